From an optimization exercise on the open Yosys and OpenROAD flow, aimed at small area; shortcuts taken in it are not production practice.
Where RTL was checked, it was by simulation tests only, not by an equivalence proof against the original.
The runs stand in the order in which they began. Some may have run side by side, so a run need not build on the results above it, and the first need not be the original design.
Not every run is shown, and edits may drop behaviour that the tests do not exercise.
Function not checked in run 5: the RTL went through the layout flow alone.

==> design/flow/design.v <==
`timescale 1ns / 1ps
module stopwatch(input CLOCK, input rst, input tick, input SW1, SW0, SW2, SW3, SW4, input [3:0] layer, input [31:0] x, y, output reg [15:0] oled_data); 
    parameter [6:0] a = 62;  
    parameter [6:0] b = 24;
    parameter [6:0] c = 48;
    parameter [6:0] d = 30;
    wire stopwatch, one, two, three, four, five, six, seven, eight, nine, zero, 
        zero1, one1, two1, three1, four1, five1, six1, 
        zero2, one2, two2, three2, four2, five2, 
        vert, vert2, colon1;
    reg [300:0] state;
    reg [31:0] COUNT;
    wire [15:0] timer [300:0];
    assign vert2 = (y >=7 && y <=13);
    assign stopwatch = (x == b && (y==8 || y==9||y==12)) || (x == b+1 && (y==7 || y==10||y==13)) || (x == b+2 && (y==7 || y==10||y==13)) || (x == b+3 && (y==7 || y==10||y==13)) || (x == b+4 && (y==8 || y==11||y==12))
                    || (x==b+6 && y==7) || (x==b+7 && y==7) || (x==b+8 && vert2) || (x==b+9 && y==7) || (x==b+10 && y==7)
                    || (x==b+12 && (y>= 8 && y<= 12)) || (x == b+13 && (y==7||y==13)) || (x == b+14 && (y==7||y==13)) || (x == b+15 && (y==7||y==13)) || (x==b+16 && (y>= 8 && y<= 12))
                    || (x==b+18 && vert2) || (x == b+19 && (y==7||y==10)) || (x == b+20 && (y==7||y==10)) || (x == b+21 && (y==7||y==10)) || (x == b+22 && (y==8||y==9))
                    || (x==b+24 && (y >=7 && y <=12)) || (x==b+25 && y==13) || (x == b+26 && (y==11||y==12)) || (x==b+27 && y==13)  || (x==b+28 && (y >=7 && y <=12))
                    || (x==b+30 && (y >=9 && y <=12)) || (x == b+31 && (y==8||y==11)) || (x == b+32 && (y==7||y==11)) || (x == b+33 && (y==8||y==11)) || (x==b+34 && (y >=9 && y <=12))
                    || (x==b+36 && y==7) || (x==b+37 && y==7) || (x==b+38 && vert2) || (x==b+39 && y==7) || (x==b+40 && y==7)
                    || (x==b+42 && (y >=8 && y <=12)) || (x == b+43 && (y==7||y==13)) || (x == b+44 && (y==7||y==13)) || (x == b+45 && (y==7||y==13)) || (x == b+46 && (y==8||y==12))
                    || (x==b+48 && vert2) || (x==b+49 && y==10) || (x==b+50 && y==10) || (x==b+51 && y==10) || (x==b+52 && vert2)
                    || ((x >=23 && x<=77) && y ==15);
    assign vert = (y >= 24 && y <= 37);
    assign colon1 = ((x==43 || x == 44) && (y==27 || y==28 || y==33 || y==34));
    assign zero = ((x == a || x == a+1) && (y >= 26 && y <= 35)) || ((x >= a+2 && x <= a+7) && (y == 24 || y == 25 || y == 36 || y == 37)) || ((x == a+8 || x == a+9) && (y >= 26 && y <= 35));
    assign one = ((x >= a && x <= a+3) && (y == 27 || y == 26 || y == 37 || y == 36)) || ((x == a+4 || x == a+5) && vert) || ((x >= a+6 && x <= a+9) && (y == 36 || y==37));
    assign two = ((x == a || x==a+1) && (y == 27 || y == 26 || (y >= 34 && y <= 37))) || ((x == a+2 || x==a+3) && (y == 24 || y == 25 || y == 32 || y == 33 || y == 36 || y == 37)) || ((x == a+4 || x==a+5) && (y == 24 || y == 25 || y == 30 || y == 31 || y == 36 || y == 37)) || ((x == a+6 || x==a+7) && (y == 24 || y == 25 || y == 28 || y == 29 || y == 36 || y == 37)) || ((x == a+8 || x==a+9) && (y == 26 || y == 27 || y == 36 || y == 37));
    assign three = ((x == a || x == a+1) && (y == 26 || y == 27 || y == 34 || y == 35)) || ((x == a+2 || x == a+3) && (y == 24 || y == 25 || y == 36 || y == 37)) || ((x == a+4 || x == a+5) && (y == 24 || y == 25 || y == 36 || y == 37 || y == 30 || y == 31)) || ((x == a+6 || x == a+7) && (y == 24 || y == 25 || y == 36 || y == 37 || y == 30 || y == 31)) || ((x == a+8 || x == a+9) && (y == 26 || y == 27 || y == 28 || y == 29 || y == 35 || y == 32 || y == 33 || y == 34));
    assign four = ((x==a || x ==a+1) && (y>=24 && y<=33)) || ((x>=a+2 && x <= a+5) && (y==32 || y==33)) || ((x==a+6 || x ==a+7) && (y>=26 && y<=37)) || ((x==a+8 || x ==a+9) && (y==33 || y==32));
    assign five = ((x==a || x ==a+1) && ((y>=24 && y<=31) || y == 36 || y ==37)) || ((x>=a+2 && x <=a+7) && (y==24 || y==25 || y==30 || y==31 || y==36 ||y==37)) || ((x==a+8 || x ==a+9) && (y==24 || y==25 || y==32 || y==33 || y==34 ||y==35));
    assign six = ((x==a || x ==a+1) && (y>=26 && y<=35)) || ((x>=a+2 && x <=a+7) && (y==24 || y==25 || y==30 || y==31 || y==36 ||y==37)) || ((x==a+8 || x ==a+9) && (y==24 || y==25 || y==32 || y==33 || y==34 ||y==35));
    assign seven = ((x>=a && x <=a+3) && (y==24 || y==25)) || ((x==a+4 || x ==a+5) && ((y>= 30 && y<=37) || y==24 || y==25)) || ((x==a+6 || x ==a+7) && (y== 28 || y==29 || y==24 || y==25)) || ((x==a+8 || x ==a+9) && (y== 26 || y==27 || y==24 || y==25));
    assign eight = ((x==a || x ==a+1) && ((y>=26 && y<=29) || (y>=32 && y<=35))) || ((x==a+8 || x ==a+9) && ((y>=26 && y<=29) || (y>=32 && y<=35))) || ((x>=a+2 && x <=a+7) && (y==24 || y==25 || y==30 || y==31 || y==36 || y==37));
    assign nine = ((x==a || x ==a+1) && (y>=26 && y<=29)) || ((x==a+8 || x ==a+9) && ((y>=26 && y<=29) || (y>=32 && y<=35))) || ((x>=a+2 && x <=a+7) && (y==24 || y==25 || y==30 || y==31 || y==36 || y==37));
    assign zero1 = ((x == c || x == c+1) && (y >= 26 && y <= 35)) || ((x >= c+2 && x <= c+7) && (y == 24 || y == 25 || y == 36 || y == 37)) || ((x == c+8 || x == c+9) && (y >= 26 && y <= 35));
    assign one1 = ((x >= c && x <= c+3) && (y == 27 || y == 26 || y == 37 || y == 36)) || ((x == c+4 || x == c+5) && vert) || ((x >= c+6 && x <= c+9) && (y == 36 || y==37));
    assign two1 = ((x == c || x==c+1) && (y == 27 || y == 26 || (y >= 34 && y <= 37))) || ((x == c+2 || x==c+3) && (y == 24 || y == 25 || y == 32 || y == 33 || y == 36 || y == 37)) || ((x == c+4 || x==c+5) && (y == 24 || y == 25 || y == 30 || y == 31 || y == 36 || y == 37)) || ((x == c+6 || x==c+7) && (y == 24 || y == 25 || y == 28 || y == 29 || y == 36 || y == 37)) || ((x == c+8 || x==c+9) && (y == 26 || y == 27 || y == 36 || y == 37));
    assign three1 = ((x == c || x == c+1) && (y == 26 || y == 27 || y == 34 || y == 35)) || ((x == c+2 || x == c+3) && (y == 24 || y == 25 || y == 36 || y == 37)) || ((x == c+4 || x == c+5) && (y == 24 || y == 25 || y == 36 || y == 37 || y == 30 || y == 31)) || ((x == c+6 || x == c+7) && (y == 24 || y == 25 || y == 36 || y == 37 || y == 30 || y == 31)) || ((x == c+8 || x == c+9) && (y == 26 || y == 27 || y == 28 || y == 29 || y == 35 || y == 32 || y == 33 || y == 34));
    assign four1 = ((x==c || x ==c+1) && (y>=24 && y<=33)) || ((x>=c+2 && x <= c+5) && (y==32 || y==33)) || ((x==c+6 || x ==c+7) && (y>=26 && y<=37)) || ((x==c+8 || x ==c+9) && (y==33 || y==32));
    assign five1 = ((x==c || x ==c+1) && ((y>=24 && y<=31) || y == 36 || y ==37)) || ((x>=c+2 && x <=c+7) && (y==24 || y==25 || y==30 || y==31 || y==36 ||y==37)) || ((x==c+8 || x ==c+9) && (y==24 || y==25 || y==32 || y==33 || y==34 ||y==35));
    assign six1 = ((x==c || x ==c+1) && (y>=26 && y<=35)) || ((x>=c+2 && x <=c+7) && (y==24 || y==25 || y==30 || y==31 || y==36 ||y==37)) || ((x==c+8 || x ==c+9) && (y==24 || y==25 || y==32 || y==33 || y==34 ||y==35));
    assign zero2 = ((x == d || x == d+1) && (y >= 26 && y <= 35)) || ((x >= d+2 && x <= d+7) && (y == 24 || y == 25 || y == 36 || y == 37)) || ((x == d+8 || x == d+9) && (y >= 26 && y <= 35));
    assign one2 = ((x >= d && x <= d+3) && (y == 27 || y == 26 || y == 37 || y == 36)) || ((x == d+4 || x == d+5) && vert) || ((x >= d+6 && x <= d+9) && (y == 36 || y==37));
    assign two2 = ((x == d || x==d+1) && (y == 27 || y == 26 || (y >= 34 && y <= 37))) || ((x == d+2 || x==d+3) && (y == 24 || y == 25 || y == 32 || y == 33 || y == 36 || y == 37)) || ((x == d+4 || x==d+5) && (y == 24 || y == 25 || y == 30 || y == 31 || y == 36 || y == 37)) || ((x == d+6 || x==d+7) && (y == 24 || y == 25 || y == 28 || y == 29 || y == 36 || y == 37)) || ((x == d+8 || x==d+9) && (y == 26 || y == 27 || y == 36 || y == 37));
    assign three2 = ((x == d || x == d+1) && (y == 26 || y == 27 || y == 34 || y == 35)) || ((x == d+2 || x == d+3) && (y == 24 || y == 25 || y == 36 || y == 37)) || ((x == d+4 || x == d+5) && (y == 24 || y == 25 || y == 36 || y == 37 || y == 30 || y == 31)) || ((x == d+6 || x == d+7) && (y == 24 || y == 25 || y == 36 || y == 37 || y == 30 || y == 31)) || ((x == d+8 || x == d+9) && (y == 26 || y == 27 || y == 28 || y == 29 || y == 35 || y == 32 || y == 33 || y == 34));
    assign four2 = ((x==d || x ==d+1) && (y>=24 && y<=33)) || ((x>=d+2 && x <= d+5) && (y==32 || y==33)) || ((x==d+6 || x ==d+7) && (y>=26 && y<=37)) || ((x==d+8 || x ==d+9) && (y==33 || y==32));
    assign five2 = ((x==d || x ==d+1) && ((y>=24 && y<=31) || y == 36 || y ==37)) || ((x>=d+2 && x <=d+7) && (y==24 || y==25 || y==30 || y==31 || y==36 ||y==37)) || ((x==d+8 || x ==d+9) && (y==24 || y==25 || y==32 || y==33 || y==34 ||y==35));
    assign timer[0] = zero || colon1 || zero1 || zero2 || stopwatch;
    assign timer[1] = one || colon1 || zero1 || zero2 || stopwatch;
    assign timer[2] = two || colon1 || zero1 || zero2 || stopwatch;
    assign timer[3] = three || colon1 || zero1 || zero2 || stopwatch;
    assign timer[4] = four || colon1 || zero1 || zero2 || stopwatch;
    assign timer[5] = five || colon1 || zero1 || zero2 || stopwatch;
    assign timer[6] = six || colon1 || zero1 || zero2 || stopwatch;
    assign timer[7] = seven || colon1 || zero1 || zero2 || stopwatch;
    assign timer[8] = eight || colon1 || zero1 || zero2 || stopwatch;
    assign timer[9] = nine || colon1 || zero1 || zero2 || stopwatch;
    assign timer[10] = zero || colon1 || one1 || zero2 || stopwatch;
    assign timer[11] = one || colon1 || one1 || zero2 || stopwatch;
    assign timer[12] = two || colon1 || one1 || zero2 || stopwatch;
    assign timer[13] = three || colon1 || one1 || zero2 || stopwatch;
    assign timer[14] = four || colon1 || one1 || zero2 || stopwatch;
    assign timer[15] = five || colon1 || one1 || zero2 || stopwatch;
    assign timer[16] = six || colon1 || one1 || zero2 || stopwatch;
    assign timer[17] = seven || colon1 || one1 || zero2 || stopwatch;
    assign timer[18] = eight || colon1 || one1 || zero2 || stopwatch;
    assign timer[19] = nine || colon1 || one1 || zero2 || stopwatch;
    assign timer[20] = zero || colon1 || two1 || zero2 || stopwatch;
    assign timer[21] = one || colon1 || two1 || zero2 || stopwatch;
    assign timer[22] = two || colon1 || two1 || zero2 || stopwatch;
    assign timer[23] = three || colon1 || two1 || zero2 || stopwatch;
    assign timer[24] = four || colon1 || two1 || zero2 || stopwatch;
    assign timer[25] = five || colon1 || two1 || zero2 || stopwatch;
    assign timer[26] = six || colon1 || two1 || zero2 || stopwatch;
    assign timer[27] = seven || colon1 || two1 || zero2 || stopwatch;
    assign timer[28] = eight || colon1 || two1 || zero2 || stopwatch;
    assign timer[29] = nine || colon1 || two1 || zero2 || stopwatch;
    assign timer[30] = zero || colon1 || three1 || zero2 || stopwatch;
    assign timer[31] = one || colon1 || three1 || zero2 || stopwatch;
    assign timer[32] = two || colon1 || three1 || zero2 || stopwatch;
    assign timer[33] = three || colon1 || three1 || zero2 || stopwatch;
    assign timer[34] = four || colon1 || three1 || zero2 || stopwatch;
    assign timer[35] = five || colon1 || three1 || zero2 || stopwatch;
    assign timer[36] = six || colon1 || three1 || zero2 || stopwatch;
    assign timer[37] = seven || colon1 || three1 || zero2 || stopwatch;
    assign timer[38] = eight || colon1 || three1 || zero2 || stopwatch;
    assign timer[39] = nine || colon1 || three1 || zero2 || stopwatch;
    assign timer[40] = zero || colon1 || four1 || zero2 || stopwatch;
    assign timer[41] = one || colon1 || four1 || zero2 || stopwatch;
    assign timer[42] = two || colon1 || four1 || zero2 || stopwatch;
    assign timer[43] = three || colon1 || four1 || zero2 || stopwatch;
    assign timer[44] = four || colon1 || four1 || zero2 || stopwatch;
    assign timer[45] = five || colon1 || four1 || zero2 || stopwatch;
    assign timer[46] = six || colon1 || four1 || zero2 || stopwatch;
    assign timer[47] = seven || colon1 || four1 || zero2 || stopwatch;
    assign timer[48] = eight || colon1 || four1 || zero2 || stopwatch;
    assign timer[49] = nine || colon1 || four1 || zero2 || stopwatch;
    assign timer[50] = zero || colon1 || five1 || zero2 || stopwatch;
    assign timer[51] = one || colon1 || five1 || zero2 || stopwatch;
    assign timer[52] = two || colon1 || five1 || zero2 || stopwatch;
    assign timer[53] = three || colon1 || five1 || zero2 || stopwatch;
    assign timer[54] = four || colon1 || five1 || zero2 || stopwatch; 
    assign timer[55] = five || colon1 || five1 || zero2 || stopwatch;
    assign timer[56] = six || colon1 || five1 || zero2 || stopwatch;
    assign timer[57] = seven || colon1 || five1 || zero2 || stopwatch;
    assign timer[58] = eight || colon1 || five1 || zero2 || stopwatch;
    assign timer[59] = nine || colon1 || five1 || zero2 || stopwatch;
    assign timer[60] = zero || colon1 || zero1 || one2 || stopwatch;
    assign timer[61] = one || colon1 || zero1 || one2 || stopwatch;
    assign timer[62] = two || colon1 || zero1 || one2 || stopwatch;
    assign timer[63] = three || colon1 || zero1 || one2 || stopwatch;
    assign timer[64] = four || colon1 || zero1 || one2 || stopwatch;
    assign timer[65] = five || colon1 || zero1 || one2 || stopwatch;
    assign timer[66] = six || colon1 || zero1 || one2 || stopwatch;
    assign timer[67] = seven || colon1 || zero1 || one2 || stopwatch;
    assign timer[68] = eight || colon1 || zero1 || one2 || stopwatch;
    assign timer[69] = nine || colon1 || zero1 || one2 || stopwatch;
    assign timer[70] = zero || colon1 || one1 || one2 || stopwatch;
    assign timer[71] = one || colon1 || one1 || one2 || stopwatch;
    assign timer[72] = two || colon1 || one1 || one2 || stopwatch;
    assign timer[73] = three || colon1 || one1 || one2 || stopwatch;
    assign timer[74] = four || colon1 || one1 || one2 || stopwatch;
    assign timer[75] = five || colon1 || one1 || one2 || stopwatch;
    assign timer[76] = six || colon1 || one1 || one2 || stopwatch;
    assign timer[77] = seven || colon1 || one1 || one2 || stopwatch;
    assign timer[78] = eight || colon1 || one1 || one2 || stopwatch;
    assign timer[79] = nine || colon1 || one1 || one2 || stopwatch;
    assign timer[80] = zero || colon1 || two1 || one2 || stopwatch;
    assign timer[81] = one || colon1 || two1 || one2 || stopwatch;
    assign timer[82] = two || colon1 || two1 || one2 || stopwatch;
    assign timer[83] = three || colon1 || two1 || one2 || stopwatch;
    assign timer[84] = four || colon1 || two1 || one2 || stopwatch;
    assign timer[85] = five || colon1 || two1 || one2 || stopwatch;
    assign timer[86] = six || colon1 || two1 || one2 || stopwatch;
    assign timer[87] = seven || colon1 || two1 || one2 || stopwatch;
    assign timer[88] = eight || colon1 || two1 || one2 || stopwatch;
    assign timer[89] = nine || colon1 || two1 || one2 || stopwatch;
    assign timer[90] = zero || colon1 || three1 || one2 || stopwatch;
    assign timer[91] = one || colon1 || three1 || one2 || stopwatch;
    assign timer[92] = two || colon1 || three1 || one2 || stopwatch;
    assign timer[93] = three || colon1 || three1 || one2 || stopwatch;
    assign timer[94] = four || colon1 || three1 || one2 || stopwatch;
    assign timer[95] = five || colon1 || three1 || one2 || stopwatch;
    assign timer[96] = six || colon1 || three1 || one2 || stopwatch;
    assign timer[97] = seven || colon1 || three1 || one2 || stopwatch;
    assign timer[98] = eight || colon1 || three1 || one2 || stopwatch;
    assign timer[99] = nine || colon1 || three1 || one2|| stopwatch;
    assign timer[100] = zero || colon1 || four1 || one2|| stopwatch;
    assign timer[101] = one || colon1 || four1 || one2|| stopwatch;
    assign timer[102] = two || colon1 || four1 || one2|| stopwatch;
    assign timer[103] = three || colon1 || four1 || one2|| stopwatch;
    assign timer[104] = four || colon1 || four1 || one2|| stopwatch;
    assign timer[105] = five || colon1 || four1 || one2|| stopwatch;
    assign timer[106] = six || colon1 || four1 || one2|| stopwatch;
    assign timer[107] = seven || colon1 || four1 || one2|| stopwatch;
    assign timer[108] = eight || colon1 || four1 || one2|| stopwatch;
    assign timer[109] = nine || colon1 || four1 || one2|| stopwatch;
    assign timer[110] = zero || colon1 || five1 || one2|| stopwatch;
    assign timer[111] = one || colon1 || five1 || one2|| stopwatch;
    assign timer[112] = two || colon1 || five1 || one2|| stopwatch;
    assign timer[113] = three || colon1 || five1 || one2|| stopwatch;
    assign timer[114] = four || colon1 || five1 || one2|| stopwatch;
    assign timer[115] = five || colon1 || five1 || one2|| stopwatch;
    assign timer[116] = six || colon1 || five1 || one2|| stopwatch;
    assign timer[117] = seven || colon1 || five1 || one2|| stopwatch;
    assign timer[118] = eight || colon1 || five1 || one2|| stopwatch;
    assign timer[119] = nine || colon1 || five1 || one2|| stopwatch;
    assign timer[120] = zero || colon1 || zero1 || two2 || stopwatch;
    assign timer[121] = one || colon1 || zero1 || two2|| stopwatch;
    assign timer[122] = two || colon1 || zero1 || two2|| stopwatch;
    assign timer[123] = three || colon1 || zero1 || two2|| stopwatch;
    assign timer[124] = four || colon1 || zero1 || two2|| stopwatch;
    assign timer[125] = five || colon1 || zero1 || two2|| stopwatch;
    assign timer[126] = six || colon1 || zero1 || two2|| stopwatch;
    assign timer[127] = seven || colon1 || zero1 || two2|| stopwatch;
    assign timer[128] = eight || colon1 || zero1 || two2|| stopwatch;
    assign timer[129] = nine || colon1 || zero1 || two2|| stopwatch;
    assign timer[130] = zero || colon1 || one1 || two2|| stopwatch;
    assign timer[131] = one || colon1 || one1 || two2|| stopwatch;
    assign timer[132] = two || colon1 || one1 || two2|| stopwatch;
    assign timer[133] = three || colon1 || one1 || two2|| stopwatch;
    assign timer[134] = four || colon1 || one1 || two2|| stopwatch;
    assign timer[135] = five || colon1 || one1 || two2|| stopwatch;
    assign timer[136] = six || colon1 || one1 || two2|| stopwatch;
    assign timer[137] = seven || colon1 || one1 || two2|| stopwatch;
    assign timer[138] = eight || colon1 || one1 || two2|| stopwatch;
    assign timer[139] = nine || colon1 || one1 || two2|| stopwatch;
    assign timer[140] = zero || colon1 || two1 || two2|| stopwatch;
    assign timer[141] = one || colon1 || two1 || two2|| stopwatch;
    assign timer[142] = two || colon1 || two1 || two2|| stopwatch;
    assign timer[143] = three || colon1 || two1 || two2|| stopwatch;
    assign timer[144] = four || colon1 || two1 || two2|| stopwatch;
    assign timer[145] = five || colon1 || two1 || two2|| stopwatch;
    assign timer[146] = six || colon1 || two1 || two2|| stopwatch;
    assign timer[147] = seven || colon1 || two1 || two2|| stopwatch;
    assign timer[148] = eight || colon1 || two1 || two2|| stopwatch;
    assign timer[149] = nine || colon1 || two1 || two2|| stopwatch;
    assign timer[150] = zero || colon1 || three1 || two2|| stopwatch;
    assign timer[151] = one || colon1 || three1 || two2|| stopwatch;
    assign timer[152] = two || colon1 || three1 || two2|| stopwatch;
    assign timer[153] = three || colon1 || three1 || two2|| stopwatch;
    assign timer[154] = four || colon1 || three1 || two2|| stopwatch;
    assign timer[155] = five || colon1 || three1 || two2|| stopwatch;
    assign timer[156] = six || colon1 || three1 || two2|| stopwatch;
    assign timer[157] = seven || colon1 || three1 || two2|| stopwatch;
    assign timer[158] = eight || colon1 || three1 || two2|| stopwatch;
    assign timer[159] = nine || colon1 || three1 || two2|| stopwatch;
    assign timer[160] = zero || colon1 || four1 || two2|| stopwatch;
    assign timer[161] = one || colon1 || four1 || two2|| stopwatch;
    assign timer[162] = two || colon1 || four1 || two2|| stopwatch;
    assign timer[163] = three || colon1 || four1 || two2|| stopwatch;
    assign timer[164] = four || colon1 || four1 || two2|| stopwatch;
    assign timer[165] = five || colon1 || four1 || two2|| stopwatch;
    assign timer[166] = six || colon1 || four1 || two2|| stopwatch;
    assign timer[167] = seven || colon1 || four1 || two2|| stopwatch;
    assign timer[168] = eight || colon1 || four1 || two2|| stopwatch;
    assign timer[169] = nine || colon1 || four1 || two2|| stopwatch;
    assign timer[170] = zero || colon1 || five1 || two2|| stopwatch;
    assign timer[171] = one || colon1 || five1 || two2|| stopwatch;
    assign timer[172] = two || colon1 || five1 || two2|| stopwatch;
    assign timer[173] = three || colon1 || five1 || two2|| stopwatch;
    assign timer[174] = four || colon1 || five1 || two2|| stopwatch;
    assign timer[175] = five || colon1 || five1 || two2|| stopwatch;
    assign timer[176] = six || colon1 || five1 || two2|| stopwatch;
    assign timer[177] = seven || colon1 || five1 || two2|| stopwatch;
    assign timer[178] = eight || colon1 || five1 || two2|| stopwatch;
    assign timer[179] = nine || colon1 || five1 || two2|| stopwatch;
    assign timer[180] = zero || colon1 || zero1 || three2|| stopwatch;
    assign timer[181] = one || colon1 || zero1 || three2|| stopwatch;
    assign timer[182] = two || colon1 || zero1 || three2|| stopwatch;
    assign timer[183] = three || colon1 || zero1 || three2|| stopwatch;
    assign timer[184] = four || colon1 || zero1 || three2|| stopwatch;
    assign timer[185] = five || colon1 ||zero1 || three2|| stopwatch;
    assign timer[186] = six || colon1 ||zero1 || three2|| stopwatch;
    assign timer[187] = seven || colon1 || zero1 || three2|| stopwatch;
    assign timer[188] = eight || colon1 || zero1 || three2|| stopwatch;
    assign timer[189] = nine || colon1 || zero1 || three2|| stopwatch;
    assign timer[190] = zero || colon1 || one1 || three2|| stopwatch;
    assign timer[191] = one || colon1 || one1 || three2|| stopwatch;
    assign timer[192] = two || colon1 || one1 || three2|| stopwatch;
    assign timer[193] = three || colon1 || one1 || three2|| stopwatch;
    assign timer[194] = four || colon1 || one1 || three2|| stopwatch;
    assign timer[195] = five || colon1 ||one1 || three2|| stopwatch;
    assign timer[196] = six || colon1 ||one1 || three2|| stopwatch;
    assign timer[197] = seven || colon1 || one1 || three2|| stopwatch;
    assign timer[198] = eight || colon1 || one1 || three2|| stopwatch;
    assign timer[199] = nine || colon1 || one1 || three2|| stopwatch;    
    assign timer[200] = zero || colon1 || two1 || three2|| stopwatch;
    assign timer[201] = one || colon1 || two1 || three2|| stopwatch;
    assign timer[202] = two || colon1 || two1 || three2|| stopwatch;
    assign timer[203] = three || colon1 || two1 || three2|| stopwatch;
    assign timer[204] = four || colon1 || two1 || three2|| stopwatch;
    assign timer[205] = five || colon1 ||two1 || three2|| stopwatch;
    assign timer[206] = six || colon1 ||two1 || three2|| stopwatch;
    assign timer[207] = seven || colon1 || two1 || three2|| stopwatch;
    assign timer[208] = eight || colon1 || two1 || three2|| stopwatch;
    assign timer[209] = nine || colon1 || two1 || three2|| stopwatch;    
    assign timer[210] = zero || colon1 || three1 || three2|| stopwatch;
    assign timer[211] = one || colon1 || three1 || three2|| stopwatch;
    assign timer[212] = two || colon1 || three1 || three2|| stopwatch;
    assign timer[213] = three || colon1 || three1 || three2|| stopwatch;
    assign timer[214] = four || colon1 || three1 || three2|| stopwatch;
    assign timer[215] = five || colon1 || three1 || three2|| stopwatch;
    assign timer[216] = six || colon1 ||three1 || three2|| stopwatch;
    assign timer[217] = seven || colon1 || three1 || three2|| stopwatch;
    assign timer[218] = eight || colon1 || three1 || three2|| stopwatch;
    assign timer[219] = nine || colon1 || three1 || three2|| stopwatch;    
    assign timer[220] = zero || colon1 || four1 || three2|| stopwatch;
    assign timer[221] = one || colon1 || four1 || three2|| stopwatch;
    assign timer[222] = two || colon1 || four1 || three2|| stopwatch;
    assign timer[223] = three || colon1 || four1 || three2|| stopwatch;
    assign timer[224] = four || colon1 || four1 || three2|| stopwatch;
    assign timer[225] = five || colon1 || four1 || three2|| stopwatch;
    assign timer[226] = six || colon1 || four1 || three2|| stopwatch;
    assign timer[227] = seven || colon1 || four1 || three2|| stopwatch;
    assign timer[228] = eight || colon1 || four1 || three2|| stopwatch;
    assign timer[229] = nine || colon1 || four1 || three2|| stopwatch;
    assign timer[230] = zero || colon1 || five1 || three2|| stopwatch;
    assign timer[231] = one || colon1 || five1 || three2|| stopwatch;
    assign timer[232] = two || colon1 || five1 || three2|| stopwatch;
    assign timer[233] = three || colon1 || five1 || three2|| stopwatch;
    assign timer[234] = four || colon1 || five1 || three2|| stopwatch;
    assign timer[235] = five || colon1 || five1 || three2|| stopwatch;
    assign timer[236] = six || colon1 || five1 || three2|| stopwatch;
    assign timer[237] = seven || colon1 || five1 || three2|| stopwatch;
    assign timer[238] = eight || colon1 || five1 || three2|| stopwatch;
    assign timer[239] = nine || colon1 || five1 || three2|| stopwatch;
    assign timer[240] = zero || colon1 || zero1 || four2|| stopwatch;
    assign timer[241] = one || colon1 || zero1 || four2|| stopwatch;
    assign timer[242] = two || colon1 || zero1 || four2|| stopwatch;
    assign timer[243] = three || colon1 || zero1 || four2|| stopwatch;
    assign timer[244] = four || colon1 || zero1 || four2|| stopwatch;
    assign timer[245] = five || colon1 ||zero1 || four2|| stopwatch;
    assign timer[246] = six || colon1 ||zero1 || four2|| stopwatch;
    assign timer[247] = seven || colon1 || zero1 || four2|| stopwatch;
    assign timer[248] = eight || colon1 || zero1 || four2|| stopwatch;
    assign timer[249] = nine || colon1 || zero1 ||four2|| stopwatch;
    assign timer[250] = zero || colon1 || one1 || four2|| stopwatch;
    assign timer[251] = one || colon1 || one1 || four2|| stopwatch;
    assign timer[252] = two || colon1 || one1 || four2|| stopwatch;
    assign timer[253] = three || colon1 || one1 || four2|| stopwatch;
    assign timer[254] = four || colon1 || one1 || four2|| stopwatch;
    assign timer[255] = five || colon1 ||one1 || four2|| stopwatch;
    assign timer[256] = six || colon1 ||one1 || four2|| stopwatch;
    assign timer[257] = seven || colon1 || one1 || four2|| stopwatch;
    assign timer[258] = eight || colon1 || one1 ||four2|| stopwatch;
    assign timer[259] = nine || colon1 || one1 || four2|| stopwatch;    
    assign timer[260] = zero || colon1 || two1 || four2|| stopwatch;
    assign timer[261] = one || colon1 || two1 || four2|| stopwatch;
    assign timer[262] = two || colon1 || two1 || four2|| stopwatch;
    assign timer[263] = three || colon1 || two1 || four2|| stopwatch;
    assign timer[264] = four || colon1 || two1 || four2|| stopwatch;
    assign timer[265] = five || colon1 ||two1 || four2|| stopwatch;
    assign timer[266] = six || colon1 ||two1 || four2|| stopwatch;
    assign timer[267] = seven || colon1 || two1 || four2|| stopwatch;
    assign timer[268] = eight || colon1 || two1 || four2|| stopwatch;
    assign timer[269] = nine || colon1 || two1 || four2 || stopwatch;    
    assign timer[270] = zero || colon1 || three1 || four2|| stopwatch;
    assign timer[271] = one || colon1 || three1 || four2|| stopwatch;
    assign timer[272] = two || colon1 || three1 || four2|| stopwatch;
    assign timer[273] = three || colon1 || three1 || four2|| stopwatch;
    assign timer[274] = four || colon1 || three1 || four2|| stopwatch;
    assign timer[275] = five || colon1 || three1 || four2|| stopwatch;
    assign timer[276] = six || colon1 ||three1 || four2|| stopwatch;
    assign timer[277] = seven || colon1 || three1 || four2|| stopwatch;
    assign timer[278] = eight || colon1 || three1 || four2|| stopwatch;
    assign timer[279] = nine || colon1 || three1 || four2|| stopwatch;    
    assign timer[280] = zero || colon1 || four1 || four2|| stopwatch;
    assign timer[281] = one || colon1 || four1 || four2|| stopwatch;
    assign timer[282] = two || colon1 || four1 || four2|| stopwatch;
    assign timer[283] = three || colon1 || four1 || four2|| stopwatch;
    assign timer[284] = four || colon1 || four1 || four2|| stopwatch;
    assign timer[285] = five || colon1 || four1 || four2|| stopwatch;
    assign timer[286] = six || colon1 || four1 || four2|| stopwatch;
    assign timer[287] = seven || colon1 || four1 || four2|| stopwatch;
    assign timer[288] = eight || colon1 || four1 || four2|| stopwatch;
    assign timer[289] = nine || colon1 || four1 || four2|| stopwatch;
    assign timer[290] = zero || colon1 || five1 || four2|| stopwatch;
    assign timer[291] = one || colon1 || five1 || four2|| stopwatch;
    assign timer[292] = two || colon1 || five1 || four2|| stopwatch;
    assign timer[293] = three || colon1 || five1 || four2|| stopwatch;
    assign timer[294] = four || colon1 || five1 || four2|| stopwatch;
    assign timer[295] = five || colon1 || five1 || four2|| stopwatch;
    assign timer[296] = six || colon1 || five1 || four2|| stopwatch;
    assign timer[297] = seven || colon1 || five1 || four2|| stopwatch;
    assign timer[298] = eight || colon1 || five1 || four2|| stopwatch;
    assign timer[299] = nine || colon1 || five1 || four2|| stopwatch;
    assign timer[300] = zero || colon1 || zero1 || five2|| stopwatch;
    always @ (posedge CLOCK) begin
        if (rst) begin
            state <= 0;
            COUNT <= 0;
        end
        else if (!tick) begin
            state <= state;
            COUNT <= COUNT;
        end
        else if (SW1 && layer == 5) begin
            state <= 0;
            COUNT <= 0;
        end
        else if (SW0 && layer == 5) begin
            COUNT <= COUNT + 1;
            if (COUNT == 50 && state < 240) begin
                state <= state + 1;
                COUNT <= 0;
            end
            else state <= state;
        end
        else COUNT <= COUNT;
    end
    always @ (posedge CLOCK) begin  
        if (rst) oled_data <= 0;
        else if (SW2 && layer == 5) oled_data <= timer[state] ? 16'b1111100000000000 : 16'b1111111111100000;
        else if (SW3 && layer ==5) oled_data <= timer[state] ? 16'b0000000000011111 : 16'b0000011111100000;
        else if (SW4 && layer ==5) oled_data <= timer[state] ? 16'b0 : 16'b1111100000011111;
        else oled_data <= timer[state] ? 16'b1111111111111111 : 0;
    end
endmodule
==> design/flow/run.sh <==
#!/bin/bash
# synth_recipe.tcl (not shown) runs the flow's synth.tcl, then flattens the netlist and writes it again
# the make line also repeats each setting of config.mk as NAME=value (left out here)
make -C /OpenROAD-flow-scripts/flow DESIGN_CONFIG=/design/flow/config.mk WORK_HOME=/design/flow/orfs CLKGATE_MAP_FILE= SYNTH_SCRIPT=/design/flow/synth_recipe.tcl finish
==> design/flow/config.mk <==
export PLATFORM = sky130hd
export DESIGN_NAME = stopwatch
export DESIGN_NICKNAME = stopwatch
export VERILOG_FILES = /design/flow/design.v
export SDC_FILE = /design/flow/constraint.sdc
export NUM_CORES = 4
export LEC_CHECK = 0
export CAP_MARGIN = 20
export CORE_MARGIN = 2
export CORE_UTILIZATION = 40
export SLEW_MARGIN = 20
==> design/flow/constraint.sdc <==
create_clock -name core_clock -period 10.0 [get_ports {CLOCK}]
set_input_delay 2.0000 -clock core_clock [delete_from_list [all_inputs] [get_ports {CLOCK}]]
set_output_delay 2.0000 -clock core_clock [all_outputs]
set_load 0.01 [all_outputs]
==> results of run 1 <==
==> registers in the layout (all words and copies together) (netlist names) <==
name	cells
COUNT	32
state	301
oled_data	3
==> worst paths after layout <==
check | end | slack [ps] | startpoint
setup reg to reg | oled_data[14] | 2940 | state[2]
hold reg to reg | state[292] | 470 | state[292]
hold / removal | state[292] | 470 | state[292]
setup / recovery | oled_data[14] | 2760 | y[3]
==> routing by layer <==
metal / GRT usage, % / vias up / wire length, um
met5: 0 / - / 29
met4: 25.0 / 4 / 8910
met3: 13.8 / 498 / 15900
met2: 58.4 / 2024 / 48400
met1: 50.9 / 13000 / 45900
li1: - / 11600 / -
==> final cells by class <==
| class | instances | area share (%) |
|---|---|---|
| Multi-Input combinational cell | 2463 | 57.3 |
| Inverter | 43 | 0.653 |
| Clock inverter | 14 | 0.872 |
| Timing Repair Buffer | 181 | 6.37 |
| Sequential cell | 336 | 26.8 |
| Antenna cell | 1 | 0.00996 |
| Clock buffer | 54 | 4.26 |
| Tap cell | 748 | 3.73 |
==> critical path: cells and delay by family <==
family	cells	cell delay (ps)
adder cells (fa/ha/maj)	1	380
AND/OR/NAND/NOR	7	2150
AO/OA/AOI/OAI	7	1710
buffers and inverters	2	1440
==> cell families after synthesis <==
family	synth area share (%)
xor+xnor	1.54
flops	30.3
fa+ha+maj	0.450
mux	0.135
compound gates	22.6
simple gates	39.7
buf+inv	5.31
==> per-stage QoR <==
step / utilization (%) / cell area [sq um] / hold slack (ps) / setup slack, ps
2_1_floorplan: - / 22200 / 432 / 4810
3_3_place_gp: 43.3 / 23800 / 446 / 2430
3_5_place_dp: 43.3 / 23800 / 458 / 2390
4_1_cts: 45.6 / 25100 / 466 / 2990
5_1_grt: 45.7 / 25100 / 494 / 2650
6_report: 45.7 / 25100 / 470 / 2760
==> cells in the mapped netlist, types with 15 or more instances <==
master / number / share of area, %
nor2_1: 574 / 9.7
dfxtp_1: 336 / 30
nand2_1: 223 / 3.8
nor4_1: 164 / 4.6
a21oi_1: 145 / 3.3
nand3_1: 140 / 3.2
a31oi_1: 128 / 3.6
nand4_1: 115 / 3.2
nor3_1: 104 / 2.3
clkbuf_1: 102 / 1.7
and3_1: 86 / 2.4
and2_1: 69 / 1.9
o21ai_0: 67 / 1.5
o22ai_1: 52 / 1.5
a41oi_1: 49 / 1.9
buf_2: 47 / 1.1
inv_1: 40 / 0.68
and4_1: 33 / 1.3
buf_4: 28 / 0.95
a221oi_1: 26 / 1.0
nand2b_1: 22 / 0.62
o21a_1: 22 / 0.74
xor2_1: 22 / 0.87
a211oi_1: 21 / 0.71
a32oi_1: 21 / 0.83
o2111ai_1: 20 / 0.79
xnor2_1: 17 / 0.67
nand4b_1: 16 / 0.63
nor2b_1: 15 / 0.42
==> flow_summary.toml, run 1 <==
[job]
cap_violations = 0

[synth]
synth_async_sr_flop_share_pct = 0
syn_area_per_cell_sq_um = 7.30
synth-warning-count = 1
seq_area_frac_synth_pct = 30.3
ys_types = 114
synth_nets = 3128
ys_seq_elements = 336
synth-edff-count = 0
synth.cell_area_sq_mm = 0.0222
synth_flop_cell = "dfxtp_1"
netlist_instances = 3044

[place]
dp_hpwl_mm = 89.3
gp_congestion = 1.11
placed_cells = 3771
portBuffers = 91

[sta]
period_share_pct = 72.4
worstMarginPinSlew_ps = 1330
maxSlewViolCount = 0
max_freq_ghz = 0.138
setup_tns_ps = 0
post-route-min-period_ps = 7240
max_slew_margin_pct = 10.7
setup_violations = 0
final_hold_viol_count = 0
fin_skew_ps = 52.3
rsz0062_at_grt = "no"

[cells_and_area]
fin_nets = 3147
drive_above_1_share_pct = 7.64
multi_input_area_sq_mm = 0.0144
final_common_cell = "nor2_1"
synthToLayoutAreaGrowth_pct = 13.0
final_cells = 3840
seq_area_sq_mm = 0.00673
fillers = 5595
final_cell_mix = "nor2_1, dfxtp_1, nand2_1"

[drt]
drt_iter0_drc = 4491
num_vias = 27200
ant_nets = 0
drc_errors = 0
vias_per_cell = 7.07
dr.pass1.iters = 7
routedWlPerCell_um = 31.1
totalWireLength_mm = 119

[die]
fp-row-count = 86
start_util_pct = 40.4
core_area_sq_mm = 0.0550
die_h_um = 240
die-area_sq_mm = 0.0575
die_x_um = 240
io_pins = 92

[worst_setup_path]
end_kind = "flip-flop"
crit_required_ps = 10450
crit_chain = "clkdlybuf4s50_1 -> or3b_1 -> or3_4 -> a32oi_1 -> o211ai_1 -> buf_4 -> nor3_1 -> nor4b_1 -> a31oi_1 -> a21oi_1 -> nand4_1 -> nor4_2 -> a21oi_1 -> ha_1 -> a21oi_1 -> a21oi_1 -> nor2_1"
crit_fanout = 28
crit_slowest_cell = "clkdlybuf4s50_1"
crit_path_start_kind = "input port"
worst-endpoint-arrival_ps = 7700
r2r.worst_path.cells = 17
crit_path_max_incr_delay_ps = 1090
worst-setup-path-type = "input port to flip-flop"
crit_top_cell = "a21oi_1"

[status]
outcome = "complete, no violations"

[global_route]
grt_max_degree = 199
gr-total-overflow = 0
grt_pass1_vias = 25100
antenna_found_initial = 4
grtUsageTotal_pct = 40.3
grt_first_pass_wirelength_mm = 171

[clock_network]
cts_sinks = 336
cts_hold_buffers = 0
clk_latency_ps = 610
post_cts_buffers = 0
cts_max_path_buffers = 3
cts_root_buf = "clkbuf_16"
cts_tree = "done"
cts-buffers-inserted = 38
clk_pin_slew_worst_paths_ps = 60
h-tree-depth = 2
post_cts_resized = 0

[min_path]
hold_depth = 2
min_path_type = "flip-flop to flip-flop"
Power of run 1 is not shown: the default activity estimate is doubtful for this run.
==> run 2: changes to the inputs <==
==> design/flow/design.v (replaced) <==
module stopwatch(input CLOCK, input rst, input tick, input SW1, SW0, SW2, SW3, SW4, input [3:0] layer, input [31:0] x, y, output [15:0] oled_data);
    reg [5:0] cnt;
    reg [3:0] u;
    reg [2:0] t;
    reg [2:0] m;
    reg r, g_, b;
    wire l5 = layer == 4'd5;
    wire act = tick & l5;
    wire top = cnt[5] & cnt[4] & cnt[1];
    always @(posedge CLOCK) begin
        if (rst | (act & SW1)) begin
            cnt <= 0; u <= 0; t <= 0; m <= 0;
        end else if (act & SW0) begin
            cnt <= top ? 6'd0 : cnt + 6'd1;
            if (top & ~m[2]) begin
                if (u[3] & u[0]) begin
                    u <= 0;
                    if (t[2] & t[0]) begin t <= 0; m <= m + 3'd1; end
                    else t <= t + 3'd1;
                end else u <= u + 4'd1;
            end
        end
    end
    wire [5:0] X = x[6:1];
    wire [4:0] Y = y[5:1];
    wire inrow = Y >= 5'd12 && Y <= 5'd18;
    wire ru = X >= 6'd31 && X <= 6'd35;
    wire rt = X >= 6'd24 && X <= 6'd28;
    wire rm = X >= 6'd15 && X <= 6'd19;
    wire [3:0] d = ru ? u : rt ? {1'b0, t} : {1'b0, m};
    wire [2:0] c = X[2:0] + {2'b00, ~rt};
    reg g;
    always @* begin
        case ({d, c, Y[2:0]})
            10'd5,
            10'd6,
            10'd7,
            10'd0,
            10'd1,
            10'd12,
            10'd10,
            10'd20,
            10'd18,
            10'd28,
            10'd26,
            10'd37,
            10'd38,
            10'd39,
            10'd32,
            10'd33,
            10'd69,
            10'd66,
            10'd77,
            10'd74,
            10'd84,
            10'd85,
            10'd86,
            10'd87,
            10'd80,
            10'd81,
            10'd82,
            10'd90,
            10'd98,
            10'd133,
            10'd129,
            10'd130,
            10'd140,
            10'd136,
            10'd138,
            10'd148,
            10'd151,
            10'd146,
            10'd156,
            10'd158,
            10'd154,
            10'd165,
            10'd162,
            10'd197,
            10'd193,
            10'd204,
            10'd202,
            10'd212,
            10'd215,
            10'd210,
            10'd220,
            10'd223,
            10'd218,
            10'd229,
            10'd230,
            10'd224,
            10'd225,
            10'd260,
            10'd261,
            10'd262,
            10'd263,
            10'd256,
            10'd264,
            10'd272,
            10'd285,
            10'd286,
            10'd287,
            10'd280,
            10'd281,
            10'd282,
            10'd288,
            10'd324,
            10'd325,
            10'd326,
            10'd327,
            10'd322,
            10'd332,
            10'd335,
            10'd330,
            10'd340,
            10'd343,
            10'd338,
            10'd348,
            10'd351,
            10'd346,
            10'd356,
            10'd352,
            10'd353,
            10'd389,
            10'd390,
            10'd391,
            10'd384,
            10'd385,
            10'd396,
            10'd399,
            10'd394,
            10'd404,
            10'd407,
            10'd402,
            10'd412,
            10'd415,
            10'd410,
            10'd420,
            10'd416,
            10'd417,
            10'd452,
            10'd460,
            10'd468,
            10'd471,
            10'd464,
            10'd465,
            10'd466,
            10'd476,
            10'd478,
            10'd484,
            10'd485,
            10'd517,
            10'd518,
            10'd512,
            10'd513,
            10'd524,
            10'd527,
            10'd522,
            10'd532,
            10'd535,
            10'd530,
            10'd540,
            10'd543,
            10'd538,
            10'd549,
            10'd550,
            10'd544,
            10'd545,
            10'd581,
            10'd582,
            10'd588,
            10'd591,
            10'd586,
            10'd596,
            10'd599,
            10'd594,
            10'd604,
            10'd607,
            10'd602,
            10'd613,
            10'd614,
            10'd608,
            10'd609,
            10'd1023: g = 1'b1;
            default: g = 1'b0;
        endcase
    end
    wire dig = inrow & (ru | rt | rm) & g;
    reg [52:0] trow;
    always @* begin
        case (y[5:0])
            6'd7: trow = 53'b10001001110011111000100010001001111001110011111001110;
            6'd8: trow = 53'b10001010001000100001010010001010001010001000100010001;
            6'd9: trow = 53'b10001000001000100010001010001010001010001000100000001;
            6'd10: trow = 53'b11111000001000100010001010001001111010001000100001110;
            6'd11: trow = 53'b10001000001000100011111010101000001010001000100010000;
            6'd12: trow = 53'b10001010001000100010001010101000001010001000100010001;
            6'd13: trow = 53'b10001001110000100000000001010000001001110000100001110;
            default: trow = 53'd0;
        endcase
    end
    wire [6:0] tx = x[6:0] - 7'd24;
    wire ttl = (x[6:0] >= 7'd24 && x[6:0] <= 7'd76 && trow[tx[5:0]]) || (y[5:0] == 6'd15 && x[6:0] >= 7'd23 && x[6:0] <= 7'd77);
    wire col = (x[6:0] == 7'd43 || x[6:0] == 7'd44) && (y[5:0] == 6'd27 || y[5:0] == 6'd28 || y[5:0] == 6'd33 || y[5:0] == 6'd34);
    wire lit = ttl | col | dig;
    wire s2 = SW2 & l5;
    wire s3 = ~SW2 & SW3 & l5;
    wire s4 = ~SW2 & ~SW3 & SW4 & l5;
    wire sd = ~(s2 | s3 | s4);
    always @(posedge CLOCK) begin
        if (rst) begin r <= 0; g_ <= 0; b <= 0; end
        else begin
            r <= lit ? (s2 | sd) : (s2 | s4);
            g_ <= lit ? sd : (s2 | s3);
            b <= lit ? (s3 | sd) : s4;
        end
    end
    assign oled_data = {{5{r}}, {6{g_}}, {5{b}}};
endmodule
==> flow_summary.toml, run 2 <==
[die]
core_area_sq_mm = 0.00718
die-area_sq_mm = 0.00803
die_x_um = 89.6
io_pins = 92
start_util_pct = 40.9
fp-row-count = 31
die_h_um = 89.6

[synth]
ys_top_cells_by_count = "nor2_1, nand2_1, clkbuf_1, a21oi_1, nand3_1"
synth_async_sr_flop_share_pct = 0
synth_nets = 505
synth-warning-count = 1
syn_area_per_cell_sq_um = 7.01
ys_types = 75
netlist_instances = 418
yosysTopAreaCellShare_pct = 13.0
seq_area_frac_synth_pct = 13.0
synth_most_common_cell = "nor2_1"
synth.area.top_cells = "dfxtp_1, nor2_1, ha_1"
ys_seq_elements = 19
synth.cell_area_sq_mm = 0.00293
synth-edff-count = 0
yosys.area.top_type = "dfxtp_1"
synth_flop_cell = "dfxtp_1"

[sta]
setup_tns_ps = 0
rsz0062_at_grt = "no"
period_share_pct = 64.4
maxSlewViolCount = 0
post-route-min-period_ps = 6440
max_slew_margin_pct = 34.7
fin_skew_ps = 5.43
final_hold_viol_count = 0
max_freq_ghz = 0.155
setup_violations = 0
worstMarginPinSlew_ps = 972

[clock_network]
cts_sinks = 19
cts_max_path_buffers = 2
cts_root_buf = "clkbuf_8"
h-tree-depth = 1
cts-buffers-inserted = 3
post_cts_resized = 0
clk_latency_ps = 250
post_cts_buffers = 0
cts_hold_buffers = 0
clk_pin_slew_worst_paths_ps = 70
cts_tree = "done"

[drt]
met1_length_mm = 3.72
routedWlPerCell_um = 15.0
wl_met3_um = 381
vias_per_cell = 5.91
num_vias = 3043
route.top_layer_used = "met4"
dr.pass1.iters = 5
drt_iter0_drc = 254
totalWireLength_mm = 7.73
drc_errors = 0
met2_length_mm = 3.59
ant_nets = 0

[cells_and_area]
fin_nets = 504
final_common_cell = "nor2_1"
drive_above_1_share_pct = 6.01
final_cell_mix = "nor2_1, clkdlybuf4s50_1, nand2_1"
diodes = 0
top_regs = "cnt x6, u x4"
synthToLayoutAreaGrowth_pct = 11.7
multi_input_area_sq_mm = 0.00226
fillers = 731
regMostFlops = "cnt"
largest_reg_flops = 6
seq_area_sq_um = 380

[worst_setup_path]
crit_fanout = 12
reg2reg_from = "t[0]"
worst-endpoint-arrival_ps = 6570
worst-setup-path-type = "input port to flip-flop"
crit_path_start = "x[3]"
crit_required_ps = 10130
end_kind = "flip-flop"
crit_path_start_kind = "input port"

[place]
portBuffers = 40
dp_hpwl_mm = 5.58
gp_congestion = 0.889

[global_route]
grt_pass1_vias = 2670
grt_max_degree = 44
grt_first_pass_wirelength_mm = 12.7
antenna_found_initial = 0
gr-total-overflow = 0
grtUsageTotal_pct = 19.2

[min_path]
min_path_type = "flip-flop to flip-flop"
hold_path_startpoint = "m[2]"

[status]
outcome = "complete, no violations"

[job]
cap_violations = 0
## run 2: routing by layer
| metal | GRT usage [%] | up-vias |
|---|---|---|
| met3 | 1.10 | 4 |
| met1 | 29.0 | 1408 |
| met2 | 30.3 | 99 |
| li1 | - | 1532 |
| met4 | 3.53 | 0 |
| met5 | 0 | - |
## run 2: stage by stage
step                util (%)  hold slack [ps]  setup slack, ps  area (sq um)  std cells
finish                  45.6              516             3560          3270        515
global route            45.6              561             3280          3270        515
CTS                     45.6              514             3610          3270        515
detailed placement      45.0              498             3340          3230        511
global placement        45.0              496             3310          3230        511
floorplan                  -              463             4730          2930        418
## run 2: cells by family (layout without fill, tap and decap cells)
family	count (synthesis)	after routing	synth area share [%]
AO/OA/AOI/OAI	126	126	31.8
multiplexers	9	9	3.33
AND/OR/NAND/NOR	176	176	31.9
buffers and inverters	59	57	9.99
XOR/XNOR	18	18	5.38
flip-flops	19	19	13.0
adder cells (fa/ha/maj)	11	11	4.69
## run 2: critical path: stages
cell	delay, ps
clkdlybuf4s50_1	790
inv_1	300
ha_1	280
or2_1	230
o211a_4	180
inv_4	90
ha_1	150
ha_1	190
xor2_1	750
nand2_1	110
nor4_1	250
nand3_1	160
a21oi_1	280
a2111oi_4	90
o211ai_2	250
nor2_4	80
nor4_1	300
a211oi_2	80
## run 2: path summary, 6_finish.rpt
path	end	slack [ps]	depth (start not counted)
setup / recovery	r	3560	18
hold / removal	m[2]	520	2
hold reg to reg	m[2]	520	2
setup reg to reg	r	7390	10
## run 2: final cells by class
| type | instances | area share (%) |
|---|---|---|
| clock buffers | 4 | 1.38 |
| inverters | 9 | 1.11 |
| multi-input cells | 340 | 69.0 |
| flip-flops and latches | 19 | 11.6 |
| well taps | 99 | 3.78 |
| repair buffers | 44 | 13.1 |
Power of run 2 is not shown: the default activity estimate is doubtful for this run.
==> run 3: changes to the inputs <==
==> design/flow/flow/run.sh (new file) <==
#!/bin/bash
# Own layout flow: the standard ORFS flow, with two changes:
#  1. synthesis uses an area-oriented ABC recipe (flow/abc_area.script) in place of ORFS's;
#     the rest of the synthesis script is ORFS's own, so registers keep their names and cells.
#  2. ports are buffered with sky130_fd_sc_hd__buf_1 instead of the buffer buffer_ports picks.
set -euo pipefail
W=$(pwd)
rm -rf "$W/scripts_mod"
cp -r "$FLOW_HOME/scripts" "$W/scripts_mod"
cp "$W/flow/abc_area.script" "$W/scripts_mod/abc_area.script"
SCRIPTS_DIR="$W/scripts_mod" bash standard.sh synth > "$W/flow_synth.log" 2>&1
BUFFER_PORTS_ARGS="-buffer_cell sky130_fd_sc_hd__buf_1" bash standard.sh > "$W/flow_layout.log" 2>&1
==> design/flow/flow/abc_area.script (new file) <==
strash
dch -f
map -a
topo
==> design/flow/standard.sh (new file) <==
#!/bin/bash
# synth_recipe.tcl (not shown) runs the flow's synth.tcl, then flattens the netlist and writes it again
# the make line also repeats each setting of config.mk as NAME=value (left out here)
make -C /OpenROAD-flow-scripts/flow DESIGN_CONFIG=/design/flow/config.mk WORK_HOME=/design/flow/orfs CLKGATE_MAP_FILE= SYNTH_SCRIPT=/design/flow/synth_recipe.tcl "${@:-finish}"
--- a/design/flow/config.mk
+++ b/design/flow/config.mk
@@ -5,6 +5,7 @@
 export SDC_FILE = /design/flow/constraint.sdc
 export NUM_CORES = 4
 export LEC_CHECK = 0
+export ABC_AREA = 1
 export CAP_MARGIN = 20
 export CORE_MARGIN = 2
 export CORE_UTILIZATION = 40
removed: design/flow/run.sh
==> flow_summary.toml, run 3 <==
[status]
outcome = "complete, no violations"

[synth]
synth_most_common_cell = "nor2_1"
synth.cell_area_sq_mm = 0.00245
netlist_instances = 431
seq_area_frac_synth_pct = 15.5
yosysTopAreaCellShare_pct = 15.5
synth-warning-count = 1
synth_flop_cell = "dfxtp_1"
ys_types = 33
syn_area_per_cell_sq_um = 5.68
ys_top_cells_by_count = "nor2_1, clkinv_1, nand2_1, o21ai_0, a21oi_1"
synth_async_sr_flop_share_pct = 0
yosys.area.top_type = "dfxtp_1"
synth.area.top_cells = "dfxtp_1, nor2_1, clkinv_1"
synth_nets = 518
ys_seq_elements = 19
synth-edff-count = 0

[clock_network]
post_cts_buffers = 0
clk_latency_ps = 250
h-tree-depth = 1
clk_pin_slew_worst_paths_ps = 70
cts_tree = "done"
cts-buffers-inserted = 3
cts_max_path_buffers = 2
post_cts_resized = 0
cts_root_buf = "clkbuf_8"
cts_sinks = 19
cts_hold_buffers = 0

[worst_setup_path]
crit_chain = "buf_1 -> clkinv_1 -> ha_1 -> or2_2 -> nand3_1 -> ha_1 -> clkinv_1 -> nor2_1 -> clkinv_1 -> nor2_1 -> nor2_1 -> o21ai_0 -> nor2_1 -> nor3_1 -> a21oi_1 -> nand4_1 -> o211ai_1 -> a311oi_1 -> nor2_1 -> clkinv_1 -> nand2_1 -> a31oi_1"
cp_num_buf_inv = 5
r2r-end = "r"
crit_path_start_kind = "input port"
worst-setup-path-type = "input port to flip-flop"
reg2reg_slack_ps = 7170
crit_required_ps = 10170
reg2reg_from = "t[0]"
path_depth = 22
worst-endpoint-arrival_ps = 6200
crit_slowest_cell = "clkinv_1"
crit_top_cell = "nor2_1"
crit_fanout = 10
path_delay_family = "simple AND/OR/NAND/NOR gates"
endpoint = "r"
r2r.worst_path.cells = 17
crit_path_max_incr_delay_ps = 390
crit_path_start = "x[3]"
end_kind = "flip-flop"

[die]
fp-row-count = 28
die_h_um = 82.2
die-area_sq_mm = 0.00676
core_area_sq_mm = 0.00592
start_util_pct = 41.3
die_x_um = 82.2
io_pins = 92

[drt]
vias_per_cell = 5.51
drc_errors = 0
num_vias = 2944
ant_nets = 0
dr.pass1.iters = 7
totalWireLength_mm = 6.71
routedWlPerCell_um = 12.6
drt_iter0_drc = 196

[cells_and_area]
diodes = 0
drive_above_1_share_pct = 1.96
fin_nets = 547
regMostFlops = "cnt"
final_common_cell = "nor2_1"
finish.instance_area_sq_mm = 0.00262
top_regs = "cnt x6, u x4"
synthToLayoutAreaGrowth_pct = 6.90
postLayoutCoreUtil_pct = 44.2
final_cell_mix = "nor2_1, clkinv_1, nand2_1"
largest_reg_flops = 6

[global_route]
grtUsageTotal_pct = 20.2
antenna_found_initial = 0
gr-total-overflow = 0
grt_first_pass_wirelength_mm = 11.1
grt_pass1_vias = 2619
grt_max_degree = 11

[sta]
max_freq_ghz = 0.166
setup_violations = 0
max_slew_margin_pct = 55.5
worstMarginPinSlew_ps = 660
rsz0062_at_grt = "no"
final_hold_viol_count = 0
fin_skew_ps = 3.33
maxSlewViolCount = 0
period_share_pct = 60.3
whs_ps = 453
post-route-min-period_ps = 6030
setup_tns_ps = 0

[job]
cap_violations = 0

[place]
portBuffers = 40
dpl_cell_area_sq_mm = 0.00257
dp_hpwl_mm = 5.46
gp_congestion = 0.921

[min_path]
hold_depth = 2
min_path_type = "flip-flop to flip-flop"
[run 3: logic make-up after synthesis]
kind of cell,share of synthesized area (%)
flops,15.5
buf+inv,17.3
compound gates,26.6
simple gates,33.8
xor+xnor,1.07
fa+ha+maj,5.62
[run 3: per-stage QoR]
| stage | setup WS [ps] | std cells |
|---|---|---|
| final | 3970 | 534 |
| after global routing | 3480 | 534 |
| after detailed placement | 3800 | 530 |
| after floorplan | 4980 | 431 |
| after CTS | 4050 | 534 |
| after global placement | 3750 | 530 |
[run 3: layer usage]
metal  vias to the layer above  routed length [um]  global-route usage, %
li1                       1507                   -                      -
met1                      1305                3160                   28.3
met2                       120                3040                   32.7
met3                        12                 444                   3.59
met4                         0                  65                   3.33
met5                         -                   0                      0
[run 3: tightest hold or removal path: cells and delay by family, from the launching register on]
| kind | cells | cell delay [ps] |
|---|---|---|
| DFF | 1 | 300 |
| AOI/OAI and AO/OA | 1 | 60 |
| buffers and inverters | 1 | 50 |
[run 3: worst min path at each step]
stage / from / endpoint
floorplan: cnt[5] / cnt[5]
global placement: cnt[5] / cnt[5]
detailed placement: cnt[5] / cnt[5]
CTS: cnt[5] / cnt[5]
global route: cnt[5] / cnt[5]
finish: cnt[5] / cnt[5]
[run 3: final cells by class]
cell class,count,area (sq um)
tap,75,93.8
timing repair buffer,40,150
inverter,81,304
sequential,19,380
clock buffer,4,45.0
fill,684,3300
multi-input combinational,315,1640
Power of run 3 is not shown: the default activity estimate is doubtful for this run.
==> run 4: changes to the inputs <==
==> design/flow/design.v (replaced) <==
module stopwatch(input CLOCK, input rst, input tick, input SW1, SW0, SW2, SW3, SW4, input [3:0] layer, input [31:0] x, y, output [15:0] oled_data);
    reg [5:0] cnt;    
    reg [3:0] u;
    reg [2:0] t;
    reg [2:0] m;
    reg r, g, b;      
    wire act = tick & (layer == 4'd5);
    wire clr = rst | (act & SW1);
    wire inc = act & SW0;
    wire top = cnt[5] & cnt[4] & cnt[1];       
    wire run = ~(((m[2])));                           
    wire tinc = inc & top & run;
    wire uw = tinc & (((u[0] & ~u[1] & u[3])));                      
    wire tw = uw & (((~t[1] & t[2])));                        
    wire [3:0] u_nx = {((~u[0] & u[3]) | (u[1] & u[3]) | (u[0] & u[2])), ((u[2] & ~u[3]) | (u[0] & ~u[1] & ~u[3])), ((~u[1] & ~u[2] & ~u[3]) | (u[2] & u[3]) | (~u[0] & ~u[2] & ~u[3])), ((u[1] & ~u[3]) | (~u[0] & u[3]))};
    wire [2:0] t_nx = {((t[1] & t[2]) | (t[0] & ~t[1] & ~t[2])), ((~t[1] & ~t[2]) | (~t[0] & ~t[2])), ((t[1]))};
    wire [2:0] m_nx = {((m[2]) | (m[0] & ~m[1])), ((~m[0]) | (~m[1])), ((m[1] & ~m[2]))};
    always @(posedge CLOCK) begin
        if (clr) begin
            cnt <= 6'd0; u <= 4'd0; t <= 3'd0; m <= 3'd0;
        end else if (inc) begin
            cnt <= top ? 6'd0 : cnt + 6'd1;
            if (tinc) u <= u_nx;
            if (uw) t <= t_nx;
            if (tw) m <= m_nx;
        end
    end
    wire [12:0] xy = {x[6:0], y[5:0]};
    wire [5:0] X = x[6:1];
    wire [4:0] Y = y[5:1];
    wire ttl = (xy[0] & xy[1] & xy[2] & xy[3] & ~xy[4] & ~xy[5] & xy[11]) | (~xy[2] & xy[3] & ~xy[4] & ~xy[5] & ~xy[6] & ~xy[7] & ~xy[9] & xy[11]) | (~xy[2] & xy[3] & ~xy[4] & ~xy[5] & ~xy[6] & ~xy[8] & xy[9] & ~xy[10] & xy[11]) | (xy[0] & xy[1] & xy[2] & xy[3] & ~xy[4] & ~xy[5] & ~xy[9] & ~xy[10] & xy[12]) | (xy[0] & xy[3] & ~xy[4] & ~xy[5] & ~xy[6] & ~xy[7] & xy[9] & ~xy[10] & xy[12]) | (xy[0] & xy[1] & xy[2] & xy[3] & ~xy[4] & ~xy[5] & xy[9] & xy[10] & ~xy[12]) | (xy[0] & xy[1] & xy[3] & ~xy[4] & ~xy[5] & ~xy[6] & xy[7] & xy[10] & xy[11]) | (xy[0] & xy[1] & xy[2] & ~xy[4] & ~xy[5] & xy[8] & xy[9] & xy[10] & xy[11]) | (~xy[0] & ~xy[1] & xy[3] & ~xy[4] & ~xy[5] & ~xy[6] & ~xy[7] & ~xy[9] & xy[11]) | (~xy[2] & xy[3] & ~xy[4] & ~xy[5] & ~xy[6] & ~xy[7] & xy[9] & ~xy[10] & xy[12]) | (xy[0] & xy[1] & xy[2] & ~xy[4] & ~xy[5] & ~xy[6] & ~xy[7] & ~xy[10] & xy[12]) | (xy[0] & xy[1] & xy[2] & ~xy[4] & ~xy[5] & xy[7] & xy[9] & xy[10] & ~xy[11] & ~xy[12]) | (~xy[2] & xy[3] & ~xy[4] & ~xy[5] & ~xy[6] & xy[7] & ~xy[8] & ~xy[9] & ~xy[10] & xy[12]) | (~xy[1] & ~xy[2] & xy[3] & ~xy[4] & ~xy[5] & ~xy[6] & xy[7] & xy[8] & xy[9] & xy[11]) | (~xy[0] & ~xy[1] & xy[2] & xy[3] & ~xy[4] & ~xy[5] & ~xy[6] & xy[7] & xy[10] & xy[11]) | (~xy[0] & ~xy[1] & xy[3] & ~xy[4] & ~xy[5] & ~xy[6] & ~xy[7] & xy[9] & xy[10] & ~xy[11] & ~xy[12]) | (xy[0] & xy[1] & xy[2] & xy[3] & ~xy[4] & ~xy[5] & ~xy[8] & ~xy[10] & xy[12]) | (xy[0] & xy[1] & xy[2] & ~xy[4] & ~xy[5] & ~xy[6] & ~xy[7] & xy[10] & xy[11]) | (~xy[0] & xy[1] & ~xy[2] & xy[3] & ~xy[4] & ~xy[5] & ~xy[8] & xy[9] & ~xy[10] & xy[12]) | (~xy[0] & ~xy[1] & xy[3] & ~xy[4] & ~xy[5] & ~xy[6] & xy[7] & ~xy[9] & ~xy[10] & xy[12]) | (xy[0] & xy[1] & xy[2] & ~xy[4] & ~xy[5] & ~xy[7] & xy[8] & xy[9] & xy[11]) | (~xy[1] & xy[3] & ~xy[4] & ~xy[5] & ~xy[6] & ~xy[7] & xy[9] & ~xy[10] & xy[12]) | (xy[0] & xy[1] & xy[2] & ~xy[4] & ~xy[5] & xy[7] & ~xy[8] & xy[9] & ~xy[10] & xy[11]) | (xy[0] & xy[2] & xy[3] & ~xy[4] & ~xy[5] & ~xy[7] & xy[8] & ~xy[9] & ~xy[10] & xy[12]) | (xy[0] & xy[1] & xy[2] & ~xy[4] & ~xy[5] & xy[6] & xy[8] & ~xy[9] & ~xy[10] & xy[11]) | (xy[0] & xy[1] & xy[3] & ~xy[4] & ~xy[5] & ~xy[7] & ~xy[8] & xy[9] & xy[10] & xy[11]) | (xy[0] & xy[2] & xy[3] & ~xy[4] & ~xy[5] & xy[7] & xy[8] & ~xy[9] & ~xy[10] & xy[11]) | (xy[0] & xy[1] & xy[2] & ~xy[4] & ~xy[5] & ~xy[7] & ~xy[8] & ~xy[9] & ~xy[10] & xy[11]) | (~xy[0] & ~xy[1] & xy[3] & ~xy[4] & ~xy[5] & ~xy[6] & ~xy[8] & xy[9] & ~xy[10] & xy[11]) | (xy[1] & ~xy[2] & xy[3] & ~xy[4] & ~xy[5] & ~xy[6] & xy[7] & xy[8] & xy[10] & xy[11]) | (xy[0] & xy[2] & xy[3] & ~xy[4] & ~xy[5] & xy[6] & ~xy[8] & ~xy[9] & xy[10] & xy[11]) | (xy[0] & xy[1] & xy[2] & ~xy[4] & ~xy[5] & ~xy[6] & xy[7] & ~xy[9] & ~xy[10] & xy[11]) | (xy[0] & xy[2] & xy[3] & ~xy[4] & ~xy[5] & xy[7] & ~xy[8] & xy[9] & xy[10] & ~xy[11] & ~xy[12]) | (~xy[0] & xy[1] & ~xy[2] & xy[3] & ~xy[4] & ~xy[5] & ~xy[7] & xy[8] & xy[9] & ~xy[10] & xy[11]) | (~xy[0] & xy[1] & ~xy[2] & xy[3] & ~xy[4] & ~xy[5] & xy[7] & ~xy[8] & xy[9] & xy[10] & ~xy[11] & ~xy[12]) | (xy[0] & xy[1] & xy[2] & xy[3] & ~xy[4] & ~xy[5] & ~xy[7] & ~xy[10] & xy[12]) | (xy[0] & xy[3] & ~xy[4] & ~xy[5] & ~xy[6] & xy[7] & xy[8] & xy[9] & xy[10] & xy[11]) | (xy[0] & ~xy[1] & ~xy[2] & xy[3] & ~xy[4] & ~xy[5] & ~xy[6] & xy[7] & xy[9] & xy[11]) | (xy[0] & xy[1] & xy[2] & ~xy[4] & ~xy[5] & ~xy[7] & xy[8] & ~xy[9] & ~xy[10] & xy[12]) | (xy[0] & ~xy[2] & xy[3] & ~xy[4] & ~xy[5] & ~xy[6] & xy[8] & ~xy[9] & xy[10] & xy[11]) | (xy[0] & xy[3] & ~xy[4] & ~xy[5] & ~xy[6] & ~xy[7] & ~xy[8] & ~xy[9] & ~xy[10] & xy[11]) | (xy[0] & xy[1] & xy[3] & ~xy[4] & ~xy[5] & xy[7] & xy[8] & ~xy[9] & xy[10] & xy[11]) | (xy[1] & ~xy[2] & xy[3] & ~xy[4] & ~xy[5] & ~xy[6] & xy[7] & ~xy[8] & xy[9] & xy[11]) | (~xy[1] & xy[3] & ~xy[4] & ~xy[5] & ~xy[6] & xy[7] & ~xy[8] & xy[9] & ~xy[10] & xy[11]) | (xy[0] & xy[2] & xy[3] & ~xy[4] & ~xy[5] & xy[6] & xy[8] & ~xy[9] & ~xy[10] & xy[11]) | (~xy[0] & xy[1] & ~xy[2] & xy[3] & ~xy[4] & ~xy[5] & xy[7] & ~xy[8] & xy[9] & ~xy[10] & xy[11]) | (xy[0] & xy[1] & xy[2] & ~xy[4] & ~xy[5] & xy[6] & ~xy[8] & xy[9] & xy[10] & ~xy[11] & ~xy[12]) | (xy[0] & xy[1] & xy[2] & xy[3] & ~xy[4] & ~xy[5] & xy[6] & xy[7] & xy[8] & xy[10] & ~xy[12]) | (xy[0] & xy[2] & xy[3] & ~xy[4] & ~xy[5] & xy[6] & ~xy[8] & xy[9] & xy[10] & ~xy[11] & ~xy[12]) | (xy[0] & xy[1] & xy[2] & ~xy[4] & ~xy[5] & xy[6] & xy[7] & ~xy[8] & ~xy[9] & ~xy[10] & xy[12]) | (xy[0] & xy[2] & xy[3] & ~xy[4] & ~xy[5] & xy[6] & xy[7] & ~xy[8] & ~xy[9] & ~xy[10] & xy[12]) | (~xy[0] & ~xy[1] & xy[2] & xy[3] & xy[4] & ~xy[5] & xy[6] & xy[7] & ~xy[8] & xy[9] & ~xy[10] & xy[11]) | (xy[0] & xy[1] & xy[3] & ~xy[4] & ~xy[5] & ~xy[6] & ~xy[7] & xy[8] & xy[9] & xy[10] & ~xy[11] & ~xy[12]) | (~xy[0] & xy[1] & ~xy[2] & ~xy[3] & ~xy[4] & xy[5] & ~xy[6] & ~xy[7] & xy[8] & xy[9] & ~xy[10] & xy[11]) | (~xy[0] & xy[1] & ~xy[2] & ~xy[3] & ~xy[4] & xy[5] & xy[6] & xy[7] & ~xy[8] & xy[9] & ~xy[10] & xy[11]) | (xy[0] & xy[1] & ~xy[2] & xy[3] & xy[4] & ~xy[5] & xy[6] & xy[7] & ~xy[8] & xy[9] & ~xy[10] & xy[11]) | (~xy[0] & ~xy[1] & ~xy[2] & xy[3] & ~xy[4] & ~xy[5] & xy[6] & ~xy[7] & ~xy[8] & xy[9] & xy[10] & xy[11]) | (~xy[0] & ~xy[1] & xy[2] & xy[3] & xy[4] & ~xy[5] & ~xy[6] & ~xy[7] & xy[8] & xy[9] & ~xy[10] & xy[11]) | (~xy[0] & ~xy[1] & ~xy[2] & xy[3] & ~xy[4] & ~xy[5] & xy[6] & xy[7] & xy[8] & ~xy[9] & xy[10] & xy[11]) | (~xy[0] & xy[1] & ~xy[2] & xy[3] & ~xy[4] & ~xy[5] & xy[6] & ~xy[8] & xy[9] & xy[10] & ~xy[11] & ~xy[12]) | (xy[0] & xy[1] & ~xy[2] & xy[3] & xy[4] & ~xy[5] & ~xy[6] & ~xy[7] & xy[8] & xy[9] & ~xy[10] & xy[11]) | (xy[0] & ~xy[1] & ~xy[2] & ~xy[3] & ~xy[4] & xy[5] & ~xy[6] & ~xy[7] & xy[8] & xy[9] & ~xy[10] & xy[11]) | (xy[0] & ~xy[1] & ~xy[2] & ~xy[3] & ~xy[4] & xy[5] & xy[6] & xy[7] & ~xy[8] & xy[9] & ~xy[10] & xy[11]) | (~xy[1] & ~xy[2] & xy[3] & ~xy[4] & ~xy[5] & ~xy[6] & ~xy[7] & ~xy[8] & xy[9] & xy[10] & ~xy[11] & ~xy[12]);    
    wire su = (X[5]) | (X[1] & X[2] & X[4]);
    wire st = (X[3] & X[4]);
    wire [3:0] d = su ? u : st ? {1'b0, t} : {1'b0, m};
    wire [2:0] cc = {(~X[0] & ~X[3]) | (X[0] & ~X[2] & X[3]), (X[0] & ~X[1]) | (~X[0] & X[1]) | (~X[1] & ~X[3]) | (X[1] & ~X[2] & X[3]), (X[1] & ~X[2]) | (~X[0] & X[2]) | (X[0] & ~X[3])};
    wire [9:0] rom_in = {d, cc, Y[2:0]};
    wire glyph = (rom_in[1] & ~rom_in[2] & rom_in[4] & ~rom_in[7]) | (~rom_in[0] & ~rom_in[1] & rom_in[2] & rom_in[4] & ~rom_in[7]) | (~rom_in[1] & ~rom_in[2] & ~rom_in[4] & ~rom_in[6] & ~rom_in[7]) | (rom_in[1] & ~rom_in[2] & rom_in[7] & ~rom_in[8] & ~rom_in[9]) | (rom_in[0] & rom_in[1] & rom_in[4] & ~rom_in[7] & rom_in[9]) | (rom_in[2] & ~rom_in[3] & ~rom_in[4] & rom_in[8] & ~rom_in[9]) | (rom_in[0] & ~rom_in[1] & rom_in[2] & ~rom_in[4] & ~rom_in[7] & ~rom_in[8]) | (rom_in[4] & ~rom_in[5] & ~rom_in[6] & rom_in[7] & ~rom_in[8]) | (~rom_in[0] & ~rom_in[1] & rom_in[2] & rom_in[4] & rom_in[6]) | (~rom_in[1] & ~rom_in[2] & rom_in[3] & ~rom_in[4] & ~rom_in[7]) | (~rom_in[0] & ~rom_in[1] & ~rom_in[2] & rom_in[7] & rom_in[8]) | (rom_in[0] & rom_in[1] & rom_in[4] & ~rom_in[5] & rom_in[6]) | (rom_in[1] & rom_in[2] & ~rom_in[4] & ~rom_in[6] & ~rom_in[7] & ~rom_in[9]) | (~rom_in[0] & rom_in[1] & rom_in[2] & ~rom_in[4] & ~rom_in[7] & ~rom_in[8] & rom_in[9]) | (rom_in[0] & rom_in[3] & rom_in[5] & rom_in[7] & rom_in[8]) | (~rom_in[2] & rom_in[4] & ~rom_in[5] & rom_in[7] & rom_in[9]) | (rom_in[0] & ~rom_in[1] & ~rom_in[3] & ~rom_in[4] & rom_in[6] & ~rom_in[8] & ~rom_in[9]) | (rom_in[0] & rom_in[2] & ~rom_in[3] & ~rom_in[4] & rom_in[8]) | (rom_in[0] & rom_in[1] & rom_in[4] & rom_in[6] & rom_in[8]) | (~rom_in[0] & ~rom_in[1] & rom_in[2] & rom_in[7] & rom_in[9]) | (rom_in[1] & rom_in[3] & rom_in[5] & rom_in[7] & rom_in[8]) | (~rom_in[0] & ~rom_in[1] & rom_in[2] & rom_in[3] & ~rom_in[7] & rom_in[8]) | (~rom_in[0] & rom_in[2] & rom_in[3] & rom_in[5] & rom_in[6] & rom_in[7]) | (rom_in[0] & ~rom_in[1] & rom_in[2] & rom_in[3] & ~rom_in[4] & rom_in[6] & ~rom_in[8]) | (rom_in[0] & ~rom_in[1] & rom_in[2] & ~rom_in[3] & ~rom_in[6] & rom_in[7] & ~rom_in[8]) | (rom_in[1] & ~rom_in[2] & ~rom_in[3] & rom_in[6] & rom_in[8]) | (rom_in[1] & rom_in[2] & ~rom_in[3] & ~rom_in[4] & rom_in[8]) | (rom_in[0] & rom_in[1] & rom_in[3] & rom_in[4] & rom_in[6] & ~rom_in[7]) | (~rom_in[0] & ~rom_in[2] & ~rom_in[3] & rom_in[4] & rom_in[6] & rom_in[7] & ~rom_in[9]) | (~rom_in[0] & rom_in[1] & rom_in[2] & rom_in[3] & ~rom_in[4] & ~rom_in[7] & ~rom_in[8]);
    wire inrow = (Y >= 5'd12) && (Y <= 5'd18);
    wire inreg = (X >= 6'd15 && X <= 6'd19) || (X >= 6'd24 && X <= 6'd28) || (X >= 6'd31 && X <= 6'd35);
    wire lit = ttl | (inrow & inreg & glyph);
    wire l5 = layer == 4'd5;
    wire s2 = SW2 & l5;
    wire s3 = ~SW2 & SW3 & l5;
    wire s4 = ~SW2 & ~SW3 & SW4 & l5;
    wire sd = ~(s2 | s3 | s4);
    always @(posedge CLOCK) begin
        if (rst) begin
            r <= 1'b0; g <= 1'b0; b <= 1'b0;
        end else begin
            r <= lit ? (s2 | sd) : (s2 | s4);
            g <= lit ? sd : (s2 | s3);
            b <= lit ? (s3 | sd) : s4;
        end
    end
    assign oled_data = {{5{r}}, {6{g}}, {5{b}}};
endmodule
==> design/flow/flow/abc_area.script (replaced) <==
strash
dc2
balance
rewrite
refactor
balance
rewrite
rewrite -z
balance
refactor -z
rewrite -z
balance
dc2
balance -l
resub -K 6 -l
rewrite -l
resub -K 6 -N 2 -l
refactor -l
resub -K 8 -l
balance -l
resub -K 8 -N 2 -l
rewrite -l
resub -K 10 -l
rewrite -z -l
resub -K 10 -N 2 -l
balance -l
resub -K 12 -l
refactor -z -l
resub -K 12 -N 2 -l
rewrite -z -l
balance -l
balance
rewrite
refactor
balance
rewrite
rewrite -z
balance
refactor -z
rewrite -z
balance
balance -l
resub -K 6 -l
rewrite -l
resub -K 6 -N 2 -l
refactor -l
resub -K 8 -l
balance -l
resub -K 8 -N 2 -l
rewrite -l
resub -K 10 -l
rewrite -z -l
resub -K 10 -N 2 -l
balance -l
resub -K 12 -l
refactor -z -l
resub -K 12 -N 2 -l
rewrite -z -l
balance -l
dch -f
map -a
strash
dch -f
map -a
topo
==> flow_summary.toml, run 4 <==
[drt]
drc_errors = 0
dr.pass1.iters = 5
totalWireLength_mm = 5.61
drt_iter0_drc = 200
routedWlPerCell_um = 13.5
vias_per_cell = 5.91
num_vias = 2454
ant_nets = 0

[synth]
ys_types = 28
synth_nets = 412
synth.area.top_cells = "dfxtp_1, nor2_1, clkinv_1"
synth-compound-area-share_pct = 28.1
yosys.area.top_type = "dfxtp_1"
synth.cell_area_sq_mm = 0.00194
seq_area_frac_synth_pct = 19.6
synth-edff-count = 0
synth_async_sr_flop_share_pct = 0
synth-simple-area-share_pct = 34.1
yosysTopAreaCellShare_pct = 19.6
synth-warning-count = 1
syn_area_per_cell_sq_um = 5.82
ys_seq_elements = 19
synth_flop_cell = "dfxtp_1"
synthMuxAreaShare_pct = 0
ys_top_cells_by_count = "nor2_1, clkinv_1, nand2_1, o21ai_0, nor3_1"
synth_most_common_cell = "nor2_1"
netlist_instances = 333
synth_xor_xnor_area_share_pct = 0
synth_top_family_by_area = "simple AND/OR/NAND/NOR gates"
synth_fa_ha_area_share_pct = 1.94

[place]
dp_hpwl_mm = 4.42
dpl_cell_area_sq_mm = 0.00204
portBuffers = 40
gp_congestion = 0.925

[global_route]
grt_pass1_vias = 2047
antenna_found_initial = 0
grt_first_pass_wirelength_mm = 9.16
grtUsageTotal_pct = 20.9
gr-total-overflow = 0
grt_max_degree = 13

[worst_setup_path]
worst-endpoint-arrival_ps = 5600
worst-setup-path-type = "input port to flip-flop"
r2r.worst_path.cells = 10
crit_fanout = 9
crit_slowest_cell = "nor3_1"
end_kind = "flip-flop"
crit_path_start_kind = "input port"
crit_required_ps = 10190
crit_path_max_incr_delay_ps = 590
crit_chain = "buf_1 -> clkinv_1 -> ha_1 -> nor3_1 -> clkinv_1 -> nor2_1 -> clkinv_1 -> nor2_1 -> clkinv_1 -> nor2_1 -> clkinv_1 -> nor3_1 -> o32ai_1 -> nand4_1 -> o221a_2 -> nor2_1 -> nor2_1 -> nand2_1 -> a21oi_1"

[die]
die-area_sq_mm = 0.00542
fp-row-count = 25
start_util_pct = 41.3
core_area_sq_mm = 0.00469
die_x_um = 73.6
die_h_um = 73.6
io_pins = 92

[sta]
final_hold_viol_count = 0
period_share_pct = 54.1
worstMarginPinSlew_ps = 692
rsz0062_at_grt = "no"
max_freq_ghz = 0.185
setup_tns_ps = 0
fin_skew_ps = 7.15
maxSlewViolCount = 0
setup_violations = 0
max_slew_margin_pct = 53.3
post-route-min-period_ps = 5410

[cells_and_area]
drive_above_1_share_pct = 1.94
largest_reg_flops = 6
regMostFlops = "cnt"
synthToLayoutAreaGrowth_pct = 7.42
finish.instance_area_sq_mm = 0.00208
final_cell_mix = "nor2_1, clkinv_1, buf_1"
fin_nets = 441
diodes = 0
top_regs = "cnt x6, u x4"
final_common_cell = "nor2_1"

[clock_network]
cts_tree = "done"
cts-buffers-inserted = 3
clk_latency_ps = 260
cts_hold_buffers = 0
cts_max_path_buffers = 2
post_cts_resized = 0
cts_root_buf = "clkbuf_8"
post_cts_buffers = 0
h-tree-depth = 1
clk_pin_slew_worst_paths_ps = 80
cts_sinks = 19

[min_path]
hold_depth = 2
min_path_type = "flip-flop to flip-flop"

[job]
cap_violations = 0

[status]
outcome = "complete, no violations"
-- run 4: cell types whose count changed after synthesis, moves of 8 or more --
| cell | change |
|---|---|
| nand3_1 | -8 |
| nand2_1 | -15 |
| nor2_1 | -24 |
| ha_1 | -8 |
| clkinv_1 | -29 |
| nor3_1 | +8 |
-- run 4: logic make-up after synthesis --
group	after synthesis
AOI/OAI and AO/OA	90
and+or+nand+nor	153
adders and majority gates	3
DFF	19
buffers and inverters	68
-- run 4: path summary, 6_finish.rpt --
| kind | start | endpoint | slack, ps |
|---|---|---|---|
| min reg2reg | cnt[5] | cnt[5] | 470 |
| max | x[2] | g | 4590 |
| max reg2reg | u[1] | g | 7460 |
| min | cnt[5] | cnt[5] | 470 |
-- run 4: layout make-up --
class / instances / area [sq um]
clock buffers: 3 / 41.3
clock inverters: 1 / 5.00
fillers: 517 / 2610
inverters: 52 / 195
multi-input cells: 246 / 1240
flip-flops and latches: 19 / 380
well taps: 54 / 67.6
repair buffers: 40 / 150
-- run 4: per-layer routing --
| metal | global-route usage (%) | vias to the layer above | wire length (um) |
|---|---|---|---|
| met3 | 2.61 | 18 | 466 |
| met2 | 32.0 | 138 | 2480 |
| li1 | - | 1217 | - |
| met1 | 30.0 | 1081 | 2540 |
| met5 | 0 | - | 0 |
| met4 | 7.07 | 0 | 121 |
-- run 4: critical path, delay by kind of cell --
family                     cells  cell delay [ps]
and+or+nand+nor                9             1490
buffers and inverters          6             1270
AOI/OAI and AO/OA              3              490
adders and majority gates      1              370
-- run 4: through the flow --
step	worst slack [ps]	hold slack (ps)	instances	util (%)
2_1_floorplan	5560	437	333	-
3_3_place_gp	4320	450	411	43.4
3_5_place_dp	4420	464	411	43.4
4_1_cts	4670	483	415	44.4
5_1_grt	4130	518	415	44.4
6_report	4590	474	415	44.4
Power of run 4 is not shown: the default activity estimate is doubtful for this run.
==> run 5: changes to the inputs <==
==> design/flow/design.v (replaced) <==
module stopwatch(input CLOCK, input rst, input tick, input SW1, SW0, SW2, SW3, SW4, input [3:0] layer, input [31:0] x, y, output [15:0] oled_data);
    reg [2:0] t;
    reg [2:0] m;
    reg [3:0] u;
    reg [5:0] cnt;
    reg g;
    reg r;
    reg b;
    wire n0, n1, n2, n3, n4, n5, n6, n7, n8, n9, n10, n11, n12, n13, n14, n15, n16, n17, n18, n19, n20, n21, n22, n23, n24, n25, n26, n27, n28, n29, n30, n31, n32, n33, n34, n35, n36, n37, n38, n39, n40, n41, n42, n43, n44, n45, n46, n47, n48, n49, n50, n51, n52, n53, n54, n55, n56, n57, n58, n59, n60, n61, n62, n63, n64, n65, n66, n67, n68, n69, n70, n71, n72, n73, n74, n75, n76, n77, n78, n79, n80, n81, n82, n83, n84, n85, n86, n87, n88, n89, n90, n91, n92, n93, n94, n95, n96, n97, n98, n99, n100, n101, n102, n103, n104, n105, n106, n107, n108, n109, n110, n111, n112, n113, n114, n115, n116, n117, n118, n119, n120, n121, n122, n123, n124, n125, n126, n127, n128, n129, n130, n131, n132, n133, n134, n135, n136, n137, n138, n139, n140, n141, n142, n143, n144, n145, n146, n147, n148, n149, n150, n151, n152, n153, n154, n155, n156, n157, n158, n159, n160, n161, n162, n163, n164, n165, n166, n167, n168, n169, n170, n171, n172, n173, n174, n175, n176, n177, n178, n179, n180, n181, n182, n183, n184, n185, n186, n187, n188, n189, n190, n191, n192, n193, n194, n195, n196, n197, n198, n199, n200, n201, n202, n203, n204, n205, n206, n207, n208, n209, n210, n211, n212, n213, n214, n215, n216, n217, n218, n219, n220, n221, n222, n223, n224, n225, n226, n227, n228, n229, n230, n231, n232, n233, n234, n235, n236, n237, n238, n239, n240, n241, n242, n243, n244, n245, n246, n247, n248, n249, n250, n251, n252, n253, n254, n255, n256, n257, n258, n259, n260, n261, n262, n263, n264, n265, n266, n267, n268, n269, n270, n271, n272, n273, n274, n275, n276, n277, n278, n279, n280, n281, n282, n283, n284, n285, n286, n287, n288, n289, n290, n291, n292, n293, n294, n295, n296, n297, n298, n299, n300, n301, n302, n303, n304, n305, n306, n307, n308, n309, n310, n311, n312, n313, n314, n315, n316, n317, n318, n319, n320, n321, n322, n323, n324, n325, n326, n327, n328, n329, n330, n331, n332, n333, n334, n335, n336, n337, n338, n339, n340, n341, n342, n343, n344, n345, n346, n347;
    assign n0 = layer[0] & ~layer[1];
    assign n1 = layer[2] & ~layer[3];
    assign n2 = n0 & n1;
    assign n3 = tick & n2;
    assign n4 = SW1 & n3;
    assign n5 = ~rst & ~n4;
    assign n6 = SW0 & n3;
    assign n7 = cnt[1] & cnt[4];
    assign n8 = cnt[5] & n7;
    assign n9 = n6 & n8;
    assign n10 = ~m[2] & n9;
    assign n11 = u[3] & n10;
    assign n12 = u[0] & ~u[1];
    assign n13 = n11 & n12;
    assign n14 = ~t[1] & n13;
    assign n15 = n5 & ~n14;
    assign n16 = ~t[0] & ~n13;
    assign n17 = n15 & ~n16;
    assign n18 = n5 & ~n13;
    assign n19 = t[1] & n18;
    assign n20 = t[0] & t[1];
    assign n21 = ~t[2] & ~n20;
    assign n22 = n5 & n21;
    assign n23 = n13 & n22;
    assign n24 = ~(~n19 & ~n23);
    assign n25 = t[2] & n15;
    assign n26 = t[0] & n23;
    assign n27 = ~(~n25 & ~n26);
    assign n28 = t[2] & n14;
    assign n29 = m[1] & n28;
    assign n30 = m[0] & ~n28;
    assign n31 = ~n29 & ~n30;
    assign n32 = n5 & ~n31;
    assign n33 = m[0] & n29;
    assign n34 = ~m[1] & ~n28;
    assign n35 = n5 & ~n34;
    assign n36 = ~n33 & n35;
    assign n37 = m[0] & n31;
    assign n38 = ~m[2] & ~n37;
    assign n39 = n5 & ~n38;
    assign n40 = ~u[3] & n10;
    assign n41 = u[1] & n40;
    assign n42 = u[0] & n10;
    assign n43 = ~u[0] & ~n11;
    assign n44 = ~n42 & ~n43;
    assign n45 = ~n41 & ~n44;
    assign n46 = n5 & ~n45;
    assign n47 = n5 & n40;
    assign n48 = u[0] & u[1];
    assign n49 = ~u[2] & ~n48;
    assign n50 = n47 & n49;
    assign n51 = u[2] & n5;
    assign n52 = n11 & n51;
    assign n53 = u[1] & n5;
    assign n54 = ~n10 & n53;
    assign n55 = ~n52 & ~n54;
    assign n56 = ~(~n50 & n55);
    assign n57 = n12 & n47;
    assign n58 = ~n11 & n51;
    assign n59 = ~(~n57 & ~n58);
    assign n60 = u[3] & n18;
    assign n61 = n42 & n51;
    assign n62 = ~(~n60 & ~n61);
    assign n63 = n5 & ~n9;
    assign n64 = cnt[0] & n6;
    assign n65 = ~cnt[0] & ~n6;
    assign n66 = ~n64 & ~n65;
    assign n67 = n63 & n66;
    assign n68 = ~cnt[1] & ~n64;
    assign n69 = cnt[1] & n64;
    assign n70 = n63 & ~n69;
    assign n71 = ~n68 & n70;
    assign n72 = cnt[2] & n69;
    assign n73 = ~cnt[2] & ~n69;
    assign n74 = n63 & ~n73;
    assign n75 = ~n72 & n74;
    assign n76 = cnt[3] & n72;
    assign n77 = ~cnt[3] & ~n72;
    assign n78 = n63 & ~n77;
    assign n79 = ~n76 & n78;
    assign n80 = cnt[4] & n76;
    assign n81 = ~cnt[4] & ~n76;
    assign n82 = n63 & ~n81;
    assign n83 = ~n80 & n82;
    assign n84 = ~cnt[5] & ~n80;
    assign n85 = n63 & ~n84;
    assign n86 = ~SW2 & ~SW3;
    assign n87 = x[1] & ~x[2];
    assign n88 = ~x[1] & x[2];
    assign n89 = ~n87 & ~n88;
    assign n90 = x[2] & x[3];
    assign n91 = x[1] & x[4];
    assign n92 = ~x[1] & ~x[4];
    assign n93 = ~n91 & ~n92;
    assign n94 = ~n90 & ~n93;
    assign n95 = n89 & ~n94;
    assign n96 = ~x[2] & ~x[3];
    assign n97 = ~n90 & ~n96;
    assign n98 = ~x[5] & ~n90;
    assign n99 = x[5] & n90;
    assign n100 = ~n98 & ~n99;
    assign n101 = u[0] & ~n100;
    assign n102 = x[4] & ~n90;
    assign n103 = t[0] & n102;
    assign n104 = x[4] & ~x[5];
    assign n105 = ~x[4] & x[5];
    assign n106 = ~n104 & ~n105;
    assign n107 = m[0] & ~n106;
    assign n108 = ~n103 & ~n107;
    assign n109 = ~n101 & n108;
    assign n110 = ~n97 & ~n109;
    assign n111 = ~y[2] & ~n110;
    assign n112 = ~y[3] & ~n111;
    assign n113 = u[2] & ~n100;
    assign n114 = t[2] & n102;
    assign n115 = m[2] & ~n106;
    assign n116 = ~n114 & ~n115;
    assign n117 = ~n113 & n116;
    assign n118 = y[1] & ~y[2];
    assign n119 = u[3] & ~n100;
    assign n120 = ~n97 & ~n119;
    assign n121 = ~y[1] & y[2];
    assign n122 = ~n120 & n121;
    assign n123 = ~n118 & ~n122;
    assign n124 = n117 & ~n123;
    assign n125 = n109 & ~n119;
    assign n126 = y[2] & n125;
    assign n127 = y[3] & ~n126;
    assign n128 = ~n124 & n127;
    assign n129 = ~n112 & ~n128;
    assign n130 = n95 & ~n129;
    assign n131 = u[1] & ~n100;
    assign n132 = t[1] & n102;
    assign n133 = m[1] & ~n106;
    assign n134 = ~n132 & ~n133;
    assign n135 = ~n131 & n134;
    assign n136 = y[1] & y[2];
    assign n137 = ~n120 & n136;
    assign n138 = ~n125 & n137;
    assign n139 = ~y[2] & y[3];
    assign n140 = ~y[1] & n139;
    assign n141 = ~n95 & ~n140;
    assign n142 = y[2] & ~y[3];
    assign n143 = n141 & ~n142;
    assign n144 = ~n138 & n143;
    assign n145 = n135 & ~n144;
    assign n146 = ~n130 & n145;
    assign n147 = ~y[2] & ~y[3];
    assign n148 = ~n117 & n147;
    assign n149 = y[3] & n97;
    assign n150 = ~x[2] & ~y[3];
    assign n151 = ~n119 & n150;
    assign n152 = ~n149 & ~n151;
    assign n153 = ~n93 & ~n109;
    assign n154 = ~n152 & n153;
    assign n155 = ~n148 & ~n154;
    assign n156 = ~y[1] & ~n155;
    assign n157 = ~y[3] & n87;
    assign n158 = ~n140 & ~n157;
    assign n159 = n119 & ~n158;
    assign n160 = ~n97 & ~n147;
    assign n161 = n118 & n160;
    assign n162 = ~n89 & n93;
    assign n163 = ~n161 & ~n162;
    assign n164 = n109 & ~n163;
    assign n165 = ~n119 & n142;
    assign n166 = ~n164 & ~n165;
    assign n167 = n117 & ~n166;
    assign n168 = ~n159 & ~n167;
    assign n169 = ~n156 & n168;
    assign n170 = ~n135 & ~n169;
    assign n171 = ~n93 & ~n140;
    assign n172 = ~n135 & ~n171;
    assign n173 = n135 & ~n140;
    assign n174 = n97 & ~n173;
    assign n175 = ~n172 & n174;
    assign n176 = ~y[3] & n109;
    assign n177 = ~y[3] & n119;
    assign n178 = ~n95 & ~n177;
    assign n179 = ~n159 & n160;
    assign n180 = ~n178 & n179;
    assign n181 = ~n176 & n180;
    assign n182 = ~n175 & ~n181;
    assign n183 = ~n117 & ~n182;
    assign n184 = ~n93 & n117;
    assign n185 = n136 & ~n184;
    assign n186 = n141 & ~n185;
    assign n187 = ~n120 & ~n149;
    assign n188 = n117 & n118;
    assign n189 = ~n187 & n188;
    assign n190 = n95 & ~n189;
    assign n191 = ~n109 & ~n190;
    assign n192 = ~n186 & n191;
    assign n193 = ~n183 & ~n192;
    assign n194 = ~n170 & n193;
    assign n195 = ~n146 & n194;
    assign n196 = y[3] & ~y[5];
    assign n197 = y[4] & n196;
    assign n198 = ~y[3] & ~y[4];
    assign n199 = y[5] & n198;
    assign n200 = ~n136 & n199;
    assign n201 = ~n197 & ~n200;
    assign n202 = x[4] & n89;
    assign n203 = x[3] & ~n202;
    assign n204 = ~x[4] & x[6];
    assign n205 = ~x[5] & n204;
    assign n206 = ~x[6] & ~n98;
    assign n207 = ~n205 & ~n206;
    assign n208 = ~n203 & ~n207;
    assign n209 = ~n201 & n208;
    assign n210 = ~n195 & n209;
    assign n211 = y[0] & ~y[4];
    assign n212 = ~y[5] & n211;
    assign n213 = n136 & n212;
    assign n214 = ~x[1] & ~y[3];
    assign n215 = n213 & ~n214;
    assign n216 = ~x[0] & ~x[1];
    assign n217 = ~x[2] & ~n216;
    assign n218 = ~n215 & ~n217;
    assign n219 = ~y[4] & n196;
    assign n220 = y[0] & y[2];
    assign n221 = n219 & n220;
    assign n222 = ~y[0] & n118;
    assign n223 = n219 & n222;
    assign n224 = ~n213 & ~n223;
    assign n225 = ~n221 & n224;
    assign n226 = ~n218 & ~n225;
    assign n227 = ~y[2] & n226;
    assign n228 = ~n136 & n216;
    assign n229 = n219 & n228;
    assign n230 = ~n227 & ~n229;
    assign n231 = n204 & ~n230;
    assign n232 = ~y[0] & ~y[1];
    assign n233 = y[2] & ~n232;
    assign n234 = ~x[0] & n219;
    assign n235 = ~n233 & n234;
    assign n236 = x[2] & ~n232;
    assign n237 = n235 & ~n236;
    assign n238 = n99 & n213;
    assign n239 = y[0] & y[1];
    assign n240 = n139 & ~n239;
    assign n241 = ~n232 & ~n239;
    assign n242 = ~y[3] & ~n241;
    assign n243 = ~n240 & ~n242;
    assign n244 = ~x[1] & x[5];
    assign n245 = n235 & ~n244;
    assign n246 = n243 & n245;
    assign n247 = ~n238 & ~n246;
    assign n248 = ~n237 & n247;
    assign n249 = y[1] & n237;
    assign n250 = ~x[1] & ~n249;
    assign n251 = ~n248 & n250;
    assign n252 = ~n226 & ~n251;
    assign n253 = ~x[6] & n104;
    assign n254 = ~n252 & n253;
    assign n255 = ~n231 & ~n254;
    assign n256 = x[3] & ~n255;
    assign n257 = x[1] & n237;
    assign n258 = ~n213 & ~n221;
    assign n259 = n213 & n216;
    assign n260 = ~n121 & ~n241;
    assign n261 = n97 & ~n260;
    assign n262 = ~n97 & ~n220;
    assign n263 = x[1] & x[3];
    assign n264 = ~x[0] & ~y[1];
    assign n265 = ~n88 & ~n264;
    assign n266 = ~n263 & n265;
    assign n267 = n219 & n266;
    assign n268 = ~n262 & n267;
    assign n269 = ~n261 & n268;
    assign n270 = ~n259 & ~n269;
    assign n271 = ~n149 & n270;
    assign n272 = n213 & ~n271;
    assign n273 = x[0] & n87;
    assign n274 = ~n88 & ~n273;
    assign n275 = ~n272 & n274;
    assign n276 = ~n258 & ~n275;
    assign n277 = ~n257 & ~n276;
    assign n278 = x[0] & ~y[3];
    assign n279 = n213 & ~n278;
    assign n280 = x[3] & ~n279;
    assign n281 = x[0] & x[2];
    assign n282 = ~x[6] & n281;
    assign n283 = n91 & n282;
    assign n284 = ~n204 & ~n283;
    assign n285 = ~n280 & ~n284;
    assign n286 = ~n277 & n285;
    assign n287 = ~x[0] & n88;
    assign n288 = ~n273 & ~n287;
    assign n289 = ~n233 & ~n288;
    assign n290 = ~n201 & n289;
    assign n291 = n243 & n290;
    assign n292 = ~n89 & ~n224;
    assign n293 = ~x[2] & ~n235;
    assign n294 = ~n90 & ~n293;
    assign n295 = ~n292 & ~n294;
    assign n296 = ~n291 & n295;
    assign n297 = ~n258 & n288;
    assign n298 = ~x[3] & ~n297;
    assign n299 = ~x[4] & ~n298;
    assign n300 = ~n296 & n299;
    assign n301 = n247 & n270;
    assign n302 = x[4] & ~n301;
    assign n303 = ~x[2] & ~x[4];
    assign n304 = y[0] & n303;
    assign n305 = n233 & ~n304;
    assign n306 = ~x[3] & ~n305;
    assign n307 = ~x[1] & ~n306;
    assign n308 = x[2] & y[2];
    assign n309 = x[3] & ~y[1];
    assign n310 = ~n308 & n309;
    assign n311 = x[1] & ~x[4];
    assign n312 = ~n310 & n311;
    assign n313 = ~y[2] & ~n96;
    assign n314 = n241 & n313;
    assign n315 = ~y[1] & n90;
    assign n316 = n91 & ~n315;
    assign n317 = ~n314 & n316;
    assign n318 = ~n312 & ~n317;
    assign n319 = ~n307 & n318;
    assign n320 = n234 & n319;
    assign n321 = ~y[3] & ~n319;
    assign n322 = n213 & ~n321;
    assign n323 = ~n320 & ~n322;
    assign n324 = ~n302 & n323;
    assign n325 = ~n300 & n324;
    assign n326 = x[5] & ~n325;
    assign n327 = ~n286 & ~n326;
    assign n328 = ~n256 & n327;
    assign n329 = ~n210 & n328;
    assign n330 = ~rst & ~n329;
    assign n331 = ~SW3 & SW4;
    assign n332 = n330 & ~n331;
    assign n333 = n86 & n332;
    assign n334 = ~rst & n2;
    assign n335 = n329 & n334;
    assign n336 = ~n86 & n335;
    assign n337 = ~n2 & n330;
    assign n338 = ~n336 & ~n337;
    assign n339 = ~(~n333 & n338);
    assign n340 = n331 & n335;
    assign n341 = ~n332 & ~n340;
    assign n342 = ~SW3 & ~n341;
    assign n343 = SW2 & n334;
    assign n344 = ~n337 & ~n343;
    assign n345 = ~(~n342 & n344);
    assign n346 = ~SW2 & ~n341;
    assign n347 = ~(~n337 & ~n346);
    assign oled_data[0] = b;
    assign oled_data[1] = b;
    assign oled_data[2] = b;
    assign oled_data[3] = b;
    assign oled_data[4] = b;
    assign oled_data[5] = g;
    assign oled_data[6] = g;
    assign oled_data[7] = g;
    assign oled_data[8] = g;
    assign oled_data[9] = g;
    assign oled_data[10] = g;
    assign oled_data[11] = r;
    assign oled_data[12] = r;
    assign oled_data[13] = r;
    assign oled_data[14] = r;
    assign oled_data[15] = r;
    always @(posedge CLOCK) begin
        t[0] <= n17;
        t[1] <= n24;
        t[2] <= n27;
        m[0] <= n32;
        m[1] <= n36;
        m[2] <= n39;
        u[0] <= n46;
        u[1] <= n56;
        u[2] <= n59;
        u[3] <= n62;
        cnt[0] <= n67;
        cnt[1] <= n71;
        cnt[2] <= n75;
        cnt[3] <= n79;
        cnt[4] <= n83;
        cnt[5] <= n85;
        g <= n339;
        r <= n345;
        b <= n347;
    end
endmodule
--- a/design/flow/flow/abc_area.script
+++ b/design/flow/flow/abc_area.script
@@ -57,9 +57,8 @@
 resub -K 12 -N 2 -l
 rewrite -z -l
 balance -l
-dch -f
-map -a
-strash
-dch -f
-map -a
+&get -n
+&dch -f
+&nf -p -a -R 1000
+&put
 topo
--- a/design/flow/config.mk
+++ b/design/flow/config.mk
@@ -9,4 +9,6 @@
 export CAP_MARGIN = 20
 export CORE_MARGIN = 2
 export CORE_UTILIZATION = 40
+export CTS_BUF_LIST = sky130_fd_sc_hd__clkbuf_4
+export CTS_CLUSTER_SIZE = 20
 export SLEW_MARGIN = 20
==> flow_summary.toml, run 5 <==
[status]
outcome = "complete, no violations"

[sta]
rsz0062_at_grt = "no"
max_slew_margin_pct = 43.0
maxSlewViolCount = 0
final_hold_viol_count = 0
setup_tns_ps = 0
setup_violations = 0
post-route-min-period_ps = 4960
worstMarginPinSlew_ps = 847
period_share_pct = 49.6
fin_skew_ps = 4.49
max_freq_ghz = 0.202
worst_slack_ps = 5040

[min_path]
hold_depth = 2
min_path_type = "flip-flop to flip-flop"
whs_endpoint = "m[1]"
hold_path_startpoint = "m[1]"

[synth]
synth-simple-area-share_pct = 26.6
synth-compound-area-share_pct = 30.9
synth_fa_ha_area_share_pct = 7.96
netlist_instances = 243
synth-warning-count = 1
synth_xor_xnor_area_share_pct = 1.01
synth_nets = 330
synthMuxAreaShare_pct = 1.16
yosysTopAreaCellShare_pct = 22.0
synth.area.top_cells = "dfxtp_1, ha_1, o21ai_0"
synth_flop_cell = "dfxtp_1"
ys_seq_elements = 19
synth_top_family_by_area = "compound AO/OA/AOI/OAI gates"
seq_area_frac_synth_pct = 22.0
syn_area_per_cell_sq_um = 7.12
ys_top_cells_by_count = "nor2_1, nand2_1, o21ai_0, dfxtp_1"
yosys.area.top_type = "dfxtp_1"
ys_types = 46
synth.cell_area_sq_mm = 0.00173
synth_async_sr_flop_share_pct = 0
synth-edff-count = 0
synth_most_common_cell = "nor2_1"

[drt]
ant_nets = 0
drt_iter0_drc = 186
drc_errors = 0
num_vias = 1865
dr.pass1.iters = 4
vias_per_cell = 5.81
totalWireLength_mm = 4.45
routedWlPerCell_um = 13.9

[worst_setup_path]
reg2reg_from = "m[0]"
crit_path_start_kind = "input port"
worst-endpoint-arrival_ps = 5150
reg2reg_slack_ps = 7210
r2r-end = "r"
end_kind = "flip-flop"
worst-setup-path-type = "input port to flip-flop"
crit_required_ps = 10190
r2r.worst_path.cells = 11
crit_fanout = 10

[global_route]
grt_max_degree = 16
antenna_found_initial = 0
grtUsageTotal_pct = 18.4
grt_first_pass_wirelength_mm = 7.52
grt_pass1_vias = 1589
gr-total-overflow = 0

[die]
core_area_sq_mm = 0.00409
die-area_sq_mm = 0.00487
die_h_um = 69.8
die_x_um = 69.8
start_util_pct = 42.3
io_pins = 92
fp-row-count = 23

[cells_and_area]
synthToLayoutAreaGrowth_pct = 7.09
top_regs = "cnt x6, u x4"
diodes = 0
largest_reg_flops = 6
fin_nets = 359
drive_above_1_share_pct = 1.48
regMostFlops = "cnt"
final_cell_mix = "buf_1, nor2_1, nand2_1, o21ai_0, dfxtp_1"
final_common_cell = "buf_1"

[clock_network]
cts_hold_buffers = 0
clk_pin_slew_worst_paths_ps = 110
cts_sinks = 19
h-tree-depth = 1
post_cts_buffers = 0
clk_latency_ps = 300
cts_root_buf = "clkbuf_4"
post_cts_resized = 0
cts-buffers-inserted = 3
cts_max_path_buffers = 2
cts_tree = "done"

[job]
cap_violations = 0

[place]
portBuffers = 40
post-place-ws_ps = 4790
gp_congestion = 0.974
dp_hpwl_mm = 3.43
-- run 5: layer usage --
layer | wire, um | vias up | track usage [%]
li1 | - | 946 | -
met5 | 0 | - | 0
met3 | 277 | 4 | 3.63
met1 | 2230 | 849 | 27.8
met2 | 1900 | 66 | 26.8
met4 | 37 | 0 | 3.63
-- run 5: worst max-delay path by stage --
stage / start / endpoint / slack, ps / depth (start not counted)
after floorplan: x[2] / r / 5610 / 14
after CTS: x[2] / r / 5100 / 15
after global placement: x[2] / r / 4750 / 15
final: x[2] / r / 5040 / 15
after global routing: x[2] / r / 4730 / 15
after detailed placement: x[2] / r / 4790 / 15
-- run 5: worst max-delay path, cell delays in order --
cell and delay (ps):
buf_1 390, ha_1 300, o21ai_0 210, a22oi_1 230, o21ai_0 260, nor2_1 210, o21ai_0 100, o21ai_0 110
nand2_1 80, a311oi_1 300, a211oi_1 110, o31a_1 360, and3b_1 200, a31oi_1 190, o211ai_1 100
-- run 5: cells by family (layout without fill, tap and decap cells) --
kind of cell    after synthesis  count (layout)
buf+inv                      32              60
xor+xnor                      2               2
flops                        19              19
fa+ha+maj                    11              11
compound gates               81              81
simple gates                 96              96
mux                           2               2
-- run 5: final cells by class --
class                   count  area (sq um)
fillers                   452          2230
multi-input cells         192          1170
flip-flops and latches     19           380
repair buffers             40           150
well taps                  50          62.6
inverters                  16          60.1
clock buffers               3          22.5
clock inverters             1          7.51
-- run 5: metrics by stage --
step / utilization [%] / instance area [sq um] / cells / hold WS [ps]
2_1_floorplan: - / 1730 / 243 / 436
3_3_place_gp: 44.6 / 1820 / 317 / 456
3_5_place_dp: 44.6 / 1820 / 317 / 463
4_1_cts: 45.3 / 1850 / 321 / 484
5_1_grt: 45.3 / 1850 / 321 / 506
6_report: 45.3 / 1850 / 321 / 483
Power of run 5 is not shown: the default activity estimate is doubtful for this run.
==> run 6: changes to the inputs <==
==> design/flow/design.v (replaced) <==
module stopwatch(input CLOCK, input rst, input tick, input SW1, SW0, SW2, SW3, SW4, input [3:0] layer, input [31:0] x, y, output [15:0] oled_data);
    reg [2:0] t;
    reg [2:0] m;
    reg [3:0] u;
    reg [5:0] cnt;
    reg g;
    reg r;
    reg b;
    wire n0, n1, n2, n3, n4, n5, n6, n7, n8, n9, n10, n11, n12, n13, n14, n15, n16, n17, n18, n19, n20, n21, n22, n23, n24, n25, n26, n27, n28, n29, n30, n31, n32, n33, n34, n35, n36, n37, n38, n39, n40, n41, n42, n43, n44, n45, n46, n47, n48, n49, n50, n51, n52, n53, n54, n55, n56, n57, n58, n59, n60, n61, n62, n63, n64, n65, n66, n67, n68, n69, n70, n71, n72, n73, n74, n75, n76, n77, n78, n79, n80, n81, n82, n83, n84, n85, n86, n87, n88, n89, n90, n91, n92, n93, n94, n95, n96, n97, n98, n99, n100, n101, n102, n103, n104, n105, n106, n107, n108, n109, n110, n111, n112, n113, n114, n115, n116, n117, n118, n119, n120, n121, n122, n123, n124, n125, n126, n127, n128, n129, n130, n131, n132, n133, n134, n135, n136, n137, n138, n139, n140, n141, n142, n143, n144, n145, n146, n147, n148, n149, n150, n151, n152, n153, n154, n155, n156, n157, n158, n159, n160, n161, n162, n163, n164, n165, n166, n167, n168, n169, n170, n171, n172, n173, n174, n175, n176, n177, n178, n179, n180, n181, n182, n183, n184, n185, n186, n187, n188, n189, n190, n191, n192, n193, n194, n195, n196, n197, n198, n199, n200, n201, n202, n203, n204, n205, n206, n207, n208, n209, n210, n211, n212, n213, n214, n215, n216, n217, n218, n219, n220, n221, n222, n223, n224, n225, n226, n227, n228, n229, n230, n231, n232, n233, n234, n235, n236, n237, n238, n239, n240, n241, n242, n243, n244, n245, n246, n247, n248, n249, n250, n251, n252, n253, n254, n255, n256, n257, n258, n259, n260, n261, n262, n263, n264, n265, n266, n267, n268, n269, n270, n271, n272, n273, n274, n275, n276, n277, n278, n279, n280, n281, n282, n283, n284, n285, n286, n287, n288, n289, n290, n291, n292, n293, n294, n295, n296, n297, n298, n299, n300, n301, n302, n303, n304, n305, n306, n307, n308, n309, n310, n311, n312, n313, n314, n315, n316, n317, n318, n319, n320, n321, n322;
    assign n0 = layer[0] & ~layer[1];
    assign n1 = layer[2] & ~layer[3];
    assign n2 = n0 & n1;
    assign n3 = tick & n2;
    assign n4 = SW0 & n3;
    assign n5 = cnt[1] & cnt[4];
    assign n6 = cnt[5] & n5;
    assign n7 = n4 & n6;
    assign n8 = ~m[2] & n7;
    assign n9 = u[0] & n8;
    assign n10 = ~u[1] & n9;
    assign n11 = u[3] & n10;
    assign n12 = ~t[0] & ~n11;
    assign n13 = SW1 & n3;
    assign n14 = ~rst & ~n13;
    assign n15 = ~t[1] & n11;
    assign n16 = n14 & ~n15;
    assign n17 = ~n12 & n16;
    assign n18 = ~n11 & n14;
    assign n19 = t[1] & n18;
    assign n20 = t[0] & t[1];
    assign n21 = ~t[2] & ~n20;
    assign n22 = n14 & n21;
    assign n23 = n11 & n22;
    assign n24 = ~(~n19 & ~n23);
    assign n25 = t[0] & n23;
    assign n26 = t[2] & n16;
    assign n27 = ~(~n25 & ~n26);
    assign n28 = t[2] & n15;
    assign n29 = m[1] & n28;
    assign n30 = m[0] & ~n28;
    assign n31 = ~n29 & ~n30;
    assign n32 = n14 & ~n31;
    assign n33 = m[0] & n29;
    assign n34 = ~m[1] & ~n28;
    assign n35 = n14 & ~n34;
    assign n36 = ~n33 & n35;
    assign n37 = m[0] & n31;
    assign n38 = ~m[2] & ~n37;
    assign n39 = n14 & ~n38;
    assign n40 = ~u[3] & n14;
    assign n41 = n8 & n40;
    assign n42 = u[1] & n41;
    assign n43 = u[3] & n8;
    assign n44 = ~u[0] & ~n43;
    assign n45 = ~n9 & n14;
    assign n46 = ~n44 & n45;
    assign n47 = ~(~n42 & ~n46);
    assign n48 = u[0] & u[1];
    assign n49 = ~u[2] & ~n48;
    assign n50 = n41 & n49;
    assign n51 = u[2] & n14;
    assign n52 = n43 & n51;
    assign n53 = u[1] & n14;
    assign n54 = ~n8 & n53;
    assign n55 = ~n52 & ~n54;
    assign n56 = ~(~n50 & n55);
    assign n57 = n10 & n40;
    assign n58 = ~n43 & n51;
    assign n59 = ~(~n57 & ~n58);
    assign n60 = n9 & n51;
    assign n61 = u[3] & n18;
    assign n62 = ~(~n60 & ~n61);
    assign n63 = ~n7 & n14;
    assign n64 = ~cnt[0] & ~n4;
    assign n65 = cnt[0] & n4;
    assign n66 = ~n64 & ~n65;
    assign n67 = n63 & n66;
    assign n68 = ~cnt[1] & ~n65;
    assign n69 = cnt[1] & n65;
    assign n70 = n63 & ~n69;
    assign n71 = ~n68 & n70;
    assign n72 = ~cnt[2] & ~n69;
    assign n73 = cnt[2] & n69;
    assign n74 = n63 & ~n73;
    assign n75 = ~n72 & n74;
    assign n76 = ~cnt[3] & ~n73;
    assign n77 = cnt[3] & n73;
    assign n78 = n63 & ~n77;
    assign n79 = ~n76 & n78;
    assign n80 = ~cnt[4] & ~n77;
    assign n81 = cnt[4] & n77;
    assign n82 = n63 & ~n81;
    assign n83 = ~n80 & n82;
    assign n84 = ~cnt[5] & ~n81;
    assign n85 = n63 & ~n84;
    assign n86 = ~SW2 & ~SW3;
    assign n87 = x[2] & x[3];
    assign n88 = x[5] & ~n87;
    assign n89 = ~x[5] & n87;
    assign n90 = ~n88 & ~n89;
    assign n91 = ~u[1] & n90;
    assign n92 = x[4] & ~n87;
    assign n93 = ~t[1] & n92;
    assign n94 = ~x[4] & x[5];
    assign n95 = x[4] & ~x[5];
    assign n96 = ~n94 & ~n95;
    assign n97 = ~m[1] & ~n96;
    assign n98 = ~n93 & ~n97;
    assign n99 = ~n91 & n98;
    assign n100 = ~u[2] & n90;
    assign n101 = ~t[2] & n92;
    assign n102 = ~m[2] & ~n96;
    assign n103 = ~n101 & ~n102;
    assign n104 = ~n100 & n103;
    assign n105 = ~y[2] & ~y[3];
    assign n106 = n104 & n105;
    assign n107 = u[3] & n90;
    assign n108 = ~x[2] & ~n107;
    assign n109 = ~y[3] & ~n108;
    assign n110 = ~u[0] & n90;
    assign n111 = ~t[0] & n92;
    assign n112 = ~m[0] & ~n96;
    assign n113 = ~n111 & ~n112;
    assign n114 = ~n110 & n113;
    assign n115 = x[1] & ~x[4];
    assign n116 = ~x[1] & x[4];
    assign n117 = ~n115 & ~n116;
    assign n118 = x[2] & ~x[3];
    assign n119 = y[3] & ~n118;
    assign n120 = n117 & ~n119;
    assign n121 = n114 & n120;
    assign n122 = ~n109 & n121;
    assign n123 = ~n106 & ~n122;
    assign n124 = ~y[1] & ~n123;
    assign n125 = ~y[1] & ~y[2];
    assign n126 = y[3] & n125;
    assign n127 = x[1] & ~x[2];
    assign n128 = ~y[3] & n127;
    assign n129 = ~n126 & ~n128;
    assign n130 = n107 & ~n129;
    assign n131 = y[1] & ~y[2];
    assign n132 = ~x[2] & ~x[3];
    assign n133 = ~n87 & ~n132;
    assign n134 = y[3] & ~n133;
    assign n135 = n131 & n134;
    assign n136 = ~x[1] & x[2];
    assign n137 = ~n127 & ~n136;
    assign n138 = ~n117 & ~n137;
    assign n139 = ~n135 & ~n138;
    assign n140 = ~n114 & ~n139;
    assign n141 = y[2] & ~y[3];
    assign n142 = ~n107 & n141;
    assign n143 = ~n140 & ~n142;
    assign n144 = ~n104 & ~n143;
    assign n145 = ~n130 & ~n144;
    assign n146 = ~n124 & n145;
    assign n147 = n99 & ~n146;
    assign n148 = ~n115 & ~n133;
    assign n149 = ~n131 & n148;
    assign n150 = ~n99 & ~n126;
    assign n151 = n117 & ~n126;
    assign n152 = n99 & ~n151;
    assign n153 = ~n150 & ~n152;
    assign n154 = ~n149 & ~n153;
    assign n155 = ~n104 & ~n154;
    assign n156 = ~n148 & n153;
    assign n157 = ~n117 & n137;
    assign n158 = ~n87 & ~n157;
    assign n159 = n134 & ~n158;
    assign n160 = ~n130 & n159;
    assign n161 = ~y[3] & ~n148;
    assign n162 = n114 & ~n161;
    assign n163 = y[1] & y[2];
    assign n164 = n158 & n163;
    assign n165 = ~n141 & ~n164;
    assign n166 = n162 & ~n165;
    assign n167 = ~n160 & ~n166;
    assign n168 = ~n156 & n167;
    assign n169 = ~n155 & ~n168;
    assign n170 = ~y[2] & ~n107;
    assign n171 = y[2] & n107;
    assign n172 = n148 & ~n171;
    assign n173 = ~n170 & n172;
    assign n174 = y[2] & y[3];
    assign n175 = ~y[1] & ~n174;
    assign n176 = y[3] & n163;
    assign n177 = ~n175 & ~n176;
    assign n178 = ~n104 & n177;
    assign n179 = ~n173 & n178;
    assign n180 = ~n105 & ~n174;
    assign n181 = ~n171 & ~n180;
    assign n182 = ~n162 & n181;
    assign n183 = ~n158 & ~n182;
    assign n184 = ~n179 & n183;
    assign n185 = ~y[2] & n162;
    assign n186 = n99 & ~n185;
    assign n187 = y[1] & n171;
    assign n188 = ~y[1] & n180;
    assign n189 = n158 & ~n188;
    assign n190 = ~n187 & n189;
    assign n191 = ~n186 & ~n190;
    assign n192 = ~n184 & n191;
    assign n193 = ~n169 & ~n192;
    assign n194 = ~n147 & n193;
    assign n195 = ~x[3] & ~x[5];
    assign n196 = x[6] & ~n195;
    assign n197 = x[3] & ~n116;
    assign n198 = n88 & ~n197;
    assign n199 = x[1] & n87;
    assign n200 = x[4] & n199;
    assign n201 = ~x[4] & x[6];
    assign n202 = ~n200 & ~n201;
    assign n203 = ~n198 & n202;
    assign n204 = ~n196 & ~n203;
    assign n205 = ~n194 & n204;
    assign n206 = x[0] & n127;
    assign n207 = ~x[0] & n136;
    assign n208 = ~n206 & ~n207;
    assign n209 = y[2] & n208;
    assign n210 = ~x[3] & ~n209;
    assign n211 = y[0] & y[2];
    assign n212 = n119 & n211;
    assign n213 = ~n210 & ~n212;
    assign n214 = n94 & n213;
    assign n215 = y[0] & y[1];
    assign n216 = ~y[0] & ~y[1];
    assign n217 = ~n215 & ~n216;
    assign n218 = ~n105 & n177;
    assign n219 = ~n217 & ~n218;
    assign n220 = ~n105 & n217;
    assign n221 = ~n208 & ~n220;
    assign n222 = ~n219 & n221;
    assign n223 = n214 & n222;
    assign n224 = ~n205 & ~n223;
    assign n225 = ~y[3] & ~n163;
    assign n226 = y[5] & ~n225;
    assign n227 = ~y[4] & ~y[5];
    assign n228 = ~y[3] & y[4];
    assign n229 = ~n227 & ~n228;
    assign n230 = ~n226 & n229;
    assign n231 = ~n224 & n230;
    assign n232 = ~x[0] & ~x[1];
    assign n233 = ~n125 & n232;
    assign n234 = ~x[2] & ~n233;
    assign n235 = n217 & ~n234;
    assign n236 = ~y[0] & n131;
    assign n237 = ~n211 & ~n236;
    assign n238 = ~n232 & n237;
    assign n239 = x[0] & x[2];
    assign n240 = y[3] & n239;
    assign n241 = ~x[3] & ~n240;
    assign n242 = ~n238 & ~n241;
    assign n243 = ~n235 & n242;
    assign n244 = ~n211 & ~n243;
    assign n245 = ~n208 & ~n243;
    assign n246 = ~x[1] & n118;
    assign n247 = ~y[3] & ~n232;
    assign n248 = y[1] & ~n247;
    assign n249 = ~n246 & ~n248;
    assign n250 = ~n245 & n249;
    assign n251 = ~n244 & ~n250;
    assign n252 = ~x[0] & ~n163;
    assign n253 = ~x[1] & x[3];
    assign n254 = x[2] & ~n216;
    assign n255 = x[1] & ~x[3];
    assign n256 = ~n211 & n255;
    assign n257 = ~n254 & n256;
    assign n258 = ~n253 & ~n257;
    assign n259 = n252 & ~n258;
    assign n260 = ~n251 & ~n259;
    assign n261 = n201 & ~n260;
    assign n262 = ~x[2] & n253;
    assign n263 = ~n252 & n262;
    assign n264 = n237 & ~n262;
    assign n265 = ~n263 & ~n264;
    assign n266 = n214 & n265;
    assign n267 = ~n261 & ~n266;
    assign n268 = ~n199 & ~n267;
    assign n269 = n133 & n137;
    assign n270 = ~y[2] & ~n269;
    assign n271 = x[4] & ~n270;
    assign n272 = ~n176 & ~n271;
    assign n273 = ~y[2] & n216;
    assign n274 = x[1] & n273;
    assign n275 = ~n211 & ~n274;
    assign n276 = ~n92 & ~n118;
    assign n277 = ~n275 & ~n276;
    assign n278 = n247 & n277;
    assign n279 = y[0] & n132;
    assign n280 = ~n273 & ~n279;
    assign n281 = x[0] & ~n280;
    assign n282 = ~n215 & ~n281;
    assign n283 = ~n278 & ~n282;
    assign n284 = ~n272 & n283;
    assign n285 = x[2] & ~n125;
    assign n286 = x[3] & ~n285;
    assign n287 = n115 & ~n286;
    assign n288 = n252 & ~n253;
    assign n289 = ~n287 & n288;
    assign n290 = ~n277 & n289;
    assign n291 = ~n284 & ~n290;
    assign n292 = ~x[1] & n213;
    assign n293 = ~n291 & n292;
    assign n294 = ~x[6] & n95;
    assign n295 = n243 & n294;
    assign n296 = ~n293 & n295;
    assign n297 = n217 & ~n258;
    assign n298 = x[5] & ~n297;
    assign n299 = ~n291 & n298;
    assign n300 = ~n296 & ~n299;
    assign n301 = ~n268 & n300;
    assign n302 = ~n225 & n227;
    assign n303 = ~n301 & n302;
    assign n304 = ~n231 & ~n303;
    assign n305 = ~rst & ~n304;
    assign n306 = ~SW3 & SW4;
    assign n307 = n305 & ~n306;
    assign n308 = n86 & n307;
    assign n309 = ~n2 & n305;
    assign n310 = ~rst & n2;
    assign n311 = n304 & n310;
    assign n312 = ~n86 & n311;
    assign n313 = ~n309 & ~n312;
    assign n314 = ~(~n308 & n313);
    assign n315 = n306 & n311;
    assign n316 = ~n307 & ~n315;
    assign n317 = ~SW3 & ~n316;
    assign n318 = SW2 & n310;
    assign n319 = ~n309 & ~n318;
    assign n320 = ~(~n317 & n319);
    assign n321 = ~SW2 & ~n316;
    assign n322 = ~(~n309 & ~n321);
    assign oled_data[0] = b;
    assign oled_data[1] = b;
    assign oled_data[2] = b;
    assign oled_data[3] = b;
    assign oled_data[4] = b;
    assign oled_data[5] = g;
    assign oled_data[6] = g;
    assign oled_data[7] = g;
    assign oled_data[8] = g;
    assign oled_data[9] = g;
    assign oled_data[10] = g;
    assign oled_data[11] = r;
    assign oled_data[12] = r;
    assign oled_data[13] = r;
    assign oled_data[14] = r;
    assign oled_data[15] = r;
    always @(posedge CLOCK) begin
        t[0] <= n17;
        t[1] <= n24;
        t[2] <= n27;
        m[0] <= n32;
        m[1] <= n36;
        m[2] <= n39;
        u[0] <= n47;
        u[1] <= n56;
        u[2] <= n59;
        u[3] <= n62;
        cnt[0] <= n67;
        cnt[1] <= n71;
        cnt[2] <= n75;
        cnt[3] <= n79;
        cnt[4] <= n83;
        cnt[5] <= n85;
        g <= n314;
        r <= n320;
        b <= n322;
    end
endmodule
==> design/flow/flow/run.sh (replaced) <==
#!/bin/bash
# Own layout flow: the standard ORFS flow (standard.sh), with three changes:
#  1. synthesis maps the logic with an area-oriented ABC recipe (flow/abc_area.script, used
#     through ABC_AREA=1 from a copy of ORFS's scripts folder); the rest of the synthesis
#     script is ORFS's own, so registers keep their names and cell types;
#  2. synthesis does not extract half/full adders (ADDER_MAP_FILE empty), so ABC maps all logic;
#  3. ports are buffered with sky130_fd_sc_hd__buf_1 instead of the cell buffer_ports picks.
# Each step's full output goes to its own log file in the work folder.
set -euo pipefail
W=$(pwd)
rm -rf "$W/scripts_mod"
cp -r "$FLOW_HOME/scripts" "$W/scripts_mod"
cp "$W/flow/abc_area.script" "$W/scripts_mod/abc_area.script"
SCRIPTS_DIR="$W/scripts_mod" ADDER_MAP_FILE= bash standard.sh synth > "$W/flow_synth.log" 2>&1
BUFFER_PORTS_ARGS="-buffer_cell sky130_fd_sc_hd__buf_1" bash standard.sh > "$W/flow_layout.log" 2>&1
==> flow_summary.toml, run 6 <==
[status]
outcome = "complete, no violations"

[synth]
synth_flop_cell = "dfxtp_1"
synth-warning-count = 1
synth_async_sr_flop_share_pct = 0
synth_nets = 309
synth-edff-count = 0
ys_seq_elements = 19
yosysTopAreaCellShare_pct = 23.7
synth.cell_area_sq_mm = 0.00160
ys_top_cells_by_count = "nor2_1, nand2_1, o21ai_0, dfxtp_1"
seq_area_frac_synth_pct = 23.7
ys_types = 43
synth.area.top_cells = "dfxtp_1, nor2_1, buf_4"
netlist_instances = 233
yosys.area.top_type = "dfxtp_1"
syn_area_per_cell_sq_um = 6.88
synth_most_common_cell = "nor2_1"

[place]
portBuffers = 40
gp_congestion = 0.844
dp_hpwl_mm = 2.89

[global_route]
grt_pass1_vias = 1426
grt_max_degree = 20
gr-total-overflow = 0
grtUsageTotal_pct = 17.3
met3_usage_pct = 2.17
antenna_found_initial = 0
top_usage_layer = "met2"
grt_first_pass_wirelength_mm = 6.19
met1_usage_pct = 24.7
use_met2_pct = 26.2

[clock_network]
h-tree-depth = 1
clk_latency_ps = 300
post_cts_buffers = 0
clk_pin_slew_worst_paths_ps = 120
cts_tree = "done"
post_cts_resized = 0
cts_root_buf = "clkbuf_4"
cts-buffers-inserted = 3
cts_hold_buffers = 0
cts_max_path_buffers = 2
cts_sinks = 19

[drt]
dr.pass1.iters = 5
drc_errors = 0
num_vias = 1762
totalWireLength_mm = 3.82
drt_iter0_drc = 85
routedWlPerCell_um = 12.3
vias_per_cell = 5.67
ant_nets = 0

[cells_and_area]
final_cell_mix = "buf_1, nor2_1, nand2_1"
regMostFlops = "cnt"
fin_nets = 338
final_common_cell = "buf_1"
top_regs = "cnt x6, u x4"
postLayoutCoreUtil_pct = 43.8
seq_area_sq_um = 380
diodes = 0
multi_input_area_sq_mm = 0.00110
synthToLayoutAreaGrowth_pct = 7.64
largest_reg_flops = 6
drive_above_1_share_pct = 1.53
fillers = 424

[job]
cap_violations = 0

[die]
core_area_sq_mm = 0.00394
start_util_pct = 40.7
io_pins = 92
die_h_um = 67.3
die_x_um = 67.3
fp-row-count = 23
die-area_sq_mm = 0.00453

[sta]
final_hold_viol_count = 0
rsz0062_at_grt = "no"
fin_skew_ps = 8.02
setup_tns_ps = 0
post-route-min-period_ps = 4960
setup_violations = 0
max_freq_ghz = 0.202
maxSlewViolCount = 0
worstMarginPinSlew_ps = 722
whs_ps = 488
max_slew_margin_pct = 51.9
period_share_pct = 49.6

[min_path]
min_path_type = "flip-flop to flip-flop"

[worst_setup_path]
crit_slowest_cell = "nor2b_1"
worst-setup-path-type = "input port to flip-flop"
worst-endpoint-arrival_ps = 5160
crit_fanout = 13
crit_path_max_incr_delay_ps = 450
crit_path_start_kind = "input port"
crit_chain = "buf_1 -> nand2_1 -> xnor2_1 -> nor2b_1 -> a21oi_1 -> o311ai_0 -> nand3_1 -> o211ai_1 -> a31oi_1 -> o31ai_1 -> nor2b_1 -> o21ai_0 -> o311ai_0"
crit_required_ps = 10200
end_kind = "flip-flop"
[run 6: cell types whose count changed after synthesis, moves of 3 or more]
cell and delta:
clkinv_1 -14, ha_1 -11, nand2b_1 +6, nand3_1 +6, a221oi_1 -3, nand2_1 +3
nor2_1 +3, o22ai_1 +3, o31ai_1 -3, xnor2_1 +3
[run 6: path summary, 6_finish.rpt]
| path | startpoint | end | slack [ps] | depth (start not counted) |
|---|---|---|---|---|
| hold / removal | cnt[2] | cnt[2] | 490 | 1 |
| setup reg to reg | u[3] | g | 7170 | 10 |
| hold reg to reg | cnt[2] | cnt[2] | 490 | 1 |
| setup / recovery | x[2] | g | 5040 | 13 |
[run 6: logic make-up after synthesis]
logic type	after synthesis	synth area share, %
multiplexers	3	1.87
AND/OR/NAND/NOR	115	34.8
AO/OA/AOI/OAI	72	28.4
buffers and inverters	18	7.96
flip-flops	19	23.7
XOR/XNOR	6	3.28
[run 6: metrics by stage]
stage / area, sq um / instances / setup slack [ps]
final: 1730 / 311 / 5040
after global routing: 1730 / 311 / 4740
after CTS: 1730 / 311 / 5050
after detailed placement: 1700 / 307 / 4760
after global placement: 1700 / 307 / 4810
after floorplan: 1600 / 233 / 5810
[run 6: critical path, delay by kind of cell]
family                    cells  cell delay, ps
AOI/OAI and AO/OA             7            1470
and+or+nand+nor               4            1030
xor gates and xnor gates      1             230
buffers and inverters         1             430
[run 6: final cells by class]
| cell class | count | share of cell area (%) |
|---|---|---|
| multi-input cells | 196 | 63.5 |
| flip-flops and latches | 19 | 22.0 |
| repair buffers | 40 | 8.70 |
| well taps | 50 | 3.62 |
| clock buffers | 3 | 1.30 |
| clock inverters | 1 | 0.435 |
| inverters | 2 | 0.435 |
[run 6: metal layers]
layer / wire length [um] / share of wire, %
met2: 1660 / 43
met4: 50 / 1.3
met5: 0 / 0
met3: 237 / 6.2
met1: 1870 / 49
Power of run 6 is not shown: the default activity estimate is doubtful for this run.
==> run 7: changes to the inputs <==
--- a/design/flow/flow/run.sh
+++ b/design/flow/flow/run.sh
@@ -12,4 +12,4 @@
 cp -r "$FLOW_HOME/scripts" "$W/scripts_mod"
 cp "$W/flow/abc_area.script" "$W/scripts_mod/abc_area.script"
 SCRIPTS_DIR="$W/scripts_mod" ADDER_MAP_FILE= bash standard.sh synth > "$W/flow_synth.log" 2>&1
-BUFFER_PORTS_ARGS="-buffer_cell sky130_fd_sc_hd__buf_1" bash standard.sh > "$W/flow_layout.log" 2>&1
+CTS_ARGS="-buf_list sky130_fd_sc_hd__clkbuf_4 -dont_use_dummy_load -sink_clustering_enable -sink_clustering_size 20 -repair_clock_nets" BUFFER_PORTS_ARGS="-buffer_cell sky130_fd_sc_hd__buf_1" bash standard.sh > "$W/flow_layout.log" 2>&1
==> flow_summary.toml, run 7 <==
[status]
outcome = "complete, no violations"

[die]
core_area_sq_mm = 0.00394
die_x_um = 67.3
fp-row-count = 23
io_pins = 92
start_util_pct = 40.7
die-area_sq_mm = 0.00453
die_h_um = 67.3

[sta]
period_share_pct = 49.7
setup_tns_ps = 0
max_slew_margin_pct = 50.6
worst_slack_ps = 5030
setup_violations = 0
rsz0062_at_grt = "no"
post-route-min-period_ps = 4970
final_hold_viol_count = 0
max_freq_ghz = 0.201
maxSlewViolCount = 0
fin_skew_ps = 32.2
worstMarginPinSlew_ps = 740

[global_route]
grt_first_pass_wirelength_mm = 6.18
antenna_found_initial = 0
grtUsageTotal_pct = 17.2
grt_pass1_vias = 1425
gr-total-overflow = 0
grt_max_degree = 20

[drt]
dr.pass1.iters = 5
vias_per_cell = 5.71
totalWireLength_mm = 3.84
drt_iter0_drc = 92
ant_nets = 0
num_vias = 1769
routedWlPerCell_um = 12.4
drc_errors = 0

[synth]
synth_flop_cell = "dfxtp_1"
synth_async_sr_flop_share_pct = 0
ys_types = 43
yosysTopAreaCellShare_pct = 23.7
seq_area_frac_synth_pct = 23.7
yosys.area.top_type = "dfxtp_1"
ys_top_cells_by_count = "nor2_1, nand2_1, o21ai_0, dfxtp_1"
ys_seq_elements = 19
synth-warning-count = 1
synth-edff-count = 0
netlist_instances = 233
synth.cell_area_sq_mm = 0.00160
synth.area.top_cells = "dfxtp_1, nor2_1, buf_4"
synth_nets = 309
synth_most_common_cell = "nor2_1"
syn_area_per_cell_sq_um = 6.88

[clock_network]
cts_tree = "done"
cts_max_path_buffers = 2
cts_root_buf = "clkbuf_4"
cts_hold_buffers = 0
h-tree-depth = 1
clk_pin_slew_worst_paths_ps = 120
post_cts_buffers = 0
cts-buffers-inserted = 3
cts_sinks = 19
post_cts_resized = 0
clk_latency_ps = 310

[place]
dp_hpwl_mm = 2.89
portBuffers = 40
post-place-ws_ps = 4760
gp_congestion = 0.844

[worst_setup_path]
end_kind = "flip-flop"
crit_fanout = 13
worst-endpoint-arrival_ps = 5150
worst-setup-path-type = "input port to flip-flop"
r2r.worst_path.cells = 10
crit_required_ps = 10180
crit_path_start_kind = "input port"

[cells_and_area]
drive_above_1_share_pct = 1.15
top_regs = "cnt x6, u x4"
largest_reg_flops = 6
regMostFlops = "cnt"
synthToLayoutAreaGrowth_pct = 7.18
diodes = 0
multi_input_area_sq_mm = 0.00110
final_cell_mix = "buf_1, nor2_1, nand2_1"
seq_area_sq_um = 380
fin_nets = 338
fillers = 423
final_common_cell = "buf_1"

[min_path]
min_path_type = "flip-flop to flip-flop"
hold_depth = 1

[job]
cap_violations = 0
## run 7: cell counts after synthesis
No cell type changed its count.
## run 7: layout make-up
type	instances	share of cell area (%)
inverters	2	0.437
repair buffers	40	8.73
flip-flops and latches	19	22.1
multi-input cells	196	63.8
well taps	50	3.64
clock buffers	3	1.31
## run 7: routing by layer
layer	global-route usage, %	wire, um	up-vias
li1	-	-	901
met1	24.7	1920	793
met2	26.2	1620	71
met3	2.17	254	4
met4	6.38	51	0
met5	0	0	-
## run 7: cell families (layout without fill, tap and decap cells)
logic type                count (synthesis)  in the layout  synth area share, %
AOI/OAI and AO/OA                        72             72                 28.4
xor gates and xnor gates                  6              6                 3.28
buffers and inverters                    18             45                 7.96
DFF                                      19             19                 23.7
muxes                                     3              3                 1.87
and+or+nand+nor                         115            115                 34.8
## run 7: path summary, 6_finish.rpt
path	startpoint	endpoint	slack [ps]
worst min register to register	cnt[2]	cnt[2]	490
worst min-delay path	cnt[2]	cnt[2]	490
worst max-delay path	x[2]	g	5030
worst max register to register	u[3]	g	7180
## run 7: per-stage QoR
stage          cells  utilization [%]  hold WS, ps  instance area, sq um
4_1_cts          310             43.6          486                  1720
3_3_place_gp     307             43.0          453                  1700
6_report         310             43.6          489                  1720
5_1_grt          310             43.6          534                  1720
3_5_place_dp     307             43.0          463                  1700
2_1_floorplan    233                -          440                  1600
## run 7: worst max-delay path, stage by stage
cell      delay [ps]
buf_1            420
nand2_1          250
xnor2_1          230
nor2b_1          440
a21oi_1          140
o311ai_0         370
nand3_1          120
o211ai_1         140
a31oi_1          120
o31ai_1          300
nor2b_1          210
o21ai_0          130
o311ai_0         270
Power of run 7 is not shown: the default activity estimate is doubtful for this run.
==> run 8: changes to the inputs <==
--- a/design/flow/flow/run.sh
+++ b/design/flow/flow/run.sh
@@ -12,4 +12,4 @@
 cp -r "$FLOW_HOME/scripts" "$W/scripts_mod"
 cp "$W/flow/abc_area.script" "$W/scripts_mod/abc_area.script"
 SCRIPTS_DIR="$W/scripts_mod" ADDER_MAP_FILE= bash standard.sh synth > "$W/flow_synth.log" 2>&1
-CTS_ARGS="-buf_list sky130_fd_sc_hd__clkbuf_4 -dont_use_dummy_load -sink_clustering_enable -sink_clustering_size 20 -repair_clock_nets" BUFFER_PORTS_ARGS="-buffer_cell sky130_fd_sc_hd__buf_1" bash standard.sh > "$W/flow_layout.log" 2>&1
+CTS_ARGS="-buf_list sky130_fd_sc_hd__clkbuf_8 -root_buf sky130_fd_sc_hd__clkbuf_8 -dont_use_dummy_load -sink_clustering_enable -sink_clustering_size 30 -sink_clustering_max_diameter 1000 -repair_clock_nets" BUFFER_PORTS_ARGS="-buffer_cell sky130_fd_sc_hd__buf_1" bash standard.sh > "$W/flow_layout.log" 2>&1
==> flow_summary.toml, run 8 <==
[cells_and_area]
synthToLayoutAreaGrowth_pct = 8.35
top_regs = "cnt x6, u x4"
regMostFlops = "cnt"
final_common_cell = "buf_1"
drive_above_1_share_pct = 1.15
fin_nets = 338
final_cell_mix = "buf_1, nor2_1, nand2_1"
largest_reg_flops = 6
diodes = 0

[clock_network]
post_cts_resized = 0
cts_sinks = 19
clk_pin_slew_worst_paths_ps = 80
post_cts_buffers = 0
cts-buffers-inserted = 3
cts_hold_buffers = 0
clk_latency_ps = 260
cts_max_path_buffers = 2
cts_tree = "done"
h-tree-depth = 1
cts_root_buf = "clkbuf_8"

[drt]
dr.pass1.iters = 4
num_vias = 1757
vias_per_cell = 5.67
drc_errors = 0
drt_iter0_drc = 102
ant_nets = 0
totalWireLength_mm = 3.83
routedWlPerCell_um = 12.4

[place]
dp_hpwl_mm = 2.89
portBuffers = 40
gp_congestion = 0.844

[worst_setup_path]
worst-endpoint-arrival_ps = 5140
crit_fanout = 13
crit_required_ps = 10140
reg2reg_from = "u[3]"
end_kind = "flip-flop"
crit_path_start = "x[2]"
crit_path_start_kind = "input port"
worst-setup-path-type = "input port to flip-flop"

[synth]
ys_top_cells_by_count = "nor2_1, nand2_1, o21ai_0, dfxtp_1"
synth_nets = 309
syn_area_per_cell_sq_um = 6.88
synth-edff-count = 0
seq_area_frac_synth_pct = 23.7
synth_flop_cell = "dfxtp_1"
synth.area.top_cells = "dfxtp_1, nor2_1, buf_4"
synth_most_common_cell = "nor2_1"
ys_seq_elements = 19
synth_async_sr_flop_share_pct = 0
synth.cell_area_sq_mm = 0.00160
netlist_instances = 233
yosys.area.top_type = "dfxtp_1"
synth-warning-count = 1
yosysTopAreaCellShare_pct = 23.7
ys_types = 43

[min_path]
min_path_type = "flip-flop to flip-flop"
hold_path_startpoint = "cnt[2]"

[sta]
fin_skew_ps = 17.0
period_share_pct = 50.0
rsz0062_at_grt = "no"
setup_tns_ps = 0
setup_violations = 0
max_slew_margin_pct = 51.0
final_hold_viol_count = 0
max_freq_ghz = 0.200
post-route-min-period_ps = 5000
worstMarginPinSlew_ps = 735
maxSlewViolCount = 0

[die]
die_h_um = 67.3
core_area_sq_mm = 0.00394
die-area_sq_mm = 0.00453
start_util_pct = 40.7
io_pins = 92
die_x_um = 67.3
fp-row-count = 23

[global_route]
grt_max_degree = 20
grt_pass1_vias = 1423
gr-total-overflow = 0
grt_first_pass_wirelength_mm = 6.19
antenna_found_initial = 0
grtUsageTotal_pct = 17.4

[job]
cap_violations = 0

[status]
outcome = "complete, no violations"
## run 8: cell families after synthesis
logic type	after synthesis	synth area share [%]
AO/OA/AOI/OAI	72	28.4
XOR/XNOR	6	3.28
buffers and inverters	18	7.96
flip-flops	19	23.7
multiplexers	3	1.87
AND/OR/NAND/NOR	115	34.8
## run 8: worst paths after layout
check / to / slack [ps] / cells after the start
hold reg to reg: cnt[2] / 480 / 1
hold / removal: cnt[2] / 480 / 1
setup / recovery: g / 5000 / 13
setup reg to reg: g / 7190 / 10
## run 8: area by class of cell
cell class              instances  area [sq um]
multi-input cells             196          1100
flip-flops and latches         19           380
fillers                       421          2200
well taps                      50          62.6
inverters                       2          7.51
clock buffers                   3          41.3
repair buffers                 40           150
## run 8: per-stage QoR
step	area [sq um]	util, %	worst slack [ps]	cells	hold WS (ps)
2_1_floorplan	1600	-	5810	233	440
3_3_place_gp	1700	43.0	4810	307	453
3_5_place_dp	1700	43.0	4760	307	463
4_1_cts	1740	44.1	4990	310	480
5_1_grt	1740	44.1	4670	310	524
6_report	1740	44.1	5000	310	482
## run 8: worst max-delay path, stage by stage
cell and delay, ps:
buf_1 430, nand2_1 240, xnor2_1 220, nor2b_1 450
a21oi_1 140, o311ai_0 370, nand3_1 120, o211ai_1 140
a31oi_1 110, o31ai_1 300, nor2b_1 210, o21ai_0 130
o311ai_0 270
## run 8: routing by layer
layer,wire length [um],global-route usage (%),vias up
met5,0,0,-
met4,65,7.91,0
met3,270,2.17,4
met2,1640,26.4,75
met1,1850,24.5,777
li1,-,-,901
Power of run 8 is not shown: the default activity estimate is doubtful for this run.
==> run 9: changes to the inputs <==
==> design/flow/design.v (replaced) <==
module stopwatch(input CLOCK, input rst, input tick, input SW1, SW0, SW2, SW3, SW4, input [3:0] layer, input [31:0] x, y, output [15:0] oled_data);
    reg [2:0] t;
    reg [2:0] m;
    reg [3:0] u;
    reg [5:0] cnt;
    reg g;
    reg r;
    reg b;
    wire n0, n1, n2, n3, n4, n5, n6, n7, n8, n9, n10, n11, n12, n13, n14, n15, n16, n17, n18, n19, n20, n21, n22, n23, n24, n25, n26, n27, n28, n29, n30, n31, n32, n33, n34, n35, n36, n37, n38, n39, n40, n41, n42, n43, n44, n45, n46, n47, n48, n49, n50, n51, n52, n53, n54, n55, n56, n57, n58, n59, n60, n61, n62, n63, n64, n65, n66, n67, n68, n69, n70, n71, n72, n73, n74, n75, n76, n77, n78, n79, n80, n81, n82, n83, n84, n85, n86, n87, n88, n89, n90, n91, n92, n93, n94, n95, n96, n97, n98, n99, n100, n101, n102, n103, n104, n105, n106, n107, n108, n109, n110, n111, n112, n113, n114, n115, n116, n117, n118, n119, n120, n121, n122, n123, n124, n125, n126, n127, n128, n129, n130, n131, n132, n133, n134, n135, n136, n137, n138, n139, n140, n141, n142, n143, n144, n145, n146, n147, n148, n149, n150, n151, n152, n153, n154, n155, n156, n157, n158, n159, n160, n161, n162, n163, n164, n165, n166, n167, n168, n169, n170, n171, n172, n173, n174, n175, n176, n177, n178, n179, n180, n181, n182, n183, n184, n185, n186, n187, n188, n189, n190, n191, n192, n193, n194, n195, n196, n197, n198, n199, n200, n201, n202, n203, n204, n205, n206, n207, n208, n209, n210, n211, n212, n213, n214, n215, n216, n217, n218, n219, n220, n221, n222, n223, n224, n225, n226, n227, n228, n229, n230, n231, n232, n233, n234, n235, n236, n237, n238, n239, n240, n241, n242, n243, n244, n245, n246, n247, n248, n249, n250, n251, n252, n253, n254, n255, n256, n257, n258, n259, n260, n261, n262, n263, n264, n265, n266, n267, n268, n269, n270, n271, n272, n273, n274, n275, n276, n277, n278, n279, n280, n281, n282, n283, n284, n285, n286, n287, n288, n289, n290, n291, n292, n293, n294, n295, n296, n297, n298, n299, n300, n301, n302, n303, n304, n305, n306, n307, n308, n309, n310, n311, n312, n313, n314, n315, n316, n317, n318, n319, n320, n321;
    assign n0 = layer[0] & ~layer[1];
    assign n1 = layer[2] & ~layer[3];
    assign n2 = n0 & n1;
    assign n3 = tick & n2;
    assign n4 = SW1 & n3;
    assign n5 = ~rst & ~n4;
    assign n6 = SW0 & n3;
    assign n7 = cnt[0] & cnt[5];
    assign n8 = cnt[1] & cnt[2];
    assign n9 = n7 & n8;
    assign n10 = ~m[2] & n9;
    assign n11 = n6 & n10;
    assign n12 = u[0] & n11;
    assign n13 = ~u[1] & n12;
    assign n14 = u[3] & n13;
    assign n15 = ~t[1] & n14;
    assign n16 = n5 & ~n15;
    assign n17 = ~t[0] & ~n14;
    assign n18 = n16 & ~n17;
    assign n19 = n5 & ~n14;
    assign n20 = t[1] & n19;
    assign n21 = t[0] & t[1];
    assign n22 = ~t[2] & ~n21;
    assign n23 = n5 & n22;
    assign n24 = n14 & n23;
    assign n25 = ~(~n20 & ~n24);
    assign n26 = t[2] & n16;
    assign n27 = t[0] & n24;
    assign n28 = ~(~n26 & ~n27);
    assign n29 = t[2] & n15;
    assign n30 = m[1] & n29;
    assign n31 = m[0] & ~n29;
    assign n32 = ~n30 & ~n31;
    assign n33 = n5 & ~n32;
    assign n34 = m[0] & n30;
    assign n35 = ~m[1] & ~n29;
    assign n36 = n5 & ~n35;
    assign n37 = ~n34 & n36;
    assign n38 = m[0] & n32;
    assign n39 = ~m[2] & ~n38;
    assign n40 = n5 & ~n39;
    assign n41 = ~u[3] & n5;
    assign n42 = n11 & n41;
    assign n43 = u[1] & n42;
    assign n44 = u[3] & n11;
    assign n45 = ~u[0] & ~n44;
    assign n46 = n5 & ~n12;
    assign n47 = ~n45 & n46;
    assign n48 = ~(~n43 & ~n47);
    assign n49 = u[1] & ~n11;
    assign n50 = u[2] & n44;
    assign n51 = ~n49 & ~n50;
    assign n52 = n5 & ~n51;
    assign n53 = u[0] & u[1];
    assign n54 = ~u[2] & ~n53;
    assign n55 = n42 & n54;
    assign n56 = ~(~n52 & ~n55);
    assign n57 = n13 & n41;
    assign n58 = u[2] & n5;
    assign n59 = ~n44 & n58;
    assign n60 = ~(~n57 & ~n59);
    assign n61 = u[3] & n19;
    assign n62 = n12 & n58;
    assign n63 = ~(~n61 & ~n62);
    assign n64 = ~cnt[0] & ~cnt[5];
    assign n65 = ~n7 & ~n64;
    assign n66 = n6 & ~n9;
    assign n67 = n5 & n66;
    assign n68 = ~n65 & n67;
    assign n69 = n5 & ~n6;
    assign n70 = cnt[0] & n69;
    assign n71 = ~(~n68 & ~n70);
    assign n72 = cnt[0] & n67;
    assign n73 = cnt[1] & n69;
    assign n74 = ~(~n72 & ~n73);
    assign n75 = cnt[1] & n67;
    assign n76 = cnt[2] & n69;
    assign n77 = ~(~n75 & ~n76);
    assign n78 = cnt[2] & n67;
    assign n79 = cnt[3] & n69;
    assign n80 = ~(~n78 & ~n79);
    assign n81 = cnt[3] & n67;
    assign n82 = cnt[4] & n69;
    assign n83 = ~(~n81 & ~n82);
    assign n84 = cnt[4] & n67;
    assign n85 = cnt[5] & n69;
    assign n86 = ~(~n84 & ~n85);
    assign n87 = SW2 & n2;
    assign n88 = SW3 & n2;
    assign n89 = ~n87 & ~n88;
    assign n90 = x[2] & x[3];
    assign n91 = x[1] & n90;
    assign n92 = x[4] & ~x[6];
    assign n93 = n91 & n92;
    assign n94 = ~x[1] & x[4];
    assign n95 = ~x[2] & n94;
    assign n96 = x[3] & ~n95;
    assign n97 = ~x[5] & ~x[6];
    assign n98 = ~x[4] & ~x[5];
    assign n99 = x[6] & ~n98;
    assign n100 = ~n97 & ~n99;
    assign n101 = ~n96 & n100;
    assign n102 = ~n93 & ~n101;
    assign n103 = x[1] & ~x[2];
    assign n104 = ~x[1] & x[2];
    assign n105 = ~n103 & ~n104;
    assign n106 = x[1] & ~x[4];
    assign n107 = ~n94 & ~n106;
    assign n108 = ~n90 & n107;
    assign n109 = n105 & ~n108;
    assign n110 = ~x[5] & ~n90;
    assign n111 = x[5] & n90;
    assign n112 = ~n110 & ~n111;
    assign n113 = u[1] & ~n112;
    assign n114 = x[4] & x[5];
    assign n115 = ~n98 & ~n114;
    assign n116 = m[1] & n115;
    assign n117 = x[4] & ~n90;
    assign n118 = t[1] & n117;
    assign n119 = ~n116 & ~n118;
    assign n120 = ~n113 & n119;
    assign n121 = ~y[1] & ~y[2];
    assign n122 = n120 & n121;
    assign n123 = ~x[2] & ~x[3];
    assign n124 = ~n90 & ~n123;
    assign n125 = x[4] & ~n124;
    assign n126 = n107 & ~n121;
    assign n127 = ~n125 & ~n126;
    assign n128 = ~n122 & n127;
    assign n129 = u[0] & ~n112;
    assign n130 = m[0] & n115;
    assign n131 = t[0] & n117;
    assign n132 = ~n130 & ~n131;
    assign n133 = ~n129 & n132;
    assign n134 = y[2] & ~n133;
    assign n135 = ~y[3] & ~n124;
    assign n136 = ~n134 & n135;
    assign n137 = u[3] & ~n112;
    assign n138 = x[3] & n137;
    assign n139 = n121 & n138;
    assign n140 = ~u[2] & ~n112;
    assign n141 = ~m[2] & n115;
    assign n142 = ~t[2] & n117;
    assign n143 = ~n141 & ~n142;
    assign n144 = ~n140 & n143;
    assign n145 = ~n139 & n144;
    assign n146 = ~n136 & n145;
    assign n147 = ~n128 & n146;
    assign n148 = y[2] & ~n137;
    assign n149 = n133 & n148;
    assign n150 = y[3] & ~n149;
    assign n151 = y[1] & y[2];
    assign n152 = ~n121 & ~n151;
    assign n153 = ~n120 & n133;
    assign n154 = ~n152 & ~n153;
    assign n155 = n150 & n154;
    assign n156 = y[2] & ~y[3];
    assign n157 = n120 & n156;
    assign n158 = ~n155 & ~n157;
    assign n159 = n144 & n150;
    assign n160 = y[3] & n137;
    assign n161 = ~n124 & ~n133;
    assign n162 = ~n160 & n161;
    assign n163 = n120 & ~n162;
    assign n164 = ~n159 & n163;
    assign n165 = ~n124 & ~n137;
    assign n166 = ~y[3] & ~n165;
    assign n167 = ~n133 & ~n166;
    assign n168 = y[1] & ~n144;
    assign n169 = ~n138 & n168;
    assign n170 = n167 & n169;
    assign n171 = ~n164 & ~n170;
    assign n172 = n158 & ~n171;
    assign n173 = ~n147 & ~n172;
    assign n174 = n109 & ~n173;
    assign n175 = ~x[2] & y[3];
    assign n176 = ~x[3] & ~y[1];
    assign n177 = n107 & n176;
    assign n178 = n167 & n177;
    assign n179 = n103 & n137;
    assign n180 = ~n178 & ~n179;
    assign n181 = ~n147 & n180;
    assign n182 = ~n175 & ~n181;
    assign n183 = ~n105 & ~n107;
    assign n184 = y[3] & ~n151;
    assign n185 = y[1] & ~n124;
    assign n186 = n184 & n185;
    assign n187 = ~n183 & ~n186;
    assign n188 = n133 & ~n187;
    assign n189 = ~n137 & n156;
    assign n190 = ~n188 & ~n189;
    assign n191 = ~n144 & ~n190;
    assign n192 = ~y[3] & n144;
    assign n193 = ~n160 & ~n192;
    assign n194 = n121 & ~n193;
    assign n195 = ~n191 & ~n194;
    assign n196 = ~n182 & n195;
    assign n197 = ~n120 & ~n196;
    assign n198 = ~n128 & n168;
    assign n199 = ~n163 & n198;
    assign n200 = ~n109 & ~n158;
    assign n201 = ~n199 & n200;
    assign n202 = ~n197 & ~n201;
    assign n203 = ~n174 & n202;
    assign n204 = ~n102 & ~n203;
    assign n205 = ~x[0] & ~n104;
    assign n206 = x[0] & ~n103;
    assign n207 = ~n205 & ~n206;
    assign n208 = ~x[0] & ~x[1];
    assign n209 = ~x[2] & ~n208;
    assign n210 = ~y[1] & n209;
    assign n211 = ~n207 & ~n210;
    assign n212 = ~x[3] & ~n211;
    assign n213 = ~x[4] & x[5];
    assign n214 = ~n212 & n213;
    assign n215 = ~y[0] & y[1];
    assign n216 = y[0] & ~y[1];
    assign n217 = ~n215 & ~n216;
    assign n218 = n152 & n217;
    assign n219 = y[3] & ~n218;
    assign n220 = y[0] & n151;
    assign n221 = ~n184 & ~n220;
    assign n222 = y[0] & n121;
    assign n223 = ~n215 & ~n222;
    assign n224 = n221 & n223;
    assign n225 = n207 & ~n224;
    assign n226 = ~n219 & n225;
    assign n227 = n214 & n226;
    assign n228 = ~n204 & ~n227;
    assign n229 = ~y[3] & ~n151;
    assign n230 = y[5] & ~n229;
    assign n231 = ~y[4] & ~y[5];
    assign n232 = ~y[3] & y[4];
    assign n233 = ~n231 & ~n232;
    assign n234 = ~n230 & n233;
    assign n235 = ~n228 & n234;
    assign n236 = y[0] & y[2];
    assign n237 = ~x[3] & ~n236;
    assign n238 = ~x[0] & ~n236;
    assign n239 = ~x[0] & x[1];
    assign n240 = ~n238 & ~n239;
    assign n241 = ~x[2] & ~n240;
    assign n242 = ~n151 & ~n215;
    assign n243 = ~n105 & ~n242;
    assign n244 = n121 & n239;
    assign n245 = x[3] & ~n244;
    assign n246 = ~n243 & n245;
    assign n247 = ~n241 & n246;
    assign n248 = ~n237 & ~n247;
    assign n249 = ~x[2] & ~n217;
    assign n250 = ~n207 & ~n249;
    assign n251 = ~n248 & ~n250;
    assign n252 = n151 & ~n208;
    assign n253 = ~y[0] & ~n121;
    assign n254 = ~n222 & ~n253;
    assign n255 = ~x[0] & ~y[1];
    assign n256 = n254 & n255;
    assign n257 = ~n252 & ~n256;
    assign n258 = ~n90 & ~n257;
    assign n259 = x[2] & ~n151;
    assign n260 = ~n237 & n259;
    assign n261 = ~x[1] & n237;
    assign n262 = n254 & ~n261;
    assign n263 = ~n260 & n262;
    assign n264 = ~n239 & ~n263;
    assign n265 = n114 & ~n264;
    assign n266 = ~n258 & n265;
    assign n267 = ~n251 & n266;
    assign n268 = ~n237 & ~n239;
    assign n269 = ~n238 & ~n268;
    assign n270 = ~x[4] & x[6];
    assign n271 = ~n176 & ~n249;
    assign n272 = ~y[0] & ~n271;
    assign n273 = ~x[3] & ~n105;
    assign n274 = ~n176 & n208;
    assign n275 = ~n273 & ~n274;
    assign n276 = ~n272 & n275;
    assign n277 = n270 & ~n276;
    assign n278 = ~n261 & ~n277;
    assign n279 = ~n269 & ~n278;
    assign n280 = ~x[5] & ~y[1];
    assign n281 = n94 & n280;
    assign n282 = ~n214 & ~n281;
    assign n283 = n248 & ~n282;
    assign n284 = ~x[5] & n91;
    assign n285 = ~y[3] & ~n284;
    assign n286 = n151 & ~n285;
    assign n287 = ~n215 & ~n236;
    assign n288 = n209 & ~n287;
    assign n289 = n208 & n217;
    assign n290 = n259 & n289;
    assign n291 = ~n288 & ~n290;
    assign n292 = n97 & ~n291;
    assign n293 = ~n286 & ~n292;
    assign n294 = ~n283 & n293;
    assign n295 = ~n279 & n294;
    assign n296 = ~n267 & n295;
    assign n297 = x[1] & n206;
    assign n298 = ~x[3] & ~n297;
    assign n299 = n92 & ~n298;
    assign n300 = ~n91 & n270;
    assign n301 = ~n261 & n300;
    assign n302 = ~x[5] & ~n301;
    assign n303 = ~n299 & n302;
    assign n304 = ~n221 & n231;
    assign n305 = ~n303 & n304;
    assign n306 = ~n296 & n305;
    assign n307 = ~n235 & ~n306;
    assign n308 = ~rst & n307;
    assign n309 = ~n89 & n308;
    assign n310 = ~SW3 & SW4;
    assign n311 = n2 & n310;
    assign n312 = ~rst & ~n311;
    assign n313 = ~n307 & n312;
    assign n314 = n89 & n313;
    assign n315 = ~(~n309 & ~n314);
    assign n316 = n308 & n311;
    assign n317 = ~n313 & ~n316;
    assign n318 = ~n88 & ~n317;
    assign n319 = ~rst & n87;
    assign n320 = ~(~n318 & ~n319);
    assign n321 = ~n87 & ~n317;
    assign oled_data[0] = b;
    assign oled_data[1] = b;
    assign oled_data[2] = b;
    assign oled_data[3] = b;
    assign oled_data[4] = b;
    assign oled_data[5] = g;
    assign oled_data[6] = g;
    assign oled_data[7] = g;
    assign oled_data[8] = g;
    assign oled_data[9] = g;
    assign oled_data[10] = g;
    assign oled_data[11] = r;
    assign oled_data[12] = r;
    assign oled_data[13] = r;
    assign oled_data[14] = r;
    assign oled_data[15] = r;
    always @(posedge CLOCK) begin
        t[0] <= n18;
        t[1] <= n25;
        t[2] <= n28;
        m[0] <= n33;
        m[1] <= n37;
        m[2] <= n40;
        u[0] <= n48;
        u[1] <= n56;
        u[2] <= n60;
        u[3] <= n63;
        cnt[0] <= n71;
        cnt[1] <= n74;
        cnt[2] <= n77;
        cnt[3] <= n80;
        cnt[4] <= n83;
        cnt[5] <= n86;
        g <= n315;
        r <= n320;
        b <= n321;
    end
endmodule
--- a/design/flow/flow/run.sh
+++ b/design/flow/flow/run.sh
@@ -12,4 +12,4 @@
 cp -r "$FLOW_HOME/scripts" "$W/scripts_mod"
 cp "$W/flow/abc_area.script" "$W/scripts_mod/abc_area.script"
 SCRIPTS_DIR="$W/scripts_mod" ADDER_MAP_FILE= bash standard.sh synth > "$W/flow_synth.log" 2>&1
-CTS_ARGS="-buf_list sky130_fd_sc_hd__clkbuf_8 -root_buf sky130_fd_sc_hd__clkbuf_8 -dont_use_dummy_load -sink_clustering_enable -sink_clustering_size 30 -sink_clustering_max_diameter 1000 -repair_clock_nets" BUFFER_PORTS_ARGS="-buffer_cell sky130_fd_sc_hd__buf_1" bash standard.sh > "$W/flow_layout.log" 2>&1
+BUFFER_PORTS_ARGS="-buffer_cell sky130_fd_sc_hd__buf_1" bash standard.sh > "$W/flow_layout.log" 2>&1
==> flow_summary.toml, run 9 <==
[cells_and_area]
fin_nets = 325
regMostFlops = "cnt"
largest_reg_flops = 6
drive_above_1_share_pct = 1.61
final_cells = 296
top_regs = "cnt x6, u x4"
final_cell_mix = "buf_1, nand2_1, nor2_1"
diodes = 0
final_common_cell = "buf_1"
fillers = 392
synthToLayoutAreaGrowth_pct = 7.45

[clock_network]
post_cts_resized = 0
cts_root_buf = "clkbuf_4"
cts_max_path_buffers = 2
cts-buffers-inserted = 3
h-tree-depth = 1
cts_hold_buffers = 0
cts_tree = "done"
cts_sinks = 19
clk_latency_ps = 300
post_cts_buffers = 0
clk_pin_slew_worst_paths_ps = 110

[global_route]
gr-total-overflow = 0
antenna_found_initial = 0
grtUsageTotal_pct = 18.7
grt_first_pass_wirelength_mm = 6.50
grt_max_degree = 15
grt_pass1_vias = 1488

[drt]
vias_per_cell = 5.88
totalWireLength_mm = 4.08
dr.pass1.iters = 4
drt_iter0_drc = 131
ant_nets = 0
drc_errors = 0
num_vias = 1739
routedWlPerCell_um = 13.8

[place]
placed_cells = 292
dp_hpwl_mm = 3.03
portBuffers = 40
gp_congestion = 0.863

[synth]
yosys.area.top_type = "dfxtp_1"
syn_area_per_cell_sq_um = 7.18
synth-simple-area-share_pct = 24.9
synth_xor_xnor_area_share_pct = 4.44
synth_async_sr_flop_share_pct = 0
synth_nets = 296
synth.area.top_cells = "dfxtp_1, buf_4, nand2_1"
ys_seq_elements = 19
synthMuxAreaShare_pct = 1.35
synth-warning-count = 1
synth_top_family_by_area = "compound AO/OA/AOI/OAI gates"
yosysTopAreaCellShare_pct = 24.1
synth_most_common_cell = "nand2_1"
synth_flop_cell = "dfxtp_1"
synth_fa_ha_area_share_pct = 0
seq_area_frac_synth_pct = 24.1
ys_top_cells_by_count = "nand2_1, nor2_1, a21oi_1, dfxtp_1, buf_4"
netlist_instances = 220
synth.cell_area_sq_mm = 0.00158
ys_types = 44
synth-edff-count = 0
synth-compound-area-share_pct = 35.7

[worst_setup_path]
crit_fanout = 14
crit_required_ps = 10200
end_kind = "flip-flop"
crit_path_start_kind = "input port"
worst-endpoint-arrival_ps = 5420
worst-setup-path-type = "input port to flip-flop"

[sta]
whs_ps = 486
fin_skew_ps = 3.63
setup_violations = 0
final_hold_viol_count = 0
max_freq_ghz = 0.192
rsz0062_at_grt = "no"
maxSlewViolCount = 0
max_slew_margin_pct = 49.4
worstMarginPinSlew_ps = 754
period_share_pct = 52.2
setup_tns_ps = 0
post-route-min-period_ps = 5220

[die]
die-area_sq_mm = 0.00447
die_x_um = 66.8
start_util_pct = 42.5
fp-row-count = 22
die_h_um = 66.8
io_pins = 92
core_area_sq_mm = 0.00372

[job]
cap_violations = 0

[min_path]
min_path_type = "flip-flop to flip-flop"

[status]
outcome = "complete, no violations"
-- run 9: cell count changes in the layout (fill, tap and decap cells not counted), moves of 4 or more --
cell | before | now
nor2_1 | 35 | 22
a22o_1 | 1 | 7
a32oi_1 | 0 | 4
clkinv_1 | 2 | 8
nor2b_1 | 7 | 2
o21ai_0 | 22 | 14
nand2b_1 | 10 | 4
a21boi_0 | 0 | 4
-- run 9: area by class of cell --
type / instances / area (sq um) / share of cell area [%]
clock buffer: 3 / 22.5 / 1.33
tap: 48 / 60.1 / 3.54
multi-input combinational: 177 / 1050 / 61.8
inverter: 8 / 30.0 / 1.77
timing repair buffer: 40 / 150 / 8.85
sequential: 19 / 380 / 22.4
clock inverter: 1 / 5.00 / 0.295
-- run 9: worst paths after layout --
| check | from | end | slack, ps | depth (start not counted) |
|---|---|---|---|---|
| worst max-delay path | x[2] | r | 4780 | 17 |
| worst max register to register | m[0] | r | 7020 | 15 |
| worst min register to register | cnt[3] | cnt[4] | 490 | 1 |
| worst min-delay path | cnt[3] | cnt[4] | 490 | 1 |
-- run 9: kinds of logic (layout without fill, tap and decap cells) --
| kind of cell | count (synthesis) | in the layout |
|---|---|---|
| simple gates | 84 | 84 |
| buf+inv | 24 | 52 |
| flops | 19 | 19 |
| xor+xnor | 8 | 8 |
| compound gates | 83 | 83 |
| mux | 2 | 2 |
-- run 9: metrics by stage --
step | instance area, sq um | util (%) | worst slack (ps)
2_1_floorplan | 1580 | - | 5590
3_3_place_gp | 1670 | 44.9 | 4470
3_5_place_dp | 1670 | 44.9 | 4510
4_1_cts | 1700 | 45.7 | 4840
5_1_grt | 1700 | 45.7 | 4470
6_report | 1700 | 45.7 | 4780
-- run 9: per-layer routing --
metal / up-vias / GRT usage [%] / part of all wire (%)
li1: 876 / - / -
met1: 786 / 23.7 / 45
met2: 68 / 30.5 / 47
met3: 9 / 2.53 / 6.0
met4: 0 / 9.69 / 1.9
met5: - / 0 / 0
-- run 9: critical path, stage by stage --
cell and delay, ps:
buf_1 460, nand2_1 310, a32o_1 340, a21oi_1 370
clkinv_1 160, a21oi_1 170, a32oi_1 70, nand3_1 150
a32oi_1 100, o21a_1 210, a221o_1 290, a21oi_1 160
o32ai_1 120, nor3b_1 170, a21oi_1 180, a21o_1 110
o21ai_0 60
Power of run 9 is not shown: the default activity estimate is doubtful for this run.
==> run 10: changes to the inputs <==
==> design/flow/design.v (replaced) <==
module stopwatch(input CLOCK, input rst, input tick, input SW1, SW0, SW2, SW3, SW4, input [3:0] layer, input [31:0] x, y, output [15:0] oled_data);
    reg [2:0] t;
    reg [3:0] u;
    reg [5:0] cnt;
    reg g;
    reg r;
    reg b;
    reg [2:0] m;
    wire n0, n1, n2, n3, n4, n5, n6, n7, n8, n9, n10, n11, n12, n13, n14, n15, n16, n17, n18, n19, n20, n21, n22, n23, n24, n25, n26, n27, n28, n29, n30, n31, n32, n33, n34, n35, n36, n37, n38, n39, n40, n41, n42, n43, n44, n45, n46, n47, n48, n49, n50, n51, n52, n53, n54, n55, n56, n57, n58, n59, n60, n61, n62, n63, n64, n65, n66, n67, n68, n69, n70, n71, n72, n73, n74, n75, n76, n77, n78, n79, n80, n81, n82, n83, n84, n85, n86, n87, n88, n89, n90, n91, n92, n93, n94, n95, n96, n97, n98, n99, n100, n101, n102, n103, n104, n105, n106, n107, n108, n109, n110, n111, n112, n113, n114, n115, n116, n117, n118, n119, n120, n121, n122, n123, n124, n125, n126, n127, n128, n129, n130, n131, n132, n133, n134, n135, n136, n137, n138, n139, n140, n141, n142, n143, n144, n145, n146, n147, n148, n149, n150, n151, n152, n153, n154, n155, n156, n157, n158, n159, n160, n161, n162, n163, n164, n165, n166, n167, n168, n169, n170, n171, n172, n173, n174, n175, n176, n177, n178, n179, n180, n181, n182, n183, n184, n185, n186, n187, n188, n189, n190, n191, n192, n193, n194, n195, n196, n197, n198, n199, n200, n201, n202, n203, n204, n205, n206, n207, n208, n209, n210, n211, n212, n213, n214, n215, n216, n217, n218, n219, n220, n221, n222, n223, n224, n225, n226, n227, n228, n229, n230, n231, n232, n233, n234, n235, n236, n237, n238, n239, n240, n241, n242, n243, n244, n245, n246, n247, n248, n249, n250, n251, n252, n253, n254, n255, n256, n257, n258, n259, n260, n261, n262, n263, n264, n265, n266, n267, n268, n269, n270, n271, n272, n273, n274, n275, n276, n277, n278, n279, n280, n281, n282, n283, n284, n285, n286, n287, n288, n289, n290, n291, n292, n293, n294, n295, n296, n297, n298, n299, n300, n301, n302, n303, n304, n305, n306, n307, n308, n309, n310, n311, n312, n313, n314, n315, n316, n317, n318, n319, n320, n321, n322;
    assign n0 = layer[0] & ~layer[1];
    assign n1 = layer[2] & ~layer[3];
    assign n2 = n0 & n1;
    assign n3 = tick & n2;
    assign n4 = SW0 & n3;
    assign n5 = cnt[0] & cnt[5];
    assign n6 = cnt[1] & cnt[2];
    assign n7 = n5 & n6;
    assign n8 = ~m[2] & n7;
    assign n9 = n4 & n8;
    assign n10 = u[0] & n9;
    assign n11 = u[3] & n10;
    assign n12 = t[0] & n11;
    assign n13 = SW1 & n3;
    assign n14 = ~rst & ~n13;
    assign n15 = ~t[0] & ~n11;
    assign n16 = n14 & ~n15;
    assign n17 = ~n12 & n16;
    assign n18 = t[1] & n12;
    assign n19 = n14 & ~n18;
    assign n20 = ~t[1] & ~n12;
    assign n21 = t[2] & n12;
    assign n22 = ~n20 & ~n21;
    assign n23 = n19 & n22;
    assign n24 = t[2] & ~n12;
    assign n25 = ~n18 & ~n24;
    assign n26 = n14 & ~n25;
    assign n27 = ~u[0] & ~n9;
    assign n28 = ~n10 & n14;
    assign n29 = ~n27 & n28;
    assign n30 = ~n11 & n14;
    assign n31 = u[1] & n10;
    assign n32 = ~u[1] & ~n10;
    assign n33 = ~n31 & ~n32;
    assign n34 = n30 & n33;
    assign n35 = ~u[2] & ~n31;
    assign n36 = u[2] & n31;
    assign n37 = n14 & ~n36;
    assign n38 = ~n35 & n37;
    assign n39 = u[3] & ~n10;
    assign n40 = ~n36 & ~n39;
    assign n41 = n14 & ~n40;
    assign n42 = ~n4 & n14;
    assign n43 = cnt[0] & n42;
    assign n44 = ~cnt[0] & ~cnt[5];
    assign n45 = ~n5 & ~n44;
    assign n46 = n4 & ~n7;
    assign n47 = n14 & n46;
    assign n48 = ~n45 & n47;
    assign n49 = ~(~n43 & ~n48);
    assign n50 = cnt[0] & n47;
    assign n51 = cnt[1] & n42;
    assign n52 = ~(~n50 & ~n51);
    assign n53 = cnt[1] & n47;
    assign n54 = cnt[2] & n42;
    assign n55 = ~(~n53 & ~n54);
    assign n56 = cnt[2] & n47;
    assign n57 = cnt[3] & n42;
    assign n58 = ~(~n56 & ~n57);
    assign n59 = cnt[3] & n47;
    assign n60 = cnt[4] & n42;
    assign n61 = ~(~n59 & ~n60);
    assign n62 = cnt[4] & n47;
    assign n63 = cnt[5] & n42;
    assign n64 = ~(~n62 & ~n63);
    assign n65 = SW2 & n2;
    assign n66 = SW3 & n2;
    assign n67 = ~n65 & ~n66;
    assign n68 = y[3] & y[5];
    assign n69 = x[1] & ~x[2];
    assign n70 = ~x[1] & x[2];
    assign n71 = ~n69 & ~n70;
    assign n72 = ~x[1] & ~x[4];
    assign n73 = x[1] & x[4];
    assign n74 = ~n72 & ~n73;
    assign n75 = ~n71 & n74;
    assign n76 = ~x[3] & ~n74;
    assign n77 = ~n75 & ~n76;
    assign n78 = ~y[2] & y[3];
    assign n79 = ~y[1] & n78;
    assign n80 = y[2] & ~y[3];
    assign n81 = ~n79 & ~n80;
    assign n82 = x[2] & x[3];
    assign n83 = ~x[5] & ~n82;
    assign n84 = x[5] & n82;
    assign n85 = ~n83 & ~n84;
    assign n86 = u[1] & ~n85;
    assign n87 = x[4] & ~x[5];
    assign n88 = ~x[4] & x[5];
    assign n89 = ~n87 & ~n88;
    assign n90 = m[1] & ~n89;
    assign n91 = x[4] & ~n82;
    assign n92 = t[1] & n91;
    assign n93 = ~n90 & ~n92;
    assign n94 = ~n86 & n93;
    assign n95 = ~x[2] & ~y[3];
    assign n96 = x[2] & y[3];
    assign n97 = ~n95 & ~n96;
    assign n98 = ~y[1] & ~n74;
    assign n99 = ~n97 & n98;
    assign n100 = ~n94 & n99;
    assign n101 = n81 & ~n100;
    assign n102 = n77 & ~n101;
    assign n103 = ~y[2] & n82;
    assign n104 = u[3] & ~n85;
    assign n105 = ~n103 & n104;
    assign n106 = n94 & ~n105;
    assign n107 = u[0] & ~n85;
    assign n108 = m[0] & ~n89;
    assign n109 = t[0] & n91;
    assign n110 = ~n108 & ~n109;
    assign n111 = ~n107 & n110;
    assign n112 = ~n77 & n111;
    assign n113 = n106 & ~n112;
    assign n114 = n101 & ~n113;
    assign n115 = ~x[2] & ~x[3];
    assign n116 = ~n82 & ~n115;
    assign n117 = y[1] & n78;
    assign n118 = ~n116 & n117;
    assign n119 = ~n75 & ~n80;
    assign n120 = ~n118 & n119;
    assign n121 = ~n111 & n120;
    assign n122 = ~n114 & ~n121;
    assign n123 = ~n102 & n122;
    assign n124 = ~n111 & n116;
    assign n125 = ~y[3] & n116;
    assign n126 = ~y[2] & ~n125;
    assign n127 = ~n124 & ~n126;
    assign n128 = ~y[1] & ~n125;
    assign n129 = ~y[2] & ~n128;
    assign n130 = ~y[1] & y[3];
    assign n131 = y[2] & n130;
    assign n132 = n77 & ~n131;
    assign n133 = ~n129 & n132;
    assign n134 = y[1] & y[2];
    assign n135 = ~n79 & ~n134;
    assign n136 = ~n77 & n135;
    assign n137 = ~n106 & ~n136;
    assign n138 = ~n133 & n137;
    assign n139 = ~n127 & n138;
    assign n140 = u[2] & ~n85;
    assign n141 = m[2] & ~n89;
    assign n142 = t[2] & n91;
    assign n143 = ~n141 & ~n142;
    assign n144 = ~n140 & n143;
    assign n145 = ~n139 & n144;
    assign n146 = ~n123 & n145;
    assign n147 = ~n104 & n116;
    assign n148 = ~y[3] & ~n147;
    assign n149 = ~n111 & ~n148;
    assign n150 = n94 & ~n149;
    assign n151 = ~n94 & ~n111;
    assign n152 = y[3] & n116;
    assign n153 = n81 & ~n152;
    assign n154 = ~y[1] & ~y[2];
    assign n155 = n152 & n154;
    assign n156 = n77 & ~n155;
    assign n157 = ~n153 & n156;
    assign n158 = ~n144 & n157;
    assign n159 = ~n151 & ~n158;
    assign n160 = ~n150 & n159;
    assign n161 = ~n136 & n160;
    assign n162 = y[3] & ~n116;
    assign n163 = n77 & n162;
    assign n164 = ~n74 & n116;
    assign n165 = ~n154 & ~n164;
    assign n166 = ~n79 & ~n165;
    assign n167 = n111 & n166;
    assign n168 = ~n163 & ~n167;
    assign n169 = n94 & ~n168;
    assign n170 = n130 & ~n165;
    assign n171 = ~y[3] & n75;
    assign n172 = ~n170 & ~n171;
    assign n173 = n151 & ~n172;
    assign n174 = ~n144 & ~n173;
    assign n175 = ~n169 & n174;
    assign n176 = ~n161 & n175;
    assign n177 = ~n146 & ~n176;
    assign n178 = ~n111 & ~n116;
    assign n179 = n106 & n178;
    assign n180 = ~n160 & ~n179;
    assign n181 = n80 & ~n180;
    assign n182 = n78 & n121;
    assign n183 = ~n75 & ~n105;
    assign n184 = ~n182 & n183;
    assign n185 = n138 & ~n184;
    assign n186 = ~n181 & ~n185;
    assign n187 = ~n177 & n186;
    assign n188 = ~x[4] & x[6];
    assign n189 = ~x[5] & n188;
    assign n190 = ~x[6] & ~n83;
    assign n191 = ~n189 & ~n190;
    assign n192 = x[3] & ~n71;
    assign n193 = ~y[4] & ~n134;
    assign n194 = ~y[3] & ~n193;
    assign n195 = x[3] & ~x[4];
    assign n196 = ~y[4] & ~y[5];
    assign n197 = ~n195 & ~n196;
    assign n198 = ~n194 & n197;
    assign n199 = ~n192 & n198;
    assign n200 = ~n191 & n199;
    assign n201 = ~n187 & n200;
    assign n202 = ~x[1] & x[3];
    assign n203 = x[1] & ~x[3];
    assign n204 = ~n202 & ~n203;
    assign n205 = ~y[0] & ~y[1];
    assign n206 = y[2] & ~n205;
    assign n207 = ~x[0] & y[3];
    assign n208 = ~n206 & n207;
    assign n209 = ~n204 & n208;
    assign n210 = x[3] & n117;
    assign n211 = ~y[0] & ~n210;
    assign n212 = y[0] & ~n134;
    assign n213 = ~n131 & n212;
    assign n214 = ~n211 & ~n213;
    assign n215 = ~n209 & ~n214;
    assign n216 = ~x[0] & ~x[1];
    assign n217 = n152 & ~n204;
    assign n218 = x[0] & n217;
    assign n219 = ~x[2] & ~y[2];
    assign n220 = x[3] & ~n219;
    assign n221 = ~n218 & ~n220;
    assign n222 = ~x[1] & ~y[3];
    assign n223 = ~n221 & ~n222;
    assign n224 = ~y[1] & ~n223;
    assign n225 = n216 & ~n224;
    assign n226 = x[0] & n69;
    assign n227 = ~n70 & ~n226;
    assign n228 = ~x[3] & ~n227;
    assign n229 = ~n134 & ~n205;
    assign n230 = y[3] & ~n229;
    assign n231 = x[1] & n82;
    assign n232 = n230 & ~n231;
    assign n233 = ~n219 & ~n232;
    assign n234 = ~n228 & n233;
    assign n235 = ~n225 & n234;
    assign n236 = n188 & ~n235;
    assign n237 = y[0] & y[1];
    assign n238 = ~n205 & ~n237;
    assign n239 = n223 & ~n238;
    assign n240 = ~x[2] & x[3];
    assign n241 = ~n225 & n240;
    assign n242 = ~n239 & ~n241;
    assign n243 = ~x[6] & n87;
    assign n244 = ~n242 & n243;
    assign n245 = ~n236 & ~n244;
    assign n246 = ~n215 & ~n245;
    assign n247 = ~n192 & ~n230;
    assign n248 = ~y[5] & ~n117;
    assign n249 = n238 & ~n248;
    assign n250 = y[0] & n134;
    assign n251 = y[3] & y[4];
    assign n252 = ~n250 & ~n251;
    assign n253 = ~n249 & n252;
    assign n254 = ~n247 & ~n253;
    assign n255 = ~x[4] & ~n206;
    assign n256 = ~n116 & n238;
    assign n257 = ~y[0] & n154;
    assign n258 = ~n256 & ~n257;
    assign n259 = ~n255 & n258;
    assign n260 = ~n216 & ~n259;
    assign n261 = ~n202 & ~n260;
    assign n262 = ~x[0] & n70;
    assign n263 = ~n226 & ~n262;
    assign n264 = ~n82 & n263;
    assign n265 = n214 & n264;
    assign n266 = n261 & n265;
    assign n267 = ~n254 & ~n266;
    assign n268 = ~x[4] & ~n267;
    assign n269 = n154 & n231;
    assign n270 = ~x[2] & n195;
    assign n271 = ~n269 & ~n270;
    assign n272 = ~n261 & n271;
    assign n273 = n208 & ~n272;
    assign n274 = x[0] & ~n82;
    assign n275 = ~n259 & n274;
    assign n276 = ~x[0] & n231;
    assign n277 = ~y[3] & ~n82;
    assign n278 = ~n216 & n277;
    assign n279 = n237 & ~n278;
    assign n280 = ~n276 & ~n279;
    assign n281 = ~n275 & n280;
    assign n282 = ~n214 & ~n217;
    assign n283 = x[4] & ~n282;
    assign n284 = ~n281 & n283;
    assign n285 = ~n273 & ~n284;
    assign n286 = ~n268 & n285;
    assign n287 = x[5] & ~n286;
    assign n288 = ~n246 & ~n287;
    assign n289 = ~y[2] & y[4];
    assign n290 = ~n237 & n289;
    assign n291 = x[3] & x[5];
    assign n292 = ~n206 & n291;
    assign n293 = ~n290 & n292;
    assign n294 = ~n263 & n293;
    assign n295 = ~n196 & ~n294;
    assign n296 = ~n288 & ~n295;
    assign n297 = ~n201 & ~n296;
    assign n298 = ~n68 & ~n297;
    assign n299 = ~SW3 & SW4;
    assign n300 = n2 & n299;
    assign n301 = ~rst & ~n300;
    assign n302 = n298 & n301;
    assign n303 = n67 & ~n302;
    assign n304 = ~rst & ~n298;
    assign n305 = ~n67 & ~n304;
    assign n306 = ~n303 & ~n305;
    assign n307 = ~rst & n65;
    assign n308 = n300 & n304;
    assign n309 = ~n302 & ~n308;
    assign n310 = ~n66 & ~n309;
    assign n311 = ~(~n307 & ~n310);
    assign n312 = ~n65 & ~n309;
    assign n313 = ~m[0] & ~n21;
    assign n314 = m[0] & n21;
    assign n315 = n14 & ~n314;
    assign n316 = ~n313 & n315;
    assign n317 = ~m[1] & ~n314;
    assign n318 = m[1] & n314;
    assign n319 = n14 & ~n318;
    assign n320 = ~n317 & n319;
    assign n321 = ~m[2] & ~n318;
    assign n322 = n14 & ~n321;
    assign oled_data[0] = b;
    assign oled_data[1] = b;
    assign oled_data[2] = b;
    assign oled_data[3] = b;
    assign oled_data[4] = b;
    assign oled_data[5] = g;
    assign oled_data[6] = g;
    assign oled_data[7] = g;
    assign oled_data[8] = g;
    assign oled_data[9] = g;
    assign oled_data[10] = g;
    assign oled_data[11] = r;
    assign oled_data[12] = r;
    assign oled_data[13] = r;
    assign oled_data[14] = r;
    assign oled_data[15] = r;
    always @(posedge CLOCK) begin
        t[0] <= n17;
        t[1] <= n23;
        t[2] <= n26;
        u[0] <= n29;
        u[1] <= n34;
        u[2] <= n38;
        u[3] <= n41;
        cnt[0] <= n49;
        cnt[1] <= n52;
        cnt[2] <= n55;
        cnt[3] <= n58;
        cnt[4] <= n61;
        cnt[5] <= n64;
        g <= n306;
        r <= n311;
        b <= n312;
        m[0] <= n316;
        m[1] <= n320;
        m[2] <= n322;
    end
endmodule
==> flow_summary.toml, run 10 <==
[drt]
drt_iter0_drc = 192
totalWireLength_mm = 3.76
vias_per_cell = 5.75
ant_nets = 0
routedWlPerCell_um = 12.8
drc_errors = 0
num_vias = 1695
dr.pass1.iters = 5

[synth]
synth_top_family_by_area = "compound AO/OA/AOI/OAI gates"
synth_flop_cell = "dfxtp_1"
synth-simple-area-share_pct = 27.9
synth_xor_xnor_area_share_pct = 4.51
synth.cell_area_sq_mm = 0.00156
synth-edff-count = 0
synth_async_sr_flop_share_pct = 0
synthMuxAreaShare_pct = 1.29
synth_fa_ha_area_share_pct = 0
syn_area_per_cell_sq_um = 7.10
yosys.area.top_type = "dfxtp_1"
synth-warning-count = 1
ys_top_cells_by_count = "nand2_1, nor2_1, dfxtp_1, a21oi_1, o21ai_0"
synth_nets = 295
yosysTopAreaCellShare_pct = 24.5
synth.area.top_cells = "dfxtp_1, buf_4, nand2_1"
netlist_instances = 219
seq_area_frac_synth_pct = 24.5
ys_types = 44
synth-compound-area-share_pct = 32.9
synth_most_common_cell = "nand2_1"
ys_seq_elements = 19

[die]
fp-row-count = 22
core_area_sq_mm = 0.00369
io_pins = 92
start_util_pct = 42.2
die-area_sq_mm = 0.00440
die_h_um = 66.4
die_x_um = 66.4

[global_route]
grt_pass1_vias = 1375
grt_first_pass_wirelength_mm = 6.09
antenna_found_initial = 0
grt_max_degree = 19
grtUsageTotal_pct = 17.1
gr-total-overflow = 0

[cells_and_area]
largest_reg_flops = 6
diodes = 0
fin_nets = 324
final_cell_mix = "buf_1, nand2_1, nor2_1"
final_common_cell = "buf_1"
drive_above_1_share_pct = 1.62
regMostFlops = "cnt"
final_cells = 295
synthToLayoutAreaGrowth_pct = 7.72
top_regs = "cnt x6, u x4"

[sta]
setup_tns_ps = 0
worstMarginPinSlew_ps = 1000
max_freq_ghz = 0.180
rsz0062_at_grt = "no"
maxSlewViolCount = 0
period_share_pct = 55.7
whs_ps = 496
final_hold_viol_count = 0
setup_violations = 0
worst_slack_ps = 4430
fin_skew_ps = 12.1
post-route-min-period_ps = 5570
max_slew_margin_pct = 32.2

[place]
dp_hpwl_mm = 2.90
portBuffers = 40
placed_cells = 291
gp_congestion = 0.853
post-place-ws_ps = 4230

[worst_setup_path]
worst-setup-path-type = "input port to flip-flop"
cp_num_buf_inv = 1
end_kind = "flip-flop"
crit_fanout = 10
crit_chain = "buf_1 -> nand2_1 -> xor2_1 -> a222oi_1 -> o21ai_0 -> nand2_1 -> a21oi_1 -> a221o_1 -> a221oi_1 -> o21ai_0 -> nand4_1 -> a22oi_1 -> or2_0 -> o31ai_1 -> nand2_1 -> o21ai_0"
crit_required_ps = 10230
crit_slowest_cell = "a222oi_1"
crit_path_start_kind = "input port"
worst-endpoint-arrival_ps = 5790
path_delay_family = "compound AO/OA/AOI/OAI gates"
crit_path_max_incr_delay_ps = 870

[clock_network]
h-tree-depth = 1
clk_latency_ps = 300
cts_max_path_buffers = 2
cts_sinks = 19
post_cts_resized = 0
cts_tree = "done"
clk_pin_slew_worst_paths_ps = 120
post_cts_buffers = 0
cts_root_buf = "clkbuf_4"
cts-buffers-inserted = 3
cts_hold_buffers = 0

[min_path]
min_path_type = "flip-flop to flip-flop"

[job]
cap_violations = 0

[status]
outcome = "complete, no violations"
[run 10: cell types whose count changed after synthesis, moves of 4 or more]
| cell | change |
|---|---|
| xnor2_1 | -4 |
| xor2_1 | +4 |
| a21o_1 | -4 |
| nor2_1 | +5 |
[run 10: final cells by class]
class	count	area [sq um]
Multi-Input combinational cell	179	1040
Sequential cell	19	380
Timing Repair Buffer	40	150
Fill cell	411	2010
Clock buffer	3	22.5
Tap cell	48	60.1
Clock inverter	1	7.51
Inverter	5	18.8
[run 10: routing by layer]
| layer | global-route usage, % | wire (um) | share of wire (%) |
|---|---|---|---|
| met1 | 25.2 | 1820 | 48 |
| met2 | 26.5 | 1740 | 46 |
| met3 | 3.07 | 185 | 4.9 |
| met4 | 2.30 | 19 | 0.50 |
| met5 | 0 | 0 | 0 |
[run 10: kinds of logic (layout without fill, tap and decap cells)]
| logic type | Yosys count | in the layout |
|---|---|---|
| compound gates | 77 | 77 |
| xor+xnor | 8 | 8 |
| buf+inv | 21 | 49 |
| flops | 19 | 19 |
| mux | 2 | 2 |
| simple gates | 92 | 92 |
[run 10: through the flow]
stage / utilization (%) / cell area (sq um)
final: 45.4 / 1680
after global routing: 45.4 / 1680
after CTS: 45.4 / 1680
after detailed placement: 44.6 / 1650
after global placement: 44.6 / 1650
after floorplan: - / 1560
[run 10: path summary, 6_finish.rpt]
check | startpoint | to | slack, ps | cells after the start
worst max-delay path | x[3] | r | 4430 | 16
worst min-delay path | cnt[3] | cnt[3] | 500 | 1
worst max register to register | u[0] | r | 6700 | 13
worst min register to register | cnt[3] | cnt[3] | 500 | 1
Power of run 10 is not shown: the default activity estimate is doubtful for this run.
==> run 11: changes to the inputs <==
==> design/flow/design.v (replaced) <==
module stopwatch(input CLOCK, input rst, input tick, input SW1, SW0, SW2, SW3, SW4, input [3:0] layer, input [31:0] x, y, output [15:0] oled_data);
    reg [2:0] t;
    reg [2:0] m;
    reg [3:0] u;
    reg [5:0] cnt;
    reg g;
    reg r;
    reg b;
    wire n0, n1, n2, n3, n4, n5, n6, n7, n8, n9, n10, n11, n12, n13, n14, n15, n16, n17, n18, n19, n20, n21, n22, n23, n24, n25, n26, n27, n28, n29, n30, n31, n32, n33, n34, n35, n36, n37, n38, n39, n40, n41, n42, n43, n44, n45, n46, n47, n48, n49, n50, n51, n52, n53, n54, n55, n56, n57, n58, n59, n60, n61, n62, n63, n64, n65, n66, n67, n68, n69, n70, n71, n72, n73, n74, n75, n76, n77, n78, n79, n80, n81, n82, n83, n84, n85, n86, n87, n88, n89, n90, n91, n92, n93, n94, n95, n96, n97, n98, n99, n100, n101, n102, n103, n104, n105, n106, n107, n108, n109, n110, n111, n112, n113, n114, n115, n116, n117, n118, n119, n120, n121, n122, n123, n124, n125, n126, n127, n128, n129, n130, n131, n132, n133, n134, n135, n136, n137, n138, n139, n140, n141, n142, n143, n144, n145, n146, n147, n148, n149, n150, n151, n152, n153, n154, n155, n156, n157, n158, n159, n160, n161, n162, n163, n164, n165, n166, n167, n168, n169, n170, n171, n172, n173, n174, n175, n176, n177, n178, n179, n180, n181, n182, n183, n184, n185, n186, n187, n188, n189, n190, n191, n192, n193, n194, n195, n196, n197, n198, n199, n200, n201, n202, n203, n204, n205, n206, n207, n208, n209, n210, n211, n212, n213, n214, n215, n216, n217, n218, n219, n220, n221, n222, n223, n224, n225, n226, n227, n228, n229, n230, n231, n232, n233, n234, n235, n236, n237, n238, n239, n240, n241, n242, n243, n244, n245, n246, n247, n248, n249, n250, n251, n252, n253, n254, n255, n256, n257, n258, n259, n260, n261, n262, n263, n264, n265, n266, n267, n268, n269, n270, n271, n272, n273, n274, n275, n276, n277, n278, n279, n280, n281, n282, n283, n284, n285, n286, n287, n288, n289, n290, n291, n292, n293, n294, n295, n296, n297, n298, n299, n300, n301, n302, n303, n304, n305, n306, n307, n308, n309, n310, n311, n312, n313, n314, n315, n316;
    assign n0 = layer[0] & ~layer[1];
    assign n1 = layer[2] & ~layer[3];
    assign n2 = n0 & n1;
    assign n3 = tick & n2;
    assign n4 = SW1 & n3;
    assign n5 = ~rst & ~n4;
    assign n6 = SW0 & n3;
    assign n7 = cnt[0] & cnt[5];
    assign n8 = cnt[1] & cnt[2];
    assign n9 = n7 & n8;
    assign n10 = ~m[2] & n9;
    assign n11 = n6 & n10;
    assign n12 = u[0] & n11;
    assign n13 = ~u[1] & n12;
    assign n14 = u[3] & n13;
    assign n15 = ~t[1] & n14;
    assign n16 = n5 & ~n15;
    assign n17 = ~t[0] & ~n14;
    assign n18 = n16 & ~n17;
    assign n19 = t[0] & t[1];
    assign n20 = ~t[2] & ~n19;
    assign n21 = n5 & n20;
    assign n22 = n14 & n21;
    assign n23 = t[1] & n5;
    assign n24 = ~n14 & n23;
    assign n25 = ~(~n22 & ~n24);
    assign n26 = t[2] & n16;
    assign n27 = t[0] & n22;
    assign n28 = ~(~n26 & ~n27);
    assign n29 = t[2] & n15;
    assign n30 = ~m[1] & n29;
    assign n31 = ~m[0] & ~n29;
    assign n32 = n5 & ~n31;
    assign n33 = ~n30 & n32;
    assign n34 = m[0] & n29;
    assign n35 = m[1] & ~n34;
    assign n36 = ~n30 & ~n35;
    assign n37 = n5 & ~n36;
    assign n38 = m[0] & n30;
    assign n39 = ~m[2] & ~n38;
    assign n40 = n5 & ~n39;
    assign n41 = ~u[3] & n11;
    assign n42 = u[1] & n41;
    assign n43 = u[3] & n11;
    assign n44 = ~u[0] & ~n43;
    assign n45 = ~n12 & ~n44;
    assign n46 = ~n42 & ~n45;
    assign n47 = n5 & ~n46;
    assign n48 = u[0] & u[1];
    assign n49 = ~u[2] & ~n48;
    assign n50 = n41 & n49;
    assign n51 = u[1] & ~n11;
    assign n52 = u[2] & n43;
    assign n53 = ~n51 & ~n52;
    assign n54 = ~n50 & n53;
    assign n55 = n5 & ~n54;
    assign n56 = ~u[2] & ~n13;
    assign n57 = n5 & ~n43;
    assign n58 = ~n56 & n57;
    assign n59 = u[2] & n12;
    assign n60 = u[3] & ~n13;
    assign n61 = ~n59 & ~n60;
    assign n62 = n5 & ~n61;
    assign n63 = ~cnt[0] & ~cnt[5];
    assign n64 = ~n7 & ~n63;
    assign n65 = n6 & ~n9;
    assign n66 = n5 & n65;
    assign n67 = ~n64 & n66;
    assign n68 = n5 & ~n6;
    assign n69 = cnt[0] & n68;
    assign n70 = ~(~n67 & ~n69);
    assign n71 = cnt[0] & n66;
    assign n72 = cnt[1] & n68;
    assign n73 = ~(~n71 & ~n72);
    assign n74 = cnt[1] & n66;
    assign n75 = cnt[2] & n68;
    assign n76 = ~(~n74 & ~n75);
    assign n77 = cnt[2] & n66;
    assign n78 = cnt[3] & n68;
    assign n79 = ~(~n77 & ~n78);
    assign n80 = cnt[3] & n66;
    assign n81 = cnt[4] & n68;
    assign n82 = ~(~n80 & ~n81);
    assign n83 = cnt[4] & n66;
    assign n84 = cnt[5] & n68;
    assign n85 = ~(~n83 & ~n84);
    assign n86 = SW3 & n2;
    assign n87 = y[0] & y[2];
    assign n88 = ~y[1] & ~y[2];
    assign n89 = ~y[0] & n88;
    assign n90 = ~n87 & ~n89;
    assign n91 = ~y[0] & ~y[1];
    assign n92 = y[0] & y[1];
    assign n93 = ~n91 & ~n92;
    assign n94 = ~x[2] & ~x[3];
    assign n95 = n93 & n94;
    assign n96 = n90 & ~n95;
    assign n97 = x[2] & x[3];
    assign n98 = ~x[0] & ~n97;
    assign n99 = ~n90 & ~n98;
    assign n100 = ~n96 & ~n99;
    assign n101 = ~y[2] & ~n93;
    assign n102 = x[1] & ~x[2];
    assign n103 = ~x[1] & x[2];
    assign n104 = ~n102 & ~n103;
    assign n105 = ~n94 & ~n97;
    assign n106 = n104 & n105;
    assign n107 = n101 & n106;
    assign n108 = ~x[0] & x[1];
    assign n109 = n87 & n94;
    assign n110 = ~n108 & ~n109;
    assign n111 = ~n107 & n110;
    assign n112 = n88 & n97;
    assign n113 = ~x[4] & ~n112;
    assign n114 = ~n111 & ~n113;
    assign n115 = ~n100 & n114;
    assign n116 = y[1] & y[2];
    assign n117 = ~x[3] & ~n87;
    assign n118 = ~x[2] & ~x[4];
    assign n119 = ~n117 & ~n118;
    assign n120 = ~x[0] & ~x[1];
    assign n121 = x[3] & n87;
    assign n122 = n120 & ~n121;
    assign n123 = ~n119 & n122;
    assign n124 = ~n116 & ~n123;
    assign n125 = ~n115 & n124;
    assign n126 = ~n97 & ~n120;
    assign n127 = x[4] & ~n126;
    assign n128 = ~y[3] & ~n127;
    assign n129 = x[5] & ~n128;
    assign n130 = ~n125 & n129;
    assign n131 = y[3] & ~n93;
    assign n132 = n111 & n131;
    assign n133 = ~n88 & n120;
    assign n134 = x[3] & ~n103;
    assign n135 = ~n133 & n134;
    assign n136 = ~n132 & ~n135;
    assign n137 = x[2] & ~y[1];
    assign n138 = n87 & ~n137;
    assign n139 = ~x[2] & ~y[0];
    assign n140 = y[1] & n139;
    assign n141 = ~n120 & ~n140;
    assign n142 = ~n138 & n141;
    assign n143 = x[4] & ~x[5];
    assign n144 = ~x[1] & ~x[3];
    assign n145 = ~x[6] & ~n144;
    assign n146 = n143 & n145;
    assign n147 = ~n142 & n146;
    assign n148 = ~n136 & n147;
    assign n149 = ~x[4] & x[6];
    assign n150 = y[3] & n116;
    assign n151 = n141 & ~n150;
    assign n152 = n149 & ~n151;
    assign n153 = x[0] & n102;
    assign n154 = ~x[0] & n103;
    assign n155 = ~n153 & ~n154;
    assign n156 = ~x[4] & x[5];
    assign n157 = ~x[1] & x[3];
    assign n158 = n156 & ~n157;
    assign n159 = n155 & n158;
    assign n160 = ~n152 & ~n159;
    assign n161 = x[1] & n97;
    assign n162 = ~n94 & ~n117;
    assign n163 = ~n116 & ~n162;
    assign n164 = ~n161 & ~n163;
    assign n165 = ~n160 & n164;
    assign n166 = ~x[3] & n149;
    assign n167 = x[2] & ~n91;
    assign n168 = ~n87 & n108;
    assign n169 = ~n167 & n168;
    assign n170 = n166 & n169;
    assign n171 = x[3] & n156;
    assign n172 = y[1] & n171;
    assign n173 = x[0] & y[2];
    assign n174 = n166 & n173;
    assign n175 = ~n172 & ~n174;
    assign n176 = ~n104 & ~n131;
    assign n177 = ~n175 & n176;
    assign n178 = ~n170 & ~n177;
    assign n179 = ~n165 & n178;
    assign n180 = ~n148 & n179;
    assign n181 = ~n130 & n180;
    assign n182 = ~y[3] & ~n116;
    assign n183 = ~y[4] & ~y[5];
    assign n184 = ~y[0] & n116;
    assign n185 = n183 & ~n184;
    assign n186 = ~n182 & n185;
    assign n187 = ~n181 & n186;
    assign n188 = ~x[1] & x[4];
    assign n189 = x[1] & ~x[4];
    assign n190 = ~n188 & ~n189;
    assign n191 = n104 & ~n190;
    assign n192 = ~x[3] & ~n191;
    assign n193 = y[1] & ~y[2];
    assign n194 = x[5] & ~n97;
    assign n195 = ~x[5] & n97;
    assign n196 = ~n194 & ~n195;
    assign n197 = u[2] & n196;
    assign n198 = x[4] & ~n97;
    assign n199 = t[2] & n198;
    assign n200 = ~n143 & ~n156;
    assign n201 = m[2] & ~n200;
    assign n202 = ~n199 & ~n201;
    assign n203 = ~n197 & n202;
    assign n204 = n193 & n203;
    assign n205 = ~n192 & ~n204;
    assign n206 = u[1] & n196;
    assign n207 = t[1] & n198;
    assign n208 = m[1] & ~n200;
    assign n209 = ~n207 & ~n208;
    assign n210 = ~n206 & n209;
    assign n211 = u[3] & n196;
    assign n212 = u[0] & n196;
    assign n213 = t[0] & n198;
    assign n214 = m[0] & ~n200;
    assign n215 = ~n213 & ~n214;
    assign n216 = ~n212 & n215;
    assign n217 = ~n211 & n216;
    assign n218 = n116 & ~n217;
    assign n219 = n192 & ~n218;
    assign n220 = y[3] & n211;
    assign n221 = ~n105 & ~n216;
    assign n222 = ~n220 & n221;
    assign n223 = ~n219 & ~n222;
    assign n224 = y[3] & n88;
    assign n225 = y[2] & ~y[3];
    assign n226 = ~n224 & ~n225;
    assign n227 = ~n223 & n226;
    assign n228 = n210 & ~n227;
    assign n229 = n105 & n190;
    assign n230 = ~n88 & ~n229;
    assign n231 = ~n224 & ~n230;
    assign n232 = ~n210 & n231;
    assign n233 = n105 & n224;
    assign n234 = n210 & n233;
    assign n235 = ~n232 & ~n234;
    assign n236 = ~y[1] & ~n235;
    assign n237 = n192 & ~n236;
    assign n238 = ~n105 & ~n189;
    assign n239 = ~y[3] & ~n238;
    assign n240 = n211 & n238;
    assign n241 = ~n239 & ~n240;
    assign n242 = ~n237 & n241;
    assign n243 = n190 & n203;
    assign n244 = n116 & ~n243;
    assign n245 = ~n224 & ~n244;
    assign n246 = ~n242 & n245;
    assign n247 = ~n216 & ~n246;
    assign n248 = ~n228 & ~n247;
    assign n249 = ~n205 & ~n248;
    assign n250 = ~y[1] & n203;
    assign n251 = ~n217 & ~n250;
    assign n252 = y[2] & ~n251;
    assign n253 = y[3] & ~n252;
    assign n254 = ~n225 & ~n253;
    assign n255 = n228 & n254;
    assign n256 = ~n216 & n225;
    assign n257 = ~y[3] & n102;
    assign n258 = ~n224 & ~n257;
    assign n259 = n211 & ~n258;
    assign n260 = y[3] & ~n192;
    assign n261 = ~n259 & n260;
    assign n262 = ~n256 & ~n261;
    assign n263 = n238 & ~n262;
    assign n264 = n235 & ~n263;
    assign n265 = ~n203 & ~n264;
    assign n266 = ~n211 & n225;
    assign n267 = ~n104 & ~n190;
    assign n268 = y[3] & n193;
    assign n269 = ~n105 & n268;
    assign n270 = ~n267 & ~n269;
    assign n271 = n216 & ~n270;
    assign n272 = ~n266 & ~n271;
    assign n273 = n203 & ~n272;
    assign n274 = ~n259 & ~n273;
    assign n275 = ~n210 & ~n274;
    assign n276 = ~n265 & ~n275;
    assign n277 = ~n255 & n276;
    assign n278 = ~n249 & n277;
    assign n279 = x[3] & ~n188;
    assign n280 = n194 & ~n279;
    assign n281 = x[4] & n161;
    assign n282 = ~n280 & ~n281;
    assign n283 = ~n166 & n282;
    assign n284 = x[6] & ~n282;
    assign n285 = ~n283 & ~n284;
    assign n286 = ~n278 & n285;
    assign n287 = ~n155 & n171;
    assign n288 = ~y[5] & n93;
    assign n289 = y[5] & ~n93;
    assign n290 = n90 & ~n289;
    assign n291 = ~n288 & n290;
    assign n292 = n287 & n291;
    assign n293 = ~n286 & ~n292;
    assign n294 = y[5] & ~n182;
    assign n295 = ~y[3] & y[4];
    assign n296 = ~n183 & ~n295;
    assign n297 = ~n294 & n296;
    assign n298 = ~n293 & n297;
    assign n299 = ~n187 & ~n298;
    assign n300 = ~SW3 & SW4;
    assign n301 = ~SW2 & ~n300;
    assign n302 = n2 & ~n301;
    assign n303 = ~rst & ~n302;
    assign n304 = ~n299 & n303;
    assign n305 = ~n86 & n304;
    assign n306 = ~rst & n2;
    assign n307 = n299 & n306;
    assign n308 = ~SW2 & ~SW3;
    assign n309 = n307 & ~n308;
    assign n310 = ~(~n305 & ~n309);
    assign n311 = n300 & n307;
    assign n312 = SW2 & n306;
    assign n313 = ~n305 & ~n312;
    assign n314 = ~(~n311 & n313);
    assign n315 = ~SW2 & n311;
    assign n316 = ~(~n304 & ~n315);
    assign oled_data[0] = b;
    assign oled_data[1] = b;
    assign oled_data[2] = b;
    assign oled_data[3] = b;
    assign oled_data[4] = b;
    assign oled_data[5] = g;
    assign oled_data[6] = g;
    assign oled_data[7] = g;
    assign oled_data[8] = g;
    assign oled_data[9] = g;
    assign oled_data[10] = g;
    assign oled_data[11] = r;
    assign oled_data[12] = r;
    assign oled_data[13] = r;
    assign oled_data[14] = r;
    assign oled_data[15] = r;
    always @(posedge CLOCK) begin
        t[0] <= n18;
        t[1] <= n25;
        t[2] <= n28;
        m[0] <= n33;
        m[1] <= n37;
        m[2] <= n40;
        u[0] <= n47;
        u[1] <= n55;
        u[2] <= n58;
        u[3] <= n62;
        cnt[0] <= n70;
        cnt[1] <= n73;
        cnt[2] <= n76;
        cnt[3] <= n79;
        cnt[4] <= n82;
        cnt[5] <= n85;
        g <= n310;
        r <= n314;
        b <= n316;
    end
endmodule
--- a/design/flow/flow/abc_area.script
+++ b/design/flow/flow/abc_area.script
@@ -58,7 +58,7 @@
 rewrite -z -l
 balance -l
 &get -n
-&dch -f
-&nf -p -a -R 1000
+&dch
+&nf -p -a -R 1000 -E 100 -F 8 -A 8
 &put
 topo
==> flow_summary.toml, run 11 <==
[sta]
final_hold_viol_count = 0
setup_violations = 0
setup_tns_ps = 0
post-route-min-period_ps = 5230
period_share_pct = 52.3
max_slew_margin_pct = 46.3
whs_ps = 479
max_freq_ghz = 0.191
rsz0062_at_grt = "no"
worstMarginPinSlew_ps = 804
fin_skew_ps = 4.80
maxSlewViolCount = 0

[clock_network]
h-tree-depth = 1
cts_hold_buffers = 0
cts_max_path_buffers = 2
cts-buffers-inserted = 3
cts_tree = "done"
post_cts_buffers = 0
clk_latency_ps = 290
cts_root_buf = "clkbuf_4"
cts_sinks = 19
post_cts_resized = 0
clk_pin_slew_worst_paths_ps = 110

[worst_setup_path]
reg2reg_from = "t[0]"
crit_path_start = "x[3]"
crit_path_start_kind = "input port"
worst-endpoint-arrival_ps = 5420
crit_fanout = 17
worst-setup-path-type = "input port to flip-flop"
crit_required_ps = 10190
r2r.worst_path.cells = 14
end_kind = "flip-flop"

[drt]
route.top_layer_used = "met4"
drt_iter0_drc = 237
vias_per_cell = 5.77
wl_met3_um = 207
ant_nets = 0
met1_length_mm = 1.86
met2_length_mm = 1.66
dr.pass1.iters = 5
routedWlPerCell_um = 12.8
totalWireLength_mm = 3.76
drc_errors = 0
num_vias = 1690

[synth]
synth-warning-count = 1
syn_area_per_cell_sq_um = 7.18
synth.cell_area_sq_mm = 0.00156
synth.area.top_cells = "dfxtp_1, buf_4, nand2_1"
ys_types = 44
synth_nets = 293
netlist_instances = 217
ys_seq_elements = 19
synth_most_common_cell = "nand2_1"
ys_top_cells_by_count = "nand2_1, nor2_1, dfxtp_1, o21ai_0"
synth_flop_cell = "dfxtp_1"
yosys.area.top_type = "dfxtp_1"
synth_async_sr_flop_share_pct = 0
seq_area_frac_synth_pct = 24.4
yosysTopAreaCellShare_pct = 24.4
synth-edff-count = 0

[die]
fp-row-count = 22
start_util_pct = 42.0
io_pins = 92
die_x_um = 66.4
core_area_sq_mm = 0.00372
die_h_um = 66.4
die-area_sq_mm = 0.00441

[global_route]
grt_pass1_vias = 1403
gr-total-overflow = 0
antenna_found_initial = 0
grt_max_degree = 18
grt_first_pass_wirelength_mm = 6.29
grtUsageTotal_pct = 17.7

[cells_and_area]
drive_above_1_share_pct = 1.63
multi_input_area_sq_mm = 0.00103
final_common_cell = "buf_1"
final_cell_mix = "buf_1, nand2_1, nor2_1"
final_cells = 293
top_regs = "cnt x6, u x4"
seq_area_sq_um = 380
finish.instance_area_sq_mm = 0.00168
fin_nets = 322
regMostFlops = "cnt"
largest_reg_flops = 6
synthToLayoutAreaGrowth_pct = 7.54
fillers = 402
diodes = 0

[min_path]
hold_path_startpoint = "cnt[3]"
hold_depth = 1
min_path_type = "flip-flop to flip-flop"

[place]
portBuffers = 40
dp_hpwl_mm = 2.83
dpl_cell_area_sq_mm = 0.00165
gp_congestion = 0.874
placed_cells = 289

[job]
cap_violations = 0

[status]
outcome = "complete, no violations"
## run 11: cell type report
type,instances,area share (%)
clock inverters,1,0.299
flip-flops and latches,19,22.7
clock buffers,3,1.34
inverters,8,1.79
multi-input cells,174,61.3
well taps,48,3.58
repair buffers,40,8.96
## run 11: cells by family (layout without fill, tap and decap cells)
| family | after synthesis | count (layout) | synth area share [%] |
|---|---|---|---|
| simple gates | 86 | 86 | 26.6 |
| mux | 4 | 4 | 2.73 |
| buf+inv | 24 | 52 | 9.63 |
| xor+xnor | 7 | 7 | 3.93 |
| flops | 19 | 19 | 24.4 |
| compound gates | 77 | 77 | 32.7 |
## run 11: through the flow
step	utilization [%]	setup WS (ps)
after floorplan	-	5650
after global placement	44.4	4530
after detailed placement	44.4	4510
after CTS	45.1	4820
after global routing	45.1	4400
final	45.1	4770
## run 11: path summary, 6_finish.rpt
check | slack (ps) | to
setup / recovery | 4770 | r
hold / removal | 480 | cnt[4]
setup reg to reg | 7080 | r
hold reg to reg | 480 | cnt[4]
## run 11: layer usage
layer / GRT usage [%] / vias up
met2: 26.5 / 57
met5: 0 / -
li1: - / 858
met4: 3.06 / 0
met3: 3.07 / 4
met1: 26.6 / 771
## run 11: worst max-delay path, cell delays in order
cell	delay [ps]
buf_1	490
nand2_1	330
a32o_1	350
a21oi_1	350
nand2_1	120
nand3_1	100
a22o_1	150
a31oi_1	80
a222oi_1	260
o31ai_1	140
a22oi_1	190
a211oi_1	60
a21oi_1	220
a211oi_1	100
a21boi_0	170
a211o_1	290
Power of run 11 is not shown: the default activity estimate is doubtful for this run.
==> run 12: changes to the inputs <==
--- a/design/flow/flow/abc_area.script
+++ b/design/flow/flow/abc_area.script
@@ -58,7 +58,6 @@
 rewrite -z -l
 balance -l
 &get -n
-&dch
-&nf -p -a -R 1000 -E 100 -F 8 -A 8
+&nf -p -a -R 1000 -E 100
 &put
 topo
==> flow_summary.toml, run 12 <==
[die]
die-area_sq_mm = 0.00436
core_area_sq_mm = 0.00369
die_x_um = 66.0
fp-row-count = 22
start_util_pct = 41.7
io_pins = 92
die_h_um = 66.0

[synth]
ys_seq_elements = 19
yosysTopAreaCellShare_pct = 24.7
syn_area_per_cell_sq_um = 7.36
ys_types = 45
synth-edff-count = 0
synth_nets = 285
synth_async_sr_flop_share_pct = 0
synth_flop_cell = "dfxtp_1"
synth-warning-count = 1
netlist_instances = 209
synth.area.top_cells = "dfxtp_1, buf_4, nor2_1"
seq_area_frac_synth_pct = 24.7
yosys.area.top_type = "dfxtp_1"
synth.cell_area_sq_mm = 0.00154
synth_most_common_cell = "nor2_1"
ys_top_cells_by_count = "nor2_1, dfxtp_1, nand2_1, buf_4"

[worst_setup_path]
r2r.worst_path.cells = 12
worst-setup-path-type = "input port to flip-flop"
cp_num_buf_inv = 1
path_depth = 15
crit_fanout = 11
crit_required_ps = 10200
crit_slowest_cell = "a222oi_1"
crit_path_start_kind = "input port"
crit_chain = "buf_1 -> and2_0 -> xnor2_1 -> a222oi_1 -> nand2_1 -> a31oi_1 -> a311oi_1 -> a211oi_1 -> nor3_1 -> a311oi_1 -> o32ai_1 -> a31oi_1 -> nor3_1 -> a21boi_0 -> a211o_1"
end_kind = "flip-flop"
crit_path_max_incr_delay_ps = 660
path_delay_family = "compound AO/OA/AOI/OAI gates"
worst-endpoint-arrival_ps = 5720

[global_route]
grt_pass1_vias = 1458
grtUsageTotal_pct = 18.7
top_usage_layer = "met2"
gr-total-overflow = 0
antenna_found_initial = 0
met3_usage_pct = 3.58
grt_first_pass_wirelength_mm = 6.43
use_met2_pct = 31.1
grt_max_degree = 14
met1_usage_pct = 25.0

[sta]
rsz0062_at_grt = "no"
setup_violations = 0
maxSlewViolCount = 0
period_share_pct = 55.2
worstMarginPinSlew_ps = 761
fin_skew_ps = 2.70
worst_slack_ps = 4480
setup_tns_ps = 0
max_slew_margin_pct = 48.6
post-route-min-period_ps = 5520
final_hold_viol_count = 0
max_freq_ghz = 0.181

[clock_network]
cts_sinks = 19
clk_latency_ps = 300
cts_root_buf = "clkbuf_4"
clk_pin_slew_worst_paths_ps = 120
post_cts_resized = 0
h-tree-depth = 1
cts_max_path_buffers = 2
cts-buffers-inserted = 3
post_cts_buffers = 0
cts_tree = "done"
cts_hold_buffers = 0

[place]
dp_hpwl_mm = 2.98
gp_congestion = 0.882
dpl_cell_area_sq_mm = 0.00163
portBuffers = 40
post-place-ws_ps = 4160

[cells_and_area]
largest_reg_flops = 6
final_common_cell = "buf_1"
fillers = 409
final_cell_mix = "buf_1, nor2_1, dfxtp_1"
top_regs = "cnt x6, u x4"
fin_nets = 314
postLayoutCoreUtil_pct = 45.0
finish.instance_area_sq_mm = 0.00166
multi_input_area_sq_mm = 0.00100
drive_above_1_share_pct = 1.69
seq_area_sq_um = 380
diodes = 0
synthToLayoutAreaGrowth_pct = 7.80
regMostFlops = "cnt"

[drt]
dr.pass1.iters = 5
drt_iter0_drc = 180
ant_nets = 0
vias_per_cell = 5.95
num_vias = 1695
totalWireLength_mm = 3.93
drc_errors = 0
routedWlPerCell_um = 13.8

[min_path]
min_path_type = "flip-flop to flip-flop"
hold_depth = 1

[job]
cap_violations = 0

[status]
outcome = "complete, no violations"
==> run 12: cell types whose count changed after synthesis, moves of 3 or more <==
cell / change
nor2_1: +4
a222oi_1: +3
o211ai_1: +4
nand3_1: -3
a31oi_1: -3
nand2_1: -9
a311oi_1: +6
xor2_1: -3
==> run 12: worst register-to-register path: stages, from the launching register on <==
cell and delay [ps]:
dfxtp_1 370, a222oi_1 600, nand2_1 150, a31oi_1 200, a311oi_1 60, a211oi_1 270, nor3_1 90, a311oi_1 370
o32ai_1 160, a31oi_1 240, nor3_1 100, a21boi_0 150, a211o_1 310
==> run 12: final cells by class <==
cell class                 instances  share of cell area (%)
clock buffer                       3                    1.36
clock inverter                     1                   0.452
inverter                          10                    2.26
multi-input combinational        164                    60.3
sequential                        19                    22.9
tap                               48                    3.62
timing repair buffer              40                    9.05
==> run 12: cell families (layout without fill, tap and decap cells) <==
logic type	Yosys count	count (layout)	share of synthesized area, %
flip-flops	19	19	24.7
AO/OA/AOI/OAI	83	83	38.1
XOR/XNOR	5	5	2.85
multiplexers	1	1	0.650
AND/OR/NAND/NOR	75	75	23.4
buffers and inverters	26	54	10.2
==> run 12: worst paths after layout <==
path	from	endpoint	slack, ps
worst min register to register	cnt[3]	cnt[4]	480
worst max register to register	u[1]	r	6810
worst min-delay path	cnt[3]	cnt[4]	480
worst max-delay path	x[3]	r	4480
==> run 12: stage by stage <==
step / std cells / hold slack (ps)
finish: 285 / 484
global route: 285 / 498
CTS: 285 / 486
detailed placement: 281 / 459
global placement: 281 / 454
floorplan: 209 / 443
==> run 12: per-layer routing <==
layer	part of all wire (%)	vias up	routed length, um
li1	-	849	-
met1	49	796	1920
met2	45	48	1780
met3	5.0	2	198
met4	0.59	0	23
met5	0	-	0
Power of run 12 is not shown: the default activity estimate is doubtful for this run.
==> run 13: changes to the inputs <==
==> design/flow/design.v (replaced) <==
module stopwatch(input CLOCK, input rst, input tick, input SW1, SW0, SW2, SW3, SW4, input [3:0] layer, input [31:0] x, y, output [15:0] oled_data);
    reg [2:0] t;
    reg [2:0] m;
    reg [3:0] u;
    reg [5:0] cnt;
    reg g;
    reg r;
    reg b;
    wire n0, n1, n2, n3, n4, n5, n6, n7, n8, n9, n10, n11, n12, n13, n14, n15, n16, n17, n18, n19, n20, n21, n22, n23, n24, n25, n26, n27, n28, n29, n30, n31, n32, n33, n34, n35, n36, n37, n38, n39, n40, n41, n42, n43, n44, n45, n46, n47, n48, n49, n50, n51, n52, n53, n54, n55, n56, n57, n58, n59, n60, n61, n62, n63, n64, n65, n66, n67, n68, n69, n70, n71, n72, n73, n74, n75, n76, n77, n78, n79, n80, n81, n82, n83, n84, n85, n86, n87, n88, n89, n90, n91, n92, n93, n94, n95, n96, n97, n98, n99, n100, n101, n102, n103, n104, n105, n106, n107, n108, n109, n110, n111, n112, n113, n114, n115, n116, n117, n118, n119, n120, n121, n122, n123, n124, n125, n126, n127, n128, n129, n130, n131, n132, n133, n134, n135, n136, n137, n138, n139, n140, n141, n142, n143, n144, n145, n146, n147, n148, n149, n150, n151, n152, n153, n154, n155, n156, n157, n158, n159, n160, n161, n162, n163, n164, n165, n166, n167, n168, n169, n170, n171, n172, n173, n174, n175, n176, n177, n178, n179, n180, n181, n182, n183, n184, n185, n186, n187, n188, n189, n190, n191, n192, n193, n194, n195, n196, n197, n198, n199, n200, n201, n202, n203, n204, n205, n206, n207, n208, n209, n210, n211, n212, n213, n214, n215, n216, n217, n218, n219, n220, n221, n222, n223, n224, n225, n226, n227, n228, n229, n230, n231, n232, n233, n234, n235, n236, n237, n238, n239, n240, n241, n242, n243, n244, n245, n246, n247, n248, n249, n250, n251, n252, n253, n254, n255, n256, n257, n258, n259, n260, n261, n262, n263, n264, n265, n266, n267, n268, n269, n270, n271, n272, n273, n274, n275, n276, n277, n278, n279, n280, n281, n282, n283, n284, n285, n286, n287, n288, n289, n290, n291, n292, n293, n294, n295, n296, n297, n298, n299, n300, n301, n302, n303, n304, n305, n306, n307, n308, n309, n310, n311, n312, n313, n314, n315, n316, n317;
    assign n0 = u[0] & ~u[1];
    assign n1 = layer[0] & ~layer[1];
    assign n2 = layer[2] & ~layer[3];
    assign n3 = n1 & n2;
    assign n4 = tick & n3;
    assign n5 = SW0 & n4;
    assign n6 = cnt[0] & cnt[5];
    assign n7 = cnt[1] & cnt[2];
    assign n8 = n6 & n7;
    assign n9 = ~m[2] & n8;
    assign n10 = n5 & n9;
    assign n11 = u[3] & n10;
    assign n12 = n0 & n11;
    assign n13 = ~t[0] & ~n12;
    assign n14 = SW1 & n4;
    assign n15 = ~rst & ~n14;
    assign n16 = ~t[1] & n12;
    assign n17 = n15 & ~n16;
    assign n18 = ~n13 & n17;
    assign n19 = ~n12 & n15;
    assign n20 = t[1] & n19;
    assign n21 = t[0] & t[1];
    assign n22 = ~t[2] & ~n21;
    assign n23 = n15 & n22;
    assign n24 = n12 & n23;
    assign n25 = ~(~n20 & ~n24);
    assign n26 = t[2] & n17;
    assign n27 = t[0] & n24;
    assign n28 = ~(~n26 & ~n27);
    assign n29 = t[2] & n16;
    assign n30 = m[1] & n29;
    assign n31 = m[0] & ~n29;
    assign n32 = ~n30 & ~n31;
    assign n33 = n15 & ~n32;
    assign n34 = m[0] & n30;
    assign n35 = ~m[1] & ~n29;
    assign n36 = n15 & ~n35;
    assign n37 = ~n34 & n36;
    assign n38 = m[0] & n32;
    assign n39 = ~m[2] & ~n38;
    assign n40 = n15 & ~n39;
    assign n41 = ~u[3] & n10;
    assign n42 = n15 & n41;
    assign n43 = u[1] & n42;
    assign n44 = ~u[0] & ~n11;
    assign n45 = u[0] & n10;
    assign n46 = n15 & ~n45;
    assign n47 = ~n44 & n46;
    assign n48 = ~(~n43 & ~n47);
    assign n49 = u[1] & ~n10;
    assign n50 = u[2] & n11;
    assign n51 = ~n49 & ~n50;
    assign n52 = n15 & ~n51;
    assign n53 = u[0] & u[1];
    assign n54 = ~u[2] & ~n53;
    assign n55 = n42 & n54;
    assign n56 = ~(~n52 & ~n55);
    assign n57 = u[2] & n15;
    assign n58 = ~n11 & n57;
    assign n59 = n0 & n42;
    assign n60 = ~(~n58 & ~n59);
    assign n61 = u[3] & n19;
    assign n62 = n45 & n57;
    assign n63 = ~(~n61 & ~n62);
    assign n64 = ~n5 & n15;
    assign n65 = cnt[0] & n64;
    assign n66 = ~cnt[0] & ~cnt[5];
    assign n67 = ~n6 & ~n66;
    assign n68 = n5 & ~n8;
    assign n69 = n15 & n68;
    assign n70 = ~n67 & n69;
    assign n71 = ~(~n65 & ~n70);
    assign n72 = cnt[1] & n64;
    assign n73 = cnt[0] & n69;
    assign n74 = ~(~n72 & ~n73);
    assign n75 = cnt[2] & n64;
    assign n76 = cnt[1] & n69;
    assign n77 = ~(~n75 & ~n76);
    assign n78 = cnt[3] & n64;
    assign n79 = cnt[2] & n69;
    assign n80 = ~(~n78 & ~n79);
    assign n81 = cnt[4] & n64;
    assign n82 = cnt[3] & n69;
    assign n83 = ~(~n81 & ~n82);
    assign n84 = cnt[5] & n64;
    assign n85 = cnt[4] & n69;
    assign n86 = ~(~n84 & ~n85);
    assign n87 = ~SW2 & ~SW3;
    assign n88 = ~y[0] & y[1];
    assign n89 = y[0] & ~y[1];
    assign n90 = ~n88 & ~n89;
    assign n91 = ~x[2] & ~x[3];
    assign n92 = ~n90 & n91;
    assign n93 = x[2] & x[3];
    assign n94 = x[4] & ~n93;
    assign n95 = ~x[0] & ~x[1];
    assign n96 = y[0] & y[2];
    assign n97 = ~n95 & n96;
    assign n98 = ~y[1] & ~y[2];
    assign n99 = ~x[0] & ~y[0];
    assign n100 = n98 & n99;
    assign n101 = ~n97 & ~n100;
    assign n102 = n94 & ~n101;
    assign n103 = ~n92 & ~n102;
    assign n104 = y[1] & y[2];
    assign n105 = ~x[0] & x[1];
    assign n106 = ~n104 & ~n105;
    assign n107 = x[4] & n106;
    assign n108 = ~n91 & ~n93;
    assign n109 = ~y[2] & n108;
    assign n110 = x[1] & x[2];
    assign n111 = ~x[1] & ~x[2];
    assign n112 = ~n110 & ~n111;
    assign n113 = n90 & ~n112;
    assign n114 = n109 & n113;
    assign n115 = n107 & ~n114;
    assign n116 = ~n88 & n106;
    assign n117 = x[3] & ~n111;
    assign n118 = ~n98 & n110;
    assign n119 = n117 & ~n118;
    assign n120 = ~n116 & n119;
    assign n121 = ~x[4] & ~n120;
    assign n122 = ~n115 & ~n121;
    assign n123 = x[0] & x[1];
    assign n124 = ~n95 & ~n123;
    assign n125 = n112 & ~n124;
    assign n126 = ~x[3] & n96;
    assign n127 = ~n125 & n126;
    assign n128 = ~n122 & ~n127;
    assign n129 = n103 & ~n128;
    assign n130 = ~x[3] & ~n96;
    assign n131 = x[3] & n96;
    assign n132 = ~x[2] & ~n131;
    assign n133 = ~n107 & n132;
    assign n134 = ~n130 & ~n133;
    assign n135 = n95 & ~n134;
    assign n136 = n97 & n107;
    assign n137 = n132 & n136;
    assign n138 = y[3] & n104;
    assign n139 = ~n137 & ~n138;
    assign n140 = ~n135 & n139;
    assign n141 = ~n129 & n140;
    assign n142 = x[5] & ~n141;
    assign n143 = y[3] & ~n90;
    assign n144 = ~y[3] & n90;
    assign n145 = ~n143 & ~n144;
    assign n146 = ~x[2] & ~y[2];
    assign n147 = x[0] & ~x[3];
    assign n148 = n112 & n147;
    assign n149 = ~n146 & ~n148;
    assign n150 = n145 & n149;
    assign n151 = x[1] & ~y[3];
    assign n152 = x[2] & ~n151;
    assign n153 = n95 & ~n98;
    assign n154 = x[3] & ~n153;
    assign n155 = ~n152 & n154;
    assign n156 = ~n150 & ~n155;
    assign n157 = ~x[3] & ~n123;
    assign n158 = x[4] & ~x[5];
    assign n159 = ~x[6] & n158;
    assign n160 = ~n157 & n159;
    assign n161 = ~n156 & n160;
    assign n162 = y[0] & ~n138;
    assign n163 = ~n88 & ~n162;
    assign n164 = ~n95 & ~n163;
    assign n165 = ~n149 & n164;
    assign n166 = n103 & ~n164;
    assign n167 = ~n165 & ~n166;
    assign n168 = x[1] & n93;
    assign n169 = ~x[4] & x[6];
    assign n170 = ~n168 & n169;
    assign n171 = ~n167 & n170;
    assign n172 = ~n161 & ~n171;
    assign n173 = ~n105 & n130;
    assign n174 = x[3] & ~n96;
    assign n175 = ~n88 & ~n95;
    assign n176 = n174 & n175;
    assign n177 = ~n173 & ~n176;
    assign n178 = ~n172 & n177;
    assign n179 = ~n142 & ~n178;
    assign n180 = ~y[3] & ~n104;
    assign n181 = y[2] & n88;
    assign n182 = ~y[4] & ~y[5];
    assign n183 = ~n181 & n182;
    assign n184 = ~n180 & n183;
    assign n185 = ~n179 & n184;
    assign n186 = x[1] & ~x[4];
    assign n187 = ~x[1] & x[4];
    assign n188 = ~n186 & ~n187;
    assign n189 = ~n112 & ~n188;
    assign n190 = ~x[3] & ~n189;
    assign n191 = y[2] & ~y[3];
    assign n192 = ~x[5] & ~n93;
    assign n193 = x[5] & n93;
    assign n194 = ~n192 & ~n193;
    assign n195 = u[3] & ~n194;
    assign n196 = y[2] & ~n195;
    assign n197 = y[3] & ~n196;
    assign n198 = ~n191 & ~n197;
    assign n199 = u[1] & ~n194;
    assign n200 = ~x[4] & x[5];
    assign n201 = ~n158 & ~n200;
    assign n202 = m[1] & ~n201;
    assign n203 = t[1] & n94;
    assign n204 = ~n202 & ~n203;
    assign n205 = ~n199 & n204;
    assign n206 = u[0] & ~n194;
    assign n207 = m[0] & ~n201;
    assign n208 = t[0] & n94;
    assign n209 = ~n207 & ~n208;
    assign n210 = ~n206 & n209;
    assign n211 = ~n109 & ~n210;
    assign n212 = n205 & ~n211;
    assign n213 = n198 & n212;
    assign n214 = x[3] & n195;
    assign n215 = ~y[2] & ~n210;
    assign n216 = ~n214 & n215;
    assign n217 = ~n205 & ~n216;
    assign n218 = u[2] & ~n194;
    assign n219 = m[2] & ~n201;
    assign n220 = t[2] & n94;
    assign n221 = ~n219 & ~n220;
    assign n222 = ~n218 & n221;
    assign n223 = ~n108 & ~n195;
    assign n224 = ~y[1] & ~n223;
    assign n225 = y[2] & ~n224;
    assign n226 = ~y[3] & ~n223;
    assign n227 = ~n98 & ~n226;
    assign n228 = ~n225 & n227;
    assign n229 = n222 & n228;
    assign n230 = ~n217 & n229;
    assign n231 = ~n213 & ~n230;
    assign n232 = ~n190 & ~n231;
    assign n233 = n108 & n188;
    assign n234 = ~n98 & ~n233;
    assign n235 = ~n205 & ~n234;
    assign n236 = ~y[1] & n235;
    assign n237 = ~x[2] & ~n186;
    assign n238 = n222 & n237;
    assign n239 = n104 & ~n235;
    assign n240 = ~n238 & n239;
    assign n241 = ~n236 & ~n240;
    assign n242 = ~n195 & n237;
    assign n243 = ~y[3] & ~n242;
    assign n244 = ~n210 & ~n243;
    assign n245 = ~n241 & n244;
    assign n246 = ~n198 & n205;
    assign n247 = ~n228 & n246;
    assign n248 = ~n245 & ~n247;
    assign n249 = n190 & ~n248;
    assign n250 = y[3] & n98;
    assign n251 = ~x[2] & n151;
    assign n252 = ~n250 & ~n251;
    assign n253 = n195 & ~n252;
    assign n254 = n112 & ~n188;
    assign n255 = y[1] & ~y[2];
    assign n256 = y[3] & n255;
    assign n257 = ~n108 & n256;
    assign n258 = ~n254 & ~n257;
    assign n259 = n210 & ~n258;
    assign n260 = n191 & ~n195;
    assign n261 = ~n259 & ~n260;
    assign n262 = n222 & ~n261;
    assign n263 = ~n253 & ~n262;
    assign n264 = ~n205 & ~n263;
    assign n265 = n235 & ~n250;
    assign n266 = n98 & n205;
    assign n267 = ~n108 & n195;
    assign n268 = n266 & n267;
    assign n269 = y[3] & ~n190;
    assign n270 = ~n186 & n191;
    assign n271 = ~n210 & n270;
    assign n272 = ~n269 & ~n271;
    assign n273 = n108 & ~n266;
    assign n274 = ~n272 & ~n273;
    assign n275 = ~n268 & n274;
    assign n276 = ~n265 & ~n275;
    assign n277 = ~n222 & ~n276;
    assign n278 = ~n264 & ~n277;
    assign n279 = ~n249 & n278;
    assign n280 = ~n232 & n279;
    assign n281 = x[5] & ~n117;
    assign n282 = ~n168 & ~n281;
    assign n283 = ~n169 & n282;
    assign n284 = x[6] & ~n282;
    assign n285 = x[3] & ~x[4];
    assign n286 = ~n284 & ~n285;
    assign n287 = ~n283 & n286;
    assign n288 = ~n280 & n287;
    assign n289 = n174 & n200;
    assign n290 = ~n250 & n289;
    assign n291 = n125 & n290;
    assign n292 = n145 & n291;
    assign n293 = ~n288 & ~n292;
    assign n294 = y[5] & ~n180;
    assign n295 = ~y[3] & y[4];
    assign n296 = ~n182 & ~n295;
    assign n297 = ~n294 & n296;
    assign n298 = ~n293 & n297;
    assign n299 = ~n185 & ~n298;
    assign n300 = ~rst & ~n299;
    assign n301 = ~SW3 & SW4;
    assign n302 = n300 & ~n301;
    assign n303 = n87 & n302;
    assign n304 = ~n3 & n300;
    assign n305 = ~rst & n3;
    assign n306 = n299 & n305;
    assign n307 = ~n87 & n306;
    assign n308 = ~n304 & ~n307;
    assign n309 = ~(~n303 & n308);
    assign n310 = n301 & n306;
    assign n311 = ~n302 & ~n310;
    assign n312 = ~SW3 & ~n311;
    assign n313 = SW2 & n305;
    assign n314 = ~n304 & ~n313;
    assign n315 = ~(~n312 & n314);
    assign n316 = ~SW2 & ~n311;
    assign n317 = ~(~n304 & ~n316);
    assign oled_data[0] = b;
    assign oled_data[1] = b;
    assign oled_data[2] = b;
    assign oled_data[3] = b;
    assign oled_data[4] = b;
    assign oled_data[5] = g;
    assign oled_data[6] = g;
    assign oled_data[7] = g;
    assign oled_data[8] = g;
    assign oled_data[9] = g;
    assign oled_data[10] = g;
    assign oled_data[11] = r;
    assign oled_data[12] = r;
    assign oled_data[13] = r;
    assign oled_data[14] = r;
    assign oled_data[15] = r;
    always @(posedge CLOCK) begin
        t[0] <= n18;
        t[1] <= n25;
        t[2] <= n28;
        m[0] <= n33;
        m[1] <= n37;
        m[2] <= n40;
        u[0] <= n48;
        u[1] <= n56;
        u[2] <= n60;
        u[3] <= n63;
        cnt[0] <= n71;
        cnt[1] <= n74;
        cnt[2] <= n77;
        cnt[3] <= n80;
        cnt[4] <= n83;
        cnt[5] <= n86;
        g <= n309;
        r <= n315;
        b <= n317;
    end
endmodule
==> flow_summary.toml, run 13 <==
[worst_setup_path]
crit_path_start_kind = "input port"
crit_chain = "buf_1 -> nand2_1 -> xor2_1 -> a222oi_1 -> nor2_1 -> a2111oi_0 -> a31oi_1 -> o22ai_1 -> a21oi_1 -> o21ai_0 -> a21oi_1 -> a2111oi_0 -> a41oi_1 -> nor2_1 -> or4b_1 -> nand3_1"
crit_fanout = 14
reg2reg_from = "t[1]"
crit_required_ps = 10240
crit_slowest_cell = "a222oi_1"
crit_path_max_incr_delay_ps = 710
r2r-end = "g"
worst-setup-path-type = "input port to flip-flop"
reg2reg_slack_ps = 6590
end_kind = "flip-flop"
worst-endpoint-arrival_ps = 5770
r2r.worst_path.cells = 13

[drt]
dr.pass1.iters = 5
totalWireLength_mm = 3.86
routedWlPerCell_um = 13.5
drt_iter0_drc = 164
ant_nets = 0
num_vias = 1641
drc_errors = 0
vias_per_cell = 5.76

[synth]
synth_xor_xnor_area_share_pct = 4.00
synth_nets = 285
synth_fa_ha_area_share_pct = 0
synth-edff-count = 0
synth-simple-area-share_pct = 26.8
synth_async_sr_flop_share_pct = 0
syn_area_per_cell_sq_um = 7.34
netlist_instances = 209
seq_area_frac_synth_pct = 24.8
synth_top_family_by_area = "compound AO/OA/AOI/OAI gates"
ys_types = 39
synth-compound-area-share_pct = 33.8
ys_top_cells_by_count = "nand2_1, nor2_1, dfxtp_1, buf_4, a21oi_1"
ys_seq_elements = 19
synth.cell_area_sq_mm = 0.00153
yosys.area.top_type = "dfxtp_1"
yosysTopAreaCellShare_pct = 24.8
synth-warning-count = 1
synth.area.top_cells = "dfxtp_1, buf_4, nand2_1"
synthMuxAreaShare_pct = 1.31
synth_most_common_cell = "nand2_1"
synth_flop_cell = "dfxtp_1"

[min_path]
whs_endpoint = "t[0]"
min_path_type = "flip-flop to flip-flop"
hold_depth = 2
hold_path_startpoint = "t[0]"

[sta]
maxSlewViolCount = 0
period_share_pct = 55.3
max_slew_margin_pct = 44.2
fin_skew_ps = 3.30
whs_ps = 495
setup_violations = 0
setup_tns_ps = 0
worstMarginPinSlew_ps = 838
post-route-min-period_ps = 5530
final_hold_viol_count = 0
rsz0062_at_grt = "no"
max_freq_ghz = 0.181

[global_route]
grt_pass1_vias = 1438
gr-total-overflow = 0
grt_max_degree = 16
antenna_found_initial = 0
grtUsageTotal_pct = 18.0
grt_first_pass_wirelength_mm = 6.31

[die]
fp-row-count = 22
die_x_um = 65.9
die_h_um = 65.9
io_pins = 92
start_util_pct = 41.9
die-area_sq_mm = 0.00435
core_area_sq_mm = 0.00366

[job]
cap_violations = 0

[clock_network]
clk_latency_ps = 290
cts_tree = "done"
clk_pin_slew_worst_paths_ps = 110
cts_max_path_buffers = 2
cts_hold_buffers = 0
post_cts_buffers = 0
cts_sinks = 19
cts_root_buf = "clkbuf_4"
post_cts_resized = 0
h-tree-depth = 1
cts-buffers-inserted = 3

[cells_and_area]
regMostFlops = "cnt"
largest_reg_flops = 6
drive_above_1_share_pct = 2.11
postLayoutCoreUtil_pct = 45.3
final_cell_mix = "buf_1, nand2_1, nor2_1"
fillers = 374
diodes = 0
final_cells = 285
final_common_cell = "buf_1"
fin_nets = 314
top_regs = "cnt x6, u x4"
synthToLayoutAreaGrowth_pct = 8.08

[status]
outcome = "complete, no violations"

[place]
gp_congestion = 0.880
dp_hpwl_mm = 2.98
portBuffers = 40
placed_cells = 281
-- run 13: changes by cell type after synthesis, sizes merged, moves of 4 or more --
cell / change
nand2: +7
a311oi: -6
a31oi: +5
clkinv: -4
nor2: -4
-- run 13: cells by family after synthesis --
kind of cell,count (synthesis)
and+or+nand+nor,83
muxes,2
xor gates and xnor gates,7
buffers and inverters,22
AOI/OAI and AO/OA,76
DFF,19
-- run 13: worst max-delay path: cells and delay by family --
family	cells	cell delay, ps
simple gates	5	990
compound gates	9	2120
xor+xnor	1	220
buf+inv	1	430
-- run 13: through the flow --
stage	area [sq um]	setup slack [ps]
after global placement	1620	4220
after floorplan	1530	5240
after global routing	1660	4000
final	1660	4470
after detailed placement	1620	4160
after CTS	1650	4460
-- run 13: area by class of cell --
type,instances,area (sq um),area share [%]
well taps,48,60.1,3.62
clock buffers,3,22.5,1.36
inverters,6,22.5,1.36
flip-flops and latches,19,380,22.9
repair buffers,40,150,9.06
clock inverters,1,5.00,0.302
multi-input cells,168,1020,61.4
-- run 13: worst max-delay path by stage --
stage	slack, ps	from	to
floorplan	5240	x[2]	g
global placement	4220	x[3]	g
detailed placement	4160	x[3]	g
CTS	4460	x[3]	g
global route	4000	x[3]	g
finish	4470	x[3]	g
-- run 13: per-layer routing --
layer / global-route usage, % / vias to the layer above / wire (um)
met5: 0 / - / 0
met4: 5.47 / 0 / 46
met3: 1.87 / 6 / 179
met2: 30.3 / 44 / 1800
met1: 24.1 / 747 / 1830
li1: - / 844 / -
Power of run 13 is not shown: the default activity estimate is doubtful for this run.

==> separate check: timing with driven ports <==
In the flow no input, the clock included, has a driving cell. The finished layouts below were timed again as built, in two steps. Step 1 (the two cells are an assumption about what drives the block):
set clk [get_ports {CLOCK}]
set_driving_cell -lib_cell sky130_fd_sc_hd__clkbuf_16 $clk
set_driving_cell -lib_cell sky130_fd_sc_hd__buf_2 [delete_from_list [all_inputs] $clk]
Step 2 moves the port delays by t, midway between the first and last clock arrival at a register: inputs arrive t later, outputs are due t later. That takes back most of the time a late clock gives input paths. Three values: ideal ports, drivers, drivers and shift; two values: the first two.
run | t (ns) | slack for setup (ns) | worst setup path at the end | latest minus earliest clock arrival (ns) | worst data-port slew with drivers (ns)
run 1 | 0.640 | 2.756 / 2.792 / 2.152 | input to register | 0.052 / 0.052 | 0.05
run 2 | 0.274 | 3.560 / 3.560 / 3.286 | input to register | 0.006 / 0.006 | 0.04
run 3 | 0.274 | 3.974 / 3.974 / 3.701 | input to register | 0.004 / 0.003 | 0.03
run 4 | 0.283 | 4.589 / 4.593 / 4.310 | input to register | 0.008 / 0.007 | 0.03
run 5 | 0.325 | 5.043 / 5.040 / 4.715 | input to register | 0.005 / 0.004 | 0.03
run 6 | 0.323 | 5.040 / 5.035 / 4.712 | input to register | 0.008 / 0.008 | 0.03
run 7 | 0.316 | 5.027 / 5.020 / 4.704 | input to register | 0.033 / 0.032 | 0.03
run 8 | 0.280 | 5.004 / 4.999 / 4.719 | input to register | 0.017 / 0.017 | 0.03
run 9 | 0.324 | 4.785 / 4.781 / 4.457 | input to register | 0.004 / 0.004 | 0.03
run 10 | 0.316 | 4.435 / 4.432 / 4.116 | input to register | 0.013 / 0.013 | 0.03
run 11 | 0.311 | 4.768 / 4.765 / 4.453 | input to register | 0.004 / 0.005 | 0.03
run 12 | 0.321 | 4.480 / 4.479 / 4.158 | input to register | 0.003 / 0.002 | 0.03
run 13 | 0.310 | 4.473 / 4.466 / 4.155 | input to register | 0.004 / 0.003 | 0.03
After both steps every run listed still meets setup and hold. The setup slack of run 1, which loses most, moves by +0.036 ns with the drivers and by -0.604 ns with both steps.
